This is an optimization exercise on Yosys and OpenROAD, whose aim is small area, a short achievable clock period and few clock cycles, not a production implementation.
Function was checked by simulation only, so behaviour that the tests miss may differ from the original.
Runs are listed by start time; runs that overlapped did not see each other's results, and the first one shown may already differ from the original design.
Some runs may be left out. An edit can pass the tests and still lose a function that they never use.
Power is estimated from default activity; no workload was simulated.

File: design/flow/design.v
`timescale 1ns / 1ps
module score(
	 score,
	 grid, ai, opponent, clk
    );
output [8:0] score;
input [83:0] grid;
input [6:0] ai;
input [6:0] opponent;
input clk;
reg [8:0] score_r;
assign score = score_r;
wire clk;
wire [2:0] aithrees;
wire aifour;
reg aivert;
wire aihoriz;
reg [3:0] aihoriz_r;
assign aihoriz = |aihoriz_r;
wire aidiagup;
reg [3:0] aidiagup_r;
assign aidiagup = |aidiagup_r;
wire aidiagdown;
reg [3:0] aidiagdown_r;
assign aidiagdown = |aidiagdown_r;
assign aifour = aivert | aihoriz | aidiagup | aidiagdown;
reg aivert3;
reg [2:0] aihoriz3_r;
reg [2:0] aidiagup3_r;
reg [2:0] aidiagdown3_r;
assign aithrees = aihoriz3_r[2] + aihoriz3_r[1] + aihoriz3_r[0] + aidiagup3_r[2] + aidiagup3_r[1] + aidiagup3_r[0] + aidiagdown3_r[2] + aidiagdown3_r[1] + aidiagdown3_r[0] + aivert3;
wire [2:0] opponentthrees;
wire opponentfour;
reg opponentvert;
wire opponenthoriz;
reg [3:0] opponenthoriz_r;
assign opponenthoriz = |opponenthoriz_r;
wire opponentdiagup;
reg [3:0] opponentdiagup_r;
assign opponentdiagup = |opponentdiagup_r;
wire opponentdiagdown;
reg [3:0] opponentdiagdown_r;
assign opponentdiagdown = |opponentdiagdown_r;
assign opponentfour = opponentvert | opponenthoriz | opponentdiagup | opponentdiagdown;
reg opponentvert3;
reg [2:0] opponenthoriz3_r;
reg [2:0] opponentdiagup3_r;
reg [2:0] opponentdiagdown3_r;
assign opponentthrees = opponenthoriz3_r[2] + opponenthoriz3_r[1] + opponenthoriz3_r[0] + opponentdiagup3_r[2] + opponentdiagup3_r[1] + opponentdiagup3_r[0] + opponentdiagdown3_r[2] + opponentdiagdown3_r[1] + opponentdiagdown3_r[0] + opponentvert3;
always @ (*)
  begin
    if(ai > 41)
	 begin
	   aivert = grid[ai + 1  - 1] & grid[ai + 1  - 15] & grid[ai + 1  - 29] & grid[ai + 1  - 43];
	 end
	 else
	 begin
	   aivert = 0;
	 end
	 if(ai == 83 || ai == 69 || ai == 55 || ai == 41 || ai == 27 || ai == 13)
	 begin
	   aihoriz_r[0] = grid[ai + 1  - 1] & grid[ai + 1  - 3] & grid[ai + 1  - 5] & grid[ai + 1  - 7];
	   aihoriz_r[3:1] = 0;
	 end
	 else if(ai == 81 || ai == 67 || ai == 53 || ai == 39 || ai == 25 || ai == 11)
	 begin
		aihoriz_r[0] = grid[ai + 1  - 1] & grid[ai + 1  - 3] & grid[ai + 1  - 5] & grid[ai + 1  - 7];
	   aihoriz_r[1] = grid[ai + 1  - 1] & grid[ai + 1  - 3] & grid[ai + 1  - 5] & grid[ai + 1  + 1];
      aihoriz_r[3:2] = 0;
    end
	 else if(ai == 79 || ai == 65 || ai == 51 || ai == 37 || ai == 23 || ai == 9)
	 begin
		aihoriz_r[0] = grid[ai + 1  - 1] & grid[ai + 1  - 3] & grid[ai + 1  - 5] & grid[ai + 1  - 7];
	   aihoriz_r[1] = grid[ai + 1  - 1] & grid[ai + 1  - 3] & grid[ai + 1  - 5] & grid[ai + 1  + 1];
      aihoriz_r[2] = grid[ai + 1  - 1] & grid[ai + 1  - 3] & grid[ai + 1  + 3] & grid[ai + 1  + 1];
		aihoriz_r[3] = 0;
    end
	 else if(ai == 77 || ai == 63 || ai == 49 || ai == 35 || ai == 21 || ai == 7)
	 begin
		aihoriz_r[0] = grid[ai + 1  - 1] & grid[ai + 1  - 3] & grid[ai + 1  - 5] & grid[ai + 1  - 7];
	   aihoriz_r[1] = grid[ai + 1  - 1] & grid[ai + 1  - 3] & grid[ai + 1  - 5] & grid[ai + 1  + 1];
      aihoriz_r[2] = grid[ai + 1  - 1] & grid[ai + 1  - 3] & grid[ai + 1  + 3] & grid[ai + 1  + 1];
		aihoriz_r[3] = grid[ai + 1  - 1] & grid[ai + 1  + 5] & grid[ai + 1  + 3] & grid[ai + 1  + 1];
    end
	 else if(ai == 75 || ai == 61 || ai == 47 || ai == 33 || ai == 19 || ai == 5)
    begin
		aihoriz_r[0] = 0;
	   aihoriz_r[1] = grid[ai + 1  - 1] & grid[ai + 1  - 3] & grid[ai + 1  - 5] & grid[ai + 1  + 1];
      aihoriz_r[2] = grid[ai + 1  - 1] & grid[ai + 1  - 3] & grid[ai + 1  + 3] & grid[ai + 1  + 1];
		aihoriz_r[3] = grid[ai + 1  - 1] & grid[ai + 1  + 5] & grid[ai + 1  + 3] & grid[ai + 1  + 1];
    end
	 else if(ai == 73 || ai == 59 || ai == 45 || ai == 31 || ai == 17 || ai == 3)
	 begin
		aihoriz_r[1:0] = 0;     
	   aihoriz_r[2] = grid[ai + 1  - 1] & grid[ai + 1  - 3] & grid[ai + 1  + 3] & grid[ai + 1  + 1];
		aihoriz_r[3] = grid[ai + 1  - 1] & grid[ai + 1  + 5] & grid[ai + 1  + 3] & grid[ai + 1  + 1];
    end
	 else if(ai == 71 || ai == 57 || ai == 43 || ai == 29 || ai == 15 || ai == 1)
	 begin  
		aihoriz_r[2:0] = 0;
		aihoriz_r[3] = grid[ai + 1  - 1] & grid[ai + 1  + 5] & grid[ai + 1  + 3] & grid[ai + 1  + 1];
    end
	 else
	 begin
	   aihoriz_r = 0;
	 end
	 if(ai == 77 || ai == 75|| ai == 73 || ai == 71 || ai == 57 || ai == 43)
	 begin
	   aidiagup_r[0] = grid[ai + 1  - 1] & grid[ai + 1  - 13] & grid[ai + 1  - 25] & grid[ai + 1  - 37];
	   aidiagup_r[3:1] = 0;
	 end
	 else if(ai == 63 || ai == 61 || ai == 59 || ai == 45)
	 begin
	   aidiagup_r[0] = grid[ai + 1  - 1] & grid[ai + 1  - 13] & grid[ai + 1  - 25] & grid[ai + 1  - 37];
	   aidiagup_r[1] = grid[ai + 1  - 1] & grid[ai + 1  - 13] & grid[ai + 1  - 25] & grid[ai + 1  + 11];
      aidiagup_r[3:2] = 0;
    end
	 else if(ai == 49 || ai == 47)
	 begin
	   aidiagup_r[0] = grid[ai + 1  - 1] & grid[ai + 1  - 13] & grid[ai + 1  - 25] & grid[ai + 1  - 37];
	   aidiagup_r[1] = grid[ai + 1  - 1] & grid[ai + 1  - 13] & grid[ai + 1  - 25] & grid[ai + 1  + 11];
      aidiagup_r[2] = grid[ai + 1  - 1] & grid[ai + 1  - 13] & grid[ai + 1  + 23] & grid[ai + 1  + 11];
      aidiagup_r[3] = 0;
	 end
	 else if(ai == 13 || ai == 11 || ai == 9 || ai == 7 || ai == 27 || ai == 41)
	 begin
		aidiagup_r[0] = 0;
	   aidiagup_r[1] = 0;
      aidiagup_r[2] = 0;
      aidiagup_r[3] = grid[ai + 1  - 1] & grid[ai + 1  + 35] & grid[ai + 1  + 23] & grid[ai + 1  + 11];
	 end
	 else if(ai == 25 || ai == 23 || ai == 21 || ai == 39)
	 begin
	   aidiagup_r[0] = 0;
	   aidiagup_r[1] = 0;
      aidiagup_r[2] = grid[ai + 1  - 1] & grid[ai + 1  - 13] & grid[ai + 1  + 23] & grid[ai + 1  + 11];
      aidiagup_r[3] = grid[ai + 1  - 1] & grid[ai + 1  + 35] & grid[ai + 1  + 23] & grid[ai + 1  + 11];
	 end
	 else if(ai == 37 || ai == 35)
	 begin
	   aidiagup_r[0] = 0;
	   aidiagup_r[1] = grid[ai + 1  - 1] & grid[ai + 1  - 13] & grid[ai + 1  - 25] & grid[ai + 1  + 11];
      aidiagup_r[2] = grid[ai + 1  - 1] & grid[ai + 1  - 13] & grid[ai + 1  + 23] & grid[ai + 1  + 11];
      aidiagup_r[3] = grid[ai + 1  - 1] & grid[ai + 1  + 35] & grid[ai + 1  + 23] & grid[ai + 1  + 11];
	 end
	 else if(ai == 51 || ai == 33)
	 begin
	   aidiagup_r[0] = 0;
	   aidiagup_r[1] = grid[ai + 1  - 1] & grid[ai + 1  - 13] & grid[ai + 1  - 25] & grid[ai + 1  + 11];
      aidiagup_r[2] = grid[ai + 1  - 1] & grid[ai + 1  - 13] & grid[ai + 1  + 23] & grid[ai + 1  + 11];
      aidiagup_r[3] = 0;
	 end
	 else if(ai == 19 || ai == 53)
	 begin
	   aidiagup_r[0] = 0;
	   aidiagup_r[1] = 0;
      aidiagup_r[2] = grid[ai + 1  - 1] & grid[ai + 1  - 13] & grid[ai + 1  + 23] & grid[ai + 1  + 11];
      aidiagup_r[3] = 0;
	 end
	 else if(ai == 65 || ai == 31)
	 begin
	   aidiagup_r[0] = 0;
	   aidiagup_r[1] = grid[ai + 1  - 1] & grid[ai + 1  - 13] & grid[ai + 1  - 25] & grid[ai + 1  + 11];
      aidiagup_r[2] = 0;
      aidiagup_r[3] = 0;    
	 end
	 else
	 begin
	   aidiagup_r = 0;
	 end
	 if(ai == 7 || ai == 5 || ai == 3 || ai == 1 || ai == 15 || ai == 29)
	 begin
	   aidiagdown_r[0] = grid[ai + 1  - 1] & grid[ai + 1  + 15] & grid[ai + 1  + 31] & grid[ai + 1  + 47];
	   aidiagdown_r[3:1] = 0;
	 end
	 else if(ai == 21 || ai == 19 || ai == 17 || ai == 31)
	 begin
      aidiagdown_r[0] = grid[ai + 1  - 1] & grid[ai + 1  + 15] & grid[ai + 1  + 31] & grid[ai + 1  + 47];
	   aidiagdown_r[1] = grid[ai + 1  - 1] & grid[ai + 1  + 15] & grid[ai + 1  + 31] & grid[ai + 1  - 17];
      aidiagdown_r[3:2] = 0;
    end
	 else if(ai == 35 || ai == 33)
	 begin
	   aidiagdown_r[0] = grid[ai + 1  - 1] & grid[ai + 1  + 15] & grid[ai + 1  + 31] & grid[ai + 1  + 47];
	   aidiagdown_r[1] = grid[ai + 1  - 1] & grid[ai + 1  + 15] & grid[ai + 1  + 31] & grid[ai + 1  - 17];
      aidiagdown_r[2] = grid[ai + 1  - 1] & grid[ai + 1  + 15] & grid[ai + 1  - 33] & grid[ai + 1  - 17];
	   aidiagdown_r[3] = 0;
	 end
	 else if(ai == 83 || ai == 81 || ai == 79 || ai == 77 || ai == 69 || ai == 55)
	 begin
		aidiagdown_r[0] = 0;
	   aidiagdown_r[1] = 0;
      aidiagdown_r[2] = 0;
      aidiagdown_r[3] = grid[ai + 1  - 1] & grid[ai + 1  - 49] & grid[ai + 1  - 33] & grid[ai + 1  - 17];
    end
	 else if(ai == 67 || ai == 65 || ai == 63 || ai == 53)
	 begin
	   aidiagdown_r[0] = 0;
	   aidiagdown_r[1] = 0;
      aidiagdown_r[2] = grid[ai + 1  - 1] & grid[ai + 1  + 15] & grid[ai + 1  - 33] & grid[ai + 1  - 17];
	   aidiagdown_r[3] = grid[ai + 1  - 1] & grid[ai + 1  - 49] & grid[ai + 1  - 33] & grid[ai + 1  - 17];
	 end
	 else if(ai == 51 || ai == 49)
	 begin
	   aidiagdown_r[0] = 0;
      aidiagdown_r[1] = grid[ai + 1  - 1] & grid[ai + 1  + 15] & grid[ai + 1  + 31] & grid[ai + 1  - 17];
      aidiagdown_r[2] = grid[ai + 1  - 1] & grid[ai + 1  + 15] & grid[ai + 1  - 33] & grid[ai + 1  - 17];
      aidiagdown_r[3] = grid[ai + 1  - 1] & grid[ai + 1  - 49] & grid[ai + 1  - 33] & grid[ai + 1  - 17];
	 end
	 else if(ai == 37 || ai == 47)
	 begin
	   aidiagdown_r[0] = 0;
      aidiagdown_r[1] = grid[ai + 1  - 1] & grid[ai + 1  + 15] & grid[ai + 1  + 31] & grid[ai + 1  - 17];
      aidiagdown_r[2] = grid[ai + 1  - 1] & grid[ai + 1  + 15] & grid[ai + 1  - 33] & grid[ai + 1  - 17];
      aidiagdown_r[3] = 0;
	 end
	 else if(ai == 61 || ai == 39)
	 begin
	   aidiagdown_r[0] = 0;
	   aidiagdown_r[1] = 0;
      aidiagdown_r[2] = grid[ai + 1  - 1] & grid[ai + 1  + 15] & grid[ai + 1  - 33] & grid[ai + 1  - 17];
      aidiagdown_r[3] = 0;
	 end
	 else if(ai == 23 || ai == 45)
	 begin
	   aidiagdown_r[0] = 0;
      aidiagdown_r[1] = grid[ai + 1  - 1] & grid[ai + 1  + 15] & grid[ai + 1  + 31] & grid[ai + 1  - 17];
      aidiagdown_r[2] = 0;
      aidiagdown_r[3] = 0;    
	 end
	 else
	 begin
	   aidiagdown_r = 0;
	 end
    if(ai > 27)
	 begin
	   aivert3 = grid[ai + 1  - 1] & grid[ai + 1  - 15] & grid[ai + 1  - 29];
	 end
	 else
	 begin
	   aivert3 = 0;
	 end
	 if(ai == 83 || ai == 69 || ai == 55 || ai == 41 || ai == 27 || ai == 13)
	 begin
	   aihoriz3_r[0] = grid[ai + 1  - 1] & grid[ai + 1  - 3] & grid[ai + 1  - 5];
	   aihoriz3_r[2:1] = 0;
	 end
	 else if(ai == 81 || ai == 67 || ai == 53 || ai == 39 || ai == 25 || ai == 11)
	 begin
		aihoriz3_r[0] = grid[ai + 1  - 1] & grid[ai + 1  - 3] & grid[ai + 1  - 5];
	   aihoriz3_r[1] = grid[ai + 1  - 1] & grid[ai + 1  - 3] & grid[ai + 1  + 1];
      aihoriz3_r[2] = 0;
    end
	 else if(ai == 79 || ai == 65 || ai == 51 || ai == 37 || ai == 23 || ai == 9 || ai == 77 || ai == 63 || ai == 49 || ai == 35 || ai == 21 || ai == 7 || ai == 75 || ai == 61 || ai == 47 || ai == 33 || ai == 19 || ai == 5)
	 begin
		aihoriz3_r[0] = grid[ai + 1  - 1] & grid[ai + 1  - 3] & grid[ai + 1  - 5];
	   aihoriz3_r[1] = grid[ai + 1  - 1] & grid[ai + 1  - 3] & grid[ai + 1  + 1];
      aihoriz3_r[2] = grid[ai + 1  - 1] & grid[ai + 1  + 3] & grid[ai + 1  + 1];
    end
	 else if(ai == 73 || ai == 59 || ai == 45 || ai == 31 || ai == 17 || ai == 3)
	 begin
		aihoriz3_r[0] = 0;     
	   aihoriz3_r[1] = grid[ai + 1  - 1] & grid[ai + 1  - 3] & grid[ai + 1  + 1];
      aihoriz3_r[2] = grid[ai + 1  - 1] & grid[ai + 1  + 3] & grid[ai + 1  + 1];
    end
	 else if(ai == 71 || ai == 57 || ai == 43 || ai == 29 || ai == 15 || ai == 1)
	 begin  
		aihoriz3_r[1:0] = 0;
		aihoriz3_r[2] = grid[ai + 1  - 1] & grid[ai + 1  + 3] & grid[ai + 1  + 1];
    end
	 else
	 begin
	   aihoriz3_r = 0;
	 end
	 if(ai == 79 || ai == 77 || ai == 75|| ai == 73 || ai == 71 || ai == 57 || ai == 43 || ai == 29)
	 begin
	   aidiagup3_r[0] = grid[ai + 1  - 1] & grid[ai + 1  - 13] & grid[ai + 1  - 25];
	   aidiagup3_r[2:1] = 0;
	 end
	 else if(ai == 65 || ai == 63 || ai == 61 || ai == 59 || ai == 45 || ai == 31)
	 begin
	   aidiagup3_r[0] = grid[ai + 1  - 1] & grid[ai + 1  - 13] & grid[ai + 1  - 25];
	   aidiagup3_r[1] = grid[ai + 1  - 1] & grid[ai + 1  - 13] & grid[ai + 1  + 11];
      aidiagup3_r[2] = 0;
    end
	 else if(ai == 51 || ai == 49 || ai == 47 || ai == 37 || ai == 35 || ai == 33)
	 begin
	   aidiagup3_r[0] = grid[ai + 1  - 1] & grid[ai + 1  - 13] & grid[ai + 1  - 25];
	   aidiagup3_r[1] = grid[ai + 1  - 1] & grid[ai + 1  - 13] & grid[ai + 1  + 11];
      aidiagup3_r[2] = grid[ai + 1  - 1] & grid[ai + 1  + 23] & grid[ai + 1  + 11];
	 end
	 else if(ai == 13 || ai == 11 || ai == 9 || ai == 7 || ai == 5 || ai == 27 || ai == 41 || ai == 55)
	 begin
		aidiagup3_r[0] = 0;
	   aidiagup3_r[1] = 0;
      aidiagup3_r[2] = grid[ai + 1  - 1] & grid[ai + 1  + 23] & grid[ai + 1  + 11];
	 end
	 else if(ai == 25 || ai == 23 || ai == 21 || ai == 19 || ai == 39 ||ai == 53)
	 begin
	   aidiagup3_r[0] = 0;
	   aidiagup3_r[1] = grid[ai + 1  - 1] & grid[ai + 1  - 13] & grid[ai + 1  + 11];
      aidiagup3_r[2] = grid[ai + 1  - 1] & grid[ai + 1  + 23] & grid[ai + 1  + 11];
	 end
	 else if(ai == 17 || ai == 67)
	 begin
	   aidiagup3_r[0] = 0;
	   aidiagup3_r[1] = grid[ai + 1  - 1] & grid[ai + 1  - 13] & grid[ai + 1  + 11];
      aidiagup3_r[2] = 0;
	 end
	 else
	 begin
	   aidiagup3_r = 0;
	 end
	 if(ai == 9 || ai == 7 || ai == 5|| ai == 3 || ai == 1 || ai == 15 || ai == 29 || ai == 43)
	 begin
	 	aidiagdown3_r[0] = grid[ai + 1  - 1] & grid[ai + 1  + 15] & grid[ai + 1  + 31];
	   aidiagdown3_r[2:1] = 0;
	 end
	 else if(ai == 23 || ai == 21 || ai == 19 || ai == 17 || ai == 31 || ai == 45)
	 begin
	 	aidiagdown3_r[0] = grid[ai + 1  - 1] & grid[ai + 1  + 15] & grid[ai + 1  + 31];
	   aidiagdown3_r[1] = grid[ai + 1  - 1] & grid[ai + 1  + 15] & grid[ai + 1  - 17];
      aidiagdown3_r[2] = 0;
    end
	 else if(ai == 51 || ai == 49 || ai == 47 || ai == 37 || ai == 35 || ai == 33)
	 begin
	 	aidiagdown3_r[0] = grid[ai + 1  - 1] & grid[ai + 1  + 15] & grid[ai + 1  + 31];
	   aidiagdown3_r[1] = grid[ai + 1  - 1] & grid[ai + 1  + 15] & grid[ai + 1  - 17];
      aidiagdown3_r[2] = grid[ai + 1  - 1] & grid[ai + 1  - 33] & grid[ai + 1  - 17];
	 end
	 else if(ai == 83 || ai == 81 || ai == 79 || ai == 77 || ai == 75 || ai == 69 || ai == 55 || ai == 41)
	 begin
		aidiagdown3_r[0] = 0;
	   aidiagdown3_r[1] = 0;
      aidiagdown3_r[2] = grid[ai + 1  - 1] & grid[ai + 1  - 33] & grid[ai + 1  - 17];
	 end
	 else if(ai == 67 || ai == 65 || ai == 63 || ai == 61 || ai == 53 ||ai == 39)
	 begin
	   aidiagdown3_r[0] = 0;
	   aidiagdown3_r[1] = grid[ai + 1  - 1] & grid[ai + 1  + 15] & grid[ai + 1  - 17];
      aidiagdown3_r[2] = grid[ai + 1  - 1] & grid[ai + 1  - 33] & grid[ai + 1  - 17];
	 end
	 else if(ai == 59 || ai == 25)
	 begin
	   aidiagdown3_r[0] = 0;
	   aidiagdown3_r[1] = grid[ai + 1  - 1] & grid[ai + 1  + 15] & grid[ai + 1  - 17];
      aidiagdown3_r[2] = 0;
	 end
	 else
	 begin
	   aidiagdown3_r = 0;
	 end
    if(opponent + 1 > 41)
	 begin
	   opponentvert = grid[opponent + 1 - 1] & grid[opponent + 1 - 15] & grid[opponent + 1 - 29] & grid[opponent + 1 - 43];
	 end
	 else
	 begin
	   opponentvert = 0;
	 end
	 if(opponent + 1 == 83 || opponent + 1 == 69 || opponent + 1 == 55 || opponent + 1 == 41 || opponent + 1 == 27 || opponent + 1 == 13)
	 begin
	   opponenthoriz_r[0] = grid[opponent + 1 - 1] & grid[opponent + 1 - 3] & grid[opponent + 1 - 5] & grid[opponent + 1 - 7];
	   opponenthoriz_r[3:1] = 0;
	 end
	 else if(opponent + 1 == 81 || opponent + 1 == 67 || opponent + 1 == 53 || opponent + 1 == 39 || opponent + 1 == 25 || opponent + 1 == 11)
	 begin
		opponenthoriz_r[0] = grid[opponent + 1 - 1] & grid[opponent + 1 - 3] & grid[opponent + 1 - 5] & grid[opponent + 1 - 7];
	   opponenthoriz_r[1] = grid[opponent + 1 - 1] & grid[opponent + 1 - 3] & grid[opponent + 1 - 5] & grid[opponent + 1 + 1];
      opponenthoriz_r[3:2] = 0;
    end
	 else if(opponent + 1 == 79 || opponent + 1 == 65 || opponent + 1 == 51 || opponent + 1 == 37 || opponent + 1 == 23 || opponent + 1 == 9)
	 begin
		opponenthoriz_r[0] = grid[opponent + 1 - 1] & grid[opponent + 1 - 3] & grid[opponent + 1 - 5] & grid[opponent + 1 - 7];
	   opponenthoriz_r[1] = grid[opponent + 1 - 1] & grid[opponent + 1 - 3] & grid[opponent + 1 - 5] & grid[opponent + 1 + 1];
      opponenthoriz_r[2] = grid[opponent + 1 - 1] & grid[opponent + 1 - 3] & grid[opponent + 1 + 3] & grid[opponent + 1 + 1];
		opponenthoriz_r[3] = 0;
    end
	 else if(opponent + 1 == 77 || opponent + 1 == 63 || opponent + 1 == 49 || opponent + 1 == 35 || opponent + 1 == 21 || opponent + 1 == 7)
	 begin
		opponenthoriz_r[0] = grid[opponent + 1 - 1] & grid[opponent + 1 - 3] & grid[opponent + 1 - 5] & grid[opponent + 1 - 7];
	   opponenthoriz_r[1] = grid[opponent + 1 - 1] & grid[opponent + 1 - 3] & grid[opponent + 1 - 5] & grid[opponent + 1 + 1];
      opponenthoriz_r[2] = grid[opponent + 1 - 1] & grid[opponent + 1 - 3] & grid[opponent + 1 + 3] & grid[opponent + 1 + 1];
		opponenthoriz_r[3] = grid[opponent + 1 - 1] & grid[opponent + 1 + 5] & grid[opponent + 1 + 3] & grid[opponent + 1 + 1];
    end
	 else if(opponent + 1 == 75 || opponent + 1 == 61 || opponent + 1 == 47 || opponent + 1 == 33 || opponent + 1 == 19 || opponent + 1 == 5)
    begin
		opponenthoriz_r[0] = 0;
	   opponenthoriz_r[1] = grid[opponent + 1 - 1] & grid[opponent + 1 - 3] & grid[opponent + 1 - 5] & grid[opponent + 1 + 1];
      opponenthoriz_r[2] = grid[opponent + 1 - 1] & grid[opponent + 1 - 3] & grid[opponent + 1 + 3] & grid[opponent + 1 + 1];
		opponenthoriz_r[3] = grid[opponent + 1 - 1] & grid[opponent + 1 + 5] & grid[opponent + 1 + 3] & grid[opponent + 1 + 1];
    end
	 else if(opponent + 1 == 73 || opponent + 1 == 59 || opponent + 1 == 45 || opponent + 1 == 31 || opponent + 1 == 17 || opponent + 1 == 3)
	 begin
		opponenthoriz_r[1:0] = 0;     
	   opponenthoriz_r[2] = grid[opponent + 1 - 1] & grid[opponent + 1 - 3] & grid[opponent + 1 + 3] & grid[opponent + 1 + 1];
		opponenthoriz_r[3] = grid[opponent + 1 - 1] & grid[opponent + 1 + 5] & grid[opponent + 1 + 3] & grid[opponent + 1 + 1];
    end
	 else if(opponent + 1 == 71 || opponent + 1 == 57 || opponent + 1 == 43 || opponent + 1 == 29 || opponent + 1 == 15 || opponent + 1 == 1)
	 begin  
		opponenthoriz_r[2:0] = 0;
		opponenthoriz_r[3] = grid[opponent + 1 - 1] & grid[opponent + 1 + 5] & grid[opponent + 1 + 3] & grid[opponent + 1 + 1];
    end
	 else
	 begin
	   opponenthoriz_r = 0;
	 end
	 if(opponent + 1 == 77 || opponent + 1 == 75|| opponent + 1 == 73 || opponent + 1 == 71 || opponent + 1 == 57 || opponent + 1 == 43)
	 begin
	   opponentdiagup_r[0] = grid[opponent + 1 - 1] & grid[opponent + 1 - 13] & grid[opponent + 1 - 25] & grid[opponent + 1 - 37];
	   opponentdiagup_r[3:1] = 0;
	 end
	 else if(opponent + 1 == 63 || opponent + 1 == 61 || opponent + 1 == 59 || opponent + 1 == 45)
	 begin
	   opponentdiagup_r[0] = grid[opponent + 1 - 1] & grid[opponent + 1 - 13] & grid[opponent + 1 - 25] & grid[opponent + 1 - 37];
	   opponentdiagup_r[1] = grid[opponent + 1 - 1] & grid[opponent + 1 - 13] & grid[opponent + 1 - 25] & grid[opponent + 1 + 11];
      opponentdiagup_r[3:2] = 0;
    end
	 else if(opponent + 1 == 49 || opponent + 1 == 47)
	 begin
	   opponentdiagup_r[0] = grid[opponent + 1 - 1] & grid[opponent + 1 - 13] & grid[opponent + 1 - 25] & grid[opponent + 1 - 37];
	   opponentdiagup_r[1] = grid[opponent + 1 - 1] & grid[opponent + 1 - 13] & grid[opponent + 1 - 25] & grid[opponent + 1 + 11];
      opponentdiagup_r[2] = grid[opponent + 1 - 1] & grid[opponent + 1 - 13] & grid[opponent + 1 + 23] & grid[opponent + 1 + 11];
      opponentdiagup_r[3] = 0;
	 end
	 else if(opponent + 1 == 13 || opponent + 1 == 11 || opponent + 1 == 9 || opponent + 1 == 7 || opponent + 1 == 27 || opponent + 1 == 41)
	 begin
		opponentdiagup_r[0] = 0;
	   opponentdiagup_r[1] = 0;
      opponentdiagup_r[2] = 0;
      opponentdiagup_r[3] = grid[opponent + 1 - 1] & grid[opponent + 1 + 35] & grid[opponent + 1 + 23] & grid[opponent + 1 + 11];
	 end
	 else if(opponent + 1 == 25 || opponent + 1 == 23 || opponent + 1 == 21 || opponent + 1 == 39)
	 begin
	   opponentdiagup_r[0] = 0;
	   opponentdiagup_r[1] = 0;
      opponentdiagup_r[2] = grid[opponent + 1 - 1] & grid[opponent + 1 - 13] & grid[opponent + 1 + 23] & grid[opponent + 1 + 11];
      opponentdiagup_r[3] = grid[opponent + 1 - 1] & grid[opponent + 1 + 35] & grid[opponent + 1 + 23] & grid[opponent + 1 + 11];
	 end
	 else if(opponent + 1 == 37 || opponent + 1 == 35)
	 begin
	   opponentdiagup_r[0] = 0;
	   opponentdiagup_r[1] = grid[opponent + 1 - 1] & grid[opponent + 1 - 13] & grid[opponent + 1 - 25] & grid[opponent + 1 + 11];
      opponentdiagup_r[2] = grid[opponent + 1 - 1] & grid[opponent + 1 - 13] & grid[opponent + 1 + 23] & grid[opponent + 1 + 11];
      opponentdiagup_r[3] = grid[opponent + 1 - 1] & grid[opponent + 1 + 35] & grid[opponent + 1 + 23] & grid[opponent + 1 + 11];
	 end
	 else if(opponent + 1 == 51 || opponent + 1 == 33)
	 begin
	   opponentdiagup_r[0] = 0;
	   opponentdiagup_r[1] = grid[opponent + 1 - 1] & grid[opponent + 1 - 13] & grid[opponent + 1 - 25] & grid[opponent + 1 + 11];
      opponentdiagup_r[2] = grid[opponent + 1 - 1] & grid[opponent + 1 - 13] & grid[opponent + 1 + 23] & grid[opponent + 1 + 11];
      opponentdiagup_r[3] = 0;
	 end
	 else if(opponent + 1 == 19 || opponent + 1 == 53)
	 begin
	   opponentdiagup_r[0] = 0;
	   opponentdiagup_r[1] = 0;
      opponentdiagup_r[2] = grid[opponent + 1 - 1] & grid[opponent + 1 - 13] & grid[opponent + 1 + 23] & grid[opponent + 1 + 11];
      opponentdiagup_r[3] = 0;
	 end
	 else if(opponent + 1 == 65 || opponent + 1 == 31)
	 begin
	   opponentdiagup_r[0] = 0;
	   opponentdiagup_r[1] = grid[opponent + 1 - 1] & grid[opponent + 1 - 13] & grid[opponent + 1 - 25] & grid[opponent + 1 + 11];
      opponentdiagup_r[2] = 0;
      opponentdiagup_r[3] = 0;    
	 end
	 else
	 begin
	   opponentdiagup_r = 0;
	 end
	 if(opponent + 1 == 7 || opponent + 1 == 5 || opponent + 1 == 3 || opponent + 1 == 1 || opponent + 1 == 15 || opponent + 1 == 29)
	 begin
	   opponentdiagdown_r[0] = grid[opponent + 1 - 1] & grid[opponent + 1 + 15] & grid[opponent + 1 + 31] & grid[opponent + 1 + 47];
	   opponentdiagdown_r[3:1] = 0;
	 end
	 else if(opponent + 1 == 21 || opponent + 1 == 19 || opponent + 1 == 17 || opponent + 1 == 31)
	 begin
      opponentdiagdown_r[0] = grid[opponent + 1 - 1] & grid[opponent + 1 + 15] & grid[opponent + 1 + 31] & grid[opponent + 1 + 47];
	   opponentdiagdown_r[1] = grid[opponent + 1 - 1] & grid[opponent + 1 + 15] & grid[opponent + 1 + 31] & grid[opponent + 1 - 17];
      opponentdiagdown_r[3:2] = 0;
    end
	 else if(opponent + 1 == 35 || opponent + 1 == 33)
	 begin
	   opponentdiagdown_r[0] = grid[opponent + 1 - 1] & grid[opponent + 1 + 15] & grid[opponent + 1 + 31] & grid[opponent + 1 + 47];
	   opponentdiagdown_r[1] = grid[opponent + 1 - 1] & grid[opponent + 1 + 15] & grid[opponent + 1 + 31] & grid[opponent + 1 - 17];
      opponentdiagdown_r[2] = grid[opponent + 1 - 1] & grid[opponent + 1 + 15] & grid[opponent + 1 - 33] & grid[opponent + 1 - 17];
	   opponentdiagdown_r[3] = 0;
	 end
	 else if(opponent + 1 == 83 || opponent + 1 == 81 || opponent + 1 == 79 || opponent + 1 == 77 || opponent + 1 == 69 || opponent + 1 == 55)
	 begin
		opponentdiagdown_r[0] = 0;
	   opponentdiagdown_r[1] = 0;
      opponentdiagdown_r[2] = 0;
      opponentdiagdown_r[3] = grid[opponent + 1 - 1] & grid[opponent + 1 - 49] & grid[opponent + 1 - 33] & grid[opponent + 1 - 17];
    end
	 else if(opponent + 1 == 67 || opponent + 1 == 65 || opponent + 1 == 63 || opponent + 1 == 53)
	 begin
	   opponentdiagdown_r[0] = 0;
	   opponentdiagdown_r[1] = 0;
      opponentdiagdown_r[2] = grid[opponent + 1 - 1] & grid[opponent + 1 + 15] & grid[opponent + 1 - 33] & grid[opponent + 1 - 17];
	   opponentdiagdown_r[3] = grid[opponent + 1 - 1] & grid[opponent + 1 - 49] & grid[opponent + 1 - 33] & grid[opponent + 1 - 17];
	 end
	 else if(opponent + 1 == 51 || opponent + 1 == 49)
	 begin
	   opponentdiagdown_r[0] = 0;
      opponentdiagdown_r[1] = grid[opponent + 1 - 1] & grid[opponent + 1 + 15] & grid[opponent + 1 + 31] & grid[opponent + 1 - 17];
      opponentdiagdown_r[2] = grid[opponent + 1 - 1] & grid[opponent + 1 + 15] & grid[opponent + 1 - 33] & grid[opponent + 1 - 17];
      opponentdiagdown_r[3] = grid[opponent + 1 - 1] & grid[opponent + 1 - 49] & grid[opponent + 1 - 33] & grid[opponent + 1 - 17];
	 end
	 else if(opponent + 1 == 37 || opponent + 1 == 47)
	 begin
	   opponentdiagdown_r[0] = 0;
      opponentdiagdown_r[1] = grid[opponent + 1 - 1] & grid[opponent + 1 + 15] & grid[opponent + 1 + 31] & grid[opponent + 1 - 17];
      opponentdiagdown_r[2] = grid[opponent + 1 - 1] & grid[opponent + 1 + 15] & grid[opponent + 1 - 33] & grid[opponent + 1 - 17];
      opponentdiagdown_r[3] = 0;
	 end
	 else if(opponent + 1 == 61 || opponent + 1 == 39)
	 begin
	   opponentdiagdown_r[0] = 0;
	   opponentdiagdown_r[1] = 0;
      opponentdiagdown_r[2] = grid[opponent + 1 - 1] & grid[opponent + 1 + 15] & grid[opponent + 1 - 33] & grid[opponent + 1 - 17];
      opponentdiagdown_r[3] = 0;
	 end
	 else if(opponent + 1 == 23 || opponent + 1 == 45)
	 begin
	   opponentdiagdown_r[0] = 0;
      opponentdiagdown_r[1] = grid[opponent + 1 - 1] & grid[opponent + 1 + 15] & grid[opponent + 1 + 31] & grid[opponent + 1 - 17];
      opponentdiagdown_r[2] = 0;
      opponentdiagdown_r[3] = 0;    
	 end
	 else
	 begin
	   opponentdiagdown_r = 0;
	 end
    if(opponent + 1 > 27)
	 begin
	   opponentvert3 = grid[opponent + 1 - 1] & grid[opponent + 1 - 15] & grid[opponent + 1 - 29];
	 end
	 else
	 begin
	   opponentvert3 = 0;
	 end
	 if(opponent + 1 == 83 || opponent + 1 == 69 || opponent + 1 == 55 || opponent + 1 == 41 || opponent + 1 == 27 || opponent + 1 == 13)
	 begin
	   opponenthoriz3_r[0] = grid[opponent + 1 - 1] & grid[opponent + 1 - 3] & grid[opponent + 1 - 5];
	   opponenthoriz3_r[2:1] = 0;
	 end
	 else if(opponent + 1 == 81 || opponent + 1 == 67 || opponent + 1 == 53 || opponent + 1 == 39 || opponent + 1 == 25 || opponent + 1 == 11)
	 begin
		opponenthoriz3_r[0] = grid[opponent + 1 - 1] & grid[opponent + 1 - 3] & grid[opponent + 1 - 5];
	   opponenthoriz3_r[1] = grid[opponent + 1 - 1] & grid[opponent + 1 - 3] & grid[opponent + 1 + 1];
      opponenthoriz3_r[2] = 0;
    end
	 else if(opponent + 1 == 79 || opponent + 1 == 65 || opponent + 1 == 51 || opponent + 1 == 37 || opponent + 1 == 23 || opponent + 1 == 9 || opponent + 1 == 77 || opponent + 1 == 63 || opponent + 1 == 49 || opponent + 1 == 35 || opponent + 1 == 21 || opponent + 1 == 7 || opponent + 1 == 75 || opponent + 1 == 61 || opponent + 1 == 47 || opponent + 1 == 33 || opponent + 1 == 19 || opponent + 1 == 5)
	 begin
		opponenthoriz3_r[0] = grid[opponent + 1 - 1] & grid[opponent + 1 - 3] & grid[opponent + 1 - 5];
	   opponenthoriz3_r[1] = grid[opponent + 1 - 1] & grid[opponent + 1 - 3] & grid[opponent + 1 + 1];
      opponenthoriz3_r[2] = grid[opponent + 1 - 1] & grid[opponent + 1 + 3] & grid[opponent + 1 + 1];
    end
	 else if(opponent + 1 == 73 || opponent + 1 == 59 || opponent + 1 == 45 || opponent + 1 == 31 || opponent + 1 == 17 || opponent + 1 == 3)
	 begin
		opponenthoriz3_r[0] = 0;     
	   opponenthoriz3_r[1] = grid[opponent + 1 - 1] & grid[opponent + 1 - 3] & grid[opponent + 1 + 1];
      opponenthoriz3_r[2] = grid[opponent + 1 - 1] & grid[opponent + 1 + 3] & grid[opponent + 1 + 1];
    end
	 else if(opponent + 1 == 71 || opponent + 1 == 57 || opponent + 1 == 43 || opponent + 1 == 29 || opponent + 1 == 15 || opponent + 1 == 1)
	 begin  
		opponenthoriz3_r[1:0] = 0;
		opponenthoriz3_r[2] = grid[opponent + 1 - 1] & grid[opponent + 1 + 3] & grid[opponent + 1 + 1];
    end
	 else
	 begin
	   opponenthoriz3_r = 0;
	 end
	 if(opponent + 1 == 79 || opponent + 1 == 77 || opponent + 1 == 75|| opponent + 1 == 73 || opponent + 1 == 71 || opponent + 1 == 57 || opponent + 1 == 43 || opponent + 1 == 29)
	 begin
	   opponentdiagup3_r[0] = grid[opponent + 1 - 1] & grid[opponent + 1 - 13] & grid[opponent + 1 - 25];
	   opponentdiagup3_r[2:1] = 0;
	 end
	 else if(opponent + 1 == 65 || opponent + 1 == 63 || opponent + 1 == 61 || opponent + 1 == 59 || opponent + 1 == 45 || opponent + 1 == 31)
	 begin
	   opponentdiagup3_r[0] = grid[opponent + 1 - 1] & grid[opponent + 1 - 13] & grid[opponent + 1 - 25];
	   opponentdiagup3_r[1] = grid[opponent + 1 - 1] & grid[opponent + 1 - 13] & grid[opponent + 1 + 11];
      opponentdiagup3_r[2] = 0;
    end
	 else if(opponent + 1 == 51 || opponent + 1 == 49 || opponent + 1 == 47 || opponent + 1 == 37 || opponent + 1 == 35 || opponent + 1 == 33)
	 begin
	   opponentdiagup3_r[0] = grid[opponent + 1 - 1] & grid[opponent + 1 - 13] & grid[opponent + 1 - 25];
	   opponentdiagup3_r[1] = grid[opponent + 1 - 1] & grid[opponent + 1 - 13] & grid[opponent + 1 + 11];
      opponentdiagup3_r[2] = grid[opponent + 1 - 1] & grid[opponent + 1 + 23] & grid[opponent + 1 + 11];
	 end
	 else if(opponent + 1 == 13 || opponent + 1 == 11 || opponent + 1 == 9 || opponent + 1 == 7 || opponent + 1 == 5 || opponent + 1 == 27 || opponent + 1 == 41 || opponent + 1 == 55)
	 begin
		opponentdiagup3_r[0] = 0;
	   opponentdiagup3_r[1] = 0;
      opponentdiagup3_r[2] = grid[opponent + 1 - 1] & grid[opponent + 1 + 23] & grid[opponent + 1 + 11];
	 end
	 else if(opponent + 1 == 25 || opponent + 1 == 23 || opponent + 1 == 21 || opponent + 1 == 19 || opponent + 1 == 39 ||opponent + 1 == 53)
	 begin
	   opponentdiagup3_r[0] = 0;
	   opponentdiagup3_r[1] = grid[opponent + 1 - 1] & grid[opponent + 1 - 13] & grid[opponent + 1 + 11];
      opponentdiagup3_r[2] = grid[opponent + 1 - 1] & grid[opponent + 1 + 23] & grid[opponent + 1 + 11];
	 end
	 else if(opponent + 1 == 17 || opponent + 1 == 67)
	 begin
	   opponentdiagup3_r[0] = 0;
	   opponentdiagup3_r[1] = grid[opponent + 1 - 1] & grid[opponent + 1 - 13] & grid[opponent + 1 + 11];
      opponentdiagup3_r[2] = 0;
	 end
	 else
	 begin
	   opponentdiagup3_r = 0;
	 end
	 if(opponent + 1 == 9 || opponent + 1 == 7 || opponent + 1 == 5|| opponent + 1 == 3 || opponent + 1 == 1 || opponent + 1 == 15 || opponent + 1 == 29 || opponent + 1 == 43)
	 begin
	 	opponentdiagdown3_r[0] = grid[opponent + 1 - 1] & grid[opponent + 1 + 15] & grid[opponent + 1 + 31];
	   opponentdiagdown3_r[2:1] = 0;
	 end
	 else if(opponent + 1 == 23 || opponent + 1 == 21 || opponent + 1 == 19 || opponent + 1 == 17 || opponent + 1 == 31 || opponent + 1 == 45)
	 begin
	 	opponentdiagdown3_r[0] = grid[opponent + 1 - 1] & grid[opponent + 1 + 15] & grid[opponent + 1 + 31];
	   opponentdiagdown3_r[1] = grid[opponent + 1 - 1] & grid[opponent + 1 + 15] & grid[opponent + 1 - 17];
      opponentdiagdown3_r[2] = 0;
    end
	 else if(opponent + 1 == 51 || opponent + 1 == 49 || opponent + 1 == 47 || opponent + 1 == 37 || opponent + 1 == 35 || opponent + 1 == 33)
	 begin
	 	opponentdiagdown3_r[0] = grid[opponent + 1 - 1] & grid[opponent + 1 + 15] & grid[opponent + 1 + 31];
	   opponentdiagdown3_r[1] = grid[opponent + 1 - 1] & grid[opponent + 1 + 15] & grid[opponent + 1 - 17];
      opponentdiagdown3_r[2] = grid[opponent + 1 - 1] & grid[opponent + 1 - 33] & grid[opponent + 1 - 17];
	 end
	 else if(opponent + 1 == 83 || opponent + 1 == 81 || opponent + 1 == 79 || opponent + 1 == 77 || opponent + 1 == 75 || opponent + 1 == 69 || opponent + 1 == 55 || opponent + 1 == 41)
	 begin
		opponentdiagdown3_r[0] = 0;
	   opponentdiagdown3_r[1] = 0;
      opponentdiagdown3_r[2] = grid[opponent + 1 - 1] & grid[opponent + 1 - 33] & grid[opponent + 1 - 17];
	 end
	 else if(opponent + 1 == 67 || opponent + 1 == 65 || opponent + 1 == 63 || opponent + 1 == 61 || opponent + 1 == 53 ||opponent + 1 == 39)
	 begin
	   opponentdiagdown3_r[0] = 0;
	   opponentdiagdown3_r[1] = grid[opponent + 1 - 1] & grid[opponent + 1 + 15] & grid[opponent + 1 - 17];
      opponentdiagdown3_r[2] = grid[opponent + 1 - 1] & grid[opponent + 1 - 33] & grid[opponent + 1 - 17];
	 end
	 else if(opponent + 1 == 59 || opponent + 1 == 25)
	 begin
	   opponentdiagdown3_r[0] = 0;
	   opponentdiagdown3_r[1] = grid[opponent + 1 - 1] & grid[opponent + 1 + 15] & grid[opponent + 1 - 17];
      opponentdiagdown3_r[2] = 0;
	 end
	 else
	 begin
	   opponentdiagdown3_r = 0;
	 end
	 if(aifour)
	 begin
	   score_r = 9'b111111111;
	 end
	 else if(opponentfour)
	 begin
	   score_r = 0;
	 end
	 else
	 begin
	   if (ai % 14 > 7)
		begin
		  score_r = (200 + 10 * aithrees - 10 * opponentthrees + 14 - (ai % 14))% 512;
		end
		else
	   begin
		  score_r = (200 + 10 * aithrees - 10 * opponentthrees + ai % 14) % 512;
		end   
	 end
  end
endmodule
`timescale 1ns / 1ps
module minimax(
   opt, move,
   grid, column_counts, player, sw, clk
);
input [83:0] grid;
input [20:0] column_counts;
input player;
input sw;
input clk;
output [6:0] opt;
output move;
reg [83:0] grid_copy;
reg [83:0] grid_copy_2;
reg aimoved;
reg opponentmoved;
reg [6:0] ai;
reg [6:0] opponent;
reg [2:0] index;
reg move_r;
assign move = move_r;
reg initial_score;
reg [6:0] count;  
reg [2:0] column;
reg [6:0] opt_r;
assign opt = opt_r;
wire [8:0] optscore;
reg [8:0] optscore_r;
assign optscore = optscore_r;
wire [8:0] score;
wire [8:0] curscore;
reg [8:0] curscore_r;
assign curscore = curscore_r;
score score_(
   .score (score),
   .grid (grid_copy_2), .ai (ai), .opponent (opponent), .clk (clk)
    );
always @(posedge clk)
begin
  if (player == 0 || !sw)
  begin
    count = 0;
    move_r = 0;
    optscore_r = 0;
    opt_r = 1;
	 curscore_r = 0;
  end
  else if (count == 105)
  begin
    if(curscore >= optscore && aimoved)
    begin
      opt_r = ai;
      optscore_r = curscore_r;
    end
    move_r = 1;
    count = (count + 1) % 128;
  end
  else if (count > 105)
  begin
    move_r = 0;
  end
  else if (count % 15 == 0)
  begin
    if(count == 0)
    begin
      optscore_r = 0;
    end
    else if(curscore >= optscore && aimoved)
    begin
      opt_r = ai;
      optscore_r = curscore_r;
    end
	 initial_score = 1;
    if(column_counts[(count / 15)*3 + 2-:3] < 6)
    begin
	   column = (count / 15) % 8;
      grid_copy = grid;
      grid_copy[13 - (count / 15)*2 + column_counts[(count / 15)*3 + 2-:3] * 14-:2] = 2'b10;
      aimoved = 1;
      ai = (13 - (count / 15)*2 + column_counts[(count / 15)*3 + 2-:3] * 14) % 128;
    end
    else
    begin
      grid_copy = grid;
      aimoved = 0;
      ai = 1;
		column = 0;
    end
    count = (count + 1) % 128;
  end
  else if ((count % 15) % 2 == 1)
  begin
    if(aimoved)
	   begin
      if(column_counts[(((count % 15) - 1)/2)* 3 +2-:3] < 6 && (((count % 15) - 1)/2) != column)
      begin
        grid_copy_2 = grid_copy;
        grid_copy_2[14 - (count % 15) + column_counts[(((count % 15) - 1)/2)* 3 + 2-:3] * 14-:2] = 2'b01;
        opponentmoved = 1;
        opponent = (13 - (count % 15) + column_counts[(((count % 15) - 1)/2)* 3 + 2-:3] * 14)% 128;
      end
	   else if (ai < 70 && (((count % 15) - 1)/2) == column)
	   begin
	     grid_copy_2 = grid_copy;
        grid_copy_2[ai + 14-:2] = 2'b01;
        opponentmoved = 1;
        opponent = (ai + 13)% 128;
	   end
      else
      begin
        grid_copy_2 = grid_copy;
        opponentmoved = 0;
        opponent = 0;
      end
	 end
	 else
	 begin
	   grid_copy_2 = grid_copy;
      opponentmoved = 0;
      opponent = 0;
	 end
    count = (count + 1) % 128;
  end
  else
  begin
    if ((score < curscore || initial_score) && aimoved && opponentmoved)
    begin
      curscore_r = score;
		initial_score = 0;
    end
    count = (count + 1) % 128;
  end
end
endmodule
File: design/flow/run.sh
#!/bin/bash
# synth_recipe.tcl (not shown) runs the flow's synth.tcl, then flattens the netlist and writes it again
# the make line also repeats each setting of config.mk as NAME=value (left out here)
make -C /OpenROAD-flow-scripts/flow DESIGN_CONFIG=/design/flow/config.mk WORK_HOME=/design/flow/orfs CLKGATE_MAP_FILE= SYNTH_SCRIPT=/design/flow/synth_recipe.tcl finish
File: design/flow/config.mk
export PLATFORM = sky130hd
export DESIGN_NAME = minimax
export DESIGN_NICKNAME = minimax
export VERILOG_FILES = /design/flow/design.v
export SDC_FILE = /design/flow/constraint.sdc
export NUM_CORES = 4
export LEC_CHECK = 0
export CAP_MARGIN = 20
export CORE_MARGIN = 2
export CORE_UTILIZATION = 40
export SLEW_MARGIN = 20
File: design/flow/constraint.sdc
create_clock -name core_clock -period 11.0 [get_ports {clk}]
set_input_delay 2.2000 -clock core_clock [delete_from_list [all_inputs] [get_ports {clk}]]
set_output_delay 2.2000 -clock core_clock [all_outputs]
set_load 0.01 [all_outputs]
==> results.json, run 1 <==
{
  "crit_top_cell": "fa_1",
  "fin_crit_sh_pct": 96.24,
  "first_pass_iters": 8,
  "fp.dieW_um": 275.7,
  "synth.avg_cell_area_um2": 8.269,
  "die_y_um": 275.7,
  "routed-wl-met2_um": 51030,
  "cellPowerDensity_nw_per_um2": 139.6,
  "worstSetupEndpointType": "flip-flop",
  "wl_met3_um": 8687,
  "finalHoldViolCount": 0,
  "vias": 30610,
  "post_synth_instance_area_um2": 29520,
  "hp-start": "optscore_r[5]$_SDFFE_PP0P_",
  "grt_max_degree": 85,
  "min_path_type": "flip-flop to flip-flop",
  "drc": 0,
  "nets": 4146,
  "antenna_found_initial": 1,
  "final_common_cell": "buf_4",
  "fmax_mhz": 94.46,
  "port_buffers": 114,
  "holdPathStages": 2,
  "cp_slowest_cell": "fa_1",
  "critPathKind": "flip-flop to flip-flop",
  "fin_hold_ws_ns": 0.4875,
  "placedCellCount": 4769,
  "slew_headroom_pct": 18.79,
  "n_antenna_cell": 0,
  "worstMarginPinSlew_ns": 1.201,
  "ys.flop_type": "edfxtp_1",
  "coreArea_um2": 72960,
  "period_needed_ns": 10.59,
  "startpoint_type": "flip-flop",
  "dieArea_um2": 75990,
  "max-vdd-ir-drop_mv": 0.1624,
  "syn2layout_area_growth_pct": 20.82,
  "drtIter0Drc": 3355,
  "cts_tree": "built",
  "vias_per_cell": 6.313,
  "p_leak_nw": 13.48,
  "grt_pass1_wl_um": 172800,
  "cts_sinks": 219,
  "grt_usage_pct": 29.13,
  "synth-edff-count": 187,
  "clk-insertion-delay-late_ns": 0.56,
  "first_global_vias": 28550,
  "reg2reg_to": "curscore_r[1]$_SDFFE_PP0P_",
  "synth_cell_types": 114,
  "critical_path_required_ns": 11.43,
  "max_cap_violations": 0,
  "dp_slack_ns": 0.06972,
  "r2r-start": "ai[1]$_SDFFCE_PP0P_",
  "slowest_delay_ns": 0.55,
  "met1Wirelength_um": 48690,
  "rsz0062_at_grt": "yes",
  "final_cell_mix": "buf_4, nand2_1, nor2_1",
  "finalSetupViolations": 0,
  "placementRows": 99,
  "setup_tns_ns": 0,
  "stdcell_count": 4849,
  "synth-seq-cells": 219,
  "arrival_ns": 11.01,
  "cts_made_buffers": 22,
  "r2r_slack_ns": 0.41,
  "outcome": "complete, no violations",
  "gp_congestion": 1.024,
  "slew_viol_final": 0,
  "setup_ws_ns": 0.4137,
  "start_util_pct": 40.46,
  "clk_path_buf_depth": 3,
  "routed_wirelength_um": 113900,
  "final_core_util_pct": 48.88,
  "syn-instance-count": 3570,
  "ant_nets": 0,
  "min_to": "optscore_r[5]$_SDFFE_PP0P_",
  "ios": 116,
  "synthArstFlopShare_pct": 0,
  "ctsHoldBuffers": 0,
  "worstPathMaxFanout": 15,
  "cts_root_buffer": "clkbuf_16",
  "top_layer": "met5",
  "path_clk_slew_ns": 0.07,
  "num-fill-cells": 6911,
  "place_hpwl_um": 90550,
  "wl_per_cell_um": 23.49,
  "reg2regPathDepth": 47,
  "yosysSeqAreaShare_pct": 21.19,
  "syn-num-nets": 3842,
  "clock_skew_ns": 0.04078,
  "gr-total-overflow": 0,
  "drive_gt1_share_pct": 20.39,
  "yosys_warnings": 2,
  "htree_levels": 1
}
cells by family after synthesis:
| logic type | after synthesis | share of synthesized area (%) |
|---|---|---|
| flip-flops | 219 | 21.19 |
| AO/OA/AOI/OAI | 1089 | 24.48 |
| buffers and inverters | 382 | 5.642 |
| XOR/XNOR | 177 | 5.349 |
| AND/OR/NAND/NOR | 1255 | 20.46 |
| other | 1 | 0.01270 |
| multiplexers | 282 | 15.27 |
| adder cells (fa/ha/maj) | 165 | 7.595 |
stage by stage:
step | area [µm²] | power, mW
floorplan | 29800 | 2.815
finish | 35660 | 4.978
global placement | 33770 | 3.929
global route | 35660 | 5.265
CTS | 34570 | 4.748
detailed placement | 33770 | 3.916
cell usage after synthesis (34+ instances only):
master	number	area, µm²
nand2_1	339	1272
nor2_1	327	1227
o21ai_0	262	1311
a21oi_1	230	1151
edfxtp_1	187	5615
inv_1	146	548.0
xnor2_1	144	1261
clkbuf_1	142	533.0
ha_1	140	1752
nor3_1	124	620.6
mux2i_1	112	1121
nand3_1	99	495.5
mux4_2	96	2162
nand2b_1	69	431.7
a211oi_1	62	465.5
a21o_1	60	450.4
mux2_2	48	540.5
a31oi_1	47	294.0
and2_1	44	275.3
nand4_1	43	269.0
nor2b_1	42	262.8
a21boi_0	38	285.3
buf_2	37	185.2
a22oi_1	34	255.2
layout make-up:
type,count,area (µm²),area share [%]
Multi-Input combinational cell,2970,22600,63.36
Sequential cell,219,6260,17.55
Tap cell,959,1200,3.364
Timing Repair Buffer,506,4257,11.94
Clock inverter,17,210.2,0.5894
Inverter,155,586.8,1.645
Clock buffer,23,554.3,1.554
routing by layer:
layer	up-vias	global-route usage (%)
met5	-	0
met4	2	12.56
met3	311	3.341
met2	1616	45.81
met1	14550	40.42
li1	14130	-
power breakdown:
part           internal [mW]  leakage [nW]  switching [mW]
clock network          0.450         0.375           0.357
logic                   1.32          11.1            1.90
registers              0.937          1.97          0.0182
total                   2.71          13.5            2.27
worst max path at each step:
stage,endpoint,cells past startpoint,slack (ns),from
final,curscore_r[1]$_SDFFE_PP0P_,47,0.41,ai[1]$_SDFFCE_PP0P_
after global routing,curscore_r[0]$_SDFFE_PP0P_,48,-0.09,opponent[0]$_SDFFCE_PN0P_
after CTS,curscore_r[0]$_SDFFE_PP0P_,51,0.01,ai[1]$_SDFFCE_PP0P_
after detailed placement,curscore_r[0]$_SDFFE_PP0P_,46,0.07,opponent[0]$_SDFFCE_PN0P_
after global placement,curscore_r[7]$_SDFFE_PP0P_,48,0.16,ai[2]$_SDFFCE_PP0P_
after floorplan,curscore_r[0]$_SDFFE_PP0P_,56,-0.02,ai[1]$_SDFFCE_PP0P_
flip-flops by register name (all words and copies together), names as in the netlist:
name	flops
grid_copy	84
grid_copy_2	84
curscore_r	9
optscore_r	9
count	7
opponent	7
ai	6
opt_r	6
column	3
aimoved	1
initial_score	1
move_r	1
opponentmoved	1
critical path: cells and delay by family, from the launching register on:
family | cells | cell delay, ns
DFF | 1 | 0.54
AOI/OAI and AO/OA | 11 | 1.77
xor gates and xnor gates | 3 | 0.38
adders and majority gates | 12 | 4.61
muxes | 5 | 1.28
and+or+nand+nor | 7 | 0.97
buffers and inverters | 9 | 0.84
timing repair:
action | 4_1_cts | 5_1_grt
setup buffers | 1 | 37
setup endpoints to repair | 9 | 94
gates resized for setup | 4 | 175
endpoints found under the hold margin | 0 | 0
gates cloned | 0 | 2
pin swaps | 1 | 59
Testbench counts, summed over its fixed seeds: cycles 51,360.
==> inputs of run 2 (changes only) <==
==> design/flow/design.v (replaced) <==
module score (
   input  [83:0] grid,
   input  [41:0] t,
   output [6:0]  f4,
   output [20:0] f3
);
  assign f4[0] = (t[0] & ((grid[7] & grid[9] & grid[11]) | (grid[25] & grid[37] & grid[49]))) |
      (t[1] & ((grid[21] & grid[23] & grid[25]) | (grid[39] & grid[51] & grid[63]))) |
      (t[2] & ((grid[35] & grid[37] & grid[39]) | (grid[53] & grid[65] & grid[77]))) |
      (t[3] & ((grid[13] & grid[27] & grid[41]) | (grid[49] & grid[51] & grid[53]) | (grid[7] & grid[23] & grid[39]))) |
      (t[4] & ((grid[27] & grid[41] & grid[55]) | (grid[63] & grid[65] & grid[67]) | (grid[21] & grid[37] & grid[53]))) |
      (t[5] & ((grid[41] & grid[55] & grid[69]) | (grid[77] & grid[79] & grid[81]) | (grid[35] & grid[51] & grid[67])));
  wire w0_0 = (t[0] & grid[9] & grid[11]) |
      (t[1] & grid[23] & grid[25]) |
      (t[2] & grid[13] & grid[27]) |
      (t[3] & grid[27] & grid[41]) |
      (t[4] & grid[41] & grid[55]) |
      (t[5] & grid[55] & grid[69]);
  wire w0_1 = (t[0] & grid[25] & grid[37]) |
      (t[1] & grid[39] & grid[51]) |
      (t[2] & grid[37] & grid[39]) |
      (t[3] & grid[51] & grid[53]) |
      (t[4] & grid[65] & grid[67]) |
      (t[5] & grid[79] & grid[81]);
  wire w0_2 = (t[2] & grid[53] & grid[65]) |
      (t[3] & grid[67] & grid[79]) |
      (t[4] & grid[37] & grid[53]) |
      (t[5] & grid[51] & grid[67]);
  wire w0_3 = (t[2] & grid[9] & grid[25]) |
      (t[3] & grid[23] & grid[39]);
  wire p0_s0 = w0_0 ^ w0_1 ^ w0_2;
  wire p0_c0 = (w0_0 & w0_1) | (w0_0 & w0_2) | (w0_1 & w0_2);
  wire p0_s1 = w0_3 ^ p0_s0;
  wire p0_c1 = w0_3 & p0_s0;
  wire p0_s2 = p0_c0 ^ p0_c1;
  wire p0_c2 = p0_c0 & p0_c1;
  assign f3[2:0] = {p0_c2, p0_s2, p0_s1};
  assign f4[1] = (t[6] & ((grid[7] & grid[9] & grid[13]) | (grid[5] & grid[7] & grid[9]) | (grid[23] & grid[35] & grid[47]))) |
      (t[7] & ((grid[21] & grid[23] & grid[27]) | (grid[19] & grid[21] & grid[23]) | (grid[37] & grid[49] & grid[61]) | (grid[13] & grid[37] & grid[49]))) |
      (t[8] & ((grid[35] & grid[37] & grid[41]) | (grid[33] & grid[35] & grid[37]) | (grid[51] & grid[63] & grid[75]) | (grid[27] & grid[51] & grid[63]) | (grid[7] & grid[23] & grid[55]))) |
      (t[9] & ((grid[11] & grid[25] & grid[39]) | (grid[49] & grid[51] & grid[55]) | (grid[47] & grid[49] & grid[51]) | (grid[41] & grid[65] & grid[77]) | (grid[5] & grid[21] & grid[37]) | (grid[21] & grid[37] & grid[69]))) |
      (t[10] & ((grid[25] & grid[39] & grid[53]) | (grid[63] & grid[65] & grid[69]) | (grid[61] & grid[63] & grid[65]) | (grid[19] & grid[35] & grid[51]) | (grid[35] & grid[51] & grid[83]))) |
      (t[11] & ((grid[39] & grid[53] & grid[67]) | (grid[77] & grid[79] & grid[83]) | (grid[75] & grid[77] & grid[79]) | (grid[33] & grid[49] & grid[65])));
  wire w1_0 = (t[6] & grid[9] & grid[13]) |
      (t[7] & grid[23] & grid[27]) |
      (t[8] & grid[11] & grid[25]) |
      (t[9] & grid[25] & grid[39]) |
      (t[10] & grid[39] & grid[53]) |
      (t[11] & grid[53] & grid[67]);
  wire w1_1 = (t[6] & grid[7] & grid[9]) |
      (t[7] & grid[21] & grid[23]) |
      (t[8] & grid[37] & grid[41]) |
      (t[9] & grid[51] & grid[55]) |
      (t[10] & grid[65] & grid[69]) |
      (t[11] & grid[79] & grid[83]);
  wire w1_2 = (t[6] & grid[23] & grid[35]) |
      (t[7] & grid[37] & grid[49]) |
      (t[8] & grid[35] & grid[37]) |
      (t[9] & grid[49] & grid[51]) |
      (t[10] & grid[63] & grid[65]) |
      (t[11] & grid[77] & grid[79]);
  wire w1_3 = (t[7] & grid[13] & grid[37]) |
      (t[8] & grid[51] & grid[63]) |
      (t[9] & grid[65] & grid[77]) |
      (t[10] & grid[55] & grid[79]) |
      (t[11] & grid[49] & grid[65]);
  wire w1_4 = (t[7] & grid[9] & grid[41]) |
      (t[8] & grid[27] & grid[51]) |
      (t[9] & grid[41] & grid[65]) |
      (t[10] & grid[35] & grid[51]);
  wire w1_5 = (t[8] & grid[7] & grid[23]) |
      (t[9] & grid[21] & grid[37]) |
      (t[10] & grid[51] & grid[83]);
  wire w1_6 = (t[8] & grid[23] & grid[55]) |
      (t[9] & grid[37] & grid[69]);
  wire p1_s0 = w1_0 ^ w1_1 ^ w1_2;
  wire p1_c0 = (w1_0 & w1_1) | (w1_0 & w1_2) | (w1_1 & w1_2);
  wire p1_s1 = w1_3 ^ w1_4 ^ w1_5;
  wire p1_c1 = (w1_3 & w1_4) | (w1_3 & w1_5) | (w1_4 & w1_5);
  wire p1_s2 = w1_6 ^ p1_s0 ^ p1_s1;
  wire p1_c2 = (w1_6 & p1_s0) | (w1_6 & p1_s1) | (p1_s0 & p1_s1);
  wire p1_s3 = p1_c0 ^ p1_c1 ^ p1_c2;
  wire p1_c3 = (p1_c0 & p1_c1) | (p1_c0 & p1_c2) | (p1_c1 & p1_c2);
  assign f3[5:3] = {p1_c3, p1_s3, p1_s2};
  assign f4[2] = (t[12] & ((grid[7] & grid[11] & grid[13]) | (grid[5] & grid[7] & grid[11]) | (grid[3] & grid[5] & grid[7]) | (grid[21] & grid[33] & grid[45]))) |
      (t[13] & ((grid[21] & grid[25] & grid[27]) | (grid[19] & grid[21] & grid[25]) | (grid[17] & grid[19] & grid[21]) | (grid[35] & grid[47] & grid[59]) | (grid[11] & grid[35] & grid[47]) | (grid[7] & grid[39] & grid[55]))) |
      (t[14] & ((grid[35] & grid[39] & grid[41]) | (grid[33] & grid[35] & grid[39]) | (grid[31] & grid[33] & grid[35]) | (grid[49] & grid[61] & grid[73]) | (grid[25] & grid[49] & grid[61]) | (grid[13] & grid[25] & grid[49]) | (grid[5] & grid[21] & grid[53]) | (grid[21] & grid[53] & grid[69]))) |
      (t[15] & ((grid[9] & grid[23] & grid[37]) | (grid[49] & grid[53] & grid[55]) | (grid[47] & grid[49] & grid[53]) | (grid[45] & grid[47] & grid[49]) | (grid[39] & grid[63] & grid[75]) | (grid[27] & grid[39] & grid[63]) | (grid[3] & grid[19] & grid[35]) | (grid[19] & grid[35] & grid[67]) | (grid[35] & grid[67] & grid[83]))) |
      (t[16] & ((grid[23] & grid[37] & grid[51]) | (grid[63] & grid[67] & grid[69]) | (grid[61] & grid[63] & grid[67]) | (grid[59] & grid[61] & grid[63]) | (grid[41] & grid[53] & grid[77]) | (grid[17] & grid[33] & grid[49]) | (grid[33] & grid[49] & grid[81]))) |
      (t[17] & ((grid[37] & grid[51] & grid[65]) | (grid[77] & grid[81] & grid[83]) | (grid[75] & grid[77] & grid[81]) | (grid[73] & grid[75] & grid[77]) | (grid[31] & grid[47] & grid[63])));
  wire w2_0 = (t[12] & grid[11] & grid[13]) |
      (t[13] & grid[25] & grid[27]) |
      (t[14] & grid[9] & grid[23]) |
      (t[15] & grid[23] & grid[37]) |
      (t[16] & grid[37] & grid[51]) |
      (t[17] & grid[51] & grid[65]);
  wire w2_1 = (t[12] & grid[7] & grid[11]) |
      (t[13] & grid[21] & grid[25]) |
      (t[14] & grid[39] & grid[41]) |
      (t[15] & grid[53] & grid[55]) |
      (t[16] & grid[67] & grid[69]) |
      (t[17] & grid[81] & grid[83]);
  wire w2_2 = (t[12] & grid[5] & grid[7]) |
      (t[13] & grid[19] & grid[21]) |
      (t[14] & grid[35] & grid[39]) |
      (t[15] & grid[49] & grid[53]) |
      (t[16] & grid[63] & grid[67]) |
      (t[17] & grid[77] & grid[81]);
  wire w2_3 = (t[12] & grid[21] & grid[33]) |
      (t[13] & grid[35] & grid[47]) |
      (t[14] & grid[33] & grid[35]) |
      (t[15] & grid[47] & grid[49]) |
      (t[16] & grid[61] & grid[63]) |
      (t[17] & grid[75] & grid[77]);
  wire w2_4 = (t[12] & grid[25] & grid[41]) |
      (t[13] & grid[11] & grid[35]) |
      (t[14] & grid[49] & grid[61]) |
      (t[15] & grid[63] & grid[75]) |
      (t[16] & grid[53] & grid[77]) |
      (t[17] & grid[55] & grid[67]);
  wire w2_5 = (t[13] & grid[7] & grid[39]) |
      (t[14] & grid[25] & grid[49]) |
      (t[15] & grid[39] & grid[63]) |
      (t[16] & grid[41] & grid[53]) |
      (t[17] & grid[47] & grid[63]);
  wire w2_6 = (t[13] & grid[39] & grid[55]) |
      (t[14] & grid[13] & grid[25]) |
      (t[15] & grid[27] & grid[39]) |
      (t[16] & grid[33] & grid[49]);
  wire w2_7 = (t[14] & grid[5] & grid[21]) |
      (t[15] & grid[19] & grid[35]) |
      (t[16] & grid[49] & grid[81]);
  wire w2_8 = (t[14] & grid[21] & grid[53]) |
      (t[15] & grid[35] & grid[67]);
  wire w2_9 = (t[14] & grid[53] & grid[69]) |
      (t[15] & grid[67] & grid[83]);
  wire p2_s0 = w2_0 ^ w2_1 ^ w2_2;
  wire p2_c0 = (w2_0 & w2_1) | (w2_0 & w2_2) | (w2_1 & w2_2);
  wire p2_s1 = w2_3 ^ w2_4 ^ w2_5;
  wire p2_c1 = (w2_3 & w2_4) | (w2_3 & w2_5) | (w2_4 & w2_5);
  wire p2_s2 = w2_6 ^ w2_7 ^ w2_8;
  wire p2_c2 = (w2_6 & w2_7) | (w2_6 & w2_8) | (w2_7 & w2_8);
  wire p2_s3 = w2_9 ^ p2_s0 ^ p2_s1;
  wire p2_c3 = (w2_9 & p2_s0) | (w2_9 & p2_s1) | (p2_s0 & p2_s1);
  wire p2_s4 = p2_s2 ^ p2_s3;
  wire p2_c4 = p2_s2 & p2_s3;
  wire p2_s5 = p2_c0 ^ p2_c1 ^ p2_c2;
  wire p2_c5 = (p2_c0 & p2_c1) | (p2_c0 & p2_c2) | (p2_c1 & p2_c2);
  wire p2_s6 = p2_c3 ^ p2_c4 ^ p2_s5;
  wire p2_c6 = (p2_c3 & p2_c4) | (p2_c3 & p2_s5) | (p2_c4 & p2_s5);
  wire p2_s7 = p2_c5 ^ p2_c6;
  assign f3[8:6] = {p2_s7, p2_s6, p2_s4};
  assign f4[3] = (t[18] & ((grid[9] & grid[11] & grid[13]) | (grid[5] & grid[9] & grid[11]) | (grid[3] & grid[5] & grid[9]) | (grid[1] & grid[3] & grid[5]) | (grid[19] & grid[31] & grid[43]) | (grid[23] & grid[39] & grid[55]))) |
      (t[19] & ((grid[23] & grid[25] & grid[27]) | (grid[19] & grid[23] & grid[25]) | (grid[17] & grid[19] & grid[23]) | (grid[15] & grid[17] & grid[19]) | (grid[33] & grid[45] & grid[57]) | (grid[9] & grid[33] & grid[45]) | (grid[5] & grid[37] & grid[53]) | (grid[37] & grid[53] & grid[69]))) |
      (t[20] & ((grid[37] & grid[39] & grid[41]) | (grid[33] & grid[37] & grid[39]) | (grid[31] & grid[33] & grid[37]) | (grid[29] & grid[31] & grid[33]) | (grid[47] & grid[59] & grid[71]) | (grid[23] & grid[47] & grid[59]) | (grid[11] & grid[23] & grid[47]) | (grid[3] & grid[19] & grid[51]) | (grid[19] & grid[51] & grid[67]) | (grid[51] & grid[67] & grid[83]))) |
      (t[21] & ((grid[7] & grid[21] & grid[35]) | (grid[51] & grid[53] & grid[55]) | (grid[47] & grid[51] & grid[53]) | (grid[45] & grid[47] & grid[51]) | (grid[43] & grid[45] & grid[47]) | (grid[37] & grid[61] & grid[73]) | (grid[25] & grid[37] & grid[61]) | (grid[13] & grid[25] & grid[37]) | (grid[1] & grid[17] & grid[33]) | (grid[17] & grid[33] & grid[65]) | (grid[33] & grid[65] & grid[81]))) |
      (t[22] & ((grid[21] & grid[35] & grid[49]) | (grid[65] & grid[67] & grid[69]) | (grid[61] & grid[65] & grid[67]) | (grid[59] & grid[61] & grid[65]) | (grid[57] & grid[59] & grid[61]) | (grid[39] & grid[51] & grid[75]) | (grid[27] & grid[39] & grid[51]) | (grid[15] & grid[31] & grid[47]) | (grid[31] & grid[47] & grid[79]))) |
      (t[23] & ((grid[35] & grid[49] & grid[63]) | (grid[79] & grid[81] & grid[83]) | (grid[75] & grid[79] & grid[81]) | (grid[73] & grid[75] & grid[79]) | (grid[71] & grid[73] & grid[75]) | (grid[41] & grid[53] & grid[65]) | (grid[29] & grid[45] & grid[61])));
  wire w3_0 = (t[18] & grid[9] & grid[11]) |
      (t[19] & grid[23] & grid[25]) |
      (t[20] & grid[7] & grid[21]) |
      (t[21] & grid[21] & grid[35]) |
      (t[22] & grid[35] & grid[49]) |
      (t[23] & grid[49] & grid[63]);
  wire w3_1 = (t[18] & grid[5] & grid[9]) |
      (t[19] & grid[19] & grid[23]) |
      (t[20] & grid[37] & grid[39]) |
      (t[21] & grid[51] & grid[53]) |
      (t[22] & grid[65] & grid[67]) |
      (t[23] & grid[79] & grid[81]);
  wire w3_2 = (t[18] & grid[3] & grid[5]) |
      (t[19] & grid[17] & grid[19]) |
      (t[20] & grid[33] & grid[37]) |
      (t[21] & grid[47] & grid[51]) |
      (t[22] & grid[61] & grid[65]) |
      (t[23] & grid[75] & grid[79]);
  wire w3_3 = (t[18] & grid[19] & grid[31]) |
      (t[19] & grid[33] & grid[45]) |
      (t[20] & grid[31] & grid[33]) |
      (t[21] & grid[45] & grid[47]) |
      (t[22] & grid[59] & grid[61]) |
      (t[23] & grid[73] & grid[75]);
  wire w3_4 = (t[18] & grid[23] & grid[39]) |
      (t[19] & grid[9] & grid[33]) |
      (t[20] & grid[47] & grid[59]) |
      (t[21] & grid[61] & grid[73]) |
      (t[22] & grid[51] & grid[75]) |
      (t[23] & grid[53] & grid[65]);
  wire w3_5 = (t[19] & grid[5] & grid[37]) |
      (t[20] & grid[23] & grid[47]) |
      (t[21] & grid[37] & grid[61]) |
      (t[22] & grid[39] & grid[51]) |
      (t[23] & grid[45] & grid[61]);
  wire w3_6 = (t[19] & grid[37] & grid[53]) |
      (t[20] & grid[11] & grid[23]) |
      (t[21] & grid[25] & grid[37]) |
      (t[22] & grid[31] & grid[47]);
  wire w3_7 = (t[20] & grid[3] & grid[19]) |
      (t[21] & grid[17] & grid[33]) |
      (t[22] & grid[47] & grid[79]);
  wire w3_8 = (t[20] & grid[19] & grid[51]) |
      (t[21] & grid[33] & grid[65]);
  wire w3_9 = (t[20] & grid[51] & grid[67]) |
      (t[21] & grid[65] & grid[81]);
  wire p3_s0 = w3_0 ^ w3_1 ^ w3_2;
  wire p3_c0 = (w3_0 & w3_1) | (w3_0 & w3_2) | (w3_1 & w3_2);
  wire p3_s1 = w3_3 ^ w3_4 ^ w3_5;
  wire p3_c1 = (w3_3 & w3_4) | (w3_3 & w3_5) | (w3_4 & w3_5);
  wire p3_s2 = w3_6 ^ w3_7 ^ w3_8;
  wire p3_c2 = (w3_6 & w3_7) | (w3_6 & w3_8) | (w3_7 & w3_8);
  wire p3_s3 = w3_9 ^ p3_s0 ^ p3_s1;
  wire p3_c3 = (w3_9 & p3_s0) | (w3_9 & p3_s1) | (p3_s0 & p3_s1);
  wire p3_s4 = p3_s2 ^ p3_s3;
  wire p3_c4 = p3_s2 & p3_s3;
  wire p3_s5 = p3_c0 ^ p3_c1 ^ p3_c2;
  wire p3_c5 = (p3_c0 & p3_c1) | (p3_c0 & p3_c2) | (p3_c1 & p3_c2);
  wire p3_s6 = p3_c3 ^ p3_c4 ^ p3_s5;
  wire p3_c6 = (p3_c3 & p3_c4) | (p3_c3 & p3_s5) | (p3_c4 & p3_s5);
  wire p3_s7 = p3_c5 ^ p3_c6;
  assign f3[11:9] = {p3_s7, p3_s6, p3_s4};
  assign f4[4] = (t[24] & ((grid[7] & grid[9] & grid[11]) | (grid[3] & grid[7] & grid[9]) | (grid[1] & grid[3] & grid[7]) | (grid[21] & grid[37] & grid[53]))) |
      (t[25] & ((grid[21] & grid[23] & grid[25]) | (grid[17] & grid[21] & grid[23]) | (grid[15] & grid[17] & grid[21]) | (grid[7] & grid[31] & grid[43]) | (grid[3] & grid[35] & grid[51]) | (grid[35] & grid[51] & grid[67]))) |
      (t[26] & ((grid[35] & grid[37] & grid[39]) | (grid[31] & grid[35] & grid[37]) | (grid[29] & grid[31] & grid[35]) | (grid[21] & grid[45] & grid[57]) | (grid[9] & grid[21] & grid[45]) | (grid[1] & grid[17] & grid[49]) | (grid[17] & grid[49] & grid[65]) | (grid[49] & grid[65] & grid[81]))) |
      (t[27] & ((grid[5] & grid[19] & grid[33]) | (grid[49] & grid[51] & grid[53]) | (grid[45] & grid[49] & grid[51]) | (grid[43] & grid[45] & grid[49]) | (grid[35] & grid[59] & grid[71]) | (grid[23] & grid[35] & grid[59]) | (grid[11] & grid[23] & grid[35]) | (grid[15] & grid[31] & grid[63]) | (grid[31] & grid[63] & grid[79]))) |
      (t[28] & ((grid[19] & grid[33] & grid[47]) | (grid[63] & grid[65] & grid[67]) | (grid[59] & grid[63] & grid[65]) | (grid[57] & grid[59] & grid[63]) | (grid[37] & grid[49] & grid[73]) | (grid[25] & grid[37] & grid[49]) | (grid[29] & grid[45] & grid[77]))) |
      (t[29] & ((grid[33] & grid[47] & grid[61]) | (grid[77] & grid[79] & grid[81]) | (grid[73] & grid[77] & grid[79]) | (grid[71] & grid[73] & grid[77]) | (grid[39] & grid[51] & grid[63])));
  wire w4_0 = (t[24] & grid[7] & grid[9]) |
      (t[25] & grid[21] & grid[23]) |
      (t[26] & grid[5] & grid[19]) |
      (t[27] & grid[19] & grid[33]) |
      (t[28] & grid[33] & grid[47]) |
      (t[29] & grid[47] & grid[61]);
  wire w4_1 = (t[24] & grid[3] & grid[7]) |
      (t[25] & grid[17] & grid[21]) |
      (t[26] & grid[35] & grid[37]) |
      (t[27] & grid[49] & grid[51]) |
      (t[28] & grid[63] & grid[65]) |
      (t[29] & grid[77] & grid[79]);
  wire w4_2 = (t[24] & grid[1] & grid[3]) |
      (t[25] & grid[15] & grid[17]) |
      (t[26] & grid[31] & grid[35]) |
      (t[27] & grid[45] & grid[49]) |
      (t[28] & grid[59] & grid[63]) |
      (t[29] & grid[73] & grid[77]);
  wire w4_3 = (t[24] & grid[17] & grid[29]) |
      (t[25] & grid[31] & grid[43]) |
      (t[26] & grid[29] & grid[31]) |
      (t[27] & grid[43] & grid[45]) |
      (t[28] & grid[57] & grid[59]) |
      (t[29] & grid[71] & grid[73]);
  wire w4_4 = (t[24] & grid[21] & grid[37]) |
      (t[25] & grid[7] & grid[31]) |
      (t[26] & grid[45] & grid[57]) |
      (t[27] & grid[59] & grid[71]) |
      (t[28] & grid[49] & grid[73]) |
      (t[29] & grid[51] & grid[63]);
  wire w4_5 = (t[25] & grid[3] & grid[35]) |
      (t[26] & grid[21] & grid[45]) |
      (t[27] & grid[35] & grid[59]) |
      (t[28] & grid[37] & grid[49]) |
      (t[29] & grid[43] & grid[59]);
  wire w4_6 = (t[25] & grid[35] & grid[51]) |
      (t[26] & grid[9] & grid[21]) |
      (t[27] & grid[23] & grid[35]) |
      (t[28] & grid[29] & grid[45]);
  wire w4_7 = (t[26] & grid[1] & grid[17]) |
      (t[27] & grid[15] & grid[31]) |
      (t[28] & grid[45] & grid[77]);
  wire w4_8 = (t[26] & grid[17] & grid[49]) |
      (t[27] & grid[31] & grid[63]);
  wire w4_9 = (t[26] & grid[49] & grid[65]) |
      (t[27] & grid[63] & grid[79]);
  wire p4_s0 = w4_0 ^ w4_1 ^ w4_2;
  wire p4_c0 = (w4_0 & w4_1) | (w4_0 & w4_2) | (w4_1 & w4_2);
  wire p4_s1 = w4_3 ^ w4_4 ^ w4_5;
  wire p4_c1 = (w4_3 & w4_4) | (w4_3 & w4_5) | (w4_4 & w4_5);
  wire p4_s2 = w4_6 ^ w4_7 ^ w4_8;
  wire p4_c2 = (w4_6 & w4_7) | (w4_6 & w4_8) | (w4_7 & w4_8);
  wire p4_s3 = w4_9 ^ p4_s0 ^ p4_s1;
  wire p4_c3 = (w4_9 & p4_s0) | (w4_9 & p4_s1) | (p4_s0 & p4_s1);
  wire p4_s4 = p4_s2 ^ p4_s3;
  wire p4_c4 = p4_s2 & p4_s3;
  wire p4_s5 = p4_c0 ^ p4_c1 ^ p4_c2;
  wire p4_c5 = (p4_c0 & p4_c1) | (p4_c0 & p4_c2) | (p4_c1 & p4_c2);
  wire p4_s6 = p4_c3 ^ p4_c4 ^ p4_s5;
  wire p4_c6 = (p4_c3 & p4_c4) | (p4_c3 & p4_s5) | (p4_c4 & p4_s5);
  wire p4_s7 = p4_c5 ^ p4_c6;
  assign f3[14:12] = {p4_s7, p4_s6, p4_s4};
  assign f4[5] = (t[30] & ((grid[5] & grid[7] & grid[9]) | (grid[1] & grid[5] & grid[7]) | (grid[19] & grid[35] & grid[51]))) |
      (t[31] & ((grid[19] & grid[21] & grid[23]) | (grid[15] & grid[19] & grid[21]) | (grid[1] & grid[33] & grid[49]) | (grid[33] & grid[49] & grid[65]))) |
      (t[32] & ((grid[33] & grid[35] & grid[37]) | (grid[29] & grid[33] & grid[35]) | (grid[7] & grid[19] & grid[43]) | (grid[15] & grid[47] & grid[63]) | (grid[47] & grid[63] & grid[79]))) |
      (t[33] & ((grid[3] & grid[17] & grid[31]) | (grid[47] & grid[49] & grid[51]) | (grid[43] & grid[47] & grid[49]) | (grid[21] & grid[33] & grid[57]) | (grid[9] & grid[21] & grid[33]) | (grid[29] & grid[61] & grid[77]))) |
      (t[34] & ((grid[17] & grid[31] & grid[45]) | (grid[61] & grid[63] & grid[65]) | (grid[57] & grid[61] & grid[63]) | (grid[35] & grid[47] & grid[71]) | (grid[23] & grid[35] & grid[47]))) |
      (t[35] & ((grid[31] & grid[45] & grid[59]) | (grid[75] & grid[77] & grid[79]) | (grid[71] & grid[75] & grid[77]) | (grid[37] & grid[49] & grid[61])));
  wire w5_0 = (t[30] & grid[5] & grid[7]) |
      (t[31] & grid[19] & grid[21]) |
      (t[32] & grid[3] & grid[17]) |
      (t[33] & grid[17] & grid[31]) |
      (t[34] & grid[31] & grid[45]) |
      (t[35] & grid[45] & grid[59]);
  wire w5_1 = (t[30] & grid[1] & grid[5]) |
      (t[31] & grid[15] & grid[19]) |
      (t[32] & grid[33] & grid[35]) |
      (t[33] & grid[47] & grid[49]) |
      (t[34] & grid[61] & grid[63]) |
      (t[35] & grid[75] & grid[77]);
  wire w5_2 = (t[30] & grid[19] & grid[35]) |
      (t[31] & grid[5] & grid[29]) |
      (t[32] & grid[29] & grid[33]) |
      (t[33] & grid[43] & grid[47]) |
      (t[34] & grid[57] & grid[61]) |
      (t[35] & grid[71] & grid[75]);
  wire w5_3 = (t[31] & grid[1] & grid[33]) |
      (t[32] & grid[19] & grid[43]) |
      (t[33] & grid[33] & grid[57]) |
      (t[34] & grid[47] & grid[71]) |
      (t[35] & grid[49] & grid[61]);
  wire w5_4 = (t[31] & grid[33] & grid[49]) |
      (t[32] & grid[7] & grid[19]) |
      (t[33] & grid[21] & grid[33]) |
      (t[34] & grid[35] & grid[47]);
  wire w5_5 = (t[32] & grid[15] & grid[47]) |
      (t[33] & grid[29] & grid[61]) |
      (t[34] & grid[43] & grid[75]);
  wire w5_6 = (t[32] & grid[47] & grid[63]) |
      (t[33] & grid[61] & grid[77]);
  wire p5_s0 = w5_0 ^ w5_1 ^ w5_2;
  wire p5_c0 = (w5_0 & w5_1) | (w5_0 & w5_2) | (w5_1 & w5_2);
  wire p5_s1 = w5_3 ^ w5_4 ^ w5_5;
  wire p5_c1 = (w5_3 & w5_4) | (w5_3 & w5_5) | (w5_4 & w5_5);
  wire p5_s2 = w5_6 ^ p5_s0 ^ p5_s1;
  wire p5_c2 = (w5_6 & p5_s0) | (w5_6 & p5_s1) | (p5_s0 & p5_s1);
  wire p5_s3 = p5_c0 ^ p5_c1 ^ p5_c2;
  wire p5_c3 = (p5_c0 & p5_c1) | (p5_c0 & p5_c2) | (p5_c1 & p5_c2);
  assign f3[17:15] = {p5_c3, p5_s3, p5_s2};
  assign f4[6] = (t[36] & ((grid[3] & grid[5] & grid[7]) | (grid[17] & grid[33] & grid[49]))) |
      (t[37] & ((grid[17] & grid[19] & grid[21]) | (grid[31] & grid[47] & grid[63]))) |
      (t[38] & ((grid[31] & grid[33] & grid[35]) | (grid[45] & grid[61] & grid[77]))) |
      (t[39] & ((grid[1] & grid[15] & grid[29]) | (grid[45] & grid[47] & grid[49]) | (grid[7] & grid[19] & grid[31]))) |
      (t[40] & ((grid[15] & grid[29] & grid[43]) | (grid[59] & grid[61] & grid[63]) | (grid[21] & grid[33] & grid[45]))) |
      (t[41] & ((grid[29] & grid[43] & grid[57]) | (grid[73] & grid[75] & grid[77]) | (grid[35] & grid[47] & grid[59])));
  wire w6_0 = (t[36] & grid[3] & grid[5]) |
      (t[37] & grid[17] & grid[19]) |
      (t[38] & grid[1] & grid[15]) |
      (t[39] & grid[15] & grid[29]) |
      (t[40] & grid[29] & grid[43]) |
      (t[41] & grid[43] & grid[57]);
  wire w6_1 = (t[36] & grid[17] & grid[33]) |
      (t[37] & grid[31] & grid[47]) |
      (t[38] & grid[31] & grid[33]) |
      (t[39] & grid[45] & grid[47]) |
      (t[40] & grid[59] & grid[61]) |
      (t[41] & grid[73] & grid[75]);
  wire w6_2 = (t[38] & grid[5] & grid[17]) |
      (t[39] & grid[19] & grid[31]) |
      (t[40] & grid[33] & grid[45]) |
      (t[41] & grid[47] & grid[59]);
  wire w6_3 = (t[38] & grid[45] & grid[61]) |
      (t[39] & grid[59] & grid[75]);
  wire p6_s0 = w6_0 ^ w6_1 ^ w6_2;
  wire p6_c0 = (w6_0 & w6_1) | (w6_0 & w6_2) | (w6_1 & w6_2);
  wire p6_s1 = w6_3 ^ p6_s0;
  wire p6_c1 = w6_3 & p6_s0;
  wire p6_s2 = p6_c0 ^ p6_c1;
  wire p6_c2 = p6_c0 & p6_c1;
  assign f3[20:18] = {p6_c2, p6_s2, p6_s1};
endmodule
module score_opp (
   input  [83:0] grid,
   input  [41:0] t,
   output [6:0]  f4,
   output [20:0] f3
);
  assign f4[0] = (t[0] & ((grid[6] & grid[8] & grid[10]) | (grid[24] & grid[36] & grid[48]))) |
      (t[1] & ((grid[20] & grid[22] & grid[24]) | (grid[38] & grid[50] & grid[62]))) |
      (t[2] & ((grid[34] & grid[36] & grid[38]) | (grid[52] & grid[64] & grid[76]))) |
      (t[3] & ((grid[12] & grid[26] & grid[40]) | (grid[48] & grid[50] & grid[52]) | (grid[6] & grid[22] & grid[38]))) |
      (t[4] & ((grid[26] & grid[40] & grid[54]) | (grid[62] & grid[64] & grid[66]) | (grid[20] & grid[36] & grid[52]))) |
      (t[5] & ((grid[40] & grid[54] & grid[68]) | (grid[76] & grid[78] & grid[80]) | (grid[34] & grid[50] & grid[66])));
  wire w0_0 = (t[0] & grid[8] & grid[10]) |
      (t[1] & grid[22] & grid[24]) |
      (t[2] & grid[12] & grid[26]) |
      (t[3] & grid[26] & grid[40]) |
      (t[4] & grid[40] & grid[54]) |
      (t[5] & grid[54] & grid[68]);
  wire w0_1 = (t[0] & grid[24] & grid[36]) |
      (t[1] & grid[38] & grid[50]) |
      (t[2] & grid[36] & grid[38]) |
      (t[3] & grid[50] & grid[52]) |
      (t[4] & grid[64] & grid[66]) |
      (t[5] & grid[78] & grid[80]);
  wire w0_2 = (t[2] & grid[52] & grid[64]) |
      (t[3] & grid[66] & grid[78]) |
      (t[4] & grid[36] & grid[52]) |
      (t[5] & grid[50] & grid[66]);
  wire w0_3 = (t[2] & grid[8] & grid[24]) |
      (t[3] & grid[22] & grid[38]);
  wire p0_s0 = w0_0 ^ w0_1 ^ w0_2;
  wire p0_c0 = (w0_0 & w0_1) | (w0_0 & w0_2) | (w0_1 & w0_2);
  wire p0_s1 = w0_3 ^ p0_s0;
  wire p0_c1 = w0_3 & p0_s0;
  wire p0_s2 = p0_c0 ^ p0_c1;
  wire p0_c2 = p0_c0 & p0_c1;
  assign f3[2:0] = {p0_c2, p0_s2, p0_s1};
  assign f4[1] = (t[6] & ((grid[6] & grid[8] & grid[12]) | (grid[4] & grid[6] & grid[8]) | (grid[22] & grid[34] & grid[46]))) |
      (t[7] & ((grid[20] & grid[22] & grid[26]) | (grid[18] & grid[20] & grid[22]) | (grid[36] & grid[48] & grid[60]) | (grid[12] & grid[36] & grid[48]))) |
      (t[8] & ((grid[34] & grid[36] & grid[40]) | (grid[32] & grid[34] & grid[36]) | (grid[50] & grid[62] & grid[74]) | (grid[26] & grid[50] & grid[62]) | (grid[6] & grid[22] & grid[54]))) |
      (t[9] & ((grid[10] & grid[24] & grid[38]) | (grid[48] & grid[50] & grid[54]) | (grid[46] & grid[48] & grid[50]) | (grid[40] & grid[64] & grid[76]) | (grid[4] & grid[20] & grid[36]) | (grid[20] & grid[36] & grid[68]))) |
      (t[10] & ((grid[24] & grid[38] & grid[52]) | (grid[62] & grid[64] & grid[68]) | (grid[60] & grid[62] & grid[64]) | (grid[18] & grid[34] & grid[50]) | (grid[34] & grid[50] & grid[82]))) |
      (t[11] & ((grid[38] & grid[52] & grid[66]) | (grid[76] & grid[78] & grid[82]) | (grid[74] & grid[76] & grid[78]) | (grid[32] & grid[48] & grid[64])));
  wire w1_0 = (t[6] & grid[8] & grid[12]) |
      (t[7] & grid[22] & grid[26]) |
      (t[8] & grid[10] & grid[24]) |
      (t[9] & grid[24] & grid[38]) |
      (t[10] & grid[38] & grid[52]) |
      (t[11] & grid[52] & grid[66]);
  wire w1_1 = (t[6] & grid[6] & grid[8]) |
      (t[7] & grid[20] & grid[22]) |
      (t[8] & grid[36] & grid[40]) |
      (t[9] & grid[50] & grid[54]) |
      (t[10] & grid[64] & grid[68]) |
      (t[11] & grid[78] & grid[82]);
  wire w1_2 = (t[6] & grid[22] & grid[34]) |
      (t[7] & grid[36] & grid[48]) |
      (t[8] & grid[34] & grid[36]) |
      (t[9] & grid[48] & grid[50]) |
      (t[10] & grid[62] & grid[64]) |
      (t[11] & grid[76] & grid[78]);
  wire w1_3 = (t[7] & grid[12] & grid[36]) |
      (t[8] & grid[50] & grid[62]) |
      (t[9] & grid[64] & grid[76]) |
      (t[10] & grid[54] & grid[78]) |
      (t[11] & grid[48] & grid[64]);
  wire w1_4 = (t[7] & grid[8] & grid[40]) |
      (t[8] & grid[26] & grid[50]) |
      (t[9] & grid[40] & grid[64]) |
      (t[10] & grid[34] & grid[50]);
  wire w1_5 = (t[8] & grid[6] & grid[22]) |
      (t[9] & grid[20] & grid[36]) |
      (t[10] & grid[50] & grid[82]);
  wire w1_6 = (t[8] & grid[22] & grid[54]) |
      (t[9] & grid[36] & grid[68]);
  wire p1_s0 = w1_0 ^ w1_1 ^ w1_2;
  wire p1_c0 = (w1_0 & w1_1) | (w1_0 & w1_2) | (w1_1 & w1_2);
  wire p1_s1 = w1_3 ^ w1_4 ^ w1_5;
  wire p1_c1 = (w1_3 & w1_4) | (w1_3 & w1_5) | (w1_4 & w1_5);
  wire p1_s2 = w1_6 ^ p1_s0 ^ p1_s1;
  wire p1_c2 = (w1_6 & p1_s0) | (w1_6 & p1_s1) | (p1_s0 & p1_s1);
  wire p1_s3 = p1_c0 ^ p1_c1 ^ p1_c2;
  wire p1_c3 = (p1_c0 & p1_c1) | (p1_c0 & p1_c2) | (p1_c1 & p1_c2);
  assign f3[5:3] = {p1_c3, p1_s3, p1_s2};
  assign f4[2] = (t[12] & ((grid[6] & grid[10] & grid[12]) | (grid[4] & grid[6] & grid[10]) | (grid[2] & grid[4] & grid[6]) | (grid[20] & grid[32] & grid[44]))) |
      (t[13] & ((grid[20] & grid[24] & grid[26]) | (grid[18] & grid[20] & grid[24]) | (grid[16] & grid[18] & grid[20]) | (grid[34] & grid[46] & grid[58]) | (grid[10] & grid[34] & grid[46]) | (grid[6] & grid[38] & grid[54]))) |
      (t[14] & ((grid[34] & grid[38] & grid[40]) | (grid[32] & grid[34] & grid[38]) | (grid[30] & grid[32] & grid[34]) | (grid[48] & grid[60] & grid[72]) | (grid[24] & grid[48] & grid[60]) | (grid[12] & grid[24] & grid[48]) | (grid[4] & grid[20] & grid[52]) | (grid[20] & grid[52] & grid[68]))) |
      (t[15] & ((grid[8] & grid[22] & grid[36]) | (grid[48] & grid[52] & grid[54]) | (grid[46] & grid[48] & grid[52]) | (grid[44] & grid[46] & grid[48]) | (grid[38] & grid[62] & grid[74]) | (grid[26] & grid[38] & grid[62]) | (grid[2] & grid[18] & grid[34]) | (grid[18] & grid[34] & grid[66]) | (grid[34] & grid[66] & grid[82]))) |
      (t[16] & ((grid[22] & grid[36] & grid[50]) | (grid[62] & grid[66] & grid[68]) | (grid[60] & grid[62] & grid[66]) | (grid[58] & grid[60] & grid[62]) | (grid[40] & grid[52] & grid[76]) | (grid[16] & grid[32] & grid[48]) | (grid[32] & grid[48] & grid[80]))) |
      (t[17] & ((grid[36] & grid[50] & grid[64]) | (grid[76] & grid[80] & grid[82]) | (grid[74] & grid[76] & grid[80]) | (grid[72] & grid[74] & grid[76]) | (grid[30] & grid[46] & grid[62])));
  wire w2_0 = (t[12] & grid[10] & grid[12]) |
      (t[13] & grid[24] & grid[26]) |
      (t[14] & grid[8] & grid[22]) |
      (t[15] & grid[22] & grid[36]) |
      (t[16] & grid[36] & grid[50]) |
      (t[17] & grid[50] & grid[64]);
  wire w2_1 = (t[12] & grid[6] & grid[10]) |
      (t[13] & grid[20] & grid[24]) |
      (t[14] & grid[38] & grid[40]) |
      (t[15] & grid[52] & grid[54]) |
      (t[16] & grid[66] & grid[68]) |
      (t[17] & grid[80] & grid[82]);
  wire w2_2 = (t[12] & grid[4] & grid[6]) |
      (t[13] & grid[18] & grid[20]) |
      (t[14] & grid[34] & grid[38]) |
      (t[15] & grid[48] & grid[52]) |
      (t[16] & grid[62] & grid[66]) |
      (t[17] & grid[76] & grid[80]);
  wire w2_3 = (t[12] & grid[20] & grid[32]) |
      (t[13] & grid[34] & grid[46]) |
      (t[14] & grid[32] & grid[34]) |
      (t[15] & grid[46] & grid[48]) |
      (t[16] & grid[60] & grid[62]) |
      (t[17] & grid[74] & grid[76]);
  wire w2_4 = (t[12] & grid[24] & grid[40]) |
      (t[13] & grid[10] & grid[34]) |
      (t[14] & grid[48] & grid[60]) |
      (t[15] & grid[62] & grid[74]) |
      (t[16] & grid[52] & grid[76]) |
      (t[17] & grid[54] & grid[66]);
  wire w2_5 = (t[13] & grid[6] & grid[38]) |
      (t[14] & grid[24] & grid[48]) |
      (t[15] & grid[38] & grid[62]) |
      (t[16] & grid[40] & grid[52]) |
      (t[17] & grid[46] & grid[62]);
  wire w2_6 = (t[13] & grid[38] & grid[54]) |
      (t[14] & grid[12] & grid[24]) |
      (t[15] & grid[26] & grid[38]) |
      (t[16] & grid[32] & grid[48]);
  wire w2_7 = (t[14] & grid[4] & grid[20]) |
      (t[15] & grid[18] & grid[34]) |
      (t[16] & grid[48] & grid[80]);
  wire w2_8 = (t[14] & grid[20] & grid[52]) |
      (t[15] & grid[34] & grid[66]);
  wire w2_9 = (t[14] & grid[52] & grid[68]) |
      (t[15] & grid[66] & grid[82]);
  wire p2_s0 = w2_0 ^ w2_1 ^ w2_2;
  wire p2_c0 = (w2_0 & w2_1) | (w2_0 & w2_2) | (w2_1 & w2_2);
  wire p2_s1 = w2_3 ^ w2_4 ^ w2_5;
  wire p2_c1 = (w2_3 & w2_4) | (w2_3 & w2_5) | (w2_4 & w2_5);
  wire p2_s2 = w2_6 ^ w2_7 ^ w2_8;
  wire p2_c2 = (w2_6 & w2_7) | (w2_6 & w2_8) | (w2_7 & w2_8);
  wire p2_s3 = w2_9 ^ p2_s0 ^ p2_s1;
  wire p2_c3 = (w2_9 & p2_s0) | (w2_9 & p2_s1) | (p2_s0 & p2_s1);
  wire p2_s4 = p2_s2 ^ p2_s3;
  wire p2_c4 = p2_s2 & p2_s3;
  wire p2_s5 = p2_c0 ^ p2_c1 ^ p2_c2;
  wire p2_c5 = (p2_c0 & p2_c1) | (p2_c0 & p2_c2) | (p2_c1 & p2_c2);
  wire p2_s6 = p2_c3 ^ p2_c4 ^ p2_s5;
  wire p2_c6 = (p2_c3 & p2_c4) | (p2_c3 & p2_s5) | (p2_c4 & p2_s5);
  wire p2_s7 = p2_c5 ^ p2_c6;
  assign f3[8:6] = {p2_s7, p2_s6, p2_s4};
  assign f4[3] = (t[18] & ((grid[8] & grid[10] & grid[12]) | (grid[4] & grid[8] & grid[10]) | (grid[2] & grid[4] & grid[8]) | (grid[0] & grid[2] & grid[4]) | (grid[18] & grid[30] & grid[42]) | (grid[22] & grid[38] & grid[54]))) |
      (t[19] & ((grid[22] & grid[24] & grid[26]) | (grid[18] & grid[22] & grid[24]) | (grid[16] & grid[18] & grid[22]) | (grid[14] & grid[16] & grid[18]) | (grid[32] & grid[44] & grid[56]) | (grid[8] & grid[32] & grid[44]) | (grid[4] & grid[36] & grid[52]) | (grid[36] & grid[52] & grid[68]))) |
      (t[20] & ((grid[36] & grid[38] & grid[40]) | (grid[32] & grid[36] & grid[38]) | (grid[30] & grid[32] & grid[36]) | (grid[28] & grid[30] & grid[32]) | (grid[46] & grid[58] & grid[70]) | (grid[22] & grid[46] & grid[58]) | (grid[10] & grid[22] & grid[46]) | (grid[2] & grid[18] & grid[50]) | (grid[18] & grid[50] & grid[66]) | (grid[50] & grid[66] & grid[82]))) |
      (t[21] & ((grid[6] & grid[20] & grid[34]) | (grid[50] & grid[52] & grid[54]) | (grid[46] & grid[50] & grid[52]) | (grid[44] & grid[46] & grid[50]) | (grid[42] & grid[44] & grid[46]) | (grid[36] & grid[60] & grid[72]) | (grid[24] & grid[36] & grid[60]) | (grid[12] & grid[24] & grid[36]) | (grid[0] & grid[16] & grid[32]) | (grid[16] & grid[32] & grid[64]) | (grid[32] & grid[64] & grid[80]))) |
      (t[22] & ((grid[20] & grid[34] & grid[48]) | (grid[64] & grid[66] & grid[68]) | (grid[60] & grid[64] & grid[66]) | (grid[58] & grid[60] & grid[64]) | (grid[56] & grid[58] & grid[60]) | (grid[38] & grid[50] & grid[74]) | (grid[26] & grid[38] & grid[50]) | (grid[14] & grid[30] & grid[46]) | (grid[30] & grid[46] & grid[78]))) |
      (t[23] & ((grid[34] & grid[48] & grid[62]) | (grid[78] & grid[80] & grid[82]) | (grid[74] & grid[78] & grid[80]) | (grid[72] & grid[74] & grid[78]) | (grid[70] & grid[72] & grid[74]) | (grid[40] & grid[52] & grid[64]) | (grid[28] & grid[44] & grid[60])));
  wire w3_0 = (t[18] & grid[8] & grid[10]) |
      (t[19] & grid[22] & grid[24]) |
      (t[20] & grid[6] & grid[20]) |
      (t[21] & grid[20] & grid[34]) |
      (t[22] & grid[34] & grid[48]) |
      (t[23] & grid[48] & grid[62]);
  wire w3_1 = (t[18] & grid[4] & grid[8]) |
      (t[19] & grid[18] & grid[22]) |
      (t[20] & grid[36] & grid[38]) |
      (t[21] & grid[50] & grid[52]) |
      (t[22] & grid[64] & grid[66]) |
      (t[23] & grid[78] & grid[80]);
  wire w3_2 = (t[18] & grid[2] & grid[4]) |
      (t[19] & grid[16] & grid[18]) |
      (t[20] & grid[32] & grid[36]) |
      (t[21] & grid[46] & grid[50]) |
      (t[22] & grid[60] & grid[64]) |
      (t[23] & grid[74] & grid[78]);
  wire w3_3 = (t[18] & grid[18] & grid[30]) |
      (t[19] & grid[32] & grid[44]) |
      (t[20] & grid[30] & grid[32]) |
      (t[21] & grid[44] & grid[46]) |
      (t[22] & grid[58] & grid[60]) |
      (t[23] & grid[72] & grid[74]);
  wire w3_4 = (t[18] & grid[22] & grid[38]) |
      (t[19] & grid[8] & grid[32]) |
      (t[20] & grid[46] & grid[58]) |
      (t[21] & grid[60] & grid[72]) |
      (t[22] & grid[50] & grid[74]) |
      (t[23] & grid[52] & grid[64]);
  wire w3_5 = (t[19] & grid[4] & grid[36]) |
      (t[20] & grid[22] & grid[46]) |
      (t[21] & grid[36] & grid[60]) |
      (t[22] & grid[38] & grid[50]) |
      (t[23] & grid[44] & grid[60]);
  wire w3_6 = (t[19] & grid[36] & grid[52]) |
      (t[20] & grid[10] & grid[22]) |
      (t[21] & grid[24] & grid[36]) |
      (t[22] & grid[30] & grid[46]);
  wire w3_7 = (t[20] & grid[2] & grid[18]) |
      (t[21] & grid[16] & grid[32]) |
      (t[22] & grid[46] & grid[78]);
  wire w3_8 = (t[20] & grid[18] & grid[50]) |
      (t[21] & grid[32] & grid[64]);
  wire w3_9 = (t[20] & grid[50] & grid[66]) |
      (t[21] & grid[64] & grid[80]);
  wire p3_s0 = w3_0 ^ w3_1 ^ w3_2;
  wire p3_c0 = (w3_0 & w3_1) | (w3_0 & w3_2) | (w3_1 & w3_2);
  wire p3_s1 = w3_3 ^ w3_4 ^ w3_5;
  wire p3_c1 = (w3_3 & w3_4) | (w3_3 & w3_5) | (w3_4 & w3_5);
  wire p3_s2 = w3_6 ^ w3_7 ^ w3_8;
  wire p3_c2 = (w3_6 & w3_7) | (w3_6 & w3_8) | (w3_7 & w3_8);
  wire p3_s3 = w3_9 ^ p3_s0 ^ p3_s1;
  wire p3_c3 = (w3_9 & p3_s0) | (w3_9 & p3_s1) | (p3_s0 & p3_s1);
  wire p3_s4 = p3_s2 ^ p3_s3;
  wire p3_c4 = p3_s2 & p3_s3;
  wire p3_s5 = p3_c0 ^ p3_c1 ^ p3_c2;
  wire p3_c5 = (p3_c0 & p3_c1) | (p3_c0 & p3_c2) | (p3_c1 & p3_c2);
  wire p3_s6 = p3_c3 ^ p3_c4 ^ p3_s5;
  wire p3_c6 = (p3_c3 & p3_c4) | (p3_c3 & p3_s5) | (p3_c4 & p3_s5);
  wire p3_s7 = p3_c5 ^ p3_c6;
  assign f3[11:9] = {p3_s7, p3_s6, p3_s4};
  assign f4[4] = (t[24] & ((grid[6] & grid[8] & grid[10]) | (grid[2] & grid[6] & grid[8]) | (grid[0] & grid[2] & grid[6]) | (grid[20] & grid[36] & grid[52]))) |
      (t[25] & ((grid[20] & grid[22] & grid[24]) | (grid[16] & grid[20] & grid[22]) | (grid[14] & grid[16] & grid[20]) | (grid[6] & grid[30] & grid[42]) | (grid[2] & grid[34] & grid[50]) | (grid[34] & grid[50] & grid[66]))) |
      (t[26] & ((grid[34] & grid[36] & grid[38]) | (grid[30] & grid[34] & grid[36]) | (grid[28] & grid[30] & grid[34]) | (grid[20] & grid[44] & grid[56]) | (grid[8] & grid[20] & grid[44]) | (grid[0] & grid[16] & grid[48]) | (grid[16] & grid[48] & grid[64]) | (grid[48] & grid[64] & grid[80]))) |
      (t[27] & ((grid[4] & grid[18] & grid[32]) | (grid[48] & grid[50] & grid[52]) | (grid[44] & grid[48] & grid[50]) | (grid[42] & grid[44] & grid[48]) | (grid[34] & grid[58] & grid[70]) | (grid[22] & grid[34] & grid[58]) | (grid[10] & grid[22] & grid[34]) | (grid[14] & grid[30] & grid[62]) | (grid[30] & grid[62] & grid[78]))) |
      (t[28] & ((grid[18] & grid[32] & grid[46]) | (grid[62] & grid[64] & grid[66]) | (grid[58] & grid[62] & grid[64]) | (grid[56] & grid[58] & grid[62]) | (grid[36] & grid[48] & grid[72]) | (grid[24] & grid[36] & grid[48]) | (grid[28] & grid[44] & grid[76]))) |
      (t[29] & ((grid[32] & grid[46] & grid[60]) | (grid[76] & grid[78] & grid[80]) | (grid[72] & grid[76] & grid[78]) | (grid[70] & grid[72] & grid[76]) | (grid[38] & grid[50] & grid[62])));
  wire w4_0 = (t[24] & grid[6] & grid[8]) |
      (t[25] & grid[20] & grid[22]) |
      (t[26] & grid[4] & grid[18]) |
      (t[27] & grid[18] & grid[32]) |
      (t[28] & grid[32] & grid[46]) |
      (t[29] & grid[46] & grid[60]);
  wire w4_1 = (t[24] & grid[2] & grid[6]) |
      (t[25] & grid[16] & grid[20]) |
      (t[26] & grid[34] & grid[36]) |
      (t[27] & grid[48] & grid[50]) |
      (t[28] & grid[62] & grid[64]) |
      (t[29] & grid[76] & grid[78]);
  wire w4_2 = (t[24] & grid[0] & grid[2]) |
      (t[25] & grid[14] & grid[16]) |
      (t[26] & grid[30] & grid[34]) |
      (t[27] & grid[44] & grid[48]) |
      (t[28] & grid[58] & grid[62]) |
      (t[29] & grid[72] & grid[76]);
  wire w4_3 = (t[24] & grid[16] & grid[28]) |
      (t[25] & grid[30] & grid[42]) |
      (t[26] & grid[28] & grid[30]) |
      (t[27] & grid[42] & grid[44]) |
      (t[28] & grid[56] & grid[58]) |
      (t[29] & grid[70] & grid[72]);
  wire w4_4 = (t[24] & grid[20] & grid[36]) |
      (t[25] & grid[6] & grid[30]) |
      (t[26] & grid[44] & grid[56]) |
      (t[27] & grid[58] & grid[70]) |
      (t[28] & grid[48] & grid[72]) |
      (t[29] & grid[50] & grid[62]);
  wire w4_5 = (t[25] & grid[2] & grid[34]) |
      (t[26] & grid[20] & grid[44]) |
      (t[27] & grid[34] & grid[58]) |
      (t[28] & grid[36] & grid[48]) |
      (t[29] & grid[42] & grid[58]);
  wire w4_6 = (t[25] & grid[34] & grid[50]) |
      (t[26] & grid[8] & grid[20]) |
      (t[27] & grid[22] & grid[34]) |
      (t[28] & grid[28] & grid[44]);
  wire w4_7 = (t[26] & grid[0] & grid[16]) |
      (t[27] & grid[14] & grid[30]) |
      (t[28] & grid[44] & grid[76]);
  wire w4_8 = (t[26] & grid[16] & grid[48]) |
      (t[27] & grid[30] & grid[62]);
  wire w4_9 = (t[26] & grid[48] & grid[64]) |
      (t[27] & grid[62] & grid[78]);
  wire p4_s0 = w4_0 ^ w4_1 ^ w4_2;
  wire p4_c0 = (w4_0 & w4_1) | (w4_0 & w4_2) | (w4_1 & w4_2);
  wire p4_s1 = w4_3 ^ w4_4 ^ w4_5;
  wire p4_c1 = (w4_3 & w4_4) | (w4_3 & w4_5) | (w4_4 & w4_5);
  wire p4_s2 = w4_6 ^ w4_7 ^ w4_8;
  wire p4_c2 = (w4_6 & w4_7) | (w4_6 & w4_8) | (w4_7 & w4_8);
  wire p4_s3 = w4_9 ^ p4_s0 ^ p4_s1;
  wire p4_c3 = (w4_9 & p4_s0) | (w4_9 & p4_s1) | (p4_s0 & p4_s1);
  wire p4_s4 = p4_s2 ^ p4_s3;
  wire p4_c4 = p4_s2 & p4_s3;
  wire p4_s5 = p4_c0 ^ p4_c1 ^ p4_c2;
  wire p4_c5 = (p4_c0 & p4_c1) | (p4_c0 & p4_c2) | (p4_c1 & p4_c2);
  wire p4_s6 = p4_c3 ^ p4_c4 ^ p4_s5;
  wire p4_c6 = (p4_c3 & p4_c4) | (p4_c3 & p4_s5) | (p4_c4 & p4_s5);
  wire p4_s7 = p4_c5 ^ p4_c6;
  assign f3[14:12] = {p4_s7, p4_s6, p4_s4};
  assign f4[5] = (t[30] & ((grid[4] & grid[6] & grid[8]) | (grid[0] & grid[4] & grid[6]) | (grid[18] & grid[34] & grid[50]))) |
      (t[31] & ((grid[18] & grid[20] & grid[22]) | (grid[14] & grid[18] & grid[20]) | (grid[0] & grid[32] & grid[48]) | (grid[32] & grid[48] & grid[64]))) |
      (t[32] & ((grid[32] & grid[34] & grid[36]) | (grid[28] & grid[32] & grid[34]) | (grid[6] & grid[18] & grid[42]) | (grid[14] & grid[46] & grid[62]) | (grid[46] & grid[62] & grid[78]))) |
      (t[33] & ((grid[2] & grid[16] & grid[30]) | (grid[46] & grid[48] & grid[50]) | (grid[42] & grid[46] & grid[48]) | (grid[20] & grid[32] & grid[56]) | (grid[8] & grid[20] & grid[32]) | (grid[28] & grid[60] & grid[76]))) |
      (t[34] & ((grid[16] & grid[30] & grid[44]) | (grid[60] & grid[62] & grid[64]) | (grid[56] & grid[60] & grid[62]) | (grid[34] & grid[46] & grid[70]) | (grid[22] & grid[34] & grid[46]))) |
      (t[35] & ((grid[30] & grid[44] & grid[58]) | (grid[74] & grid[76] & grid[78]) | (grid[70] & grid[74] & grid[76]) | (grid[36] & grid[48] & grid[60])));
  wire w5_0 = (t[30] & grid[4] & grid[6]) |
      (t[31] & grid[18] & grid[20]) |
      (t[32] & grid[2] & grid[16]) |
      (t[33] & grid[16] & grid[30]) |
      (t[34] & grid[30] & grid[44]) |
      (t[35] & grid[44] & grid[58]);
  wire w5_1 = (t[30] & grid[0] & grid[4]) |
      (t[31] & grid[14] & grid[18]) |
      (t[32] & grid[32] & grid[34]) |
      (t[33] & grid[46] & grid[48]) |
      (t[34] & grid[60] & grid[62]) |
      (t[35] & grid[74] & grid[76]);
  wire w5_2 = (t[30] & grid[18] & grid[34]) |
      (t[31] & grid[4] & grid[28]) |
      (t[32] & grid[28] & grid[32]) |
      (t[33] & grid[42] & grid[46]) |
      (t[34] & grid[56] & grid[60]) |
      (t[35] & grid[70] & grid[74]);
  wire w5_3 = (t[31] & grid[0] & grid[32]) |
      (t[32] & grid[18] & grid[42]) |
      (t[33] & grid[32] & grid[56]) |
      (t[34] & grid[46] & grid[70]) |
      (t[35] & grid[48] & grid[60]);
  wire w5_4 = (t[31] & grid[32] & grid[48]) |
      (t[32] & grid[6] & grid[18]) |
      (t[33] & grid[20] & grid[32]) |
      (t[34] & grid[34] & grid[46]);
  wire w5_5 = (t[32] & grid[14] & grid[46]) |
      (t[33] & grid[28] & grid[60]) |
      (t[34] & grid[42] & grid[74]);
  wire w5_6 = (t[32] & grid[46] & grid[62]) |
      (t[33] & grid[60] & grid[76]);
  wire p5_s0 = w5_0 ^ w5_1 ^ w5_2;
  wire p5_c0 = (w5_0 & w5_1) | (w5_0 & w5_2) | (w5_1 & w5_2);
  wire p5_s1 = w5_3 ^ w5_4 ^ w5_5;
  wire p5_c1 = (w5_3 & w5_4) | (w5_3 & w5_5) | (w5_4 & w5_5);
  wire p5_s2 = w5_6 ^ p5_s0 ^ p5_s1;
  wire p5_c2 = (w5_6 & p5_s0) | (w5_6 & p5_s1) | (p5_s0 & p5_s1);
  wire p5_s3 = p5_c0 ^ p5_c1 ^ p5_c2;
  wire p5_c3 = (p5_c0 & p5_c1) | (p5_c0 & p5_c2) | (p5_c1 & p5_c2);
  assign f3[17:15] = {p5_c3, p5_s3, p5_s2};
  assign f4[6] = (t[36] & ((grid[2] & grid[4] & grid[6]) | (grid[16] & grid[32] & grid[48]))) |
      (t[37] & ((grid[16] & grid[18] & grid[20]) | (grid[30] & grid[46] & grid[62]))) |
      (t[38] & ((grid[30] & grid[32] & grid[34]) | (grid[44] & grid[60] & grid[76]))) |
      (t[39] & ((grid[0] & grid[14] & grid[28]) | (grid[44] & grid[46] & grid[48]) | (grid[6] & grid[18] & grid[30]))) |
      (t[40] & ((grid[14] & grid[28] & grid[42]) | (grid[58] & grid[60] & grid[62]) | (grid[20] & grid[32] & grid[44]))) |
      (t[41] & ((grid[28] & grid[42] & grid[56]) | (grid[72] & grid[74] & grid[76]) | (grid[34] & grid[46] & grid[58])));
  wire w6_0 = (t[36] & grid[2] & grid[4]) |
      (t[37] & grid[16] & grid[18]) |
      (t[38] & grid[0] & grid[14]) |
      (t[39] & grid[14] & grid[28]) |
      (t[40] & grid[28] & grid[42]) |
      (t[41] & grid[42] & grid[56]);
  wire w6_1 = (t[36] & grid[16] & grid[32]) |
      (t[37] & grid[30] & grid[46]) |
      (t[38] & grid[30] & grid[32]) |
      (t[39] & grid[44] & grid[46]) |
      (t[40] & grid[58] & grid[60]) |
      (t[41] & grid[72] & grid[74]);
  wire w6_2 = (t[38] & grid[4] & grid[16]) |
      (t[39] & grid[18] & grid[30]) |
      (t[40] & grid[32] & grid[44]) |
      (t[41] & grid[46] & grid[58]);
  wire w6_3 = (t[38] & grid[44] & grid[60]) |
      (t[39] & grid[58] & grid[74]);
  wire p6_s0 = w6_0 ^ w6_1 ^ w6_2;
  wire p6_c0 = (w6_0 & w6_1) | (w6_0 & w6_2) | (w6_1 & w6_2);
  wire p6_s1 = w6_3 ^ p6_s0;
  wire p6_c1 = w6_3 & p6_s0;
  wire p6_s2 = p6_c0 ^ p6_c1;
  wire p6_c2 = p6_c0 & p6_c1;
  assign f3[20:18] = {p6_c2, p6_s2, p6_s1};
endmodule
module score_stk (
   input  [83:0] grid,
   input  [41:0] t,
   output [6:0]  f4,
   output [20:0] f3
);
  assign f4[0] = (t[1] & ((grid[20] & grid[22] & grid[24]) | (grid[38] & grid[50] & grid[62]))) |
      (t[2] & ((grid[34] & grid[36] & grid[38]) | (grid[52] & grid[64] & grid[76]))) |
      (t[3] & ((grid[48] & grid[50] & grid[52]) | (grid[6] & grid[22] & grid[38]))) |
      (t[4] & ((grid[62] & grid[64] & grid[66]) | (grid[20] & grid[36] & grid[52]))) |
      (t[5] & ((grid[76] & grid[78] & grid[80]) | (grid[34] & grid[50] & grid[66])));
  wire w0_0 = (t[1] & grid[22] & grid[24]) |
      (t[2] & grid[36] & grid[38]) |
      (t[3] & grid[50] & grid[52]) |
      (t[4] & grid[64] & grid[66]) |
      (t[5] & grid[78] & grid[80]);
  wire w0_1 = (t[1] & grid[38] & grid[50]) |
      (t[2] & grid[52] & grid[64]) |
      (t[3] & grid[66] & grid[78]) |
      (t[4] & grid[36] & grid[52]) |
      (t[5] & grid[50] & grid[66]);
  wire w0_2 = (t[2] & grid[8] & grid[24]) |
      (t[3] & grid[22] & grid[38]);
  wire p0_s0 = w0_0 ^ w0_1 ^ w0_2;
  wire p0_c0 = (w0_0 & w0_1) | (w0_0 & w0_2) | (w0_1 & w0_2);
  assign f3[2:0] = {1'b0, p0_c0, p0_s0};
  assign f4[1] = (t[7] & ((grid[20] & grid[22] & grid[26]) | (grid[18] & grid[20] & grid[22]) | (grid[36] & grid[48] & grid[60]) | (grid[12] & grid[36] & grid[48]))) |
      (t[8] & ((grid[34] & grid[36] & grid[40]) | (grid[32] & grid[34] & grid[36]) | (grid[50] & grid[62] & grid[74]) | (grid[26] & grid[50] & grid[62]) | (grid[6] & grid[22] & grid[54]))) |
      (t[9] & ((grid[48] & grid[50] & grid[54]) | (grid[46] & grid[48] & grid[50]) | (grid[40] & grid[64] & grid[76]) | (grid[4] & grid[20] & grid[36]) | (grid[20] & grid[36] & grid[68]))) |
      (t[10] & ((grid[62] & grid[64] & grid[68]) | (grid[60] & grid[62] & grid[64]) | (grid[18] & grid[34] & grid[50]) | (grid[34] & grid[50] & grid[82]))) |
      (t[11] & ((grid[76] & grid[78] & grid[82]) | (grid[74] & grid[76] & grid[78]) | (grid[32] & grid[48] & grid[64])));
  wire w1_0 = (t[7] & grid[22] & grid[26]) |
      (t[8] & grid[36] & grid[40]) |
      (t[9] & grid[50] & grid[54]) |
      (t[10] & grid[64] & grid[68]) |
      (t[11] & grid[78] & grid[82]);
  wire w1_1 = (t[7] & grid[20] & grid[22]) |
      (t[8] & grid[34] & grid[36]) |
      (t[9] & grid[48] & grid[50]) |
      (t[10] & grid[62] & grid[64]) |
      (t[11] & grid[76] & grid[78]);
  wire w1_2 = (t[7] & grid[36] & grid[48]) |
      (t[8] & grid[50] & grid[62]) |
      (t[9] & grid[64] & grid[76]) |
      (t[10] & grid[54] & grid[78]) |
      (t[11] & grid[48] & grid[64]);
  wire w1_3 = (t[7] & grid[12] & grid[36]) |
      (t[8] & grid[26] & grid[50]) |
      (t[9] & grid[40] & grid[64]) |
      (t[10] & grid[34] & grid[50]);
  wire w1_4 = (t[7] & grid[8] & grid[40]) |
      (t[8] & grid[6] & grid[22]) |
      (t[9] & grid[20] & grid[36]) |
      (t[10] & grid[50] & grid[82]);
  wire w1_5 = (t[8] & grid[22] & grid[54]) |
      (t[9] & grid[36] & grid[68]);
  wire p1_s0 = w1_0 ^ w1_1 ^ w1_2;
  wire p1_c0 = (w1_0 & w1_1) | (w1_0 & w1_2) | (w1_1 & w1_2);
  wire p1_s1 = w1_3 ^ w1_4 ^ w1_5;
  wire p1_c1 = (w1_3 & w1_4) | (w1_3 & w1_5) | (w1_4 & w1_5);
  wire p1_s2 = p1_s0 ^ p1_s1;
  wire p1_c2 = p1_s0 & p1_s1;
  wire p1_s3 = p1_c0 ^ p1_c1 ^ p1_c2;
  wire p1_c3 = (p1_c0 & p1_c1) | (p1_c0 & p1_c2) | (p1_c1 & p1_c2);
  assign f3[5:3] = {p1_c3, p1_s3, p1_s2};
  assign f4[2] = (t[13] & ((grid[20] & grid[24] & grid[26]) | (grid[18] & grid[20] & grid[24]) | (grid[16] & grid[18] & grid[20]) | (grid[34] & grid[46] & grid[58]) | (grid[10] & grid[34] & grid[46]) | (grid[6] & grid[38] & grid[54]))) |
      (t[14] & ((grid[34] & grid[38] & grid[40]) | (grid[32] & grid[34] & grid[38]) | (grid[30] & grid[32] & grid[34]) | (grid[48] & grid[60] & grid[72]) | (grid[24] & grid[48] & grid[60]) | (grid[12] & grid[24] & grid[48]) | (grid[4] & grid[20] & grid[52]) | (grid[20] & grid[52] & grid[68]))) |
      (t[15] & ((grid[48] & grid[52] & grid[54]) | (grid[46] & grid[48] & grid[52]) | (grid[44] & grid[46] & grid[48]) | (grid[38] & grid[62] & grid[74]) | (grid[26] & grid[38] & grid[62]) | (grid[2] & grid[18] & grid[34]) | (grid[18] & grid[34] & grid[66]) | (grid[34] & grid[66] & grid[82]))) |
      (t[16] & ((grid[62] & grid[66] & grid[68]) | (grid[60] & grid[62] & grid[66]) | (grid[58] & grid[60] & grid[62]) | (grid[40] & grid[52] & grid[76]) | (grid[16] & grid[32] & grid[48]) | (grid[32] & grid[48] & grid[80]))) |
      (t[17] & ((grid[76] & grid[80] & grid[82]) | (grid[74] & grid[76] & grid[80]) | (grid[72] & grid[74] & grid[76]) | (grid[30] & grid[46] & grid[62])));
  wire w2_0 = (t[13] & grid[24] & grid[26]) |
      (t[14] & grid[38] & grid[40]) |
      (t[15] & grid[52] & grid[54]) |
      (t[16] & grid[66] & grid[68]) |
      (t[17] & grid[80] & grid[82]);
  wire w2_1 = (t[13] & grid[20] & grid[24]) |
      (t[14] & grid[34] & grid[38]) |
      (t[15] & grid[48] & grid[52]) |
      (t[16] & grid[62] & grid[66]) |
      (t[17] & grid[76] & grid[80]);
  wire w2_2 = (t[13] & grid[18] & grid[20]) |
      (t[14] & grid[32] & grid[34]) |
      (t[15] & grid[46] & grid[48]) |
      (t[16] & grid[60] & grid[62]) |
      (t[17] & grid[74] & grid[76]);
  wire w2_3 = (t[13] & grid[34] & grid[46]) |
      (t[14] & grid[48] & grid[60]) |
      (t[15] & grid[62] & grid[74]) |
      (t[16] & grid[52] & grid[76]) |
      (t[17] & grid[54] & grid[66]);
  wire w2_4 = (t[13] & grid[10] & grid[34]) |
      (t[14] & grid[24] & grid[48]) |
      (t[15] & grid[38] & grid[62]) |
      (t[16] & grid[40] & grid[52]) |
      (t[17] & grid[46] & grid[62]);
  wire w2_5 = (t[13] & grid[6] & grid[38]) |
      (t[14] & grid[12] & grid[24]) |
      (t[15] & grid[26] & grid[38]) |
      (t[16] & grid[32] & grid[48]);
  wire w2_6 = (t[13] & grid[38] & grid[54]) |
      (t[14] & grid[4] & grid[20]) |
      (t[15] & grid[18] & grid[34]) |
      (t[16] & grid[48] & grid[80]);
  wire w2_7 = (t[14] & grid[20] & grid[52]) |
      (t[15] & grid[34] & grid[66]);
  wire w2_8 = (t[14] & grid[52] & grid[68]) |
      (t[15] & grid[66] & grid[82]);
  wire p2_s0 = w2_0 ^ w2_1 ^ w2_2;
  wire p2_c0 = (w2_0 & w2_1) | (w2_0 & w2_2) | (w2_1 & w2_2);
  wire p2_s1 = w2_3 ^ w2_4 ^ w2_5;
  wire p2_c1 = (w2_3 & w2_4) | (w2_3 & w2_5) | (w2_4 & w2_5);
  wire p2_s2 = w2_6 ^ w2_7 ^ w2_8;
  wire p2_c2 = (w2_6 & w2_7) | (w2_6 & w2_8) | (w2_7 & w2_8);
  wire p2_s3 = p2_s0 ^ p2_s1 ^ p2_s2;
  wire p2_c3 = (p2_s0 & p2_s1) | (p2_s0 & p2_s2) | (p2_s1 & p2_s2);
  wire p2_s4 = p2_c0 ^ p2_c1 ^ p2_c2;
  wire p2_c4 = (p2_c0 & p2_c1) | (p2_c0 & p2_c2) | (p2_c1 & p2_c2);
  wire p2_s5 = p2_c3 ^ p2_s4;
  wire p2_c5 = p2_c3 & p2_s4;
  wire p2_s6 = p2_c4 ^ p2_c5;
  assign f3[8:6] = {p2_s6, p2_s5, p2_s3};
  assign f4[3] = (t[19] & ((grid[22] & grid[24] & grid[26]) | (grid[18] & grid[22] & grid[24]) | (grid[16] & grid[18] & grid[22]) | (grid[14] & grid[16] & grid[18]) | (grid[32] & grid[44] & grid[56]) | (grid[8] & grid[32] & grid[44]) | (grid[4] & grid[36] & grid[52]) | (grid[36] & grid[52] & grid[68]))) |
      (t[20] & ((grid[36] & grid[38] & grid[40]) | (grid[32] & grid[36] & grid[38]) | (grid[30] & grid[32] & grid[36]) | (grid[28] & grid[30] & grid[32]) | (grid[46] & grid[58] & grid[70]) | (grid[22] & grid[46] & grid[58]) | (grid[10] & grid[22] & grid[46]) | (grid[2] & grid[18] & grid[50]) | (grid[18] & grid[50] & grid[66]) | (grid[50] & grid[66] & grid[82]))) |
      (t[21] & ((grid[50] & grid[52] & grid[54]) | (grid[46] & grid[50] & grid[52]) | (grid[44] & grid[46] & grid[50]) | (grid[42] & grid[44] & grid[46]) | (grid[36] & grid[60] & grid[72]) | (grid[24] & grid[36] & grid[60]) | (grid[12] & grid[24] & grid[36]) | (grid[0] & grid[16] & grid[32]) | (grid[16] & grid[32] & grid[64]) | (grid[32] & grid[64] & grid[80]))) |
      (t[22] & ((grid[64] & grid[66] & grid[68]) | (grid[60] & grid[64] & grid[66]) | (grid[58] & grid[60] & grid[64]) | (grid[56] & grid[58] & grid[60]) | (grid[38] & grid[50] & grid[74]) | (grid[26] & grid[38] & grid[50]) | (grid[14] & grid[30] & grid[46]) | (grid[30] & grid[46] & grid[78]))) |
      (t[23] & ((grid[78] & grid[80] & grid[82]) | (grid[74] & grid[78] & grid[80]) | (grid[72] & grid[74] & grid[78]) | (grid[70] & grid[72] & grid[74]) | (grid[40] & grid[52] & grid[64]) | (grid[28] & grid[44] & grid[60])));
  wire w3_0 = (t[19] & grid[22] & grid[24]) |
      (t[20] & grid[36] & grid[38]) |
      (t[21] & grid[50] & grid[52]) |
      (t[22] & grid[64] & grid[66]) |
      (t[23] & grid[78] & grid[80]);
  wire w3_1 = (t[19] & grid[18] & grid[22]) |
      (t[20] & grid[32] & grid[36]) |
      (t[21] & grid[46] & grid[50]) |
      (t[22] & grid[60] & grid[64]) |
      (t[23] & grid[74] & grid[78]);
  wire w3_2 = (t[19] & grid[16] & grid[18]) |
      (t[20] & grid[30] & grid[32]) |
      (t[21] & grid[44] & grid[46]) |
      (t[22] & grid[58] & grid[60]) |
      (t[23] & grid[72] & grid[74]);
  wire w3_3 = (t[19] & grid[32] & grid[44]) |
      (t[20] & grid[46] & grid[58]) |
      (t[21] & grid[60] & grid[72]) |
      (t[22] & grid[50] & grid[74]) |
      (t[23] & grid[52] & grid[64]);
  wire w3_4 = (t[19] & grid[8] & grid[32]) |
      (t[20] & grid[22] & grid[46]) |
      (t[21] & grid[36] & grid[60]) |
      (t[22] & grid[38] & grid[50]) |
      (t[23] & grid[44] & grid[60]);
  wire w3_5 = (t[19] & grid[4] & grid[36]) |
      (t[20] & grid[10] & grid[22]) |
      (t[21] & grid[24] & grid[36]) |
      (t[22] & grid[30] & grid[46]);
  wire w3_6 = (t[19] & grid[36] & grid[52]) |
      (t[20] & grid[2] & grid[18]) |
      (t[21] & grid[16] & grid[32]) |
      (t[22] & grid[46] & grid[78]);
  wire w3_7 = (t[20] & grid[18] & grid[50]) |
      (t[21] & grid[32] & grid[64]);
  wire w3_8 = (t[20] & grid[50] & grid[66]) |
      (t[21] & grid[64] & grid[80]);
  wire p3_s0 = w3_0 ^ w3_1 ^ w3_2;
  wire p3_c0 = (w3_0 & w3_1) | (w3_0 & w3_2) | (w3_1 & w3_2);
  wire p3_s1 = w3_3 ^ w3_4 ^ w3_5;
  wire p3_c1 = (w3_3 & w3_4) | (w3_3 & w3_5) | (w3_4 & w3_5);
  wire p3_s2 = w3_6 ^ w3_7 ^ w3_8;
  wire p3_c2 = (w3_6 & w3_7) | (w3_6 & w3_8) | (w3_7 & w3_8);
  wire p3_s3 = p3_s0 ^ p3_s1 ^ p3_s2;
  wire p3_c3 = (p3_s0 & p3_s1) | (p3_s0 & p3_s2) | (p3_s1 & p3_s2);
  wire p3_s4 = p3_c0 ^ p3_c1 ^ p3_c2;
  wire p3_c4 = (p3_c0 & p3_c1) | (p3_c0 & p3_c2) | (p3_c1 & p3_c2);
  wire p3_s5 = p3_c3 ^ p3_s4;
  wire p3_c5 = p3_c3 & p3_s4;
  wire p3_s6 = p3_c4 ^ p3_c5;
  assign f3[11:9] = {p3_s6, p3_s5, p3_s3};
  assign f4[4] = (t[25] & ((grid[20] & grid[22] & grid[24]) | (grid[16] & grid[20] & grid[22]) | (grid[14] & grid[16] & grid[20]) | (grid[6] & grid[30] & grid[42]) | (grid[2] & grid[34] & grid[50]) | (grid[34] & grid[50] & grid[66]))) |
      (t[26] & ((grid[34] & grid[36] & grid[38]) | (grid[30] & grid[34] & grid[36]) | (grid[28] & grid[30] & grid[34]) | (grid[20] & grid[44] & grid[56]) | (grid[8] & grid[20] & grid[44]) | (grid[0] & grid[16] & grid[48]) | (grid[16] & grid[48] & grid[64]) | (grid[48] & grid[64] & grid[80]))) |
      (t[27] & ((grid[48] & grid[50] & grid[52]) | (grid[44] & grid[48] & grid[50]) | (grid[42] & grid[44] & grid[48]) | (grid[34] & grid[58] & grid[70]) | (grid[22] & grid[34] & grid[58]) | (grid[10] & grid[22] & grid[34]) | (grid[14] & grid[30] & grid[62]) | (grid[30] & grid[62] & grid[78]))) |
      (t[28] & ((grid[62] & grid[64] & grid[66]) | (grid[58] & grid[62] & grid[64]) | (grid[56] & grid[58] & grid[62]) | (grid[36] & grid[48] & grid[72]) | (grid[24] & grid[36] & grid[48]) | (grid[28] & grid[44] & grid[76]))) |
      (t[29] & ((grid[76] & grid[78] & grid[80]) | (grid[72] & grid[76] & grid[78]) | (grid[70] & grid[72] & grid[76]) | (grid[38] & grid[50] & grid[62])));
  wire w4_0 = (t[25] & grid[20] & grid[22]) |
      (t[26] & grid[34] & grid[36]) |
      (t[27] & grid[48] & grid[50]) |
      (t[28] & grid[62] & grid[64]) |
      (t[29] & grid[76] & grid[78]);
  wire w4_1 = (t[25] & grid[16] & grid[20]) |
      (t[26] & grid[30] & grid[34]) |
      (t[27] & grid[44] & grid[48]) |
      (t[28] & grid[58] & grid[62]) |
      (t[29] & grid[72] & grid[76]);
  wire w4_2 = (t[25] & grid[14] & grid[16]) |
      (t[26] & grid[28] & grid[30]) |
      (t[27] & grid[42] & grid[44]) |
      (t[28] & grid[56] & grid[58]) |
      (t[29] & grid[70] & grid[72]);
  wire w4_3 = (t[25] & grid[30] & grid[42]) |
      (t[26] & grid[44] & grid[56]) |
      (t[27] & grid[58] & grid[70]) |
      (t[28] & grid[48] & grid[72]) |
      (t[29] & grid[50] & grid[62]);
  wire w4_4 = (t[25] & grid[6] & grid[30]) |
      (t[26] & grid[20] & grid[44]) |
      (t[27] & grid[34] & grid[58]) |
      (t[28] & grid[36] & grid[48]) |
      (t[29] & grid[42] & grid[58]);
  wire w4_5 = (t[25] & grid[2] & grid[34]) |
      (t[26] & grid[8] & grid[20]) |
      (t[27] & grid[22] & grid[34]) |
      (t[28] & grid[28] & grid[44]);
  wire w4_6 = (t[25] & grid[34] & grid[50]) |
      (t[26] & grid[0] & grid[16]) |
      (t[27] & grid[14] & grid[30]) |
      (t[28] & grid[44] & grid[76]);
  wire w4_7 = (t[26] & grid[16] & grid[48]) |
      (t[27] & grid[30] & grid[62]);
  wire w4_8 = (t[26] & grid[48] & grid[64]) |
      (t[27] & grid[62] & grid[78]);
  wire p4_s0 = w4_0 ^ w4_1 ^ w4_2;
  wire p4_c0 = (w4_0 & w4_1) | (w4_0 & w4_2) | (w4_1 & w4_2);
  wire p4_s1 = w4_3 ^ w4_4 ^ w4_5;
  wire p4_c1 = (w4_3 & w4_4) | (w4_3 & w4_5) | (w4_4 & w4_5);
  wire p4_s2 = w4_6 ^ w4_7 ^ w4_8;
  wire p4_c2 = (w4_6 & w4_7) | (w4_6 & w4_8) | (w4_7 & w4_8);
  wire p4_s3 = p4_s0 ^ p4_s1 ^ p4_s2;
  wire p4_c3 = (p4_s0 & p4_s1) | (p4_s0 & p4_s2) | (p4_s1 & p4_s2);
  wire p4_s4 = p4_c0 ^ p4_c1 ^ p4_c2;
  wire p4_c4 = (p4_c0 & p4_c1) | (p4_c0 & p4_c2) | (p4_c1 & p4_c2);
  wire p4_s5 = p4_c3 ^ p4_s4;
  wire p4_c5 = p4_c3 & p4_s4;
  wire p4_s6 = p4_c4 ^ p4_c5;
  assign f3[14:12] = {p4_s6, p4_s5, p4_s3};
  assign f4[5] = (t[31] & ((grid[18] & grid[20] & grid[22]) | (grid[14] & grid[18] & grid[20]) | (grid[0] & grid[32] & grid[48]) | (grid[32] & grid[48] & grid[64]))) |
      (t[32] & ((grid[32] & grid[34] & grid[36]) | (grid[28] & grid[32] & grid[34]) | (grid[6] & grid[18] & grid[42]) | (grid[14] & grid[46] & grid[62]) | (grid[46] & grid[62] & grid[78]))) |
      (t[33] & ((grid[46] & grid[48] & grid[50]) | (grid[42] & grid[46] & grid[48]) | (grid[20] & grid[32] & grid[56]) | (grid[8] & grid[20] & grid[32]) | (grid[28] & grid[60] & grid[76]))) |
      (t[34] & ((grid[60] & grid[62] & grid[64]) | (grid[56] & grid[60] & grid[62]) | (grid[34] & grid[46] & grid[70]) | (grid[22] & grid[34] & grid[46]))) |
      (t[35] & ((grid[74] & grid[76] & grid[78]) | (grid[70] & grid[74] & grid[76]) | (grid[36] & grid[48] & grid[60])));
  wire w5_0 = (t[31] & grid[18] & grid[20]) |
      (t[32] & grid[32] & grid[34]) |
      (t[33] & grid[46] & grid[48]) |
      (t[34] & grid[60] & grid[62]) |
      (t[35] & grid[74] & grid[76]);
  wire w5_1 = (t[31] & grid[14] & grid[18]) |
      (t[32] & grid[28] & grid[32]) |
      (t[33] & grid[42] & grid[46]) |
      (t[34] & grid[56] & grid[60]) |
      (t[35] & grid[70] & grid[74]);
  wire w5_2 = (t[31] & grid[4] & grid[28]) |
      (t[32] & grid[18] & grid[42]) |
      (t[33] & grid[32] & grid[56]) |
      (t[34] & grid[46] & grid[70]) |
      (t[35] & grid[48] & grid[60]);
  wire w5_3 = (t[31] & grid[0] & grid[32]) |
      (t[32] & grid[6] & grid[18]) |
      (t[33] & grid[20] & grid[32]) |
      (t[34] & grid[34] & grid[46]);
  wire w5_4 = (t[31] & grid[32] & grid[48]) |
      (t[32] & grid[14] & grid[46]) |
      (t[33] & grid[28] & grid[60]) |
      (t[34] & grid[42] & grid[74]);
  wire w5_5 = (t[32] & grid[46] & grid[62]) |
      (t[33] & grid[60] & grid[76]);
  wire p5_s0 = w5_0 ^ w5_1 ^ w5_2;
  wire p5_c0 = (w5_0 & w5_1) | (w5_0 & w5_2) | (w5_1 & w5_2);
  wire p5_s1 = w5_3 ^ w5_4 ^ w5_5;
  wire p5_c1 = (w5_3 & w5_4) | (w5_3 & w5_5) | (w5_4 & w5_5);
  wire p5_s2 = p5_s0 ^ p5_s1;
  wire p5_c2 = p5_s0 & p5_s1;
  wire p5_s3 = p5_c0 ^ p5_c1 ^ p5_c2;
  wire p5_c3 = (p5_c0 & p5_c1) | (p5_c0 & p5_c2) | (p5_c1 & p5_c2);
  assign f3[17:15] = {p5_c3, p5_s3, p5_s2};
  assign f4[6] = (t[37] & ((grid[16] & grid[18] & grid[20]) | (grid[30] & grid[46] & grid[62]))) |
      (t[38] & ((grid[30] & grid[32] & grid[34]) | (grid[44] & grid[60] & grid[76]))) |
      (t[39] & ((grid[44] & grid[46] & grid[48]) | (grid[6] & grid[18] & grid[30]))) |
      (t[40] & ((grid[58] & grid[60] & grid[62]) | (grid[20] & grid[32] & grid[44]))) |
      (t[41] & ((grid[72] & grid[74] & grid[76]) | (grid[34] & grid[46] & grid[58])));
  wire w6_0 = (t[37] & grid[16] & grid[18]) |
      (t[38] & grid[30] & grid[32]) |
      (t[39] & grid[44] & grid[46]) |
      (t[40] & grid[58] & grid[60]) |
      (t[41] & grid[72] & grid[74]);
  wire w6_1 = (t[37] & grid[30] & grid[46]) |
      (t[38] & grid[4] & grid[16]) |
      (t[39] & grid[18] & grid[30]) |
      (t[40] & grid[32] & grid[44]) |
      (t[41] & grid[46] & grid[58]);
  wire w6_2 = (t[38] & grid[44] & grid[60]) |
      (t[39] & grid[58] & grid[74]);
  wire p6_s0 = w6_0 ^ w6_1 ^ w6_2;
  wire p6_c0 = (w6_0 & w6_1) | (w6_0 & w6_2) | (w6_1 & w6_2);
  assign f3[20:18] = {1'b0, p6_c0, p6_s0};
endmodule
module minimax(
   opt, move,
   grid, column_counts, player, sw, clk
);
input [83:0] grid;
input [20:0] column_counts;
input player;
input sw;
input clk;
output [6:0] opt;
output move;
reg [41:0] t, ts;
reg [6:0]  vld;                  
reg [6:0]  stv;                  
integer c, r, j;
always @(*) begin
  for (c = 0; c < 7; c = c + 1) begin
    vld[c] = !(column_counts[3*c + 2] && column_counts[3*c + 1]);
    stv[c] = !column_counts[3*c + 2] || !(column_counts[3*c + 1] || column_counts[3*c]);
    for (r = 0; r < 6; r = r + 1) begin
      t[6*c + r]  = column_counts[3*c +: 3] == r;
      ts[6*c + r] = r > 0 && column_counts[3*c +: 3] == r - 1;
    end
  end
end
wire [6:0]  a4, n4, s4;
wire [20:0] a3, n3, s3;
score     score_a (.grid(grid), .t(t),  .f4(a4), .f3(a3));
score_opp score_n (.grid(grid), .t(t),  .f4(n4), .f3(n3));
score_stk score_s (.grid(grid), .t(ts), .f4(s4), .f3(s3));
function [6:0] therm;
  input [2:0] v;
  begin
    therm[0] = v[2] | v[1] | v[0];
    therm[1] = v[2] | v[1];
    therm[2] = v[2] | v[1] & v[0];
    therm[3] = v[2];
    therm[4] = v[2] & (v[1] | v[0]);
    therm[5] = v[2] & v[1];
    therm[6] = v[2] & v[1] & v[0];
  end
endfunction
function [2:0] untherm;
  input [6:0] m;
  begin
    untherm[2] = m[3];
    untherm[1] = m[1] & ~m[3] | m[5];
    untherm[0] = m[0] & ~m[1] | m[2] & ~m[3] | m[4] & ~m[5] | m[6];
  end
endfunction
function gt6;
  input [5:0] a, b;
  integer i;
  begin
    gt6 = 1'b0;
    for (i = 0; i < 6; i = i + 1)
      gt6 = (a[i] & ~b[i]) | (~(a[i] ^ b[i]) & gt6);
  end
endfunction
function [1:0] rank;              
  input integer k;
  rank = (k == 3) ? 2'd3 : (k == 2 || k == 4) ? 2'd2 : (k == 1 || k == 5) ? 2'd1 : 2'd0;
endfunction
function [6:0] pos;
  input integer k;
  input [2:0] h;
  case (h)
    3'd0: pos = 13 - 2*k;
    3'd1: pos = 27 - 2*k;
    3'd2: pos = 41 - 2*k;
    3'd3: pos = 55 - 2*k;
    3'd4: pos = 69 - 2*k;
    default: pos = 83 - 2*k;
  endcase
endfunction
reg [7:0] nt [0:6];              
reg [7:0] st [0:6];
reg [7:0] g01, g23, g45, g456, g0123;
reg [7:0] mt;
reg [3:0] d;
reg [5:0] key [0:6];
always @(*) begin
  for (c = 0; c < 7; c = c + 1) begin
    nt[c] = vld[c] ? {n4[c], therm(n3[3*c +: 3])} : 8'd0;
    st[c] = stv[c] ? {s4[c], therm(s3[3*c +: 3])} : 8'd0;
  end
  g01 = nt[0] | nt[1];  g23 = nt[2] | nt[3];  g45 = nt[4] | nt[5];
  g456 = g45 | nt[6];   g0123 = g01 | g23;
  for (c = 0; c < 7; c = c + 1) begin
    case (c)
      0: mt = nt[1] | g23 | g456;
      1: mt = nt[0] | g23 | g456;
      2: mt = g01 | nt[3] | g456;
      3: mt = g01 | nt[2] | g456;
      4: mt = g0123 | nt[5] | nt[6];
      5: mt = g0123 | nt[4] | nt[6];
      default: mt = g0123 | g45;
    endcase
    mt = mt | st[c];
    d = {1'b0, a3[3*c +: 3]} + {1'b0, ~untherm(mt[6:0])};
    key[c] = a4[c] ? 6'b10_0000 : mt[7] ? 6'b00_0000 : {2'b01, d};
  end
end
reg [6:0] win;
reg [6:0] best;
reg       g;
always @(*) begin
  win = vld;
  for (c = 0; c < 7; c = c + 1)
    for (j = c + 1; j < 7; j = j + 1) begin
      g = gt6(key[c], key[j]) | (key[c] == key[j] && key[c][4] && rank(c) > rank(j));
      if (vld[c] &&  g) win[j] = 1'b0;
      if (vld[j] && !g) win[c] = 1'b0;
    end
  best = (vld == 7'd0) ? 7'd1 : 7'd0;
  for (c = 0; c < 7; c = c + 1)
    if (win[c]) best = best | pos(c, column_counts[3*c +: 3]);
end
wire req = player & sw;
reg  busy;
reg  move_r;
reg  [6:0] opt_r;
assign move = move_r;
assign opt  = opt_r;
always @(posedge clk) begin
  if (!req) begin
    busy   <= 1'b0;
    move_r <= 1'b0;
  end else if (!busy) begin
    busy   <= 1'b1;
    move_r <= 1'b1;
    opt_r  <= best;
  end else begin
    move_r <= 1'b0;
  end
end
endmodule
==> design/flow/flow/run.sh (new file) <==
#!/bin/bash
# Layout flow: the standard flow (standard.sh) unchanged, except that
#  - synthesis leaves adders as plain gates for abc instead of mapping them to
#    the platform's full/half adder cells (ADDER_MAP_FILE empty), which gives a
#    much shallower netlist for this design's bit counts and comparisons;
#  - every port still gets its own buffer, but a plain buf_2 rather than the
#    slow clkdlybuf4s50_1 that buffer_ports picks by default.
set -o pipefail
cp standard.sh standard_sh.log
export ADDER_MAP_FILE=
export BUFFER_PORTS_ARGS="-buffer_cell sky130_fd_sc_hd__buf_2"
bash standard.sh > standard.log 2>&1
==> design/flow/standard.sh (new file) <==
#!/bin/bash
# synth_recipe.tcl (not shown) runs the flow's synth.tcl, then flattens the netlist and writes it again
# the make line also repeats each setting of config.mk as NAME=value (left out here)
make -C /OpenROAD-flow-scripts/flow DESIGN_CONFIG=/design/flow/config.mk WORK_HOME=/design/flow/orfs CLKGATE_MAP_FILE= SYNTH_SCRIPT=/design/flow/synth_recipe.tcl "${@:-finish}"
--- a/design/flow/config.mk
+++ b/design/flow/config.mk
@@ -7,5 +7,7 @@
 export LEC_CHECK = 0
+export ABC_AREA = 1
 export CAP_MARGIN = 20
 export CORE_MARGIN = 2
-export CORE_UTILIZATION = 40
+export CORE_UTILIZATION = 65
+export PLACE_DENSITY = 0.75
 export SLEW_MARGIN = 20
removed: design/flow/run.sh
==> run 2 against run 1 <==
  * The flow now stops in 5_1_grt
  * Synthesized area down 38%
  * Synthesized cell count up 9.6%
==> results.json, run 2 <==
{
  "cts_made_buffers": 3,
  "synth-edff-count": 7,
  "cts_sinks": 9,
  "ctsHoldBuffers": 0,
  "placedCellCount": 4272,
  "post_synth_instance_area_um2": 18440,
  "synth_most_common_cell": "nand2_1",
  "ios": 116,
  "grt_usage_pct": 70.61,
  "clk_path_buf_depth": 2,
  "grt_max_degree": 23,
  "start_util_pct": 66.20,
  "placementRows": 61,
  "die_y_um": 172.4,
  "outcome": "did not finish",
  "synth-seq-cells": 9,
  "htree_levels": 1,
  "tool.error": "[ERROR GRT-0116] Global routing finished with congestion. Check the congestion regions in the DRC Viewer.",
  "lastStage": "5_1_grt",
  "gr-total-overflow": 4,
  "synthArstFlopShare_pct": 0,
  "synthTopCellsByCount": "nand2_1, nor2_1, inv_1",
  "synth_cell_types": 70,
  "postCtsSetupBuffers": 0,
  "fp.dieW_um": 172.4,
  "grt_pass1_wl_um": 161300,
  "yosysSeqAreaShare_pct": 1.357,
  "synth.largest_area_cell": "nand2_1",
  "synthTopCellsByArea": "nand2_1, nand3_1, nor2_1, inv_1, o21ai_0",
  "synth_top_area_share_pct": 28.21,
  "syn-num-nets": 4021,
  "first_global_vias": 29230,
  "port_buffers": 115,
  "cts_resized": 0,
  "synth.avg_cell_area_um2": 4.713,
  "yosys_warnings": 4,
  "place_hpwl_um": 75860,
  "cts_root_buffer": "clkbuf_16",
  "ys.flop_type": "edfxtp_1",
  "gp_congestion": 1.433,
  "syn-instance-count": 3913
}
[run 2: power groups by stage]
stage          registers, mW  clock network (mW)  logic, mW
3_5_place_dp          0.0446                   0       1.44
2_1_floorplan         0.0464                   0       1.03
3_3_place_gp          0.0445                   0       1.41
4_1_cts               0.0441              0.0643       1.44
[run 2: stage by stage]
step	power, mW	util [%]	setup WS, ns	hold WS (ns)	cell area [µm²]
4_1_cts	1.550	67.88	3.533	0.4180	18910
3_5_place_dp	1.482	67.60	3.297	0.4128	18830
3_3_place_gp	1.452	67.60	3.375	0.4008	18830
2_1_floorplan	1.080	-	5.056	0.3932	18440
[run 2: worst max path at each step]
stage                 startpoint                     end  slack [ns]
4_1_cts        column_counts[11]  opt_r[0]$_SDFFCE_PP1P_        3.53
3_5_place_dp   column_counts[11]      opt_r[4]$_DFFE_PP_        3.30
3_3_place_gp   column_counts[11]  opt_r[0]$_SDFFCE_PP1P_        3.37
2_1_floorplan  column_counts[10]      opt_r[1]$_DFFE_PP_        5.06
[run 2: layer usage]
layer | global-route usage (%) | overflow
met1 | 74.14 | 0
met2 | 85.67 | 2
met3 | 54.52 | 0
met4 | 63.72 | 2
met5 | 30.61 | 0
[run 2: cells by family after synthesis]
group                    Yosys count  share of synthesized area, %
buffers and inverters            634                         14.02
adder cells (fa/ha/maj)            1                       0.05428
flip-flops                         9                         1.357
XOR/XNOR                          40                         1.900
AND/OR/NAND/NOR                 2693                         64.55
AO/OA/AOI/OAI                    536                         18.12
Testbench counts for the RTL of run 2, summed over its fixed seeds: cycles 960.
==> inputs of run 3 (changes only) <==
--- a/design/flow/design.v
+++ b/design/flow/design.v
@@ -1102,6 +1102,6 @@
 endfunction
-reg [7:0] nt [0:6];              
-reg [7:0] st [0:6];
-reg [7:0] g01, g23, g45, g456, g0123;
-reg [7:0] mt;
+reg [6:0] nt [0:6];
+reg [6:0] st [0:6];
+reg [6:0] mt;
+reg       any4;
 reg [3:0] d;
@@ -1110,20 +1110,15 @@
   for (c = 0; c < 7; c = c + 1) begin
-    nt[c] = vld[c] ? {n4[c], therm(n3[3*c +: 3])} : 8'd0;
-    st[c] = stv[c] ? {s4[c], therm(s3[3*c +: 3])} : 8'd0;
+    nt[c] = vld[c] ? therm(n3[3*c +: 3]) : 7'd0;
+    st[c] = stv[c] ? therm(s3[3*c +: 3]) : 7'd0;
   end
-  g01 = nt[0] | nt[1];  g23 = nt[2] | nt[3];  g45 = nt[4] | nt[5];
-  g456 = g45 | nt[6];   g0123 = g01 | g23;
   for (c = 0; c < 7; c = c + 1) begin
-    case (c)
-      0: mt = nt[1] | g23 | g456;
-      1: mt = nt[0] | g23 | g456;
-      2: mt = g01 | nt[3] | g456;
-      3: mt = g01 | nt[2] | g456;
-      4: mt = g0123 | nt[5] | nt[6];
-      5: mt = g0123 | nt[4] | nt[6];
-      default: mt = g0123 | g45;
-    endcase
-    mt = mt | st[c];
-    d = {1'b0, a3[3*c +: 3]} + {1'b0, ~untherm(mt[6:0])};
-    key[c] = a4[c] ? 6'b10_0000 : mt[7] ? 6'b00_0000 : {2'b01, d};
+    mt   = st[c];
+    any4 = stv[c] & s4[c];
+    for (j = 0; j < 7; j = j + 1)
+      if (j != c) begin
+        mt   = mt | nt[j];
+        any4 = any4 | (vld[j] & n4[j]);
+      end
+    d = {1'b0, a3[3*c +: 3]} + {1'b0, ~untherm(mt)};
+    key[c] = a4[c] ? 6'b10_0000 : any4 ? 6'b00_0000 : {2'b01, d};
   end
--- a/design/flow/config.mk
+++ b/design/flow/config.mk
@@ -10,4 +10,3 @@
 export CORE_MARGIN = 2
-export CORE_UTILIZATION = 65
-export PLACE_DENSITY = 0.75
+export CORE_UTILIZATION = 40
 export SLEW_MARGIN = 20
==> run 3 against run 2 <==
  * The run now finishes clean
  * Synthesized area grew 1.8%
  * Synthesized cell count increased by 2.1%
==> results.json, run 3 <==
{
  "coreArea_um2": 46460,
  "grt_usage_pct": 49.09,
  "port_buffers": 115,
  "synth_most_common_cell": "nand2_1",
  "postCtsSetupBuffers": 0,
  "crit_top_cell": "nand2_1",
  "gp_congestion": 1.097,
  "synth_top_area_share_pct": 28.94,
  "synth-seq-cells": 9,
  "critPathKind": "primary input to flip-flop",
  "rsz0062_at_grt": "no",
  "vias_per_cell": 6.423,
  "fp.dieW_um": 220.6,
  "worstSetupEndpointType": "flip-flop",
  "crit_family": "simple AND/OR/NAND/NOR gates",
  "clk-insertion-delay-late_ns": 0.24,
  "ctsHoldBuffers": 0,
  "cp_slowest_cell": "nand2_1",
  "post_synth_instance_area_um2": 18770,
  "cts_sinks": 9,
  "cts_resized": 0,
  "cts_root_buffer": "clkbuf_16",
  "path_clk_slew_ns": 0.04,
  "final_cell_mix": "nand2_1, inv_1, nand3_1",
  "max_cap_violations": 0,
  "vias": 29440,
  "final_core_util_pct": 41.98,
  "slew_viol_final": 0,
  "fin_hold_ws_ns": 0.4203,
  "worstPathMaxFanout": 17,
  "ios": 116,
  "die_y_um": 220.6,
  "clock_skew_ns": 0.003921,
  "synth-compound-area-share_pct": 17.59,
  "cellPowerDensity_nw_per_um2": 89.67,
  "dp_slack_ns": 2.840,
  "synthTopCellsByArea": "nand2_1, nand3_1, inv_1, nor2_1, o21ai_0",
  "grt_pass1_wl_um": 175000,
  "first_global_vias": 26100,
  "clk_path_buf_depth": 2,
  "wl_met3_um": 19430,
  "synth-edff-count": 7,
  "ant_nets": 0,
  "finalHoldViolCount": 0,
  "first_pass_iters": 9,
  "cts_made_buffers": 3,
  "fmax_mhz": 118.7,
  "syn-instance-count": 3995,
  "gr-total-overflow": 0,
  "slowest_delay_ns": 0.66,
  "syn2layout_area_growth_pct": 3.900,
  "cts_tree": "built",
  "synth_xor_area_share_pct": 1.620,
  "routed_wirelength_um": 124200,
  "yosys_warnings": 4,
  "synthArstFlopShare_pct": 0,
  "synth_cell_types": 76,
  "drc": 0,
  "worstMarginPinSlew_ns": 1.257,
  "p_leak_nw": 11.10,
  "synth_fa_ha_area_share_pct": 0.05333,
  "final_common_cell": "nand2_1",
  "slew_headroom_pct": 15.89,
  "drive_gt1_share_pct": 8.602,
  "setup_ws_ns": 2.575,
  "yosysSeqAreaShare_pct": 1.333,
  "fin_crit_sh_pct": 76.59,
  "synth-simple-area-share_pct": 64.72,
  "startpoint_type": "primary input",
  "synth.mux.area_fraction_pct": 0,
  "nets": 4085,
  "htree_levels": 1,
  "arrival_ns": 8.41,
  "synth_top_family_by_area": "simple AND/OR/NAND/NOR gates",
  "critical_path_required_ns": 10.98,
  "met1Wirelength_um": 45870,
  "synth.largest_area_cell": "nand2_1",
  "setup_tns_ns": 0,
  "synthTopCellsByCount": "nand2_1, inv_1, nand3_1",
  "wl_per_cell_um": 27.10,
  "num-fill-cells": 5559,
  "min_path_type": "flip-flop to flip-flop",
  "dieArea_um2": 48680,
  "max-vdd-ir-drop_mv": 0.07635,
  "place_hpwl_um": 98230,
  "start_util_pct": 40.40,
  "syn-num-nets": 4103,
  "routed-wl-met2_um": 48700,
  "ys.flop_type": "edfxtp_1",
  "drtIter0Drc": 4749,
  "grt_max_degree": 25,
  "period_needed_ns": 8.425,
  "synth.avg_cell_area_um2": 4.698,
  "largest_reg_flops": 7,
  "outcome": "complete, no violations",
  "finalSetupViolations": 0,
  "placementRows": 79,
  "top_layer": "met5",
  "antenna_found_initial": 4,
  "cp_num_buf_inv": 3,
  "placedCellCount": 4578,
  "stdcell_count": 4584,
  "regMostFlops": "opt_r"
}
-- run 3: cell types whose count changed after synthesis, sizes merged, moves of 11 or more --
cell,previous run,this run
nand3,455,493
nand4,76,87
nor2,540,512
inv,485,515
nand2,1442,1507
a21oi,102,91
-- run 3: report_power, final --
part | switching, mW | internal [mW] | leakage (nW) | total (mW)
combinational | 1.24 | 0.405 | 11.0 | 1.64
clock | 0.0157 | 0.0484 | 0.0382 | 0.0641
sequential | 0.000860 | 0.0436 | 0.0868 | 0.0444
-- run 3: cells by family (layout without fill, tap and decap cells) --
logic type | count (synthesis) | count (layout)
and+or+nand+nor | 2755 | 2755
buffers and inverters | 673 | 654
AOI/OAI and AO/OA | 524 | 524
xor gates and xnor gates | 33 | 33
DFF | 9 | 9
adders and majority gates | 1 | 1
other | 0 | 1
-- run 3: path summary, 6_finish.rpt --
| kind | startpoint | end | slack (ns) | depth (start not counted) |
|---|---|---|---|---|
| hold reg to reg | busy$_DFF_P_ | move_r$_SDFF_PN0_ | 0.42 | 1 |
| setup reg to reg | busy$_DFF_P_ | opt_r[1]$_DFFE_PP_ | 9.86 | 1 |
| hold / removal | busy$_DFF_P_ | move_r$_SDFF_PN0_ | 0.42 | 1 |
| setup / recovery | column_counts[7] | opt_r[5]$_DFFE_PP_ | 2.57 | 38 |
-- run 3: metal layers --
metal,up-vias,GRT usage (%)
li1,13070,-
met1,13180,60.55
met2,2533,70.10
met3,645,19.22
met4,8,32.67
met5,-,0.6061
-- run 3: cell type report --
class / instances / area, µm² / share of cell area [%]
diodes: 1 / 2.502 / 0.01283
clock buffers: 4 / 78.83 / 0.4042
inverters: 525 / 1981 / 10.16
multi-input cells: 3313 / 15770 / 80.87
flip-flops and latches: 9 / 250.2 / 1.283
well taps: 607 / 759.5 / 3.894
repair buffers: 125 / 658.1 / 3.375
-- run 3: through the flow --
stage | power (mW) | cell area, µm²
after floorplan | 1.104 | 18770
after global placement | 1.606 | 19400
after detailed placement | 1.598 | 19400
after CTS | 1.666 | 19480
after global routing | 1.860 | 19500
final | 1.749 | 19500
Testbench counts for the RTL of run 3, summed over its fixed seeds: cycles 960.
==> inputs of run 4 (changes only) <==
--- a/design/flow/design.v
+++ b/design/flow/design.v
@@ -1102,6 +1102,6 @@
 endfunction
-reg [6:0] nt [0:6];
-reg [6:0] st [0:6];
-reg [6:0] mt;
-reg       any4;
+reg [7:0] nt [0:6];              
+reg [7:0] st [0:6];
+reg [7:0] g01, g23, g45, g456, g0123;
+reg [7:0] mt;
 reg [3:0] d;
@@ -1110,15 +1110,20 @@
   for (c = 0; c < 7; c = c + 1) begin
-    nt[c] = vld[c] ? therm(n3[3*c +: 3]) : 7'd0;
-    st[c] = stv[c] ? therm(s3[3*c +: 3]) : 7'd0;
+    nt[c] = vld[c] ? {n4[c], therm(n3[3*c +: 3])} : 8'd0;
+    st[c] = stv[c] ? {s4[c], therm(s3[3*c +: 3])} : 8'd0;
   end
+  g01 = nt[0] | nt[1];  g23 = nt[2] | nt[3];  g45 = nt[4] | nt[5];
+  g456 = g45 | nt[6];   g0123 = g01 | g23;
   for (c = 0; c < 7; c = c + 1) begin
-    mt   = st[c];
-    any4 = stv[c] & s4[c];
-    for (j = 0; j < 7; j = j + 1)
-      if (j != c) begin
-        mt   = mt | nt[j];
-        any4 = any4 | (vld[j] & n4[j]);
-      end
-    d = {1'b0, a3[3*c +: 3]} + {1'b0, ~untherm(mt)};
-    key[c] = a4[c] ? 6'b10_0000 : any4 ? 6'b00_0000 : {2'b01, d};
+    case (c)
+      0: mt = nt[1] | g23 | g456;
+      1: mt = nt[0] | g23 | g456;
+      2: mt = g01 | nt[3] | g456;
+      3: mt = g01 | nt[2] | g456;
+      4: mt = g0123 | nt[5] | nt[6];
+      5: mt = g0123 | nt[4] | nt[6];
+      default: mt = g0123 | g45;
+    endcase
+    mt = mt | st[c];
+    d = {1'b0, a3[3*c +: 3]} + {1'b0, ~untherm(mt[6:0])};
+    key[c] = a4[c] ? 6'b10_0000 : mt[7] ? 6'b00_0000 : {2'b01, d};
   end
--- a/design/flow/config.mk
+++ b/design/flow/config.mk
@@ -10,3 +10,4 @@
 export CORE_MARGIN = 2
-export CORE_UTILIZATION = 40
+export CORE_UTILIZATION = 45
+export SETUP_SLACK_MARGIN = 3.8
 export SLEW_MARGIN = 20
==> run 4 against run 3 <==
  * Global-route usage rose by 4.3 points
  * Highest routed layer unchanged
  * Clock skew fell by 0.0027 ns
  * Flip-flop and latch count did not move
  * Final cell count fell by 1.0%
  * Critical path type unchanged
  * Sequential power barely moved
==> results.json, run 4 <==
{
  "outcome": "complete, no violations",
  "worstSetupEndpointType": "flip-flop",
  "dieArea_um2": 42620,
  "crit_top_cell": "nand2_1",
  "finalSetupViolations": 0,
  "critical_path_required_ns": 10.99,
  "fin_hold_ws_ns": 0.4172,
  "htree_levels": 1,
  "period_needed_ns": 7.269,
  "synth_xor_area_share_pct": 1.900,
  "yosysSeqAreaShare_pct": 1.357,
  "antenna_found_initial": 3,
  "cts_tree": "built",
  "ys.flop_type": "edfxtp_1",
  "finalPower_mw": 1.925,
  "syn-instance-count": 3913,
  "holdPathStages": 1,
  "r2r_slack_ns": 9.80,
  "vias": 29850,
  "final_core_util_pct": 53.27,
  "ant_nets": 0,
  "arrival_ns": 7.26,
  "synth_cell_types": 70,
  "yosys_warnings": 4,
  "vias_per_cell": 6.581,
  "synth_top_family_by_area": "simple AND/OR/NAND/NOR gates",
  "synth.largest_area_cell": "nand2_1",
  "fmax_mhz": 137.6,
  "netSwitchingFraction_pct": 69.25,
  "gr-total-overflow": 0,
  "p_leak_nw": 11.68,
  "largest_reg_flops": 7,
  "synth.avg_cell_area_um2": 4.713,
  "startpoint_type": "primary input",
  "pwr-share-comb_pct": 94.1,
  "synth-compound-area-share_pct": 18.12,
  "synth.mux.area_fraction_pct": 0,
  "die_y_um": 206.4,
  "ios": 116,
  "drive_gt1_share_pct": 16.65,
  "reg2regPathDepth": 1,
  "finalHoldViolCount": 0,
  "clk-insertion-delay-late_ns": 0.24,
  "min_path_type": "flip-flop to flip-flop",
  "clk_path_buf_depth": 2,
  "syn2layout_area_growth_pct": 17.41,
  "p_seq_share_pct": 2.3,
  "cts_made_buffers": 3,
  "synth_most_common_cell": "nand2_1",
  "synth-simple-area-share_pct": 64.55,
  "cp_slowest_cell": "inv_1",
  "fp.dieW_um": 206.4,
  "setup_tns_ns": 0,
  "worstMarginPinSlew_ns": 0.9946,
  "final_cell_mix": "nand2_1, nor2_1, inv_1",
  "ctsHoldBuffers": 0,
  "routed_wirelength_um": 119600,
  "final_common_cell": "nand2_1",
  "synth-seq-cells": 9,
  "grt_max_degree": 23,
  "synth_fa_ha_area_share_pct": 0.05428,
  "post_synth_instance_area_um2": 18440,
  "grt_pass1_wl_um": 168400,
  "wl_per_cell_um": 26.38,
  "drtIter0Drc": 5734,
  "slew_headroom_pct": 33.20,
  "power.switching_mw": 1.333,
  "final_cell_area_um2": 21650,
  "fin_crit_sh_pct": 66.08,
  "gp_congestion": 1.207,
  "nets": 4110,
  "min_to": "move_r$_SDFF_PN0_",
  "syn-num-nets": 4021,
  "hp-start": "busy$_DFF_P_",
  "grt_usage_pct": 53.37,
  "rsz0062_at_grt": "no",
  "first_global_vias": 26240,
  "drc": 0,
  "path_clk_slew_ns": 0.04,
  "clock_skew_ns": 0.001183,
  "cellInternalPower_mw": 0.5919,
  "synthTopCellsByCount": "nand2_1, nor2_1, inv_1",
  "p_clk_share_pct": 3.5,
  "slowest_delay_ns": 0.38,
  "regMostFlops": "opt_r",
  "start_util_pct": 45.37,
  "worstPathMaxFanout": 15,
  "synthArstFlopShare_pct": 0,
  "cts_root_buffer": "clkbuf_16",
  "max-vdd-ir-drop_mv": 0.06178,
  "first_pass_iters": 12,
  "place_hpwl_um": 91940,
  "max_cap_violations": 0,
  "cellPowerDensity_nw_per_um2": 88.90,
  "synthTopCellsByArea": "nand2_1, nand3_1, nor2_1, inv_1, o21ai_0",
  "r2r-start": "busy$_DFF_P_",
  "synth-edff-count": 7,
  "synth_top_area_share_pct": 28.21,
  "cts_sinks": 9,
  "placementRows": 74,
  "port_buffers": 115,
  "slew_viol_final": 0,
  "dpl-instance-area_um2": 19050,
  "reg2reg_to": "opt_r[5]$_DFFE_PP_",
  "coreArea_um2": 40650,
  "critPathKind": "primary input to flip-flop"
}
run 4: how the worst max path moves through the flow:
stage / to / start / cells after the start
3_5_place_dp: opt_r[2]$_DFFE_PP_ / grid[20] / 28
4_1_cts: opt_r[3]$_DFFE_PP_ / grid[34] / 39
5_1_grt: opt_r[3]$_DFFE_PP_ / grid[36] / 41
6_report: opt_r[3]$_DFFE_PP_ / grid[42] / 32
2_1_floorplan: opt_r[1]$_DFFE_PP_ / column_counts[10] / 40
3_3_place_gp: opt_r[2]$_DFFE_PP_ / grid[20] / 28
run 4: logic make-up (layout without fill, tap and decap cells):
logic type | count (synthesis) | in the layout
compound gates | 536 | 536
xor+xnor | 40 | 40
fa+ha+maj | 1 | 1
buf+inv | 634 | 720
flops | 9 | 9
other cells | 0 | 3
simple gates | 2693 | 2695
run 4: cell type report:
cell class | instances | area, µm²
well taps | 532 | 665.6
repair buffers | 223 | 1690
fillers | 4603 | 18990
clock buffers | 4 | 78.83
inverters | 493 | 1969
diodes | 3 | 7.507
flip-flops and latches | 9 | 250.2
multi-input cells | 3272 | 16990
run 4: metal layers:
layer  GRT usage (%)  part of all wire (%)  up-vias  wire (µm)
li1                -                     -    13080          -
met1           64.51                    36    13240      43080
met2           73.78                    37     2727      44770
met3           24.58                    17      797      19830
met4           36.99                   9.8       10      11690
met5           3.690                  0.22        -        268
run 4: stage by stage:
stage,setup WS [ns],std cells
final,3.731,4536
after global routing,3.726,4534
after CTS,3.800,4450
after detailed placement,3.118,4429
after global placement,3.128,4429
after floorplan,5.056,3913
run 4: worst max-delay path, delay by kind of cell:
kind / cells / cell delay [ns]
buffers and inverters: 5 / 1.13
AO/OA/AOI/OAI: 3 / 0.57
AND/OR/NAND/NOR: 24 / 3.34
run 4: timing repair:
item                       CTS  global route
gates resized for setup     41           382
setup buffers               17            80
setup endpoints to repair    7             7
pin swaps                    4            64
gates cloned                 0             3
run 4: power groups by stage:
stage | registers [mW] | clock network (mW) | logic, mW
5_1_grt | 0.0449 | 0.0692 | 1.92
6_report | 0.0445 | 0.0683 | 1.81
2_1_floorplan | 0.0464 | 0 | 1.03
3_5_place_dp | 0.0452 | 0 | 1.50
4_1_cts | 0.0446 | 0.0664 | 1.52
3_3_place_gp | 0.0452 | 0 | 1.50
Testbench counts for the RTL of run 4, summed over its fixed seeds: cycles 960.
==> inputs of run 5 (changes only) <==
==> design/flow/flow/run.sh (replaced) <==
#!/bin/bash
# Layout flow: the standard flow (standard.sh), with these changes:
#  - synthesis leaves adders as plain gates for abc instead of mapping them to
#    the platform's full/half adder cells (ADDER_MAP_FILE empty), which gives a
#    much shallower netlist for this design's bit counts and comparisons;
#  - every port still gets its own buffer, but a plain buf_2 rather than the
#    slow clkdlybuf4s50_1 that buffer_ports picks by default;
set -o pipefail
cp standard.sh standard_sh.log
export ADDER_MAP_FILE=
export BUFFER_PORTS_ARGS="-buffer_cell sky130_fd_sc_hd__buf_2"
SETUP_SLACK_MARGIN=4.3 bash standard.sh cts > standard_to_cts.log 2>&1 || exit 1
SETUP_SLACK_MARGIN=0 bash standard.sh finish > standard.log 2>&1
--- a/design/flow/config.mk
+++ b/design/flow/config.mk
@@ -11,3 +11,2 @@
 export CORE_UTILIZATION = 45
-export SETUP_SLACK_MARGIN = 3.8
 export SLEW_MARGIN = 20
==> run 5 against run 4 <==
  * Still clean
  * Clock power fell by 0.6%
  * Flip-flop and latch count did not move
  * Core utilization fell by 1.8 points
  * Non-clock buffer count fell by 18
  * Global-route usage rose by 1.2 points
  * Sequential power barely moved
  * Wire length rose by 0.31%
  * Critical path depth did not move
  * Die area did not move
  * Setup slack improved by 0.053 ns
  * Synthesized cell count did not move
  * First-iteration DRC count fell by 7.8%
  * Critical path type unchanged
  * Critical endpoint unchanged
==> results.json, run 5 <==
{
  "synthTopCellsByArea": "nand2_1, nand3_1, nor2_1, inv_1, o21ai_0",
  "drc": 0,
  "gp_congestion": 1.207,
  "synth-simple-area-share_pct": 64.55,
  "htree_levels": 1,
  "synth.avg_cell_area_um2": 4.713,
  "synth_fa_ha_area_share_pct": 0.05428,
  "finalHoldViolCount": 0,
  "syn2layout_area_growth_pct": 13.48,
  "cts_made_buffers": 3,
  "clk_path_buf_depth": 2,
  "first_global_vias": 26920,
  "vias_per_cell": 6.598,
  "drtIter0Drc": 5284,
  "min_path_type": "flip-flop to flip-flop",
  "place_hpwl_um": 91940,
  "coreArea_um2": 40650,
  "synth_xor_area_share_pct": 1.900,
  "fp.dieW_um": 206.4,
  "synth.largest_area_cell": "nand2_1",
  "final_common_cell": "nand2_1",
  "synth_top_area_share_pct": 28.21,
  "synth-edff-count": 7,
  "synth-seq-cells": 9,
  "synthArstFlopShare_pct": 0,
  "ant_nets": 0,
  "arrival_ns": 7.20,
  "regMostFlops": "opt_r",
  "wl_per_cell_um": 26.56,
  "synth-compound-area-share_pct": 18.12,
  "grt_max_degree": 23,
  "synth.mux.area_fraction_pct": 0,
  "grt_usage_pct": 54.52,
  "max_cap_violations": 0,
  "period_needed_ns": 7.215,
  "synth_top_family_by_area": "simple AND/OR/NAND/NOR gates",
  "post_synth_instance_area_um2": 18440,
  "worstMarginPinSlew_ns": 1.137,
  "yosysSeqAreaShare_pct": 1.357,
  "startpoint_type": "primary input",
  "clock_skew_ns": 0.001068,
  "synthTopCellsByCount": "nand2_1, nor2_1, inv_1",
  "fmax_mhz": 138.6,
  "synth_most_common_cell": "nand2_1",
  "largest_reg_flops": 7,
  "outcome": "complete, no violations",
  "critical_path_required_ns": 10.99,
  "start_util_pct": 45.37,
  "worstPathMaxFanout": 21,
  "final_cell_mix": "nand2_1, nor2_1, inv_1",
  "p_leak_nw": 11.44,
  "max-vdd-ir-drop_mv": 0.06171,
  "syn-num-nets": 4021,
  "slew_headroom_pct": 23.63,
  "vias": 29810,
  "grt_pass1_wl_um": 172500,
  "syn-instance-count": 3913,
  "antenna_found_initial": 4,
  "cellPowerDensity_nw_per_um2": 89.81,
  "cts_root_buffer": "clkbuf_16",
  "ys.flop_type": "edfxtp_1",
  "cp_slowest_cell": "nand2_1",
  "gr-total-overflow": 0,
  "clk-insertion-delay-late_ns": 0.24,
  "nets": 4092,
  "final_cell_area_um2": 20930,
  "fin_crit_sh_pct": 65.59,
  "routed_wirelength_um": 120000,
  "setup_tns_ns": 0,
  "slowest_delay_ns": 0.38,
  "slew_viol_final": 0,
  "ios": 116,
  "port_buffers": 115,
  "crit_top_cell": "nand2_1",
  "worstSetupEndpointType": "flip-flop",
  "rsz0062_at_grt": "no",
  "placementRows": 74,
  "drive_gt1_share_pct": 14.71,
  "finalSetupViolations": 0,
  "first_pass_iters": 13,
  "synth_cell_types": 70,
  "cts_tree": "built",
  "die_y_um": 206.4,
  "cts_sinks": 9,
  "dpl-instance-area_um2": 19050,
  "critPathKind": "primary input to flip-flop",
  "path_clk_slew_ns": 0.04,
  "yosys_warnings": 4,
  "dieArea_um2": 42620
}
==> run 5: logic make-up after synthesis <==
group,after synthesis
simple gates,2693
buf+inv,634
compound gates,536
xor+xnor,40
flops,9
fa+ha+maj,1
==> run 5: path summary, 6_finish.rpt <==
check | cells past startpoint | slack [ns] | to | startpoint
min | 1 | 0.42 | move_r$_SDFF_PN0_ | busy$_DFF_P_
min reg2reg | 1 | 0.42 | move_r$_SDFF_PN0_ | busy$_DFF_P_
max reg2reg | 1 | 9.80 | opt_r[6]$_DFFE_PP_ | busy$_DFF_P_
max | 32 | 3.78 | opt_r[3]$_DFFE_PP_ | grid[36]
==> run 5: worst max-delay path: cells and delay by family <==
family          cells  cell delay [ns]
simple gates       23             2.98
buf+inv             6             1.20
compound gates      3             0.77
==> run 5: where the power goes <==
| group | switching, mW | internal, mW | total, mW |
|---|---|---|---|
| Clock | 0.0192 | 0.0488 | 0.0679 |
| Sequential | 0.00128 | 0.0435 | 0.0447 |
| Combinational | 1.29 | 0.479 | 1.77 |
==> run 5: routing by layer <==
layer / GRT usage (%) / wire [µm] / vias to the layer above
met5: 4.405 / 290 / -
met4: 38.98 / 11410 / 10
met3: 24.68 / 20190 / 806
met2: 75.36 / 44930 / 2767
met1: 65.70 / 43190 / 13200
li1: - / - / 13020
==> run 5: timing repair <==
item	CTS	global route
hold buffers	0	0
hold endpoints to repair	0	0
setup endpoints to repair	7	0
setup buffers	79	0
resized for setup	269	0
==> run 5: layout make-up <==
type / count / area [µm²]
Fill cell: 4693 / 19720
Sequential cell: 9 / 250.2
Clock buffer: 4 / 78.83
Antenna cell: 3 / 7.507
Inverter: 493 / 1936
Tap cell: 532 / 665.6
Timing Repair Buffer: 205 / 1478
Multi-Input combinational cell: 3272 / 16510
==> run 5: metrics by stage <==
stage               util [%]  power [mW]  setup WS [ns]  std cells  hold WS [ns]
floorplan                  -       1.080          5.056       3913        0.3932
global placement       46.86       1.550          3.128       4429        0.4094
detailed placement     46.86       1.545          3.118       4429        0.4162
CTS                    51.47       1.774          4.300       4515        0.4220
global route           51.47       1.987          3.575       4515        0.4422
finish                 51.49       1.879          3.785       4518        0.4194
==> inputs of run 6 (changes only) <==
--- a/design/flow/flow/run.sh
+++ b/design/flow/flow/run.sh
@@ -11,3 +11,3 @@
 export BUFFER_PORTS_ARGS="-buffer_cell sky130_fd_sc_hd__buf_2"
-SETUP_SLACK_MARGIN=4.3 bash standard.sh cts > standard_to_cts.log 2>&1 || exit 1
+SETUP_SLACK_MARGIN=3.8 bash standard.sh cts > standard_to_cts.log 2>&1 || exit 1
 SETUP_SLACK_MARGIN=0 bash standard.sh finish > standard.log 2>&1
--- a/design/flow/config.mk
+++ b/design/flow/config.mk
@@ -10,3 +10,3 @@
 export CORE_MARGIN = 2
-export CORE_UTILIZATION = 45
+export CORE_UTILIZATION = 50
 export SLEW_MARGIN = 20
==> run 6 against run 5 <==
  * Combinational power is 7% lower
  * Critical endpoint is now opt_r[0]$_SDFFCE_PP1P_
  * Largest cell class unchanged
  * Wire length shrank 0.46%
  * Global-route usage grew 5.3 points
  * Count of clock-buffer cells in the layout is the same
  * Fmax is 7.8% lower
  * Core utilization is 1.6 points higher
  * Synthesized area did not move
  * Still clean
  * Clock power increased by 7.5%
==> results.json, run 6 <==
{
  "ios": 116,
  "final_common_cell": "nand2_1",
  "clk-insertion-delay-late_ns": 0.26,
  "worstSetupEndpointType": "flip-flop",
  "antenna_found_initial": 12,
  "syn-instance-count": 3913,
  "synth.largest_area_cell": "nand2_1",
  "p_leak_nw": 10.94,
  "dp_slack_ns": 2.933,
  "regMostFlops": "opt_r",
  "synth_cell_types": 70,
  "ctsHoldBuffers": 0,
  "syn2layout_area_growth_pct": 4.933,
  "synthTopCellsByCount": "nand2_1, nor2_1, inv_1",
  "crit_top_cell": "nand2_1",
  "critPathKind": "primary input to flip-flop",
  "synth.avg_cell_area_um2": 4.713,
  "ant_nets": 0,
  "setup_ws_ns": 3.176,
  "synth_top_area_share_pct": 28.21,
  "slowest_delay_ns": 0.53,
  "first_pass_iters": 13,
  "num-fill-cells": 4119,
  "slew_headroom_pct": 15.21,
  "placementRows": 70,
  "cp_num_buf_inv": 3,
  "worstPathMaxFanout": 20,
  "synth_most_common_cell": "nand2_1",
  "port_buffers": 115,
  "outcome": "complete, no violations",
  "p_seq_share_pct": 2.6,
  "die_y_um": 196.1,
  "drc": 0,
  "finalHoldViolCount": 0,
  "path_clk_slew_ns": 0.05,
  "arrival_ns": 7.82,
  "crit_family": "simple AND/OR/NAND/NOR gates",
  "clk_path_buf_depth": 2,
  "dieArea_um2": 38440,
  "worstMarginPinSlew_ns": 1.272,
  "cts_tree": "built",
  "rsz0062_at_grt": "no",
  "post_synth_instance_area_um2": 18440,
  "cellInternalPower_mw": 0.5000,
  "finalPower_mw": 1.757,
  "slew_viol_final": 0,
  "placedCellCount": 4362,
  "place_hpwl_um": 92210,
  "nets": 4021,
  "stdcell_count": 4385,
  "yosys_warnings": 4,
  "largest_reg_flops": 7,
  "fin_crit_sh_pct": 71.13,
  "drtIter0Drc": 4857,
  "first_global_vias": 27500,
  "cts_made_buffers": 3,
  "drive_gt1_share_pct": 10.05,
  "power.switching_mw": 1.257,
  "wl_per_cell_um": 27.24,
  "vias": 30030,
  "grt_max_degree": 23,
  "startpoint_type": "primary input",
  "p_clk_share_pct": 4.2,
  "htree_levels": 1,
  "synth-seq-cells": 9,
  "critical_path_required_ns": 10.99,
  "syn-num-nets": 4021,
  "fp.dieW_um": 196.1,
  "synth-edff-count": 7,
  "clock_skew_ns": 0.01227,
  "pwr-share-comb_pct": 93.2,
  "synthTopCellsByArea": "nand2_1, nand3_1, nor2_1, inv_1, o21ai_0",
  "coreArea_um2": 36430,
  "synthArstFlopShare_pct": 0,
  "cts_root_buffer": "clkbuf_16",
  "cp_slowest_cell": "buf_2",
  "gr-total-overflow": 0,
  "grt_usage_pct": 59.80,
  "final_cell_mix": "nand2_1, nor2_1, inv_1",
  "netSwitchingFraction_pct": 71.53,
  "routed_wirelength_um": 119500,
  "cellPowerDensity_nw_per_um2": 90.77,
  "max_cap_violations": 0,
  "ys.flop_type": "edfxtp_1",
  "setup_tns_ns": 0,
  "yosysSeqAreaShare_pct": 1.357,
  "fmax_mhz": 127.8,
  "min_path_type": "flip-flop to flip-flop",
  "vias_per_cell": 6.848,
  "cts_sinks": 9,
  "grt_pass1_wl_um": 172500,
  "finalSetupViolations": 0,
  "period_needed_ns": 7.824,
  "start_util_pct": 50.61,
  "gp_congestion": 1.188,
  "max-vdd-ir-drop_mv": 0.06546
}
run 6: worst paths after layout:
check,end,start,slack (ns),depth (start not counted)
setup / recovery,opt_r[0]$_SDFFCE_PP1P_,grid[34],3.18,34
hold / removal,move_r$_SDFF_PN0_,busy$_DFF_P_,0.44,1
hold reg to reg,move_r$_SDFF_PN0_,busy$_DFF_P_,0.44,1
setup reg to reg,opt_r[2]$_DFFE_PP_,busy$_DFF_P_,9.58,1
run 6: final cells by class:
type / instances / area, µm² / area share (%)
well taps: 468 / 585.6 / 3.026
clock buffers: 4 / 78.83 / 0.4073
repair buffers: 135 / 768.2 / 3.970
diodes: 5 / 12.51 / 0.06466
inverters: 493 / 1867 / 9.647
flip-flops and latches: 9 / 250.2 / 1.293
multi-input cells: 3271 / 15790 / 81.59
run 6: kinds of logic after synthesis:
group,Yosys count,synth area share (%)
xor gates and xnor gates,40,1.900
adders and majority gates,1,0.05428
buffers and inverters,634,14.02
and+or+nand+nor,2693,64.55
AOI/OAI and AO/OA,536,18.12
DFF,9,1.357
run 6: per-layer routing:
| metal | track usage [%] | share of wire [%] | wire length [µm] | vias up |
|---|---|---|---|---|
| li1 | - | - | - | 12890 |
| met1 | 67.78 | 33 | 39700 | 13170 |
| met2 | 82.21 | 37 | 43780 | 2948 |
| met3 | 33.32 | 19 | 23060 | 1004 |
| met4 | 46.91 | 11 | 12730 | 18 |
| met5 | 0.5109 | 0.16 | 191 | - |
run 6: power groups by stage:
stage               Sequential [mW]  Combinational [mW]  Clock [mW]
finish                       0.0459                1.64      0.0730
global route                 0.0459                1.73      0.0747
CTS                          0.0457                1.51      0.0711
detailed placement           0.0460                1.49           0
global placement             0.0462                1.48           0
floorplan                    0.0464                1.03           0
run 6: timing repair:
item,in CTS,in global routing
buffers inserted,13,0
setup endpoints to repair,7,0
gates resized for setup,41,0
run 6: through the flow:
stage	utilization (%)	hold WS (ns)	instance area (µm²)
finish	53.11	0.4386	19350
global route	53.08	0.4688	19340
CTS	53.05	0.4308	19330
detailed placement	51.99	0.4238	18940
global placement	51.97	0.4015	18940
floorplan	-	0.3932	18440
==> inputs of run 7 (changes only) <==
--- a/design/flow/design.v
+++ b/design/flow/design.v
@@ -1077,9 +1077,27 @@
 endfunction
+function [3:0] add3;
+  input [2:0] a, b;
+  reg   [2:0] g, p;
+  reg         c1, c2;
+  begin
+    g = a & b;
+    p = a ^ b;
+    c1 = g[0];
+    c2 = g[1] | p[1] & g[0];
+    add3 = {g[2] | p[2] & g[1] | p[2] & p[1] & g[0], p[2] ^ c2, p[1] ^ c1, p[0]};
+  end
+endfunction
 function gt6;
   input [5:0] a, b;
-  integer i;
+  reg   [5:0] eq;
+  integer i, k;
+  reg   t;
   begin
+    eq  = ~(a ^ b);
     gt6 = 1'b0;
-    for (i = 0; i < 6; i = i + 1)
-      gt6 = (a[i] & ~b[i]) | (~(a[i] ^ b[i]) & gt6);
+    for (i = 0; i < 6; i = i + 1) begin
+      t = a[i] & ~b[i];
+      for (k = i + 1; k < 6; k = k + 1) t = t & eq[k];
+      gt6 = gt6 | t;
+    end
   end
@@ -1126,3 +1144,3 @@
     mt = mt | st[c];
-    d = {1'b0, a3[3*c +: 3]} + {1'b0, ~untherm(mt[6:0])};
+    d = add3(a3[3*c +: 3], ~untherm(mt[6:0]));
     key[c] = a4[c] ? 6'b10_0000 : mt[7] ? 6'b00_0000 : {2'b01, d};
@@ -1152,12 +1170,5 @@
 always @(posedge clk) begin
-  if (!req) begin
-    busy   <= 1'b0;
-    move_r <= 1'b0;
-  end else if (!busy) begin
-    busy   <= 1'b1;
-    move_r <= 1'b1;
-    opt_r  <= best;
-  end else begin
-    move_r <= 1'b0;
-  end
+  opt_r  <= best;
+  busy   <= req;
+  move_r <= req & !busy;
 end
--- a/design/flow/flow/run.sh
+++ b/design/flow/flow/run.sh
@@ -11,3 +11,3 @@
 export BUFFER_PORTS_ARGS="-buffer_cell sky130_fd_sc_hd__buf_2"
-SETUP_SLACK_MARGIN=3.8 bash standard.sh cts > standard_to_cts.log 2>&1 || exit 1
+SETUP_SLACK_MARGIN=4.3 bash standard.sh cts > standard_to_cts.log 2>&1 || exit 1
 SETUP_SLACK_MARGIN=0 bash standard.sh finish > standard.log 2>&1
--- a/design/flow/config.mk
+++ b/design/flow/config.mk
@@ -10,3 +10,3 @@
 export CORE_MARGIN = 2
-export CORE_UTILIZATION = 50
+export CORE_UTILIZATION = 45
 export SLEW_MARGIN = 20
==> run 7 against run 6 <==
  * Flip-flop and latch count is the same
  * Core utilization fell by 2.9 points
  * Wire length down 0.34%
  * Global-route usage shrank 7.3 points
  * Setup slack better by 0.68 ns
==> results.json, run 7 <==
{
  "outcome": "complete, no violations",
  "first_pass_iters": 15,
  "first_global_vias": 27150,
  "synth_top_area_share_pct": 27.66,
  "syn2layout_area_growth_pct": 10.88,
  "path_clk_slew_ns": 0.04,
  "wl_per_cell_um": 25.73,
  "coreArea_um2": 41670,
  "cp_slowest_cell": "nand3_1",
  "antenna_found_initial": 8,
  "synth.mux.area_fraction_pct": 0,
  "stdcell_count": 4627,
  "ios": 116,
  "yosys_warnings": 4,
  "die_y_um": 208.8,
  "ctsHoldBuffers": 0,
  "placementRows": 75,
  "synth_xor_area_share_pct": 2.354,
  "max-vdd-ir-drop_mv": 0.06444,
  "synth-seq-cells": 9,
  "largest_reg_flops": 7,
  "dpl-instance-area_um2": 19540,
  "critical_path_required_ns": 11.12,
  "cts_tree": "built",
  "ant_nets": 0,
  "synth_cell_types": 73,
  "num-fill-cells": 4924,
  "clock_skew_ns": 0.00004412,
  "yosysSeqAreaShare_pct": 0.9550,
  "met1Wirelength_um": 42440,
  "synth_most_common_cell": "nand2_1",
  "placedCellCount": 4552,
  "crit_top_cell": "nand2_1",
  "rsz0062_at_grt": "no",
  "fmax_mhz": 139.9,
  "slew_viol_final": 0,
  "setup_ws_ns": 3.852,
  "gr-total-overflow": 0,
  "ys.flop_type": "dfxtp_1",
  "fp.dieW_um": 208.8,
  "synth.largest_area_cell": "nand2_1",
  "dieArea_um2": 43580,
  "final_cell_area_um2": 20920,
  "fin_crit_sh_pct": 64.98,
  "place_hpwl_um": 92140,
  "wl_met3_um": 19310,
  "slowest_delay_ns": 0.51,
  "cts_root_buffer": "clkbuf_16",
  "post_synth_instance_area_um2": 18870,
  "critPathKind": "primary input to flip-flop",
  "drtIter0Drc": 5377,
  "nets": 4191,
  "synthTopCellsByArea": "nand2_1, nand3_1, nor2_1, inv_1, nor3_1",
  "htree_levels": 1,
  "cts_made_buffers": 3,
  "vias": 29950,
  "p_leak_nw": 11.88,
  "routed_wirelength_um": 119100,
  "clk-insertion-delay-late_ns": 0.23,
  "worstSetupEndpointType": "flip-flop",
  "slew_headroom_pct": 24.86,
  "drc": 0,
  "port_buffers": 115,
  "period_needed_ns": 7.148,
  "synthTopCellsByCount": "nand2_1, nor2_1, inv_1",
  "synth_fa_ha_area_share_pct": 0.1061,
  "drive_gt1_share_pct": 12.03,
  "finalSetupViolations": 0,
  "synth-simple-area-share_pct": 66.34,
  "synth.avg_cell_area_um2": 4.695,
  "routed-wl-met2_um": 45190,
  "finalHoldViolCount": 0,
  "worstPathMaxFanout": 19,
  "gp_congestion": 1.186,
  "fin_hold_ws_ns": 0.3837,
  "syn-num-nets": 4126,
  "max_cap_violations": 0,
  "worstSetupStartpoint": "grid[62]",
  "regMostFlops": "opt_r",
  "multi_input_area_um2": 16500,
  "dp_slack_ns": 3.207,
  "startpoint_type": "primary input",
  "arrival_ns": 7.27,
  "synth-edff-count": 0,
  "synth_top_family_by_area": "simple AND/OR/NAND/NOR gates",
  "top_layer": "met5",
  "final_common_cell": "nand2_1",
  "synthArstFlopShare_pct": 0,
  "seq_area_um2": 180.2,
  "syn-instance-count": 4018,
  "final_cell_mix": "nand2_1, nor2_1, inv_1",
  "worstMarginPinSlew_ns": 1.124,
  "grt_usage_pct": 52.53,
  "synth-compound-area-share_pct": 15.73,
  "cellPowerDensity_nw_per_um2": 88.64,
  "cts_sinks": 9,
  "hp-start": "busy$_DFF_P_",
  "grt_pass1_wl_um": 172700,
  "setup_tns_ns": 0,
  "clk_path_buf_depth": 2,
  "min_path_type": "flip-flop to flip-flop",
  "vias_per_cell": 6.472,
  "start_util_pct": 45.28,
  "grt_max_degree": 23,
  "r2r-start": "busy$_DFF_P_"
}
-- run 7: changes by cell type in the layout (fill, tap and decap cells not counted), sizes merged, moves of 14 or more --
cell	before	now
xor2	22	38
o21ai	175	141
nand3	455	491
inv	484	523
a21oi	102	88
nor3	112	146
nor2	541	591
buf	135	192
-- run 7: critical path: cells and delay by family --
kind            cells  cell delay (ns)
compound gates      5             1.00
buf+inv             6             1.22
simple gates       16             2.78
-- run 7: cell families after synthesis --
family          after synthesis
fa+ha+maj                     2
simple gates               2811
compound gates              470
flops                         9
buf+inv                     677
xor+xnor                     49
-- run 7: final timing paths --
kind / cells past startpoint / to / slack, ns
min: 1 / move_r$_DFF_P_ / 0.38
max: 27 / opt_r[3]$_DFF_P_ / 3.85
min reg2reg: 1 / move_r$_DFF_P_ / 0.38
max reg2reg: 1 / move_r$_DFF_P_ / 10.56
-- run 7: what timing repair did --
action | 4_1_cts | 5_1_grt
setup buffers | 63 | 0
setup endpoints to repair | 7 | 0
resized for setup | 181 | 0
-- run 7: layer usage --
layer,vias up,global-route usage (%)
met5,-,1.112
met4,10,38.33
met3,825,23.50
met2,2704,74.82
met1,13130,61.95
li1,13270,-
-- run 7: metrics by stage --
stage / power [mW] / utilization (%)
detailed placement: 1.626 / 46.89
global route: 1.979 / 50.17
CTS: 1.764 / 50.17
floorplan: 1.147 / -
finish: 1.854 / 50.20
global placement: 1.631 / 46.88
-- run 7: final cells by class --
cell class,instances,area share (%)
multi-input combinational,3333,78.88
inverter,543,10.13
timing repair buffer,193,6.454
tap,539,3.224
sequential,9,0.8613
clock buffer,4,0.3768
antenna,6,0.07178
-- run 7: report_power, final --
part           internal, mW  switching, mW  leakage (nW)  total, mW
logic                 0.470           1.28          11.8       1.75
clock network        0.0483         0.0145        0.0382     0.0628
registers            0.0432        0.00212        0.0745     0.0453
total                 0.561           1.29          11.9       1.85
Testbench counts for the RTL of run 7, summed over its fixed seeds: cycles 960.
==> inputs of run 8 (changes only) <==
--- a/design/flow/design.v
+++ b/design/flow/design.v
@@ -1077,27 +1077,9 @@
 endfunction
-function [3:0] add3;
-  input [2:0] a, b;
-  reg   [2:0] g, p;
-  reg         c1, c2;
-  begin
-    g = a & b;
-    p = a ^ b;
-    c1 = g[0];
-    c2 = g[1] | p[1] & g[0];
-    add3 = {g[2] | p[2] & g[1] | p[2] & p[1] & g[0], p[2] ^ c2, p[1] ^ c1, p[0]};
-  end
-endfunction
 function gt6;
   input [5:0] a, b;
-  reg   [5:0] eq;
-  integer i, k;
-  reg   t;
+  integer i;
   begin
-    eq  = ~(a ^ b);
     gt6 = 1'b0;
-    for (i = 0; i < 6; i = i + 1) begin
-      t = a[i] & ~b[i];
-      for (k = i + 1; k < 6; k = k + 1) t = t & eq[k];
-      gt6 = gt6 | t;
-    end
+    for (i = 0; i < 6; i = i + 1)
+      gt6 = (a[i] & ~b[i]) | (~(a[i] ^ b[i]) & gt6);
   end
@@ -1144,3 +1126,3 @@
     mt = mt | st[c];
-    d = add3(a3[3*c +: 3], ~untherm(mt[6:0]));
+    d = {1'b0, a3[3*c +: 3]} + {1'b0, ~untherm(mt[6:0])};
     key[c] = a4[c] ? 6'b10_0000 : mt[7] ? 6'b00_0000 : {2'b01, d};
--- a/design/flow/flow/run.sh
+++ b/design/flow/flow/run.sh
@@ -11,3 +11,3 @@
 export BUFFER_PORTS_ARGS="-buffer_cell sky130_fd_sc_hd__buf_2"
-SETUP_SLACK_MARGIN=4.3 bash standard.sh cts > standard_to_cts.log 2>&1 || exit 1
-SETUP_SLACK_MARGIN=0 bash standard.sh finish > standard.log 2>&1
+SETUP_SLACK_MARGIN=3.8 bash standard.sh cts > standard_to_cts.log 2>&1 || exit 1
+SETUP_SLACK_MARGIN=3.3 bash standard.sh finish > standard.log 2>&1
--- a/design/flow/config.mk
+++ b/design/flow/config.mk
@@ -10,3 +10,3 @@
 export CORE_MARGIN = 2
-export CORE_UTILIZATION = 45
+export CORE_UTILIZATION = 50
 export SLEW_MARGIN = 20
==> run 8 against run 7 <==
  * Count of clock-buffer cells in the layout fell by 1
  * Clock skew barely moved
  * Largest cell class unchanged
  * Total power fell by 4.6%
  * Flip-flop and latch count did not move
  * Wire length fell by 2.4%
  * Highest routed layer unchanged
  * Synthesized area fell by 1.6%
  * Setup slack got worse by 0.42 ns
  * Still clean on timing, DRC and antenna
==> results.json, run 8 <==
{
  "synth_cell_types": 76,
  "syn2layout_area_growth_pct": 5.869,
  "finalSetupViolations": 0,
  "final_cell_area_um2": 19660,
  "dpl-instance-area_um2": 18960,
  "cp_slowest_cell": "a211oi_1",
  "port_buffers": 115,
  "fin_crit_sh_pct": 68.80,
  "placementRows": 70,
  "outcome": "complete, no violations",
  "largest_reg_flops": 7,
  "clock_skew_ns": 0.00003414,
  "power.switching_mw": 1.266,
  "synthTopCellsByCount": "nand2_1, nor2_1, inv_1",
  "hp-start": "busy$_DFF_P_",
  "nets": 4110,
  "yosysSeqAreaShare_pct": 0.9703,
  "top_layer": "met5",
  "rsz0062_at_grt": "yes",
  "regMostFlops": "opt_r",
  "fp.dieW_um": 196.7,
  "path_clk_slew_ns": 0.05,
  "arrival_ns": 7.76,
  "placedCellCount": 4430,
  "holdPathStages": 1,
  "wl_met3_um": 21370,
  "max_cap_violations": 0,
  "synthTopCellsByArea": "nand2_1, nand3_1, nor2_1, inv_1, o21ai_0",
  "critical_path_required_ns": 11.19,
  "p_seq_share_pct": 3.1,
  "gp_congestion": 1.186,
  "critPathKind": "primary input to flip-flop",
  "reg2regPathDepth": 1,
  "antenna_found_initial": 5,
  "period_needed_ns": 7.568,
  "cts_made_buffers": 3,
  "fmax_mhz": 132.1,
  "drc": 0,
  "crit_top_cell": "nand2_1",
  "synth_most_common_cell": "nand2_1",
  "worstMarginPinSlew_ns": 1.119,
  "num-fill-cells": 4239,
  "first_pass_iters": 17,
  "grt_pass1_wl_um": 168200,
  "place_hpwl_um": 88920,
  "routed_wirelength_um": 116200,
  "slowest_delay_ns": 0.50,
  "worstSetupEndpointType": "flip-flop",
  "syn-instance-count": 3995,
  "pwr-share-comb_pct": 93.0,
  "finalPower_mw": 1.769,
  "ant_nets": 0,
  "cts_tree": "built",
  "synthArstFlopShare_pct": 0,
  "clk_path_buf_depth": 2,
  "ys.flop_type": "dfxtp_1",
  "worstPathMaxFanout": 17,
  "synth_top_area_share_pct": 28.30,
  "final_common_cell": "nand2_1",
  "clk-insertion-delay-late_ns": 0.25,
  "synth.avg_cell_area_um2": 4.648,
  "coreArea_um2": 36610,
  "gr-total-overflow": 0,
  "setup_tns_ns": 0,
  "syn-num-nets": 4103,
  "cts_root_buffer": "clkbuf_16",
  "finalHoldViolCount": 0,
  "final_core_util_pct": 53.70,
  "htree_levels": 1,
  "p_leak_nw": 11.35,
  "slew_viol_final": 0,
  "vias": 30090,
  "first_global_vias": 26690,
  "min_path_type": "flip-flop to flip-flop",
  "wl_per_cell_um": 25.98,
  "yosys_warnings": 4,
  "synth.largest_area_cell": "nand2_1",
  "grt_usage_pct": 57.78,
  "die_y_um": 196.7,
  "routed-wl-met2_um": 42460,
  "grt_max_degree": 24,
  "worstSetupStartpoint": "grid[38]",
  "cellInternalPower_mw": 0.5034,
  "start_util_pct": 50.72,
  "met1Wirelength_um": 40080,
  "dieArea_um2": 38690,
  "post_synth_instance_area_um2": 18570,
  "vias_per_cell": 6.731,
  "drive_gt1_share_pct": 9.298,
  "r2r-start": "busy$_DFF_P_",
  "ios": 116,
  "synth-edff-count": 0,
  "slew_headroom_pct": 24.81,
  "synth-seq-cells": 9,
  "cellPowerDensity_nw_per_um2": 90.00,
  "drtIter0Drc": 6050,
  "netSwitchingFraction_pct": 71.55,
  "cts_sinks": 9,
  "p_clk_share_pct": 4.0,
  "final_cell_mix": "nand2_1, nor2_1, inv_1",
  "max-vdd-ir-drop_mv": 0.05629,
  "startpoint_type": "primary input",
  "stdcell_count": 4471
}
run 8: cell count changes after synthesis, moves of 9 or more:
| cell | delta |
|---|---|
| o21ai_1 | -14 |
| inv_2 | -9 |
| xor2_1 | -11 |
| nand2_1 | +10 |
| nor2_1 | -15 |
| o21ai_0 | +43 |
| nor3_1 | -46 |
| nor2_4 | -13 |
| nand3_2 | -13 |
| o221ai_1 | -11 |
| inv_1 | +9 |
| a21oi_1 | +15 |
run 8: metrics by stage:
step	hold slack, ns	worst slack, ns
floorplan	0.3681	5.246
global placement	0.3720	3.160
detailed placement	0.3704	3.131
CTS	0.3782	3.802
global route	0.3846	3.261
finish	0.3784	3.432
run 8: cell type report:
| type | instances | area [µm²] | share of cell area [%] |
|---|---|---|---|
| well taps | 468 | 585.6 | 2.979 |
| repair inverters | 1 | 7.507 | 0.03819 |
| clock inverters | 1 | 5.005 | 0.02546 |
| repair buffers | 150 | 883.3 | 4.493 |
| clock buffers | 3 | 75.07 | 0.3819 |
| inverters | 535 | 2039 | 10.37 |
| multi-input cells | 3302 | 15880 | 80.77 |
| diodes | 2 | 5.005 | 0.02546 |
| flip-flops and latches | 9 | 180.2 | 0.9165 |
run 8: cells by family (layout without fill, tap and decap cells):
| logic type | count (synthesis) | after routing | share of synthesized area (%) |
|---|---|---|---|
| simple gates | 2723 | 2725 | 63.96 |
| buf+inv | 686 | 690 | 15.11 |
| compound gates | 540 | 540 | 18.20 |
| xor+xnor | 36 | 36 | 1.698 |
| flops | 9 | 9 | 0.9703 |
| fa+ha+maj | 1 | 1 | 0.05391 |
| other cells | 0 | 2 | 0 |
run 8: worst paths after layout:
check | to | slack [ns]
worst min-delay path | move_r$_DFF_P_ | 0.38
worst max register to register | move_r$_DFF_P_ | 10.56
worst min register to register | move_r$_DFF_P_ | 0.38
worst max-delay path | opt_r[6]$_DFF_P_ | 3.43
run 8: layer usage:
metal  global-route usage, %  vias to the layer above
li1                        -                    13110
met1                   68.94                    13070
met2                   78.83                     2979
met3                   28.46                      930
met4                   43.55                        6
met5                       0                        -
run 8: worst max-delay path, delay by kind of cell:
family	cells	cell delay (ns)
AO/OA/AOI/OAI	4	1.15
AND/OR/NAND/NOR	21	3.44
buffers and inverters	4	0.97
run 8: what timing repair did:
| action | 4_1_cts | 5_1_grt |
|---|---|---|
| resized for setup | 37 | 48 |
| endpoints found under the setup margin | 7 | 7 |
| cloned | 1 | 2 |
| pin swaps | 6 | 5 |
| setup buffers | 20 | 12 |
| hold buffers | 0 | 0 |
run 8: power groups by stage:
stage          Sequential, mW  Combinational [mW]  Clock (mW)
2_1_floorplan          0.0528                1.02           0
3_3_place_gp           0.0541                1.48           0
3_5_place_dp           0.0538                1.49           0
4_1_cts                0.0532                1.50      0.0687
5_1_grt                0.0535                1.73      0.0695
6_report               0.0541                1.65      0.0699
Testbench counts for the RTL of run 8, summed over its fixed seeds: cycles 960.
==> inputs of run 9 (changes only) <==
--- a/design/flow/design.v
+++ b/design/flow/design.v
@@ -1152,5 +1152,12 @@
 always @(posedge clk) begin
-  opt_r  <= best;
-  busy   <= req;
-  move_r <= req & !busy;
+  if (!req) begin
+    busy   <= 1'b0;
+    move_r <= 1'b0;
+  end else if (!busy) begin
+    busy   <= 1'b1;
+    move_r <= 1'b1;
+    opt_r  <= best;
+  end else begin
+    move_r <= 1'b0;
+  end
 end
==> run 9 against run 8 <==
  * Setup slack improved by 0.054 ns
  * Count of clock-buffer cells in the layout is 1 higher
  * Flip-flop and latch count did not move
  * Clock skew increased by 0.0092 ns
  * Sequential power down 16%
  * Critical path depth is 13 higher
  * Synthesized area is 0.69% lower
  * First-iteration DRC count down 18%
  * Critical endpoint is now opt_r[1]$_DFFE_PP_
  * Largest cell class unchanged
==> results.json, run 9 <==
{
  "rsz0062_at_grt": "no",
  "die_y_um": 196.1,
  "final_cell_area_um2": 19690,
  "cellPowerDensity_nw_per_um2": 90.29,
  "synth_cell_types": 70,
  "coreArea_um2": 36430,
  "cts_sinks": 9,
  "startpoint_type": "primary input",
  "syn-instance-count": 3913,
  "place_hpwl_um": 92210,
  "grt_pass1_wl_um": 172500,
  "final_common_cell": "nand2_1",
  "yosysSeqAreaShare_pct": 1.357,
  "dieArea_um2": 38440,
  "holdPathStages": 1,
  "ys.flop_type": "edfxtp_1",
  "yosys_warnings": 4,
  "worstPathMaxFanout": 21,
  "grt_usage_pct": 59.80,
  "drtIter0Drc": 4970,
  "synth.avg_cell_area_um2": 4.713,
  "syn-num-nets": 4021,
  "arrival_ns": 7.52,
  "critical_path_required_ns": 11.00,
  "wl_met3_um": 22940,
  "fin_hold_ws_ns": 0.4351,
  "synth_most_common_cell": "nand2_1",
  "slew_headroom_pct": 14.62,
  "max-vdd-ir-drop_mv": 0.06450,
  "antenna_found_initial": 11,
  "regMostFlops": "opt_r",
  "vias": 30220,
  "vias_per_cell": 6.858,
  "dpl-instance-area_um2": 18940,
  "fin_crit_sh_pct": 68.31,
  "p_leak_nw": 11.05,
  "drive_gt1_share_pct": 11.12,
  "min_to": "move_r$_SDFF_PN0_",
  "wl_per_cell_um": 27.13,
  "seq_area_um2": 250.2,
  "min_path_type": "flip-flop to flip-flop",
  "htree_levels": 1,
  "worstMarginPinSlew_ns": 1.281,
  "first_global_vias": 27500,
  "fmax_mhz": 133.1,
  "grt_max_degree": 23,
  "placementRows": 70,
  "syn2layout_area_growth_pct": 6.792,
  "path_clk_slew_ns": 0.05,
  "ant_nets": 0,
  "fp.dieW_um": 196.1,
  "hp-start": "busy$_DFF_P_",
  "synth-edff-count": 7,
  "post_synth_instance_area_um2": 18440,
  "cts_root_buffer": "clkbuf_16",
  "synthTopCellsByArea": "nand2_1, nand3_1, nor2_1, inv_1, o21ai_0",
  "routed-wl-met2_um": 44170,
  "synth.largest_area_cell": "nand2_1",
  "clk-insertion-delay-late_ns": 0.26,
  "clk_path_buf_depth": 2,
  "routed_wirelength_um": 119500,
  "slowest_delay_ns": 0.43,
  "period_needed_ns": 7.514,
  "drc": 0,
  "num-fill-cells": 4079,
  "r2r-start": "busy$_DFF_P_",
  "cp_slowest_cell": "inv_1",
  "port_buffers": 115,
  "outcome": "complete, no violations",
  "largest_reg_flops": 7,
  "gr-total-overflow": 0,
  "clock_skew_ns": 0.009238,
  "synthArstFlopShare_pct": 0,
  "ctsHoldBuffers": 0,
  "synth_top_area_share_pct": 28.21,
  "met1Wirelength_um": 39680,
  "worstSetupEndpointType": "flip-flop",
  "max_cap_violations": 0,
  "ios": 116,
  "gp_congestion": 1.188,
  "critPathKind": "primary input to flip-flop",
  "synth-seq-cells": 9,
  "multi_input_area_um2": 15960,
  "reg2regPathDepth": 1,
  "first_pass_iters": 13,
  "cts_tree": "built",
  "slew_viol_final": 0,
  "synthTopCellsByCount": "nand2_1, nor2_1, inv_1",
  "nets": 4039,
  "start_util_pct": 50.61,
  "finalSetupViolations": 0,
  "setup_tns_ns": 0,
  "r2r_slack_ns": 9.62,
  "finalHoldViolCount": 0,
  "top_layer": "met5",
  "crit_top_cell": "nand2_1",
  "final_cell_mix": "nand2_1, nor2_1, inv_1",
  "reg2reg_to": "opt_r[0]$_SDFFCE_PP1P_",
  "cts_made_buffers": 3
}
[run 9: cell types whose count changed in the layout (fill, tap and decap cells not counted), sizes merged, moves of 6 or more]
cell / previous run / this run
nor3: 97 / 112
diode: 2 / 8
a31oi: 18 / 26
o221ai: 15 / 21
buf: 143 / 149
nor2: 561 / 542
nand3: 482 / 455
inv: 526 / 479
xnor2: 10 / 18
dfxtp: 9 / 2
edfxtp: 0 / 7
[run 9: layout make-up]
class / count / share of cell area [%]
Sequential cell: 9 / 1.271
Multi-Input combinational cell: 3272 / 81.05
Antenna cell: 8 / 0.1017
Clock buffer: 4 / 0.4003
Tap cell: 468 / 2.973
Timing Repair Buffer: 152 / 4.606
Inverter: 493 / 9.600
[run 9: routing by layer]
layer	vias to the layer above	global-route usage, %
met2	3033	82.21
met4	16	46.91
met5	-	0.5109
met3	1025	33.32
met1	13220	67.78
li1	12920	-
[run 9: power breakdown]
group | total [mW] | internal (mW) | switching (mW)
sequential | 0.0457 | 0.0435 | 0.00227
clock | 0.0732 | 0.0492 | 0.0240
combinational | 1.66 | 0.420 | 1.24
[run 9: cells by family (layout without fill, tap and decap cells)]
family	Yosys count	after routing	synth area share [%]
buffers and inverters	634	649	14.02
AO/OA/AOI/OAI	536	536	18.12
adder cells (fa/ha/maj)	1	1	0.05428
XOR/XNOR	40	40	1.900
other	0	8	0
AND/OR/NAND/NOR	2693	2695	64.55
flip-flops	9	9	1.357
[run 9: worst max path at each step]
| stage | startpoint | end | slack, ns | cells after the start |
|---|---|---|---|---|
| 2_1_floorplan | column_counts[10] | opt_r[1]$_DFFE_PP_ | 5.06 | 40 |
| 3_3_place_gp | column_counts[11] | opt_r[2]$_DFFE_PP_ | 2.90 | 37 |
| 3_5_place_dp | column_counts[11] | opt_r[6]$_DFFE_PP_ | 2.93 | 37 |
| 4_1_cts | column_counts[10] | opt_r[0]$_SDFFCE_PP1P_ | 3.81 | 41 |
| 5_1_grt | column_counts[2] | opt_r[2]$_DFFE_PP_ | 3.26 | 38 |
| 6_report | grid[20] | opt_r[1]$_DFFE_PP_ | 3.49 | 42 |
[run 9: stage by stage]
| step | utilization, % | total power [mW] | cells | setup slack [ns] |
|---|---|---|---|---|
| 2_1_floorplan | - | 1.080 | 3913 | 5.056 |
| 3_3_place_gp | 51.97 | 1.522 | 4362 | 2.896 |
| 3_5_place_dp | 51.99 | 1.537 | 4362 | 2.933 |
| 4_1_cts | 53.05 | 1.628 | 4380 | 3.805 |
| 5_1_grt | 54.00 | 1.875 | 4399 | 3.259 |
| 6_report | 54.05 | 1.778 | 4406 | 3.486 |
[run 9: critical path: cells and delay by family]
| family | cells | cell delay, ns |
|---|---|---|
| simple gates | 34 | 3.95 |
| buf+inv | 7 | 1.25 |
| compound gates | 1 | 0.08 |
[run 9: what timing repair did]
| item | CTS | global route |
|---|---|---|
| setup buffers | 13 | 17 |
| pin swaps | 6 | 11 |
| endpoints found under the setup margin | 7 | 7 |
| gates resized for setup | 41 | 48 |
| cloned | 1 | 1 |
Testbench counts for the RTL of run 9, summed over its fixed seeds: cycles 960.

## separate check: timing with driven ports
How much do the figures lean on ideal ports? The routed layouts below were timed once more, with nothing changed but the port constraints. Step 1: set_driving_cell puts a clkbuf_16 on clk and a buf_2 on each other input, an assumption about the parent block. Step 2, shift: input delay + t, output delay - t, t = (earliest + latest rising clock arrival at the registers) / 2. This alone moves slack from input paths to output paths. Three values: ideal ports, drivers, drivers and shift; two values: the first two.
| run | t (ns) | setup WS [ns] | worst setup path at the end | worst data-port slew with drivers (ns) | cell pins on the clock port's net |
|---|---|---|---|---|---|
| run 1 | 0.590 | 0.414 / 0.414 / 0.414 | register to register | 0.06 | 1 |
| run 3 | 0.258 | 2.575 / 2.562 / 2.304 | input to register | 0.04 | 1 |
| run 4 | 0.272 | 3.731 / 3.737 / 3.465 | input to register | 0.06 | 1 |
| run 5 | 0.269 | 3.785 / 3.791 / 3.522 | input to register | 0.05 | 1 |
| run 6 | 0.282 | 3.176 / 3.181 / 2.899 | input to register | 0.08 | 1 |
| run 7 | 0.256 | 3.852 / 3.856 / 3.600 | input to register | 0.04 | 1 |
| run 8 | 0.280 | 3.432 / 3.446 / 3.166 | input to register | 0.06 | 1 |
| run 9 | 0.281 | 3.486 / 3.492 / 3.211 | input to register | 0.08 | 1 |
After both steps every run listed still meets setup and hold. The setup slack of run 6, which loses most, moves by +0.005 ns with the drivers and by -0.277 ns with both steps.
